Context: an optimization exercise on an open-source flow, tuned for small area and a short achievable clock period. The choices shown serve that exercise and are no tape-out recipe. Where RTL was checked, it was by simulation tests only, not by an equivalence proof against the original. Order is by start time. A run may have started before the one above it ended, and the first run may already hold edits. The series may have gaps, and a smaller design here may also do less where the tests do not look. Function not checked in runs 20 and 21: the RTL went through the layout flow alone.

===== flow/run.sh =====
#!/bin/bash
# synth_recipe.tcl (not shown) runs the flow's synth.tcl, then flattens the netlist and writes it again
# the make line also repeats each setting of config.mk as NAME=value (left out here)
make -C /OpenROAD-flow-scripts/flow DESIGN_CONFIG=/design/flow/config.mk WORK_HOME=/design/flow/orfs CLKGATE_MAP_FILE= SYNTH_SCRIPT=/design/flow/synth_recipe.tcl finish

===== flow/config.mk =====
export PLATFORM = sky130hd
export DESIGN_NAME = conv_bn_act
export DESIGN_NICKNAME = conv_bn_act
export VERILOG_FILES = /design/flow/design.v
export SDC_FILE = /design/flow/constraint.sdc
export NUM_CORES = 4
export LEC_CHECK = 0
export CAP_MARGIN = 20
export CORE_MARGIN = 2
export CORE_UTILIZATION = 40
export SLEW_MARGIN = 20

===== flow/constraint.sdc =====
create_clock -name core_clock -period 18.0 [get_ports {clk}]
set_input_delay 3.6000 -clock core_clock [delete_from_list [all_inputs] [get_ports {clk}]]
set_output_delay 3.6000 -clock core_clock [all_outputs]
set_load 0.01 [all_outputs]

===== flow/design.v =====
module vector_alu #(
    parameter DATA_WIDTH = 16,
    parameter IMG_WIDTH = 224,
    parameter IMG_HEIGHT = 224
)(
    input  logic                  clk,
    input  logic                  rst_n,
    input  logic [DATA_WIDTH-1:0] in_data,
    input  logic                  in_valid,
    output logic                  in_ready,
    output logic [DATA_WIDTH-1:0] out_data,
    output logic                  out_valid,
    input  logic                  out_ready,
    input  logic                  enable_bn,
    input  logic [15:0]           current_channel
);
    logic [DATA_WIDTH-1:0] bn_mean;
    logic [DATA_WIDTH-1:0] bn_var;
    logic [DATA_WIDTH-1:0] bn_gamma;
    logic [DATA_WIDTH-1:0] bn_beta;
    logic [DATA_WIDTH-1:0] weights [8:0];
    typedef enum logic [1:0] {
        IDLE,
        LOAD_PARAMS,
        PROCESS,
        FINISH
    } alu_state_t;
    alu_state_t current_state, next_state;
    logic [3:0] param_counter;
    logic [3:0] weight_counter;
    logic processing_valid;
    logic [DATA_WIDTH-1:0] result_q;   
    logic params_loaded;   
    logic [31:0] conv_result;
    logic [31:0] bn_result;
    always_comb begin
        conv_result = '0;
        bn_result = '0;
        if (in_valid && current_state == PROCESS) begin
            conv_result = $signed(in_data) * $signed(weights[4]);
            if (enable_bn) begin
                bn_result = $signed(conv_result - bn_mean);
                bn_result = $signed(bn_result * bn_gamma / 256);  
                bn_result = $signed(bn_result + bn_beta);
            end else begin
                bn_result = conv_result;
            end
        end
    end
    always_ff @(posedge clk or negedge rst_n) begin
        if (!rst_n) begin
            current_state <= IDLE;
            param_counter <= '0;
            weight_counter <= '0;
            bn_mean <= '0;
            bn_var <= '0;
            bn_gamma <= '0;
            bn_beta <= '0;
            params_loaded <= 1'b0;
            out_data <= '0;
            out_valid <= 1'b0;
            processing_valid <= 1'b0;
            result_q <= '0;
            for (int i = 0; i < 9; i++) begin
                weights[i] <= '0;
            end
        end else begin
            current_state <= next_state;
            if (current_state == LOAD_PARAMS && in_valid) begin
                if (param_counter < 4) begin
                    case (param_counter)
                        0: bn_mean <= in_data;
                        1: bn_var <= in_data;
                        2: bn_gamma <= in_data;
                        3: bn_beta <= in_data;
                    endcase
                    param_counter <= param_counter + 1;
                end else if (weight_counter < 9) begin
                    weights[weight_counter] <= in_data;
                    weight_counter <= weight_counter + 1;
                end
            end
            if (param_counter >= 4 && weight_counter >= 4) begin
                params_loaded <= 1'b1;
            end
            if (next_state == IDLE) begin
                param_counter <= '0;
                weight_counter <= '0;
                params_loaded <= 1'b0;
            end
            processing_valid <= (current_state == PROCESS) && in_valid;
            out_valid <= processing_valid;
            if ((current_state == PROCESS) && in_valid) begin
                if ($signed(bn_result) > $signed({1'b0, {(DATA_WIDTH-1){1'b1}}}))
                    result_q <= {1'b0, {(DATA_WIDTH-1){1'b1}}};  
                else if ($signed(bn_result) < $signed({1'b1, {(DATA_WIDTH-1){1'b0}}}))
                    result_q <= {1'b1, {(DATA_WIDTH-1){1'b0}}};  
                else
                    result_q <= bn_result[DATA_WIDTH-1:0];
            end
            if (processing_valid) begin
                out_data <= result_q;
            end
        end
    end
    always_comb begin
        next_state = current_state;
        case (current_state)
            IDLE: begin
                if (in_valid)
                    next_state = LOAD_PARAMS;
            end
            LOAD_PARAMS: begin
                if (params_loaded)
                    next_state = PROCESS;
            end
            PROCESS: begin
                if (!in_valid || !out_ready)
                    next_state = FINISH;
            end
            FINISH: begin
                if (!in_valid && !out_valid)
                    next_state = IDLE;
                else if (in_valid)
                    next_state = PROCESS;
            end
            default: next_state = IDLE;
        endcase
    end
    assign in_ready = (current_state == IDLE) || (current_state == LOAD_PARAMS) || 
                    ((current_state == PROCESS) && out_ready);
endmodule
module activation_unit #(
    parameter DATA_WIDTH = 16
)(
    input  logic                  clk,
    input  logic                  rst_n,
    input  logic [DATA_WIDTH-1:0] in_data,
    input  logic                  in_valid,
    output logic                  in_ready,
    output logic [DATA_WIDTH-1:0] out_data,
    output logic                  out_valid,
    input  logic                  out_ready,
    input  logic                  use_relu   
);
    logic [DATA_WIDTH-1:0] result_relu;
    logic [DATA_WIDTH-1:0] result_hswish;
    logic [DATA_WIDTH-1:0] x_plus_3;
    logic [DATA_WIDTH-1:0] relu6_result;
    logic [31:0] mult_result;
    always_comb begin
        result_relu = '0;
        result_hswish = '0;
        x_plus_3 = '0;
        relu6_result = '0;
        mult_result = '0;
        result_relu = (in_data[DATA_WIDTH-1]) ? '0 : in_data;  
        x_plus_3 = in_data + 16'h0300;  
        if (x_plus_3[DATA_WIDTH-1]) begin  
            relu6_result = '0;
        end else if ($signed(x_plus_3) > $signed(16'h0600)) begin  
            relu6_result = 16'h0600;  
        end else begin
            relu6_result = x_plus_3;
        end
        mult_result = $signed(in_data) * $signed(relu6_result);
        result_hswish = mult_result[DATA_WIDTH+8-1:8] / 6;
    end
    always_ff @(posedge clk or negedge rst_n) begin
        if (!rst_n) begin
            out_data <= '0;
            out_valid <= 1'b0;
        end else begin
            if (in_valid && in_ready) begin
                if (use_relu)
                    out_data <= result_relu;
                else
                    out_data <= result_hswish;
                out_valid <= 1'b1;
            end else if (out_valid && out_ready) begin
                out_valid <= 1'b0;
            end
        end
    end
    assign in_ready = !out_valid || out_ready;
endmodule
module conv_bn_act #(
    parameter DATA_WIDTH = 16
)(
    input  logic                  clk,
    input  logic                  rst_n,
    input  logic [DATA_WIDTH-1:0] in_data,
    input  logic                  in_valid,
    output logic                  in_ready,
    output logic [DATA_WIDTH-1:0] out_data,
    output logic                  out_valid,
    input  logic                  enable_bn,
    input  logic                  use_relu          
);
    logic [DATA_WIDTH-1:0] valu_out_data;
    logic                  valu_out_valid;
    logic                  act_ready;
    vector_alu #(
        .DATA_WIDTH(DATA_WIDTH)
    ) valu_inst (
        .clk            (clk),
        .rst_n          (rst_n),
        .in_data        (in_data),
        .in_valid       (in_valid),
        .in_ready       (in_ready),
        .out_data       (valu_out_data),
        .out_valid      (valu_out_valid),
        .out_ready      (act_ready),
        .enable_bn      (enable_bn),
        .current_channel(16'd0)
    );
    activation_unit #(
        .DATA_WIDTH(DATA_WIDTH)
    ) act_inst (
        .clk      (clk),
        .rst_n    (rst_n),
        .in_data  (valu_out_data),
        .in_valid (valu_out_valid),
        .in_ready (act_ready),
        .out_data (out_data),
        .out_valid(out_valid),
        .out_ready(1'b1),
        .use_relu (use_relu)
    );
endmodule

==> summary.txt, run 1 <==
maxcap violations=0; endpoints failing hold=0; initial cell density of the core=0.403; Area Overhead vs Synth=12.1%; hold path endpoint=valu_inst.result_q[15]$_DFFE_PN0P_; initial antenna violation count=2; CTS Hold Bufs=0; die footprint=96300 um2; DP Wirelength=79.7 mm; Cell Area, Synth=37500 um2; H-tree depth=4; FFs w/ async S/R, synth=1.00; post-synthesis area per instance=8.85 um2; ant diodes=0; Slew Limit Headroom=0.241; Clock transition at path regs=0.06 ns; largest net degree at the start of global routing=88; Final Critical Period=17.45 ns; reg-to-reg slack, setup=2.24 ns; Worst Hold Launch=valu_inst.result_q[15]$_DFFE_PN0P_; DR DRC count=0; Unique masters post-synth=107; Overall Global Routing Usage=0.219; CTS Sinks=125; status=complete, no violations; synth top area cells=fa_1, inv_1, dfrtp_1; post-synth top area cell=fa_1; top-area cell type share of the netlist area=0.397; R2R Path Start=valu_inst.out_data[9]$_DFFE_PN0P_; Final #Nets=5459; Syn Inst Count=4240; Setup CP Type=in2reg; Core Rows=112; crit path from=in_data[11]; Hold Crit Class=reg2reg; Worst path most repeated cell=fa_1; number of global-route vias before repair=30800; max incr delay on CP=0.55 ns; TritonCTS clock tree=yes; Iter 0 DRT Violations=2023; Min-Delay Path Depth=2; number of buffers on the longest clock path=2; clk root buf=clkbuf_16; Num CTS Buffers=17; Worst Setup Start Kind=input port; slowest cell on the critical path=fa_1; Via density=5.08; Synthesis Warnings=3; worst skew pair latency=0.50 ns; width of the die=310 um; Final Wtd Congestion=0.898; CP arrival=17.79 ns; Final Core Density=0.452; Final period util=0.969; reg-to-reg endpoint=act_inst.out_data[0]$_DFFE_PN0P_; Setup TNS=0 ns; Post-synth top flop=dfrtp_1; port bufs=37; most common cell after layout, fill and taps aside=inv_1; Die H=310 um; Core Region=93200 um2; I/O pin count=39; global-route wire length before repair=165 mm; mean routed wirelength per cell=17.3 um; critical path peak fanout=18; EDFF count, synth=0; Required @ worst endpoint=18.34 ns; Worst Reg-to-Reg Cells=42; crit end category=flip-flop; sequential area share after synthesis=0.0833; Initial DRT Pass Iterations=6; Clock Skews=0.0235 ns; most frequent cells in the layout=inv_1, fa_1, nand2_1; Peak Freq=57.3 MHz; Worst Max-Slew Pin Slew=1.14 ns; grt total ovfl=0; layout cells sized above 1=0.118; antenna-violating nets left=0; flops & latches, synth=125; DR vias=29000; Total Routed Length=99.0 mm; final-report max-slew violation count=0; Final setup violation count=0
worst max path at each step:
stage                                                     to  slack [ns]  cells past startpoint
after global placement     valu_inst.result_q[1]$_DFFE_PN0P_       -0.47                     62
after detailed placement   valu_inst.result_q[4]$_DFFE_PN0P_       -0.73                     59
after floorplan           valu_inst.result_q[10]$_DFFE_PN0P_        0.08                     57
final                      valu_inst.result_q[6]$_DFFE_PN0P_        0.55                     55
after global routing       valu_inst.result_q[6]$_DFFE_PN0P_       -0.02                     54
after CTS                  valu_inst.result_q[6]$_DFFE_PN0P_       0.006                     63
layout make-up:
| class | instances | area [um2] |
|---|---|---|
| repair buffers | 344 | 2750 |
| inverters | 857 | 3220 |
| fillers | 9065 | 51100 |
| clock buffers | 19 | 433 |
| flip-flops and latches | 125 | 3130 |
| clock inverters | 13 | 155 |
| multi-input cells | 3102 | 30800 |
| well taps | 1254 | 1570 |
sequential cells by signal, summed over array words and instances, names as in the netlist, 2 cells and up:
register / count
valu_inst.current_state: 2
act_inst.out_data: 15
valu_inst.result_q: 16
valu_inst.weights: 16
valu_inst.param_counter: 4
valu_inst.weight_counter: 4
valu_inst.bn_beta: 16
valu_inst.out_data: 16
valu_inst.bn_mean: 16
valu_inst.bn_gamma: 16
cell usage after synthesis (all sizes together) (29+ instances only):
library cell and instances:
nor2 183, inv 855, clkbuf 179, xnor2 120, o211ai 29, mux2 78
nor2b 45, and2 270, fa 745, ha 246, and3 51, nand2 561
nand2b 31, nor3 57, a21oi 115, xor2 41, dfrtp 125, nand3 42
o21ai 97
metrics by stage:
stage	cell area, um2	hold slack (ns)	setup slack [ns]	cells
final	42100	0.476	0.552	5714
after global routing	42100	0.517	-0.0188	5714
after CTS	41700	0.485	0.00613	5696
after detailed placement	41100	0.470	-0.730	5664
after global placement	41100	0.468	-0.474	5664
after floorplan	37700	0.370	0.0807	4282
timing repair:
item                       4_1_cts  5_1_grt
pin swaps                        1       35
resized for setup                7       71
setup endpoints to repair       14       15
buffers inserted                 0       18
gates cloned                     0        0
kinds of logic after synthesis:
| group | after synthesis | synth area share |
|---|---|---|
| AOI/OAI and AO/OA | 466 | 0.0854 |
| DFF | 125 | 0.0833 |
| buffers and inverters | 1055 | 0.106 |
| muxes | 97 | 0.0295 |
| xor gates and xnor gates | 168 | 0.0430 |
| and+or+nand+nor | 1336 | 0.173 |
| other | 2 | 0.000200 |
| adders and majority gates | 991 | 0.479 |
worst max-delay path, delay by kind of cell:
kind | cells | cell delay [ns]
AOI/OAI and AO/OA | 10 | 1.36
xor gates and xnor gates | 4 | 0.73
adders and majority gates | 16 | 7.14
buffers and inverters | 14 | 1.68
and+or+nand+nor | 11 | 3.25
per-layer routing:
layer | part of all wire | GRT usage
met5 | 0.00013 | 0
met4 | 0.019 | 0.0476
met3 | 0.051 | 0.0319
met2 | 0.49 | 0.372
met1 | 0.44 | 0.296
Power of run 1 is not shown: default switching activity piles up to over one toggle a cycle in this logic, so the estimate is an artifact.
==> inputs of run 2 (changes only) <==
==> flow/design.v (replaced) <==
module vector_alu (
    input  logic        clk,
    input  logic        rst_n,
    input  logic [15:0] in_data,
    input  logic        in_valid,
    output logic        in_ready,
    output logic [15:0] out_data,
    output logic        out_valid,
    input  logic        enable_bn
);
    localparam logic [1:0] IDLE = 2'd0, LOAD_PARAMS = 2'd1, PROCESS = 2'd2, FINISH = 2'd3;
    logic [1:0]  current_state, next_state;
    logic [3:0]  load_count;
    logic        params_loaded;
    logic [15:0] bn_mean, bn_gamma, bn_beta, w4;
    logic        take;
    logic        processing_valid;
    logic        bn_q;
    logic [31:0] r1_q;
    assign take     = (current_state == PROCESS) && in_valid;
    assign in_ready = (current_state != FINISH);
    always_comb begin
        next_state = current_state;
        case (current_state)
            IDLE:        if (in_valid) next_state = LOAD_PARAMS;
            LOAD_PARAMS: if (params_loaded) next_state = PROCESS;
            PROCESS:     if (!in_valid) next_state = FINISH;
            default: begin
                if (in_valid) next_state = PROCESS;
                else if (!out_valid) next_state = IDLE;
            end
        endcase
    end
    always_ff @(posedge clk or negedge rst_n) begin
        if (!rst_n) begin
            current_state    <= IDLE;
            load_count       <= '0;
            params_loaded    <= 1'b0;
            w4               <= '0;
            processing_valid <= 1'b0;
            out_valid        <= 1'b0;
        end else begin
            current_state <= next_state;
            if (current_state == LOAD_PARAMS && in_valid && load_count != 4'd9)
                load_count <= load_count + 4'd1;
            if (current_state == LOAD_PARAMS && in_valid && load_count == 4'd8)
                w4 <= in_data;
            if (load_count[3])
                params_loaded <= 1'b1;
            if (next_state == IDLE) begin
                load_count    <= '0;
                params_loaded <= 1'b0;
            end
            processing_valid <= take;
            out_valid        <= processing_valid;
        end
    end
    always_ff @(posedge clk) begin
        if (current_state == LOAD_PARAMS && in_valid) begin
            if (load_count == 4'd0) bn_mean  <= in_data;
            if (load_count == 4'd2) bn_gamma <= in_data;
            if (load_count == 4'd3) bn_beta  <= in_data;
        end
    end
    logic signed [31:0] conv;
    assign conv = $signed(in_data) * $signed(w4);
    always_ff @(posedge clk) begin
        if (take) begin
            r1_q <= conv - (enable_bn ? {16'd0, bn_mean} : 32'd0);
            bn_q <= enable_bn;
        end
    end
    logic [31:0] prod;
    logic [15:0] lo;
    logic        bn_sat, conv_ovf;
    logic [15:0] y;
    assign prod     = r1_q * {16'd0, bn_gamma};
    assign lo       = {1'b0, prod[22:8]} + {1'b0, bn_beta[14:0]};
    assign bn_sat   = (|prod[31:23]) | bn_beta[15] | lo[15];
    assign conv_ovf = ~((&r1_q[31:15]) | ~(|r1_q[31:15]));
    always_comb begin
        if (bn_q)
            y = bn_sat ? 16'h7fff : {1'b0, lo[14:0]};
        else if (conv_ovf)
            y = r1_q[31] ? 16'h8000 : 16'h7fff;
        else
            y = r1_q[15:0];
    end
    always_ff @(posedge clk) begin
        if (processing_valid) out_data <= y;
    end
endmodule
module activation_unit (
    input  logic        clk,
    input  logic        rst_n,
    input  logic [15:0] in_data,
    input  logic        in_valid,
    output logic [15:0] out_data,
    output logic        out_valid,
    input  logic        use_relu
);
    logic signed [15:0] y;
    assign y = $signed(in_data);
    logic        n, mid, hi;
    assign n   = y[15];
    assign mid = (y >= -16'sd767) && (y <= 16'sd768);
    assign hi  = (y >= 16'sd769) && (y <= 16'sd31999);
    logic signed [10:0] u;
    logic        [19:0] sq;
    logic        [9:0]  ua;
    assign u  = y[10:0] + 11'sd128;
    assign ua = u[10] ? -u[9:0] : u[9:0];
    assign sq = ua * ua;
    logic [11:0] wq;    
    assign wq = sq[19:9] - 12'd32 + y[11:0] + (n ? 12'd290 : 12'd0);
    logic [9:0] d3;
    assign d3 = wq / 12'd3;
    logic [15:0] q_mid, q_hi, hsw;
    assign q_mid = {6'd0, d3} + (n ? 16'd10826 : 16'd0);
    assign q_hi  = in_data - ((y >= 16'sd21846) ? 16'd21846 : (y >= 16'sd10923) ? 16'd10923 : 16'd0);
    assign hsw   = mid ? q_mid : (hi ? q_hi : 16'd0);
    always_ff @(posedge clk) begin
        out_data <= use_relu ? (n ? 16'd0 : in_data) : hsw;
    end
    always_ff @(posedge clk or negedge rst_n) begin
        if (!rst_n) out_valid <= 1'b0;
        else        out_valid <= in_valid;
    end
endmodule
module conv_bn_act #(
    parameter DATA_WIDTH = 16
)(
    input  logic                  clk,
    input  logic                  rst_n,
    input  logic [DATA_WIDTH-1:0] in_data,
    input  logic                  in_valid,
    output logic                  in_ready,
    output logic [DATA_WIDTH-1:0] out_data,
    output logic                  out_valid,
    input  logic                  enable_bn,
    input  logic                  use_relu          
);
    logic [15:0] valu_out_data;
    logic        valu_out_valid;
    vector_alu valu_inst (
        .clk      (clk),
        .rst_n    (rst_n),
        .in_data  (in_data),
        .in_valid (in_valid),
        .in_ready (in_ready),
        .out_data (valu_out_data),
        .out_valid(valu_out_valid),
        .enable_bn(enable_bn)
    );
    activation_unit act_inst (
        .clk      (clk),
        .rst_n    (rst_n),
        .in_data  (valu_out_data),
        .in_valid (valu_out_valid),
        .out_data (out_data),
        .out_valid(out_valid),
        .use_relu (use_relu)
    );
endmodule
==> summary.txt, run 2 <==
Clock transition at path regs=0.07 ns (was 0.06 ns); final-report max-slew violation count=0 (unchanged); largest net degree at the start of global routing=35 (was 88); worst skew pair latency=0.46 ns (was 0.50 ns); Core Rows=105 (was 112); Worst path most repeated cell=ha_1 (was fa_1); Iter 0 DRT Violations=1355 (was 2023); Unique masters post-synth=89 (was 107); sequential area share after synthesis=0.118 (was 0.0833); R2R Path Start=valu_inst.out_data[0]$_DFFE_PP_ (was valu_inst.out_data[9]$_DFFE_PN0P_); Post-DP Area=34400 um2 (was 41100 um2); CTS resizes=0 (was 7); Setup TNS=0 ns (unchanged); Die H=291 um (was 310 um); slowest cell on the critical path=o41ai_1 (was fa_1); FFs w/ async S/R, synth=0.187 (was 1.00); fin worst setup slack=3.77 ns (was 0.552 ns); Final period util=0.790 (was 0.969); layout cells sized above 1=0.0379 (was 0.118); Slew Limit Headroom=0.285 (was 0.241); status=complete, no violations (unchanged); Worst Max-Slew Pin Slew=1.07 ns (was 1.14 ns); Required @ worst endpoint=18.31 ns (was 18.34 ns); CTS Hold Bufs=0 (unchanged); grt total ovfl=0 (unchanged); Fillers=8016 (was 9065); DR DRC count=0 (unchanged); hold_ws=0.461 ns (was 0.476 ns); area of the multi-input gates=25700 um2 (was 30800 um2); Final Critical Period=14.23 ns (was 17.45 ns); Worst Setup Start Kind=flip-flop (was input port); Final #Nets=4460 (was 5459); CP Capture Point=act_inst.out_data[5]$_DFF_P_ (was valu_inst.result_q[6]$_DFFE_PN0P_); CP arrival=14.54 ns (was 17.79 ns); post-CTS setup buffers=0 (unchanged); max incr delay on CP=0.62 ns (was 0.55 ns); synth top area cells=fa_1, ha_1, edfxtp_1 (was fa_1, inv_1, dfrtp_1); pre-CTS worst setup slack=3.81 ns (was -0.730 ns); Initial DRT Pass Iterations=6 (unchanged); DP Wirelength=62.6 mm (was 79.7 mm); global-route wire length before repair=136 mm (was 165 mm); reg-to-reg slack, setup=3.77 ns (was 2.24 ns); crit end category=flip-flop (unchanged); Synthesis Warnings=2 (was 3); Post-synth top flop=edfxtp_1 (was dfrtp_1); width of the die=291 um (was 310 um); endpoints failing hold=0 (unchanged); Peak Freq=70.3 MHz (was 57.3 MHz); crit path from=valu_inst.out_data[0]$_DFFE_PP_ (was in_data[11]); Overall Global Routing Usage=0.203 (was 0.219); Cell Area, Synth=32900 um2 (was 37500 um2); Clock Skews=0.0249 ns (was 0.0235 ns); Final Cell Area=35100 um2 (was 42100 um2); DR vias=23600 (was 29000); EDFF count, synth=97 (was 0); Final Wtd Congestion=0.867 (was 0.898); antenna-violating nets left=0 (unchanged); Via density=5.13 (was 5.08); maxcap violations=0 (unchanged); initial antenna violation count=0 (was 2); most common cell in the netlist=inv_1 (unchanged); Worst Reg-to-Reg Cells=50 (was 42); flops & latches, synth=139 (was 125); Core Region=81700 um2 (was 93200 um2); Syn Inst Count=3562 (was 4240); die footprint=84500 um2 (was 96300 um2); synth cell count leaders=inv_1, fa_1, nand2_1, and2_1, ha_1 (unchanged); Setup CP Type=reg2reg (was in2reg); Hold Crit Class=reg2reg (unchanged); CTS Sinks=139 (was 125); most frequent cells in the layout=inv_1, fa_1, nand2_1 (unchanged); register area=3880 um2 (was 3130 um2); RSZ-0062 raised after global routing=no; most common cell after layout, fill and taps aside=inv_1 (unchanged); Num CTS Buffers=17 (unchanged); mean routed wirelength per cell=17.8 um (was 17.3 um); top-area cell type share of the netlist area=0.383 (was 0.397); Total Routed Length=82.2 mm (was 99.0 mm); TritonCTS clock tree=yes (unchanged); Area Overhead vs Synth=6.60% (was 12.1%); post-synthesis area per instance=9.23 um2 (was 8.85 um2); Top reg by flops=valu_inst.r1_q; number of buffers on the longest clock path=2 (unchanged); initial cell density of the core=0.402 (was 0.403); I/O pin count=39 (unchanged); reg-to-reg endpoint=act_inst.out_data[5]$_DFF_P_ (was act_inst.out_data[0]$_DFFE_PN0P_); clk root buf=clkbuf_16 (unchanged); number of global-route vias before repair=25100 (was 30800); ant diodes=0 (unchanged); post-synth top area cell=fa_1 (unchanged); H-tree depth=4 (unchanged); Final setup violation count=0 (unchanged); Min-Delay Path Depth=0 (was 2); port bufs=38 (was 37); critical path peak fanout=16 (was 18); max reg flops=32
[run 2: cell count changes after synthesis, sizes merged, moves of 62 or more]
cell / previous run / this run
edfxtp: 0 / 97
dfrtp: 125 / 26
inv: 855 / 741
nand2: 561 / 425
nor2: 183 / 121
fa: 745 / 629
and2: 270 / 335
[run 2: final cells by class]
| type | count | area share |
|---|---|---|
| Multi-Input combinational cell | 2535 | 0.732 |
| Sequential cell | 139 | 0.111 |
| Inverter | 741 | 0.0793 |
| Tap cell | 1070 | 0.0382 |
| Timing Repair Buffer | 89 | 0.0218 |
| Clock buffer | 19 | 0.0123 |
| Clock inverter | 13 | 0.00521 |
[run 2: critical path, delay by kind of cell, from the launching register on]
family	cells	cell delay [ns]
muxes	1	0.41
and+or+nand+nor	7	1.73
DFF	1	0.54
xor gates and xnor gates	4	1.22
adders and majority gates	13	4.82
buffers and inverters	6	0.66
AOI/OAI and AO/OA	19	4.72
[run 2: worst min path at each step]
stage	from	end	slack (ns)
after floorplan	valu_inst.out_valid$_DFF_PN0_	act_inst.out_valid$_DFF_PN0_	0.38
after global placement	valu_inst.out_valid$_DFF_PN0_	act_inst.out_valid$_DFF_PN0_	0.46
after detailed placement	valu_inst.out_valid$_DFF_PN0_	act_inst.out_valid$_DFF_PN0_	0.46
after CTS	valu_inst.out_valid$_DFF_PN0_	act_inst.out_valid$_DFF_PN0_	0.48
after global routing	valu_inst.out_valid$_DFF_PN0_	act_inst.out_valid$_DFF_PN0_	0.50
final	valu_inst.out_valid$_DFF_PN0_	act_inst.out_valid$_DFF_PN0_	0.46
[run 2: per-stage QoR]
step	instances	util
floorplan	3562	-
global placement	4573	0.421
detailed placement	4573	0.421
CTS	4605	0.429
global route	4606	0.429
finish	4606	0.429
[run 2: cells by family after synthesis]
group           after synthesis  synth area share
flops                       139             0.118
xor+xnor                    154            0.0429
compound gates              364            0.0744
buf+inv                     888             0.102
fa+ha+maj                   916             0.492
simple gates               1074             0.162
mux                          27           0.00890
[run 2: layer usage]
| metal | GRT usage | vias up | part of all wire |
|---|---|---|---|
| met5 | 0 | - | 0 |
| met4 | 0.0473 | 0 | 0.021 |
| met3 | 0.0234 | 100 | 0.045 |
| met2 | 0.366 | 558 | 0.51 |
| met1 | 0.261 | 12000 | 0.42 |
| li1 | - | 10900 | - |
Power of run 2 is left out for the same reason.
==> inputs of run 3 (changes only) <==
==> flow/design.v (replaced) <==
module vector_alu (
    input  logic        clk,
    input  logic        rst_n,
    input  logic [15:0] in_data,
    input  logic        in_valid,
    output logic        in_ready,
    output logic [15:0] y,
    output logic        y_valid,
    input  logic        enable_bn
);
    localparam logic [1:0] IDLE = 2'd0, LOAD_PARAMS = 2'd1, PROCESS = 2'd2, FINISH = 2'd3;
    logic [1:0]  current_state, next_state;
    logic [3:0]  load_count;
    logic        params_loaded;
    logic [15:0] bn_gamma, bn_beta, w4;
    logic [31:0] bn_g;      
    logic [31:0] bn_m;      
    logic        loading, take;
    logic        processing_valid;
    assign loading  = (current_state == LOAD_PARAMS);
    assign take     = (current_state == PROCESS) && in_valid;
    assign in_ready = (current_state != FINISH);
    always_comb begin
        next_state = current_state;
        case (current_state)
            IDLE:        if (in_valid) next_state = LOAD_PARAMS;
            LOAD_PARAMS: if (params_loaded) next_state = PROCESS;
            PROCESS:     if (!in_valid) next_state = FINISH;
            default: begin
                if (in_valid) next_state = PROCESS;
                else if (!y_valid) next_state = IDLE;
            end
        endcase
    end
    logic cnt3, take_w0, take_w4, op_g, op_m;
    assign cnt3    = loading && (load_count == 4'd3);
    assign take_w0 = loading && in_valid && (load_count == 4'd4);
    assign take_w4 = loading && in_valid && (load_count == 4'd8);
    always_ff @(posedge clk or negedge rst_n) begin
        if (!rst_n) begin
            current_state    <= IDLE;
            load_count       <= '0;
            params_loaded    <= 1'b0;
            w4               <= '0;
            processing_valid <= 1'b0;
            y_valid          <= 1'b0;
            op_g             <= 1'b0;
            op_m             <= 1'b0;
        end else begin
            current_state <= next_state;
            if (loading && in_valid && load_count != 4'd9)
                load_count <= load_count + 4'd1;
            if (take_w4)
                w4 <= in_data;
            if (load_count[3])
                params_loaded <= 1'b1;
            if (next_state == IDLE) begin
                load_count    <= '0;
                params_loaded <= 1'b0;
            end
            processing_valid <= take;
            y_valid          <= processing_valid;
            op_g             <= cnt3 || take_w4;
            op_m             <= take_w0;
        end
    end
    always_ff @(posedge clk) begin
        if (loading && in_valid) begin
            if (load_count == 4'd2) bn_gamma   <= in_data;
            if (load_count == 4'd3) bn_beta    <= in_data;
        end
    end
    logic [16:0] x_q;
    logic [31:0] bb_q, mt, prod, p_q;
    logic        bn_q, bn2_q;
    always_ff @(posedge clk) begin
        if (cnt3)         x_q <= {w4[15], w4};
        else if (take_w0) x_q <= {1'b0, bn_m[15:0]};
        else              x_q <= {in_data[15], in_data};
        if (cnt3 || take_w0 || take_w4) bb_q <= {16'd0, bn_gamma};
        else if (enable_bn)             bb_q <= op_g ? prod : bn_g;
        else                            bb_q <= {{16{w4[15]}}, w4};
        bn_q <= take && enable_bn;
    end
    assign mt   = bn_q ? bn_m : 32'd0;
    assign prod = x_q[15:0] * bb_q - (x_q[16] ? {bb_q[15:0], 16'd0} : 32'd0) - mt;
    always_ff @(posedge clk) begin
        if (op_g) bn_g <= prod;
        if (op_m) bn_m <= prod;
        else if (loading && in_valid && load_count == 4'd0) bn_m <= {16'd0, in_data};
        p_q   <= prod;
        bn2_q <= bn_q;
    end
    logic [15:0] lo;
    logic        bn_sat, conv_ovf;
    assign lo       = {1'b0, p_q[22:8]} + {1'b0, bn_beta[14:0]};
    assign bn_sat   = (|p_q[31:23]) | bn_beta[15] | lo[15];
    assign conv_ovf = ~((&p_q[31:15]) | ~(|p_q[31:15]));
    always_comb begin
        if (bn2_q)
            y = bn_sat ? 16'h7fff : {1'b0, lo[14:0]};
        else if (conv_ovf)
            y = p_q[31] ? 16'h8000 : 16'h7fff;
        else
            y = p_q[15:0];
    end
endmodule
module activation_unit (
    input  logic        clk,
    input  logic        rst_n,
    input  logic [15:0] in_data,
    input  logic        in_valid,
    output logic [15:0] out_data,
    output logic        out_valid,
    input  logic        use_relu
);
    logic signed [15:0] y;
    assign y = $signed(in_data);
    logic n, mid, hi;
    assign n   = y[15];
    assign mid = (y >= -16'sd767) && (y <= 16'sd768);
    assign hi  = (y >= 16'sd769) && (y <= 16'sd31999);
    logic [9:0]  a;
    logic [20:0] sq, s;
    assign a = y[9:0];
    always_comb begin
        sq = '0;
        for (int i = 0; i < 10; i++) begin
            sq = sq + ({20'd0, a[i]} << (2 * i));
            for (int j = 0; j < 10; j++)
                if (j > i) sq = sq + ({20'd0, a[i] & a[j]} << (i + j + 1));
        end
    end
    assign s = sq + ({11'd0, a} << 9) + ({11'd0, a} << 8)
             - (n ? ({11'd0, a} << 11) : 21'd0) + {1'b0, n, 19'd0};
    logic [15:0] q_hi;
    assign q_hi = in_data - ((y >= 16'sd21846) ? 16'd21846 : (y >= 16'sd10923) ? 16'd10923 : 16'd0);
    logic [11:0] w_q;
    logic [15:0] v_q;
    logic        msel_q, n_q;
    always_ff @(posedge clk) begin
        w_q    <= s[20:9];
        n_q    <= n;
        msel_q <= !use_relu && mid;
        v_q    <= use_relu ? (n ? 16'd0 : in_data) : (hi ? q_hi : 16'd0);
    end
    always_ff @(posedge clk or negedge rst_n) begin
        if (!rst_n) out_valid <= 1'b0;
        else        out_valid <= in_valid;
    end
    logic [1:0] t [5][13];   
    logic [1:0] r [13];      
    logic [9:0] d3;
    function automatic logic [1:0] add3(input logic [1:0] p, input logic [1:0] q);
        add3[0] = (~p[1] & ~p[0] & q[0]) | (p[0] & ~q[1] & ~q[0]) | (p[1] & q[1]);
        add3[1] = (~p[1] & ~p[0] & q[1]) | (p[1] & ~q[1] & ~q[0]) | (p[0] & q[0]);
    endfunction
    always_comb begin
        for (int i = 0; i < 13; i++)
            t[0][i] = (i == 12) ? 2'd0 : (i % 2) ? {w_q[i], 1'b0} : {1'b0, w_q[i]};
        for (int l = 1; l < 5; l++)
            for (int i = 0; i < 13; i++)
                t[l][i] = (i + (1 << (l - 1)) < 13) ? add3(t[l-1][i], t[l-1][(i + (1 << (l - 1))) % 13]) : t[l-1][i];
        for (int i = 0; i < 13; i++)
            r[i] = (i % 2) ? {t[4][i][0], t[4][i][1]} : t[4][i];
        for (int i = 0; i < 10; i++)
            d3[i] = r[i+1][1] | (r[i+1][0] & w_q[i]);
    end
    assign out_data = msel_q ? {n_q ? 6'h0a : 6'h00, n_q ? 2'b10 : d3[9:8], d3[7:0]} : v_q;
endmodule
module conv_bn_act #(
    parameter DATA_WIDTH = 16
)(
    input  logic                  clk,
    input  logic                  rst_n,
    input  logic [DATA_WIDTH-1:0] in_data,
    input  logic                  in_valid,
    output logic                  in_ready,
    output logic [DATA_WIDTH-1:0] out_data,
    output logic                  out_valid,
    input  logic                  enable_bn,
    input  logic                  use_relu          
);
    logic [15:0] valu_y;
    logic        valu_y_valid;
    vector_alu valu_inst (
        .clk      (clk),
        .rst_n    (rst_n),
        .in_data  (in_data),
        .in_valid (in_valid),
        .in_ready (in_ready),
        .y        (valu_y),
        .y_valid  (valu_y_valid),
        .enable_bn(enable_bn)
    );
    activation_unit act_inst (
        .clk      (clk),
        .rst_n    (rst_n),
        .in_data  (valu_y),
        .in_valid (valu_y_valid),
        .out_data (out_data),
        .out_valid(out_valid),
        .use_relu (use_relu)
    );
endmodule
==> summary.txt, run 3 <==
status=complete, no violations (unchanged); Final Wtd Congestion=0.932 (was 0.867); mean routed wirelength per cell=18.7 um (was 17.8 um); Unique masters post-synth=76 (was 89); synth top area cells=fa_1, dfxtp_1, ha_1 (was fa_1, ha_1, edfxtp_1); Num CTS Buffers=26 (was 17); Worst Setup Start Kind=flip-flop (unchanged); Die H=261 um (was 291 um); Worst Max-Slew Pin Slew=1.15 ns (was 1.07 ns); global-route wire length before repair=113 mm (was 136 mm); Worst Reg-to-Reg Cells=28 (was 50); maxcap violations=0 (unchanged); largest net degree at the start of global routing=38 (was 35); Initial DRT Pass Iterations=5 (was 6); TritonCTS clock tree=yes (unchanged); slowest cell on the critical path=o22ai_1 (was o41ai_1); Via density=5.20 (was 5.13); final-report max-slew violation count=0 (unchanged); number of global-route vias before repair=20600 (was 25100); Synthesis Warnings=4 (was 2); synth cell count leaders=inv_1, nand2_1, fa_1, ha_1, dfxtp_1 (was inv_1, fa_1, nand2_1, and2_1, ha_1); Worst Hold Launch=valu_inst.processing_valid$_DFF_PN0_ (was valu_inst.out_valid$_DFF_PN0_); Hold Crit Class=reg2reg (unchanged); post-synth top area cell=fa_1 (unchanged); Core Region=65600 um2 (was 81700 um2); Min-Delay Path Depth=0 (unchanged); Overall Global Routing Usage=0.211 (was 0.203); Core Rows=94 (was 105); grt total ovfl=0 (unchanged); Clock Skews=0.0116 ns (was 0.0249 ns); Required @ worst endpoint=18.40 ns (was 18.31 ns); CTS resizes=0 (unchanged); width of the die=261 um (was 291 um); DR DRC count=0 (unchanged); hold path endpoint=valu_inst.y_valid$_DFF_PN0_ (was act_inst.out_valid$_DFF_PN0_); Iter 0 DRT Violations=1171 (was 1355); most common cell in the netlist=inv_1 (unchanged); RSZ-0062 raised after global routing=no (unchanged); Total Routed Length=70.2 mm (was 82.2 mm); critical path peak fanout=8 (was 16); initial antenna violation count=1 (was 0); clk root buf=clkbuf_16 (unchanged); Slew Limit Headroom=0.230 (was 0.285); CTS Hold Bufs=0 (unchanged); Final #Nets=3473 (was 4460); layout cells sized above 1=0.0590 (was 0.0379); most common cell after layout, fill and taps aside=inv_1 (unchanged); max incr delay on CP=0.73 ns (was 0.62 ns); R2R Path Start=valu_inst.bn_beta[0]$_DFFE_PP_ (was valu_inst.out_data[0]$_DFFE_PP_); Peak Freq=134 MHz (was 70.3 MHz); die footprint=68300 um2 (was 84500 um2); reg-to-reg endpoint=act_inst.v_q[14]$_DFF_P_ (was act_inst.out_data[5]$_DFF_P_); antenna-violating nets left=0 (unchanged); Post-synth top flop=dfxtp_1 (was edfxtp_1); most frequent cells in the layout=inv_1, nand2_1, fa_1 (was inv_1, fa_1, nand2_1); FFs w/ async S/R, synth=0.118 (was 0.187); number of buffers on the longest clock path=3 (was 2); sequential area share after synthesis=0.209 (was 0.118); crit end category=flip-flop (unchanged); Worst path most repeated cell=a21o_1 (was ha_1); Final Critical Period=7.44 ns (was 14.23 ns); post-CTS setup buffers=0 (unchanged); flops & latches, synth=237 (was 139); DP Wirelength=54.2 mm (was 62.6 mm); endpoints failing hold=0 (unchanged); worst skew pair latency=0.54 ns (was 0.46 ns); Area Overhead vs Synth=7.98% (was 6.60%); Final setup violation count=0 (unchanged); initial cell density of the core=0.404 (was 0.402); reg-to-reg slack, setup=10.56 ns (was 3.77 ns); Setup TNS=0 ns (unchanged); Cell Area, Synth=26500 um2 (was 32900 um2); top-area cell type share of the netlist area=0.308 (was 0.383); port bufs=38 (unchanged); CP arrival=7.83 ns (was 14.54 ns); Final period util=0.413 (was 0.790); CTS Sinks=237 (was 139); I/O pin count=39 (unchanged); DR vias=19500 (was 23600); Syn Inst Count=2883 (was 3562); H-tree depth=1 (was 4); Setup CP Type=reg2reg (unchanged); Clock transition at path regs=0.06 ns (was 0.07 ns); EDFF count, synth=64 (was 97); post-synthesis area per instance=9.19 um2 (was 9.23 um2)
-- run 3: cell count changes in the layout (fill, tap and decap cells not counted), sizes merged, moves of 39 or more --
cell   delta
inv     -179
mux2     +41
nand2    +39
ha      -105
and2    -215
fa      -221
dfxtp   +129
-- run 3: worst max-delay path by stage --
stage	startpoint	end
after global routing	valu_inst.bn_beta[0]$_DFFE_PP_	act_inst.v_q[14]$_DFF_P_
after detailed placement	valu_inst.x_q[12]$_DFF_P_	valu_inst.bb_q[30]$_SDFF_PP0_
after floorplan	valu_inst.x_q[3]$_DFF_P_	valu_inst.bb_q[30]$_SDFF_PP0_
after CTS	act_inst.w_q[7]$_DFF_P_	out_data[1]
final	valu_inst.bn_beta[0]$_DFFE_PP_	act_inst.v_q[14]$_DFF_P_
after global placement	valu_inst.x_q[4]$_DFF_P_	valu_inst.bb_q[31]$_SDFF_PP0_
-- run 3: final cells by class --
type,count,area (um2)
Antenna cell,1,2.50
Clock buffer,39,793
Clock inverter,9,83.8
Fill cell,6395,37000
Inverter,569,2140
Multi-Input combinational cell,1968,18400
Sequential cell,237,5540
Tap cell,864,1080
Timing Repair Buffer,60,546
-- run 3: cell families (layout without fill, tap and decap cells) --
family,after synthesis,in the layout,share of synthesized area
AND/OR/NAND/NOR,830,830,0.140
buffers and inverters,678,677,0.0966
adder cells (fa/ha/maj),590,590,0.394
AO/OA/AOI/OAI,353,353,0.0884
flip-flops,237,237,0.209
XOR/XNOR,99,99,0.0327
multiplexers,96,96,0.0391
other,0,1,0
-- run 3: per-stage QoR --
step | instances | setup slack [ns] | util | cell area (um2) | hold WS (ns)
detailed placement | 3698 | 10.71 | 0.422 | 27700 | 0.349
CTS | 3746 | 10.66 | 0.436 | 28600 | 0.352
finish | 3747 | 10.56 | 0.436 | 28600 | 0.351
global route | 3746 | 10.17 | 0.436 | 28600 | 0.371
global placement | 3698 | 10.45 | 0.422 | 27700 | 0.335
floorplan | 2883 | 11.36 | - | 26500 | 0.331
-- run 3: worst max-delay path: cells and delay by family, from the launching register on --
kind,cells,cell delay (ns)
simple gates,2,0.30
buf+inv,2,0.46
flops,1,0.37
compound gates,19,4.67
fa+ha+maj,4,1.29
xor+xnor,1,0.19
-- run 3: routing by layer --
| metal | vias to the layer above | wire length, um | track usage |
|---|---|---|---|
| li1 | 8922 | - | - |
| met1 | 9939 | 30700 | 0.288 |
| met2 | 528 | 33900 | 0.355 |
| met3 | 103 | 3880 | 0.0262 |
| met5 | - | 0 | 0 |
| met4 | 0 | 1680 | 0.0521 |
Power of run 3 is left out for the same reason.
==> inputs of run 4 (changes only) <==
--- a/flow/config.mk
+++ b/flow/config.mk
@@ -8,4 +8,4 @@
 export CAP_MARGIN = 20
 export CORE_MARGIN = 2
-export CORE_UTILIZATION = 40
+export CORE_UTILIZATION = 60
 export SLEW_MARGIN = 20
==> summary.txt, run 4 <==
status=complete, no violations (unchanged); Clock transition at path regs=0.06 ns (about the same); Syn Inst Count=2883 (unchanged); Core Rows=76 (was 94); Fillers=3658 (was 6395); Final setup violation count=0 (unchanged); Initial DRT Pass Iterations=5 (unchanged); largest net degree at the start of global routing=38 (unchanged); Iter 0 DRT Violations=1442 (was 1171); CTS Sinks=237 (unchanged); sequential area share after synthesis=0.209 (unchanged); most common cell in the netlist=inv_1 (unchanged); Overall Global Routing Usage=0.318 (was 0.211); final-report max-slew violation count=0 (unchanged); mean routed wirelength per cell=20.2 um (was 18.7 um); flops & latches, synth=237 (unchanged); EDFF count, synth=64 (unchanged); Final #Nets=3489 (was 3473); Via density=5.63 (was 5.20); synth top area cells=fa_1, dfxtp_1, ha_1 (unchanged); worst skew pair latency=0.58 ns (was 0.54 ns); Clock Skews=0.0140 ns (was 0.0116 ns); number of buffers on the longest clock path=3 (unchanged); Final Wtd Congestion=0.933 (was 0.932); Worst Max-Slew Pin Slew=1.01 ns (was 1.15 ns); Worst path most repeated cell=a22oi_1 (was a21o_1); Area Overhead vs Synth=7.02% (was 7.98%); Worst Reg-to-Reg Cells=24 (was 28); reg-to-reg endpoint=valu_inst.bb_q[30]$_SDFF_PP0_ (was act_inst.v_q[14]$_DFF_P_); layout cells sized above 1=0.0611 (was 0.0590); number of global-route vias before repair=20700 (was 20600); Total Routed Length=70.4 mm (was 70.2 mm); crit path from=act_inst.w_q[10]$_DFF_P_ (was valu_inst.bn_beta[0]$_DFFE_PP_); Core Region=43400 um2 (was 65600 um2); synth cell count leaders=inv_1, nand2_1, fa_1, ha_1, dfxtp_1 (unchanged); grt total ovfl=0 (unchanged); CP arrival=3.84 ns (was 7.83 ns); DP Wirelength=53.7 mm (was 54.2 mm); CP Cell Sequence=clkinv_1 > ha_1 > a22oi_1 > and2_1 > nor2_1 > a22oi_1 > o311ai_0 > nor3_1 > a21oi_1 > mux2_2 > clkdlybuf4s50_1; Unique masters post-synth=76 (unchanged); FFs w/ async S/R, synth=0.118 (unchanged); reg-to-reg slack, setup=10.75 ns (was 10.56 ns); initial antenna violation count=1 (unchanged); endpoints failing hold=0 (unchanged); Setup TNS=0 ns (unchanged); Final Critical Period=7.44 ns (about the same); die footprint=45800 um2 (was 68300 um2); post-route insts no fill=3483 (was 3747); Hold Crit Class=reg2reg (unchanged); Num CTS Buffers=26 (unchanged); post-synth top area cell=fa_1 (unchanged); DR DRC count=0 (unchanged); most frequent cells in the layout=inv_1, nand2_1, fa_1 (unchanged); Slew Limit Headroom=0.326 (was 0.230); antenna-violating nets left=0 (unchanged); Synthesis Warnings=4 (unchanged); clk root buf=clkbuf_16 (unchanged); slowest cell on the critical path=dfxtp_1 (was o22ai_1); global-route wire length before repair=114 mm (was 113 mm); R2R Path Start=valu_inst.bb_q[10]$_DFF_P_ (was valu_inst.bn_beta[0]$_DFFE_PP_); Cell Area, Synth=26500 um2 (unchanged); Required @ worst endpoint=14.40 ns (was 18.40 ns); crit end category=output port (was flip-flop); Final period util=0.413 (about the same); Worst Setup Start Kind=flip-flop (unchanged); H-tree depth=1 (unchanged); post-placement cell count=3435 (was 3698); TritonCTS clock tree=yes (unchanged); top-area cell type share of the netlist area=0.308 (unchanged); Setup CP Type=reg2out (was reg2reg); Post-DP Area=27500 um2 (was 27700 um2); DR vias=19600 (was 19500); most common cell after layout, fill and taps aside=inv_1 (unchanged); CTS Hold Bufs=0 (unchanged); maxcap violations=0 (unchanged); critical path peak fanout=10 (was 8); CP Capture Point=out_data[2] (was act_inst.v_q[14]$_DFF_P_); post-CTS setup buffers=0 (unchanged); ant diodes=0 (was 1); CTS resizes=0 (unchanged); port bufs=38 (unchanged); width of the die=214 um (was 261 um); Die H=214 um (was 261 um); initial cell density of the core=0.611 (was 0.404); max incr delay on CP=0.58 ns (was 0.73 ns); RSZ-0062 raised after global routing=no (unchanged); Post-synth top flop=dfxtp_1 (unchanged); Final Cell Area=28300 um2 (was 28600 um2); post-synthesis area per instance=9.19 um2 (unchanged); Peak Freq=134 MHz (about the same); I/O pin count=39 (unchanged)
==> run 4: cell counts after synthesis <==
No cell type changed its count.
==> run 4: worst min-delay path by stage <==
stage	start	endpoint	cells after the start
floorplan	valu_inst.processing_valid$_DFF_PN0_	valu_inst.y_valid$_DFF_PN0_	0
global placement	valu_inst.processing_valid$_DFF_PN0_	valu_inst.y_valid$_DFF_PN0_	0
detailed placement	valu_inst.processing_valid$_DFF_PN0_	valu_inst.y_valid$_DFF_PN0_	0
CTS	valu_inst.processing_valid$_DFF_PN0_	valu_inst.y_valid$_DFF_PN0_	0
global route	valu_inst.processing_valid$_DFF_PN0_	valu_inst.y_valid$_DFF_PN0_	0
finish	valu_inst.processing_valid$_DFF_PN0_	valu_inst.y_valid$_DFF_PN0_	0
==> run 4: cell type report <==
class,instances,area [um2],share of cell area
clock buffer,32,683,0.0241
sequential,237,5530,0.195
inverter,569,2140,0.0754
tap,585,732,0.0258
multi-input combinational,1968,18400,0.650
timing repair buffer,76,666,0.0235
clock inverter,16,181,0.00640
==> run 4: per-layer routing <==
layer / global-route usage / vias up / share of wire / wire [um]
met5: 0 / - / 0 / 0
met4: 0.0840 / 0 / 0.028 / 1940
met3: 0.0530 / 129 / 0.080 / 5620
met2: 0.509 / 721 / 0.46 / 32100
met1: 0.453 / 9816 / 0.44 / 30700
li1: - / 8960 / - / -
==> run 4: critical path: cells and delay by family (launching register included) <==
family / cells / cell delay, ns
AO/OA/AOI/OAI: 4 / 0.69
buffers and inverters: 2 / 0.85
AND/OR/NAND/NOR: 3 / 0.45
flip-flops: 1 / 0.58
adder cells (fa/ha/maj): 1 / 0.37
multiplexers: 1 / 0.33
==> run 4: metrics by stage <==
step                      worst slack (ns)  hold WS [ns]   util
after CTS                            10.62         0.354  0.654
after detailed placement             10.87         0.339  0.634
after global placement               10.96         0.335  0.634
after floorplan                      11.36         0.331      -
final                                10.56         0.350  0.654
after global routing                 10.28         0.356  0.654
==> run 4: cell families (layout without fill, tap and decap cells) <==
group / count (synthesis) / after routing / synth area share
adders and majority gates: 590 / 590 / 0.394
muxes: 96 / 96 / 0.0391
buffers and inverters: 678 / 693 / 0.0966
DFF: 237 / 237 / 0.209
xor gates and xnor gates: 99 / 99 / 0.0327
AOI/OAI and AO/OA: 353 / 353 / 0.0884
and+or+nand+nor: 830 / 830 / 0.140
Power of run 4 is left out for the same reason.
==> inputs of run 5 (changes only) <==
--- a/flow/config.mk
+++ b/flow/config.mk
@@ -8,4 +8,4 @@
 export CAP_MARGIN = 20
 export CORE_MARGIN = 2
-export CORE_UTILIZATION = 60
+export CORE_UTILIZATION = 75
 export SLEW_MARGIN = 20
==> summary.txt, run 5 <==
number of buffers on the longest clock path=3 (unchanged); Worst Setup Start Kind=flip-flop (unchanged); Iter 0 DRT Violations=1810 (was 1442); width of the die=192 um (was 214 um); port bufs=38 (unchanged); Via density=6.09 (was 5.63); TritonCTS clock tree=yes (unchanged); hold_ws=0.342 ns (was 0.350 ns); flops & latches, synth=237 (unchanged); die footprint=36800 um2 (was 45800 um2); Clock transition at path regs=0.06 ns (about the same); endpoints failing hold=0 (unchanged); post-synth top area cell=fa_1 (unchanged); EDFF count, synth=64 (unchanged); post-CTS setup buffers=0 (unchanged); critical path peak fanout=17 (was 10); mean routed wirelength per cell=21.1 um (was 20.2 um); Setup TNS=0 ns (unchanged); Syn Inst Count=2883 (unchanged); Post-synth top flop=dfxtp_1 (unchanged); most frequent cells in the layout=inv_1, nand2_1, fa_1 (unchanged); CTS Hold Bufs=0 (unchanged); Setup CP Type=reg2reg (was reg2out); post-placement cell count=3299 (was 3435); Buffers & Inverters on Critical Path=6 (was 2); maxcap violations=0 (unchanged); top-area cell type share of the netlist area=0.308 (unchanged); Core Region=34600 um2 (was 43400 um2); RSZ-0062 raised after global routing=no (unchanged); Final #Nets=3481 (was 3489); largest net degree at the start of global routing=38 (unchanged); DR DRC count=0 (unchanged); Worst Max-Slew Pin Slew=1.09 ns (was 1.01 ns); Num CTS Buffers=24 (was 26); most common cell after layout, fill and taps aside=inv_1 (unchanged); global-route wire length before repair=113 mm (was 114 mm); Hold Crit Class=reg2reg (unchanged); Final Wtd Congestion=0.997 (was 0.933); CP arrival=8.11 ns (was 3.84 ns); Peak Freq=130 MHz (was 134 MHz); max incr delay on CP=0.91 ns (was 0.58 ns); final-report max-slew violation count=0 (unchanged); Final Core Density=0.810 (was 0.654); initial antenna violation count=1 (unchanged); layout cells sized above 1=0.0578 (was 0.0611); clk root buf=clkbuf_16 (unchanged); Final Critical Period=7.68 ns (was 7.44 ns); status=complete, no violations (unchanged); post-synthesis area per instance=9.19 um2 (unchanged); synth top area cells=fa_1, dfxtp_1, ha_1 (unchanged); Overall Global Routing Usage=0.405 (was 0.318); CTS resizes=0 (unchanged); Required @ worst endpoint=18.43 ns (was 14.40 ns); H-tree depth=1 (unchanged); Worst path most repeated cell=fa_1 (was a22oi_1); synth cell count leaders=inv_1, nand2_1, fa_1, ha_1, dfxtp_1 (unchanged); Unique masters post-synth=76 (unchanged); DP Wirelength=54.3 mm (was 53.7 mm); grt total ovfl=0 (unchanged); I/O pin count=39 (unchanged); Total Routed Length=70.7 mm (was 70.4 mm); Die H=192 um (was 214 um); initial cell density of the core=0.765 (was 0.611); number of global-route vias before repair=21300 (was 20700); CTS Sinks=237 (unchanged); Core Rows=68 (was 76); Slew Limit Headroom=0.273 (was 0.326); antenna-violating nets left=0 (unchanged); sequential area share after synthesis=0.209 (unchanged); Cell Area, Synth=26500 um2 (unchanged); slowest cell on the critical path=dfxtp_1 (unchanged); Initial DRT Pass Iterations=6 (was 5); Final period util=0.426 (was 0.413); Clock Skews=0.0262 ns (was 0.0140 ns); post-route insts no fill=3344 (was 3483); worst skew pair latency=0.55 ns (was 0.58 ns); Synthesis Warnings=4 (unchanged); Area Overhead vs Synth=5.91% (was 7.02%); DR vias=20300 (was 19600); crit end category=flip-flop (was output port); Worst path top cell family by delay=adder cells (was buffers and inverters); Final setup violation count=0 (unchanged); most common cell in the netlist=inv_1 (unchanged); FFs w/ async S/R, synth=0.118 (unchanged)
==> run 5: cell counts after synthesis <==
Identical to the previous run, type by type.
==> run 5: cell type report <==
type                       instances  area, um2
fill                            2196       6580
multi-input combinational       1968      18400
timing repair buffer              70        621
antenna                            1       2.50
tap                              455        569
inverter                         569       2140
sequential                       237       5530
clock inverter                    12        113
clock buffer                      32        661
==> run 5: cells by family after synthesis <==
family	count (synthesis)	share of synthesized area
compound gates	353	0.0884
xor+xnor	99	0.0327
fa+ha+maj	590	0.394
buf+inv	678	0.0966
flops	237	0.209
mux	96	0.0391
simple gates	830	0.140
==> run 5: metrics by stage <==
stage	setup WS (ns)	area [um2]
CTS	10.53	28000
global placement	10.72	27300
global route	10.19	28000
detailed placement	10.58	27300
floorplan	11.36	26500
finish	10.32	28000
==> run 5: worst paths after layout <==
check	start	cells after the start	slack, ns	end
setup / recovery	valu_inst.x_q[5]$_DFF_P_	25	10.32	valu_inst.bb_q[31]$_SDFF_PP0_
max in group asynchronous	rst_n	2	14.23	valu_inst.processing_valid$_DFF_PN0_
min in group asynchronous	rst_n	2	3.46	valu_inst.w4[15]$_DFFE_PN0P_
hold / removal	valu_inst.processing_valid$_DFF_PN0_	0	0.34	valu_inst.y_valid$_DFF_PN0_
setup reg to reg	valu_inst.x_q[5]$_DFF_P_	25	10.32	valu_inst.bb_q[31]$_SDFF_PP0_
hold reg to reg	valu_inst.processing_valid$_DFF_PN0_	0	0.34	valu_inst.y_valid$_DFF_PN0_
==> run 5: worst register-to-register path: stages (launching register included) <==
cell     delay, ns
dfxtp_1       0.91
buf_4         0.35
nand2_1       0.12
fa_1          0.56
inv_1         0.06
fa_1          0.52
inv_1         0.05
fa_1          0.51
inv_1         0.06
fa_1          0.46
fa_1          0.53
inv_1         0.05
fa_1          0.48
inv_1         0.05
ha_1          0.37
a21o_1        0.23
a21oi_1       0.15
nor2b_1       0.06
o21ai_0       0.21
nand2_1       0.09
a32oi_1       0.36
a21oi_1       0.20
a31oi_1       0.31
xnor2_1       0.30
mux2_2        0.37
o21ba_2       0.20
==> run 5: routing by layer <==
layer,vias to the layer above,global-route usage,share of wire
li1,8930,-,-
met1,10100,0.547,0.38
met2,1135,0.643,0.46
met3,217,0.0844,0.11
met4,0,0.164,0.044
met5,-,0,0
Power of run 5 is left out for the same reason.
==> inputs of run 6 (changes only) <==
==> flow/flow/run.sh (new file) <==
#!/bin/bash
# Standard synthesis, then inverters around full adders folded into the adders'
# polarity (flow/invfold.py), then the standard layout from floorplan on.
set -euo pipefail
here=$(pwd)
bash standard.sh synth > "$here/synth.log" 2>&1
R=orfs/results/${FLOW_PLATFORM}/conv_bn_act/base
cp "$R/1_2_yosys.v" "$here/1_2_yosys.std.v"
python3 flow/invfold.py "$here/1_2_yosys.std.v" "$R/1_2_yosys.v" > "$here/invfold.log" 2>&1
rm -f "$R/1_synth.odb" "$R/1_synth.sdc"
bash standard.sh > "$here/layout.log" 2>&1
==> flow/flow/invfold.py (new file) <==
#!/usr/bin/env python3
"""Remove inverters around sky130 full adders by flipping adder polarity.

A full adder is self-dual: inverting its three inputs inverts both outputs.
When flipping an adder lets more inverters go than it needs, the adder is
flipped. usage: invfold.py IN.v OUT.v
"""
import re, sys, collections

src = open(sys.argv[1]).read()
cell_re = re.compile(r'^\s*(sky130_fd_sc_hd__\w+)\s+(\S+)\s*\((.*?)\);\n', re.S | re.M)
pin_re = re.compile(r'\.(\w+)\(([^()]*)\)')
OUTS = {'X', 'Y', 'Q', 'Q_N', 'SUM', 'COUT', 'HI', 'LO'}

cells = collections.OrderedDict()
first = None
last = None
for m in cell_re.finditer(src):
    if first is None:
        first = m.start()
    last = m.end()
    cells[m.group(2)] = {'type': m.group(1),
                         'pins': collections.OrderedDict((p, n.strip()) for p, n in pin_re.findall(m.group(3)))}
head = src[:first]
# drop attribute lines just before the first cell
head = re.sub(r'(\s*\(\*[^\n]*\*\)\s*)+$', '\n', head)
tail = src[last:]
tail = tail[tail.index('endmodule'):]
body_between = src[first:last]
assert 'assign' not in body_between

ports = set()
for m in re.finditer(r'^\s*(input|output)\s+(?:\[[^\]]*\]\s*)?(\S+);', head, re.M):
    ports.add(m.group(2))
def is_port(n):
    return n.split('[')[0].strip() in ports or n.startswith("1'") 

drv = {}
loads = collections.defaultdict(set)
def index(name):
    c = cells[name]
    for p, n in c['pins'].items():
        if p in OUTS:
            drv[n] = (name, p)
        else:
            loads[n].add((name, p))
def unindex(name):
    c = cells[name]
    for p, n in c['pins'].items():
        if p in OUTS:
            if drv.get(n) == (name, p):
                del drv[n]
        else:
            loads[n].discard((name, p))
for name in cells:
    index(name)

def is_inv(name):
    return cells[name]['type'].startswith('sky130_fd_sc_hd__inv_')

newid = [0]
def fresh_net():
    newid[0] += 1
    return '_ifold_n%d_' % newid[0]
def fresh_cell():
    newid[0] += 1
    return '_ifold_c%d_' % newid[0]
new_wires = []

def inv_of(n):
    """an existing inverter whose input is n, or None"""
    for (c, p) in loads[n]:
        if is_inv(c) and p == 'A':
            return c
    return None

def plan(fa):
    """gain of flipping adder fa"""
    c = cells[fa]
    gain = 0
    freed = collections.Counter()
    need = set()
    for p in ('A', 'B', 'CIN'):
        n = c['pins'][p]
        d = drv.get(n)
        if d and is_inv(d[0]):
            freed[d[0]] += 1
        elif inv_of(n) is None:
            need.add(n)
    for j, k in freed.items():
        # inverter j goes if all its loads are pins of this adder
        if len(loads[cells[j]['pins']['Y']]) == k and not is_port(cells[j]['pins']['Y']):
            gain += 1
    gain -= len(need)
    for p in ('SUM', 'COUT'):
        o = c['pins'][p]
        invs = [cc for (cc, pp) in loads[o] if is_inv(cc) and pp == 'A']
        others = [x for x in loads[o] if not (is_inv(x[0]) and x[1] == 'A')]
        if is_port(o):
            others.append(('port', ''))
        gain += len(invs)
        if others:
            gain -= 1
        if sum(1 for j in invs if is_port(cells[j]['pins']['Y'])) > 1:
            return -99
    return gain

def add_inv(a, y):
    name = fresh_cell()
    cells[name] = {'type': 'sky130_fd_sc_hd__inv_1', 'pins': collections.OrderedDict([('A', a), ('Y', y)])}
    index(name)
    return name

def rename_loads(old, new):
    for (cc, pp) in list(loads[old]):
        unindex(cc)
        cells[cc]['pins'][pp] = new
        index(cc)

def remove_cell(name):
    unindex(name)
    del cells[name]

def flip(fa):
    c = cells[fa]
    # inputs
    for p in ('A', 'B', 'CIN'):
        n = c['pins'][p]
        d = drv.get(n)
        if d and is_inv(d[0]):
            z = cells[d[0]]['pins']['A']
        else:
            j = inv_of(n)
            if j is None:
                z = fresh_net(); new_wires.append(z)
                add_inv(n, z)
            else:
                z = cells[j]['pins']['Y']
        unindex(fa); c['pins'][p] = z; index(fa)
        if d and is_inv(d[0]) and not loads[n] and not is_port(n):
            remove_cell(d[0])
    # outputs
    for p in ('SUM', 'COUT'):
        o = c['pins'][p]
        invs = [cc for (cc, pp) in loads[o] if is_inv(cc) and pp == 'A']
        invs.sort(key=lambda j: not is_port(cells[j]['pins']['Y']))
        if invs:
            w = cells[invs[0]]['pins']['Y']
            for j in invs:
                wj = cells[j]['pins']['Y']
                remove_cell(j)
                if wj != w:
                    rename_loads(wj, w)
            target = w
        else:
            target = fresh_net(); new_wires.append(target)
        unindex(fa); c['pins'][p] = target; index(fa)
        if loads[o] or is_port(o):
            add_inv(target, o)

changed = True
total = 0
while changed:
    changed = False
    for fa in list(cells):
        if fa in cells and cells[fa]['type'].startswith('sky130_fd_sc_hd__fa_'):
            g = plan(fa)
            if g > 0:
                flip(fa)
                total += g
                changed = True

out = [head.rstrip('\n') + '\n']
for w in new_wires:
    out.append('  wire %s;\n' % w)
for name, c in cells.items():
    pins = ',\n'.join('    .%s(%s)' % (p, n if not n.startswith('\\') else n + ' ') for p, n in c['pins'].items())
    nm = name if not name.startswith('\\') else name
    out.append('  %s %s (\n%s\n  );\n' % (c['type'], nm, pins))
out.append(tail)
open(sys.argv[2], 'w').write(''.join(out))
ninv = sum(1 for c in cells.values() if c['type'].startswith('sky130_fd_sc_hd__inv_'))
print('invfold: removed %d inverters net, %d inverters left' % (total, ninv), file=sys.stderr)
==> flow/standard.sh (new file) <==
#!/bin/bash
# synth_recipe.tcl (not shown) runs the flow's synth.tcl, then flattens the netlist and writes it again
# the make line also repeats each setting of config.mk as NAME=value (left out here)
make -C /OpenROAD-flow-scripts/flow DESIGN_CONFIG=/design/flow/config.mk WORK_HOME=/design/flow/orfs CLKGATE_MAP_FILE= SYNTH_SCRIPT=/design/flow/synth_recipe.tcl "${@:-finish}"
--- a/flow/config.mk
+++ b/flow/config.mk
@@ -8,4 +8,4 @@
 export CAP_MARGIN = 20
 export CORE_MARGIN = 2
-export CORE_UTILIZATION = 75
+export CORE_UTILIZATION = 40
 export SLEW_MARGIN = 20
removed: flow/run.sh
==> summary.txt, run 6 <==
status=complete, no violations (unchanged); layout cells sized above 1=0.0659 (was 0.0578); antenna-violating nets left=0 (unchanged); Core Region=61900 um2 (was 34600 um2); Die H=255 um (was 192 um); width of the die=255 um (was 192 um); DP Wirelength=52.5 mm (was 54.3 mm); Clock transition at path regs=0.06 ns (about the same); number of global-route vias before repair=20000 (was 21300); I/O pin count=39 (unchanged); Overall Global Routing Usage=0.214 (was 0.405); Final period util=0.420 (was 0.426); hold_ws=0.355 ns (was 0.342 ns); critical path peak fanout=6 (was 17); DR vias=18200 (was 20300); CTS Sinks=237 (unchanged); Required @ worst endpoint=14.40 ns (was 18.43 ns); die footprint=65000 um2 (was 36800 um2); Setup TNS=0 ns (unchanged); Synthesis Warnings=4 (unchanged); post-synthesis area per instance=9.93 um2 (was 9.19 um2); TritonCTS clock tree=yes (unchanged); Syn Inst Count=2537 (was 2883); Total Routed Length=66.5 mm (was 70.7 mm); maxcap violations=0 (unchanged); H-tree depth=1 (unchanged); Worst Setup Start Kind=flip-flop (unchanged); Initial DRT Pass Iterations=5 (was 6); largest net degree at the start of global routing=37 (was 38); Core Rows=91 (was 68); Via density=5.39 (was 6.09); number of buffers on the longest clock path=3 (unchanged); CTS Hold Bufs=0 (unchanged); Peak Freq=132 MHz (was 130 MHz); final-report max-slew violation count=0 (unchanged); most common cell after layout, fill and taps aside=nand2_1 (was inv_1); Hold Crit Class=reg2reg (unchanged); global-route wire length before repair=109 mm (was 113 mm); Final Critical Period=7.56 ns (was 7.68 ns); most frequent cells in the layout=nand2_1, fa_1, inv_1 (was inv_1, nand2_1, fa_1); mean routed wirelength per cell=19.7 um (was 21.1 um); DR DRC count=0 (unchanged); endpoints failing hold=0 (unchanged); Setup CP Type=reg2out (was reg2reg); Final Wtd Congestion=0.900 (was 0.997); Slew Limit Headroom=0.242 (was 0.273); worst skew pair latency=0.55 ns (about the same); post-CTS setup buffers=0 (unchanged); Area Overhead vs Synth=8.48% (was 5.91%); CP arrival=3.96 ns (was 8.11 ns); port bufs=38 (unchanged); Num CTS Buffers=25 (was 24); Final setup violation count=0 (unchanged); Worst Max-Slew Pin Slew=1.14 ns (was 1.09 ns); Final Core Density=0.441 (was 0.810); Cell Area, Synth=25200 um2 (was 26500 um2); grt total ovfl=0 (unchanged); CTS resizes=0 (unchanged); initial cell density of the core=0.407 (was 0.765); Final #Nets=3125 (was 3481); Clock Skews=0.0133 ns (was 0.0262 ns); initial antenna violation count=2 (was 1); clk root buf=clkbuf_16 (unchanged); crit end category=output port (was flip-flop); Iter 0 DRT Violations=1230 (was 1810); RSZ-0062 raised after global routing=no (unchanged)
[run 6: cell count changes in the layout (fill, tap and decap cells not counted), moves of 2 or more]
cell / before / now
inv_1: 563 / 217
clkinv_4: 0 / 2
buf_4: 32 / 21
inv_6: 1 / 4
dfxtp_1: 144 / 140
bufinv_16: 1 / 7
clkinv_1: 6 / 4
dfxtp_2: 1 / 5
clkbuf_1: 5 / 1
[run 6: stage by stage]
stage,cells,worst slack (ns),cell area (um2)
floorplan,2537,11.50,25200
detailed placement,3324,10.74,26400
CTS,3370,10.42,27300
global route,3370,10.25,27300
finish,3371,10.44,27300
global placement,3324,10.70,26400
[run 6: area by class of cell]
cell class / count / area [um2]
antenna: 1 / 2.50
clock inverter: 18 / 288
multi-input combinational: 1968 / 18400
tap: 837 / 1050
clock buffer: 28 / 657
sequential: 237 / 5530
timing repair buffer: 59 / 538
fill: 5930 / 34600
inverter: 223 / 840
[run 6: routing by layer]
metal,vias to the layer above,GRT usage,wire [um]
li1,8227,-,-
met1,9325,0.280,28700
met2,480,0.374,33000
met3,122,0.0263,2940
met4,2,0.0588,1820
met5,-,0,13
[run 6: final timing paths]
| check | cells after the start | endpoint | startpoint | slack [ns] |
|---|---|---|---|---|
| max | 12 | out_data[1] | act_inst.w_q[7]$_DFF_P_ | 10.44 |
| min | 0 | valu_inst.y_valid$_DFF_PN0_ | valu_inst.processing_valid$_DFF_PN0_ | 0.35 |
| max reg2reg | 20 | valu_inst.bb_q[30]$_SDFF_PP0_ | valu_inst.x_q[9]$_DFF_P_ | 10.78 |
| min reg2reg | 0 | valu_inst.y_valid$_DFF_PN0_ | valu_inst.processing_valid$_DFF_PN0_ | 0.35 |
| max in group asynchronous | 2 | valu_inst.w4[1]$_DFFE_PN0P_ | rst_n | 14.17 |
| min in group asynchronous | 2 | valu_inst.w4[15]$_DFFE_PN0P_ | rst_n | 3.48 |
[run 6: critical path: stages (launching register included)]
cell and delay, ns:
dfxtp_1 0.41, inv_1 0.10, ha_1 0.32, a22o_1 0.21, a21oi_1 0.38, nand2_1 0.16, or2_2 0.33, o221ai_1 0.15
nand3b_1 0.16, a21oi_1 0.08, a311oi_1 0.48, a21oi_1 0.14, clkdlybuf4s50_1 0.52
Power of run 6 is left out for the same reason.
==> inputs of run 7 (changes only) <==
--- a/flow/flow/run.sh
+++ b/flow/flow/run.sh
@@ -3,4 +3,5 @@
 # polarity (flow/invfold.py), then the standard layout from floorplan on.
 set -euo pipefail
+export SETUP_SLACK_MARGIN=10.5
 here=$(pwd)
 bash standard.sh synth > "$here/synth.log" 2>&1
==> summary.txt, run 7 <==
Cell Area, Synth=25200 um2 (unchanged); number of buffers on the longest clock path=3 (unchanged); CP Capture Point=out_data[1] (unchanged); initial cell density of the core=0.407 (unchanged); Synthesis Warnings=4 (unchanged); port bufs=38 (unchanged); worst skew pair latency=0.54 ns (was 0.55 ns); maxcap violations=0 (unchanged); RSZ-0062 raised after global routing=no (unchanged); Total Routed Length=66.5 mm (about the same); global-route wire length before repair=109 mm (about the same); DP Wirelength=52.5 mm (unchanged); crit end category=output port (unchanged); Setup TNS=0 ns (unchanged); Hold Crit Class=reg2reg (unchanged); Worst Max-Slew Pin Slew=1.11 ns (was 1.14 ns); Overall Global Routing Usage=0.214 (about the same); critical path peak fanout=6 (unchanged); DR DRC count=0 (unchanged); antenna-violating nets left=0 (unchanged); Initial DRT Pass Iterations=6 (was 5); Final period util=0.403 (was 0.420); Iter 0 DRT Violations=1153 (was 1230); most common cell after layout, fill and taps aside=nand2_1 (unchanged); die footprint=65000 um2 (unchanged); final-report max-slew violation count=0 (unchanged); CTS Sinks=237 (unchanged); Final setup violation count=0 (unchanged); largest net degree at the start of global routing=37 (unchanged); Core Rows=91 (unchanged); Final #Nets=3125 (unchanged); reg-to-reg endpoint=valu_inst.bb_q[30]$_SDFF_PP0_ (unchanged); Clock Skews=0.0114 ns (was 0.0133 ns); post-synthesis area per instance=9.93 um2 (unchanged); Worst Setup Start Kind=flip-flop (unchanged); Clock transition at path regs=0.06 ns (about the same); Peak Freq=138 MHz (was 132 MHz); Worst Reg-to-Reg Cells=20 (unchanged); mean routed wirelength per cell=19.7 um (about the same); status=complete, no violations (unchanged); Setup CP Type=reg2out (unchanged); grt total ovfl=0 (unchanged); Final Critical Period=7.25 ns (was 7.56 ns); TritonCTS clock tree=yes (unchanged); Area Overhead vs Synth=8.58% (was 8.48%); number of global-route vias before repair=20000 (about the same); R2R Path Start=valu_inst.x_q[10]$_DFF_P_ (was valu_inst.x_q[9]$_DFF_P_); H-tree depth=1 (unchanged); Required @ worst endpoint=14.40 ns (about the same); width of the die=255 um (unchanged); clk root buf=clkbuf_16 (unchanged); Num CTS Buffers=25 (unchanged); layout cells sized above 1=0.0687 (was 0.0659); CP arrival=3.65 ns (was 3.96 ns); post-CTS setup buffers=0 (unchanged); reg-to-reg slack, setup=10.86 ns (was 10.78 ns); Via density=5.39 (about the same); most frequent cells in the layout=nand2_1, fa_1, inv_1 (unchanged); Syn Inst Count=2537 (unchanged); Final Wtd Congestion=0.900 (unchanged); I/O pin count=39 (unchanged); Core Region=61900 um2 (unchanged); endpoints failing hold=0 (unchanged); crit path from=act_inst.w_q[7]$_DFF_P_ (unchanged); Slew Limit Headroom=0.259 (was 0.242); DR vias=18200 (about the same); CTS Hold Bufs=0 (unchanged); initial antenna violation count=2 (unchanged); Die H=255 um (unchanged)
==> run 7: worst min path at each step <==
stage / to / startpoint / slack, ns / depth (start not counted)
2_1_floorplan: valu_inst.y_valid$_DFF_PN0_ / valu_inst.processing_valid$_DFF_PN0_ / 0.33 / 0
6_report: valu_inst.y_valid$_DFF_PN0_ / valu_inst.processing_valid$_DFF_PN0_ / 0.35 / 0
4_1_cts: valu_inst.y_valid$_DFF_PN0_ / valu_inst.processing_valid$_DFF_PN0_ / 0.36 / 0
5_1_grt: valu_inst.y_valid$_DFF_PN0_ / valu_inst.processing_valid$_DFF_PN0_ / 0.36 / 0
3_5_place_dp: valu_inst.y_valid$_DFF_PN0_ / valu_inst.processing_valid$_DFF_PN0_ / 0.34 / 0
3_3_place_gp: valu_inst.y_valid$_DFF_PN0_ / valu_inst.processing_valid$_DFF_PN0_ / 0.34 / 0
==> run 7: repair_timing <==
item / 4_1_cts / 5_1_grt
setup endpoints to repair: 1 / 4
pin swaps: 0 / 0
gates resized for setup: 1 / 6
==> run 7: layout make-up <==
class | count | area [um2]
diodes | 1 | 2.50
clock buffers | 28 | 657
clock inverters | 18 | 288
fillers | 5928 | 34600
inverters | 223 | 843
multi-input cells | 1968 | 18400
flip-flops and latches | 237 | 5530
well taps | 837 | 1050
repair buffers | 59 | 538
==> run 7: stage by stage <==
step	hold slack, ns	utilization	cells	worst slack, ns	cell area (um2)
after floorplan	0.331	-	2537	11.50	25200
after global placement	0.335	0.426	3324	10.70	26400
after detailed placement	0.344	0.426	3324	10.74	26400
after CTS	0.358	0.441	3370	10.56	27300
after global routing	0.360	0.441	3370	10.55	27300
final	0.355	0.442	3371	10.75	27300
==> run 7: critical path: stages (launching register included) <==
cell	delay [ns]
dfxtp_1	0.41
inv_1	0.10
ha_1	0.32
a22o_1	0.22
a21oi_2	0.23
nand2_1	0.14
or2_2	0.32
o221ai_1	0.15
o21ai_0	0.17
a311oi_2	0.42
a21oi_1	0.12
clkdlybuf4s50_1	0.52
==> run 7: layer usage <==
metal / global-route usage / wire length (um) / vias to the layer above
met5: 0 / 19 / -
met4: 0.0588 / 1920 / 2
met3: 0.0263 / 2870 / 128
met2: 0.374 / 33000 / 454
met1: 0.280 / 28800 / 9375
li1: - / - / 8227
Power of run 7 is left out for the same reason.
==> inputs of run 8 (changes only) <==
--- a/flow/flow/run.sh
+++ b/flow/flow/run.sh
@@ -3,5 +3,5 @@
 # polarity (flow/invfold.py), then the standard layout from floorplan on.
 set -euo pipefail
-export SETUP_SLACK_MARGIN=10.5
+export SETUP_SLACK_MARGIN=11.5
 here=$(pwd)
 bash standard.sh synth > "$here/synth.log" 2>&1
==> summary.txt, run 8 <==
width of the die=255 um (unchanged); Worst Setup Start Kind=flip-flop (unchanged); Peak Freq=153 MHz (was 138 MHz); Final period util=0.364 (was 0.403); Required @ worst endpoint=14.40 ns (about the same); DR DRC count=0 (unchanged); TritonCTS clock tree=yes (unchanged); most frequent cells in the layout=nand2_1, fa_1, inv_1 (unchanged); Clock Skews=0.0193 ns (was 0.0114 ns); Initial DRT Pass Iterations=5 (was 6); status=complete, no violations (unchanged); initial antenna violation count=3 (was 2); clk root buf=clkbuf_16 (unchanged); crit end category=output port (unchanged); Hold Crit Class=reg2reg (unchanged); Area Overhead vs Synth=12.0% (was 8.58%); Iter 0 DRT Violations=1225 (was 1153); die footprint=65000 um2 (unchanged); Via density=5.37 (was 5.39); Core Rows=91 (unchanged); CTS Hold Bufs=0 (unchanged); grt total ovfl=0 (unchanged); final-report max-slew violation count=0 (unchanged); Final Cell Area=28200 um2 (was 27300 um2); CTS Sinks=237 (unchanged); Worst Reg-to-Reg Cells=28 (was 20); Syn Inst Count=2537 (unchanged); Final setup violation count=0 (unchanged); RSZ-0062 raised after global routing=yes (was no); CP Capture Point=out_data[2] (was out_data[1]); endpoints failing hold=0 (unchanged); post-route insts no fill=3427 (was 3371); crit path from=act_inst.w_q[10]$_DFF_P_ (was act_inst.w_q[7]$_DFF_P_); Num CTS Buffers=25 (unchanged); port bufs=38 (unchanged); number of global-route vias before repair=19700 (was 20000); layout cells sized above 1=0.124 (was 0.0687); Core Region=61900 um2 (unchanged); Setup CP Type=reg2out (unchanged); H-tree depth=1 (unchanged); antenna-violating nets left=0 (unchanged); Worst Max-Slew Pin Slew=1.08 ns (was 1.11 ns); critical path peak fanout=10 (was 6); post-synthesis area per instance=9.93 um2 (unchanged); DP Wirelength=52.2 mm (was 52.5 mm); DR vias=18400 (was 18200); mean routed wirelength per cell=20.2 um (was 19.7 um); Overall Global Routing Usage=0.216 (was 0.214); Final Wtd Congestion=0.878 (was 0.900); R2R Path Start=valu_inst.bn_beta[10]$_DFFE_PP_ (was valu_inst.x_q[10]$_DFF_P_); Cell Area, Synth=25200 um2 (unchanged); Final #Nets=3182 (was 3125); I/O pin count=39 (unchanged); number of buffers on the longest clock path=3 (unchanged); Clock transition at path regs=0.06 ns (about the same); maxcap violations=0 (unchanged); initial cell density of the core=0.407 (unchanged); most common cell after layout, fill and taps aside=nand2_1 (unchanged); global-route wire length before repair=109 mm (about the same); CP arrival=2.95 ns (was 3.65 ns); reg-to-reg slack, setup=11.66 ns (was 10.86 ns); post-placement cell count=3324 (unchanged); Die H=255 um (unchanged); Slew Limit Headroom=0.282 (was 0.259); Setup TNS=0 ns (unchanged); Post-DP Area=26400 um2 (about the same); largest net degree at the start of global routing=37 (unchanged); worst skew pair latency=0.55 ns (was 0.54 ns); Synthesis Warnings=4 (unchanged); reg-to-reg endpoint=act_inst.v_q[14]$_DFF_P_ (was valu_inst.bb_q[30]$_SDFF_PP0_); Total Routed Length=69.1 mm (was 66.5 mm); Final Critical Period=6.55 ns (was 7.25 ns)
## run 8: worst min path at each step
stage,start,cells past startpoint,slack (ns),end
after floorplan,valu_inst.processing_valid$_DFF_PN0_,0,0.33,valu_inst.y_valid$_DFF_PN0_
after global placement,valu_inst.processing_valid$_DFF_PN0_,0,0.34,valu_inst.y_valid$_DFF_PN0_
after detailed placement,valu_inst.processing_valid$_DFF_PN0_,0,0.34,valu_inst.y_valid$_DFF_PN0_
after CTS,valu_inst.processing_valid$_DFF_PN0_,0,0.36,valu_inst.y_valid$_DFF_PN0_
after global routing,valu_inst.processing_valid$_DFF_PN0_,0,0.38,valu_inst.y_valid$_DFF_PN0_
final,valu_inst.processing_valid$_DFF_PN0_,0,0.36,valu_inst.y_valid$_DFF_PN0_
## run 8: layout make-up
type / count / area, um2
Timing Repair Buffer: 116 / 1100
Clock inverter: 15 / 111
Sequential cell: 237 / 5660
Antenna cell: 1 / 2.50
Fill cell: 5881 / 33700
Inverter: 223 / 855
Clock buffer: 30 / 676
Tap cell: 837 / 1050
Multi-Input combinational cell: 1968 / 18700
## run 8: repair_timing
| item | in CTS | in global routing |
|---|---|---|
| gates resized for setup | 116 | 67 |
| setup endpoints to repair | 69 | 28 |
| pin swaps | 3 | 17 |
| endpoints found under the hold margin | 0 | 0 |
| setup buffers | 21 | 36 |
## run 8: through the flow
stage / util / setup WS, ns / hold slack, ns
6_report: 0.455 / 11.45 / 0.362
5_1_grt: 0.455 / 11.33 / 0.377
4_1_cts: 0.446 / 11.33 / 0.362
3_5_place_dp: 0.426 / 10.65 / 0.345
3_3_place_gp: 0.426 / 10.74 / 0.336
2_1_floorplan: - / 11.55 / 0.331
## run 8: metal layers
layer	wire length (um)	track usage	part of all wire	vias up
met4	1730	0.0496	0.025	0
met1	29400	0.284	0.43	9405
met3	3990	0.0337	0.058	123
met5	0	0	0	-
li1	-	-	-	8345
met2	34000	0.376	0.49	522
## run 8: worst max-delay path: stages (launching register included)
cell and delay (ns):
dfxtp_4 0.42, clkinv_4 0.12, ha_2 0.24, nor2_1 0.12, nand2_1 0.08, and2_4 0.16
a21oi_1 0.14, o21ai_0 0.11, a211oi_1 0.32, a21oi_2 0.13, mux2_2 0.29, dlygate4sd2_1 0.28
Power of run 8 is left out for the same reason.
==> inputs of run 9 (changes only) <==
--- a/flow/flow/run.sh
+++ b/flow/flow/run.sh
@@ -3,5 +3,5 @@
 # polarity (flow/invfold.py), then the standard layout from floorplan on.
 set -euo pipefail
-export SETUP_SLACK_MARGIN=11.5
+export SETUP_SLACK_MARGIN=13.5
 here=$(pwd)
 bash standard.sh synth > "$here/synth.log" 2>&1
==> summary.txt, run 9 <==
number of global-route vias before repair=22000 (was 19700); grt total ovfl=0 (unchanged); layout cells sized above 1=0.340 (was 0.124); die footprint=65000 um2 (unchanged); Final period util=0.353 (was 0.364); Slew Limit Headroom=0.368 (was 0.282); CP arrival=2.76 ns (was 2.95 ns); H-tree depth=1 (unchanged); slowest cell on the critical path=dfxtp_4 (unchanged); most frequent cells in the layout=nand2_1, fa_1, buf_4 (was nand2_1, fa_1, inv_1); Worst path top cell family by delay=compound AO/OA/AOI/OAI gates (unchanged); Synthesis Warnings=4 (unchanged); clk root buf=clkbuf_16 (unchanged); Worst Max-Slew Pin Slew=0.948 ns (was 1.08 ns); Setup TNS=0 ns (unchanged); final-report max-slew violation count=0 (unchanged); global-route wire length before repair=128 mm (was 109 mm); Clock transition at path regs=0.07 ns (was 0.06 ns); R2R Path Start=valu_inst.x_q[4]$_DFF_P_ (was valu_inst.bn_beta[10]$_DFFE_PP_); hold_ws=0.350 ns (was 0.362 ns); Final setup violation count=0 (unchanged); critical path peak fanout=4 (was 10); post-synthesis area per instance=9.93 um2 (unchanged); Stages on worst setup path=11 (unchanged); mean routed wirelength per cell=22.9 um (was 20.2 um); crit end category=output port (unchanged); endpoints failing hold=0 (unchanged); Final Wtd Congestion=0.903 (was 0.878); Syn Inst Count=2537 (unchanged); initial antenna violation count=2 (was 3); status=complete, no violations (unchanged); Required @ worst endpoint=14.40 ns (about the same); Hold Crit Class=reg2reg (unchanged); worst skew pair latency=0.56 ns (was 0.55 ns); CTS Sinks=237 (unchanged); Core Region=61900 um2 (unchanged); Iter 0 DRT Violations=1434 (was 1225); Final #Nets=3449 (was 3182); Final Critical Period=6.36 ns (was 6.55 ns); Worst Setup Start Kind=flip-flop (unchanged); Core Rows=91 (unchanged); Num CTS Buffers=25 (unchanged); antenna-violating nets left=0 (unchanged); number of buffers on the longest clock path=3 (unchanged); port bufs=38 (unchanged); largest net degree at the start of global routing=36 (was 37); width of the die=255 um (unchanged); Via density=5.54 (was 5.37); CP Capture Point=out_data[1] (was out_data[2]); maxcap violations=0 (unchanged); Overall Global Routing Usage=0.261 (was 0.216); max incr delay on CP=0.40 ns (was 0.42 ns); TritonCTS clock tree=yes (unchanged); DP Wirelength=54.9 mm (was 52.2 mm); Die H=255 um (unchanged); Setup CP Type=reg2out (unchanged); I/O pin count=39 (unchanged); DR vias=20500 (was 18400); Cell Area, Synth=25200 um2 (unchanged); DR DRC count=0 (unchanged); Clock Skews=0.0170 ns (was 0.0193 ns); Worst Reg-to-Reg Cells=21 (was 28); Peak Freq=157 MHz (was 153 MHz); Total Routed Length=84.7 mm (was 69.1 mm); RSZ-0062 raised after global routing=yes (unchanged); crit path from=act_inst.w_q[3]$_DFF_P_ (was act_inst.w_q[10]$_DFF_P_); CTS Hold Bufs=0 (unchanged); initial cell density of the core=0.407 (unchanged); CP Cell Sequence=inv_2 > ha_4 > a22o_1 > a21oi_2 > buf_4 > o22ai_1 > nor2_1 > o21ai_1 > a311oi_1 > a21oi_1 > buf_2 (was clkinv_4 > ha_2 > nor2_1 > nand2_1 > and2_4 > a21oi_1 > o21ai_0 > a211oi_1 > a21oi_2 > mux2_2 > dlygate4sd2_1); Area Overhead vs Synth=34.1% (was 12.0%); Buffers & Inverters on Critical Path=3 (was 2); reg-to-reg slack, setup=11.69 ns (was 11.66 ns); reg-to-reg endpoint=valu_inst.bb_q[30]$_SDFF_PP0_ (was act_inst.v_q[14]$_DFF_P_); Initial DRT Pass Iterations=5 (unchanged); most common cell after layout, fill and taps aside=nand2_1 (unchanged)
run 9: worst min-delay path by stage:
stage	start	to	slack, ns	depth (start not counted)
final	valu_inst.processing_valid$_DFF_PN0_	valu_inst.y_valid$_DFF_PN0_	0.35	0
after detailed placement	valu_inst.processing_valid$_DFF_PN0_	valu_inst.y_valid$_DFF_PN0_	0.34	0
after global placement	valu_inst.processing_valid$_DFF_PN0_	valu_inst.y_valid$_DFF_PN0_	0.33	0
after CTS	valu_inst.processing_valid$_DFF_PN0_	valu_inst.y_valid$_DFF_PN0_	0.35	0
after floorplan	valu_inst.processing_valid$_DFF_PN0_	valu_inst.y_valid$_DFF_PN0_	0.33	0
after global routing	valu_inst.processing_valid$_DFF_PN0_	valu_inst.y_valid$_DFF_PN0_	0.37	0
run 9: final cells by class:
type | count | area, um2
fill | 5201 | 28200
antenna | 1 | 2.50
inverter | 223 | 890
tap | 837 | 1050
clock inverter | 12 | 129
timing repair buffer | 379 | 3740
clock buffer | 34 | 731
multi-input combinational | 1972 | 21500
sequential | 237 | 5700
run 9: worst reg2reg max path, cell delays in order (launching register included):
cell	delay, ns
dfxtp_4	0.45
buf_12	0.18
nand2_4	0.06
fa_1	0.48
fa_2	0.56
fa_2	0.44
fa_2	0.55
inv_2	0.04
fa_2	0.54
fa_2	0.46
ha_4	0.19
a21o_1	0.16
a21o_1	0.15
a21o_1	0.19
a221o_1	0.37
a22o_1	0.23
a2111oi_2	0.22
o21bai_1	0.14
a21oi_2	0.18
xnor2_2	0.13
mux2_4	0.29
o21ba_2	0.20
run 9: what timing repair did:
| item | 4_1_cts | 5_1_grt |
|---|---|---|
| pin swaps | 185 | 140 |
| setup buffers | 251 | 69 |
| resized for setup | 483 | 199 |
| hold endpoints to repair | 0 | 0 |
| gates cloned | 7 | 3 |
| endpoints found under the setup margin | 263 | 160 |
run 9: stage by stage:
stage,instance area (um2),util,instances,worst slack [ns]
after floorplan,26600,-,2537,12.04
after global placement,27200,0.440,3318,10.72
after CTS,32300,0.522,3622,11.69
after detailed placement,27200,0.440,3318,10.93
after global routing,33800,0.545,3694,11.56
final,33800,0.545,3695,11.64
run 9: routing by layer:
layer,global-route usage,up-vias,share of wire
li1,-,8910,-
met1,0.322,10500,0.39
met2,0.461,788,0.50
met3,0.0303,238,0.057
met4,0.114,2,0.053
met5,0,-,0.00015
Power of run 9 is left out for the same reason.
==> inputs of run 10 (changes only) <==
--- a/flow/flow/run.sh
+++ b/flow/flow/run.sh
@@ -3,5 +3,5 @@
 # polarity (flow/invfold.py), then the standard layout from floorplan on.
 set -euo pipefail
-export SETUP_SLACK_MARGIN=13.5
+export SETUP_SLACK_MARGIN=12.5
 here=$(pwd)
 bash standard.sh synth > "$here/synth.log" 2>&1
==> summary.txt, run 10 <==
Final period util=0.360 (was 0.353); Min-Delay Path Depth=0 (unchanged); Stages on worst setup path=11 (unchanged); CP Cell Sequence=inv_2 > ha_4 > a22o_1 > a21oi_2 > nor2_2 > a22oi_1 > o311ai_1 > nor3_1 > a21oi_2 > mux2_4 > buf_6 (was inv_2 > ha_4 > a22o_1 > a21oi_2 > buf_4 > o22ai_1 > nor2_1 > o21ai_1 > a311oi_1 > a21oi_1 > buf_2); TritonCTS clock tree=yes (unchanged); Cell Area, Synth=25200 um2 (unchanged); largest net degree at the start of global routing=37 (was 36); RSZ-0062 raised after global routing=yes (unchanged); most frequent cells in the layout=nand2_1, fa_1, buf_4 (unchanged); Slew Limit Headroom=0.292 (was 0.368); I/O pin count=39 (unchanged); number of global-route vias before repair=21400 (was 22000); Overall Global Routing Usage=0.249 (was 0.261); grt total ovfl=0 (unchanged); Final Critical Period=6.48 ns (was 6.36 ns); slowest cell on the critical path=dfxtp_4 (unchanged); Clock Skews=0.0611 ns (was 0.0170 ns); area of the multi-input gates=20800 um2 (was 21500 um2); width of the die=255 um (unchanged); Die H=255 um (unchanged); Hold Crit Class=reg2reg (unchanged); die footprint=65000 um2 (unchanged); Worst path most repeated cell=a21oi_2; Synthesis Warnings=4 (unchanged); initial antenna violation count=1 (was 2); Via density=5.47 (was 5.54); Syn Inst Count=2537 (unchanged); Worst Reg-to-Reg Cells=22 (was 21); worst skew pair latency=0.60 ns (was 0.56 ns); initial cell density of the core=0.407 (unchanged); Worst path top cell family by delay=compound AO/OA/AOI/OAI gates (unchanged); Num CTS Buffers=28 (was 25); maxcap violations=0 (unchanged); Total Routed Length=80.8 mm (was 84.7 mm); critical path peak fanout=4 (unchanged); H-tree depth=1 (unchanged); CTS Sinks=237 (unchanged); Peak Freq=154 MHz (was 157 MHz); Iter 0 DRT Violations=1488 (was 1434); Final #Nets=3416 (was 3449); Core Region=61900 um2 (unchanged); DR vias=20100 (was 20500); Final setup violation count=0 (unchanged); Setup TNS=0 ns (unchanged); Clock transition at path regs=0.06 ns (was 0.07 ns); crit end category=output port (unchanged); DR DRC count=0 (unchanged); layout cells sized above 1=0.303 (was 0.340); number of buffers on the longest clock path=3 (unchanged); Final Wtd Congestion=0.916 (was 0.903); endpoints failing hold=0 (unchanged); Fillers=5376 (was 5201); Setup CP Type=reg2out (unchanged); Worst Max-Slew Pin Slew=1.06 ns (was 0.948 ns); status=complete, no violations (unchanged); Initial DRT Pass Iterations=6 (was 5); clk root buf=clkbuf_16 (unchanged); mean routed wirelength per cell=22.0 um (was 22.9 um); max incr delay on CP=0.38 ns (was 0.40 ns); antenna-violating nets left=0 (unchanged); CP arrival=2.88 ns (was 2.76 ns); most common cell after layout, fill and taps aside=nand2_1 (unchanged); Required @ worst endpoint=14.40 ns (about the same); Buffers & Inverters on Critical Path=2 (was 3); global-route wire length before repair=124 mm (was 128 mm); Core Rows=91 (unchanged); post-synthesis area per instance=9.93 um2 (unchanged); Worst Setup Start Kind=flip-flop (unchanged); final-report max-slew violation count=0 (unchanged); register area=5700 um2 (about the same); Area Overhead vs Synth=29.2% (was 34.1%); DP Wirelength=54.9 mm (about the same); port bufs=38 (unchanged)
run 10: cell type report:
type,count,area share
multi-input combinational,1968,0.638
sequential,237,0.175
timing repair buffer,347,0.0999
tap,837,0.0322
inverter,223,0.0269
clock buffer,40,0.0238
clock inverter,12,0.00339
antenna,1,0.0000769
run 10: final timing paths:
check                                                      from                            end  slack, ns
max                                     act_inst.w_q[4]$_DFF_P_                    out_data[2]      11.52
min                        valu_inst.processing_valid$_DFF_PN0_    valu_inst.y_valid$_DFF_PN0_       0.35
max reg2reg                           valu_inst.bb_q[2]$_DFF_P_  valu_inst.bb_q[30]$_SDFF_PP0_      11.65
min reg2reg                valu_inst.processing_valid$_DFF_PN0_    valu_inst.y_valid$_DFF_PN0_       0.35
max in group asynchronous                                 rst_n   valu_inst.w4[14]$_DFFE_PN0P_      14.22
min in group asynchronous                                 rst_n    valu_inst.w4[8]$_DFFE_PN0P_       3.44
run 10: stage by stage:
stage                     worst slack, ns  hold slack (ns)   util  area, um2  std cells
final                               11.52            0.354  0.525      32500       3665
after detailed placement            10.87            0.345  0.433      26800       3319
after floorplan                     12.04            0.331      -      26000       2537
after global placement              10.95            0.336  0.433      26800       3319
after global routing                11.48            0.363  0.525      32500       3664
after CTS                           11.63            0.359  0.507      31400       3607
run 10: repair_timing:
action,CTS,global route
hold buffers,0,0
setup endpoints to repair,122,115
cloned,1,0
gates resized for setup,445,169
buffers inserted,235,57
pin swaps,181,137
run 10: metal layers:
metal | wire [um] | GRT usage | vias up
met3 | 5360 | 0.0464 | 142
met1 | 33500 | 0.322 | 10300
li1 | - | - | 8831
met5 | 0 | 0 | -
met4 | 2670 | 0.0845 | 0
met2 | 39300 | 0.419 | 778
Power of run 10 is left out for the same reason.
==> inputs of run 11 (changes only) <==
--- a/flow/design.v
+++ b/flow/design.v
@@ -134,6 +134,9 @@
     assign s = sq + ({11'd0, a} << 9) + ({11'd0, a} << 8)
              - (n ? ({11'd0, a} << 11) : 21'd0) + {1'b0, n, 19'd0};
+    logic [16:0] d1, d2;
     logic [15:0] q_hi;
-    assign q_hi = in_data - ((y >= 16'sd21846) ? 16'd21846 : (y >= 16'sd10923) ? 16'd10923 : 16'd0);
+    assign d1   = {1'b0, in_data} - 17'd10923;
+    assign d2   = {1'b0, in_data} - 17'd21846;
+    assign q_hi = !d2[16] ? d2[15:0] : !d1[16] ? d1[15:0] : in_data;
     logic [11:0] w_q;
     logic [15:0] v_q;
--- a/flow/flow/run.sh
+++ b/flow/flow/run.sh
@@ -3,5 +3,5 @@
 # polarity (flow/invfold.py), then the standard layout from floorplan on.
 set -euo pipefail
-export SETUP_SLACK_MARGIN=12.5
+export SETUP_SLACK_MARGIN=11.5
 here=$(pwd)
 bash standard.sh synth > "$here/synth.log" 2>&1
==> summary.txt, run 11 <==
maxcap violations=0 (unchanged); Hold Crit Class=reg2reg (unchanged); slowest cell on the critical path=dfxtp_4 (unchanged); number of buffers on the longest clock path=3 (unchanged); Final Wtd Congestion=0.855 (was 0.916); largest net degree at the start of global routing=37 (unchanged); post-synthesis area per instance=9.92 um2 (was 9.93 um2); Post-DP Area=26400 um2 (was 26800 um2); Via density=5.44 (was 5.47); Total Routed Length=72.8 mm (was 80.8 mm); Iter 0 DRT Violations=1082 (was 1488); DP Wirelength=52.6 mm (was 54.9 mm); antenna-violating nets left=0 (unchanged); most common cell after layout, fill and taps aside=nand2_1 (unchanged); endpoints failing hold=0 (unchanged); Core Rows=92 (was 91); critical path peak fanout=5 (was 4); grt total ovfl=0 (unchanged); post-placement cell count=3336 (was 3319); Final period util=0.363 (was 0.360); Setup TNS=0 ns (unchanged); Slew Limit Headroom=0.296 (was 0.292); Min-Delay Path Depth=0 (unchanged); clk root buf=clkbuf_16 (unchanged); Initial DRT Pass Iterations=5 (was 6); Worst Max-Slew Pin Slew=1.06 ns (about the same); CP arrival=2.93 ns (was 2.88 ns); crit end category=output port (unchanged); Die H=256 um (was 255 um); width of the die=256 um (was 255 um); most frequent cells in the layout=nand2_1, fa_1, inv_1 (was nand2_1, fa_1, buf_4); DR vias=19000 (was 20100); Final Cell Area=28900 um2 (was 32500 um2); TritonCTS clock tree=yes (unchanged); I/O pin count=39 (unchanged); CTS Hold Bufs=0 (unchanged); global-route wire length before repair=113 mm (was 124 mm); DR DRC count=0 (unchanged); Clock Skews=0.0346 ns (was 0.0611 ns); CP Cell Sequence=inv_1 > ha_2 > a22o_1 > a21oi_4 > nand2_2 > o22a_1 > o21ai_2 > buf_4 > nor2_1 > a221oi_1 > a311oi_2 > a21oi_1 > buf_2 (was inv_2 > ha_4 > a22o_1 > a21oi_2 > nor2_2 > a22oi_1 > o311ai_1 > nor3_1 > a21oi_2 > mux2_4 > buf_6); Cell Area, Synth=25300 um2 (was 25200 um2); layout cells sized above 1=0.153 (was 0.303); Area Overhead vs Synth=14.2% (was 29.2%); Setup CP Type=reg2out (unchanged); initial cell density of the core=0.403 (was 0.407); Peak Freq=153 MHz (was 154 MHz); Syn Inst Count=2553 (was 2537); Worst Reg-to-Reg Cells=23 (was 22); final-report max-slew violation count=0 (unchanged); hold_ws=0.359 ns (was 0.354 ns); Clock transition at path regs=0.06 ns (about the same); Synthesis Warnings=4 (unchanged); Final setup violation count=0 (unchanged); RSZ-0062 raised after global routing=yes (unchanged); Final #Nets=3224 (was 3416); initial antenna violation count=3 (was 1); worst skew pair latency=0.56 ns (was 0.60 ns); CTS Sinks=237 (unchanged); Final Critical Period=6.53 ns (was 6.48 ns); port bufs=38 (unchanged); post-route insts no fill=3489 (was 3665); ant diodes=0 (was 1); status=complete, no violations (unchanged); max incr delay on CP=0.37 ns (was 0.38 ns); Required @ worst endpoint=14.40 ns (about the same); mean routed wirelength per cell=20.9 um (was 22.0 um); Num CTS Buffers=26 (was 28); die footprint=65300 um2 (was 65000 um2); Worst Setup Start Kind=flip-flop (unchanged); H-tree depth=1 (unchanged); Core Region=62900 um2 (was 61900 um2); number of global-route vias before repair=20100 (was 21400); Overall Global Routing Usage=0.219 (was 0.249)
==> run 11: worst max-delay path, delay by kind of cell, from the launching register on <==
| family | cells | cell delay [ns] |
|---|---|---|
| simple gates | 2 | 0.11 |
| buf+inv | 3 | 0.38 |
| compound gates | 7 | 1.29 |
| flops | 1 | 0.37 |
| fa+ha+maj | 1 | 0.22 |
==> run 11: metal layers <==
metal  vias up  track usage  part of all wire
li1       8511            -                 -
met1      9762        0.280              0.41
met2       564        0.385              0.50
met3       142       0.0272             0.054
met4         0       0.0684             0.032
met5         -            0                 0
==> run 11: final cells by class <==
cell class              instances  area [um2]
clock buffers                  34         712
repair buffers                161        1500
flip-flops and latches        237        5660
well taps                     846        1060
multi-input cells            1982       19000
fillers                      5934       33900
inverters                     215         837
clock inverters                14         144
==> run 11: what timing repair did <==
action | CTS | global route
gates cloned | 0 | 0
pin swaps | 11 | 33
resized for setup | 128 | 97
endpoints found under the setup margin | 67 | 37
buffers inserted | 34 | 71
==> run 11: through the flow <==
stage               utilization  worst slack (ns)
floorplan                     -             11.55
global placement          0.420             10.68
detailed placement        0.420             10.57
CTS                       0.444             11.42
global route              0.460             11.34
finish                    0.460             11.47
==> run 11: final timing paths <==
path,from,to,slack (ns)
worst min register to register,valu_inst.processing_valid$_DFF_PN0_,valu_inst.y_valid$_DFF_PN0_,0.36
min in group asynchronous,rst_n,valu_inst.w4[10]$_DFFE_PN0P_,3.48
worst max register to register,valu_inst.bb_q[7]$_DFF_P_,valu_inst.bb_q[31]$_SDFF_PP0_,11.54
worst max-delay path,act_inst.w_q[8]$_DFF_P_,out_data[1],11.47
max in group asynchronous,rst_n,valu_inst.op_g$_DFF_PN0_,14.17
worst min-delay path,valu_inst.processing_valid$_DFF_PN0_,valu_inst.y_valid$_DFF_PN0_,0.36
Power of run 11 is left out for the same reason.
==> inputs of run 12 (changes only) <==
--- a/flow/design.v
+++ b/flow/design.v
@@ -71,11 +71,21 @@
         end
     end
-    logic [16:0] x_q;
+    logic [16:0] xs;
+    logic [18:0] xe;
+    logic [8:0]  b_one, b_two, b_neg;
     logic [31:0] bb_q, mt, prod, p_q;
     logic        bn_q, bn2_q;
-    always_ff @(posedge clk) begin
-        if (cnt3)         x_q <= {w4[15], w4};
-        else if (take_w0) x_q <= {1'b0, bn_m[15:0]};
-        else              x_q <= {in_data[15], in_data};
+    always_comb begin
+        if (cnt3)         xs = {w4[15], w4};
+        else if (take_w0) xs = {1'b0, bn_m[15:0]};
+        else              xs = {in_data[15], in_data};
+    end
+    assign xe = {xs[16], xs, 1'b0};
+    always_ff @(posedge clk) begin
+        for (int j = 0; j < 9; j++) begin
+            b_one[j] <= xe[2*j+1] ^ xe[2*j];
+            b_two[j] <= (xe[2*j+2] & ~xe[2*j+1] & ~xe[2*j]) | (~xe[2*j+2] & xe[2*j+1] & xe[2*j]);
+            b_neg[j] <= xe[2*j+2];
+        end
         if (cnt3 || take_w0 || take_w4) bb_q <= {16'd0, bn_gamma};
         else if (enable_bn)             bb_q <= op_g ? prod : bn_g;
@@ -83,6 +93,18 @@
         bn_q <= take && enable_bn;
     end
+    logic [31:0] rows [9];
+    logic [31:0] negs;
+    always_comb begin
+        negs = '0;
+        for (int j = 0; j < 9; j++) begin
+            rows[j] = '0;
+            for (int k = 2 * j; k < 32; k++)
+                rows[j][k] = ((b_one[j] & bb_q[k-2*j]) | (b_two[j] & ((k > 2 * j) ? bb_q[(k-2*j+31)%32] : 1'b0))) ^ b_neg[j];
+            negs[2*j] = b_neg[j];
+        end
+    end
     assign mt   = bn_q ? bn_m : 32'd0;
-    assign prod = x_q[15:0] * bb_q - (x_q[16] ? {bb_q[15:0], 16'd0} : 32'd0) - mt;
+    assign prod = rows[0] + rows[1] + rows[2] + rows[3] + rows[4] + rows[5] + rows[6]
+                + rows[7] + rows[8] + negs - mt;
     always_ff @(posedge clk) begin
         if (op_g) bn_g <= prod;
==> summary.txt, run 12 <==
CP arrival=2.93 ns (about the same); initial antenna violation count=2 (was 3); mean routed wirelength per cell=22.0 um (was 20.9 um); Initial DRT Pass Iterations=7 (was 5); Required @ worst endpoint=14.40 ns (about the same); initial cell density of the core=0.404 (was 0.403); Clock transition at path regs=0.06 ns (about the same); RSZ-0062 raised after global routing=yes (unchanged); Final Wtd Congestion=0.892 (was 0.855); Via density=5.72 (was 5.44); grt total ovfl=0 (unchanged); Slew Limit Headroom=0.303 (was 0.296); most common cell after layout, fill and taps aside=fa_1 (was nand2_1); global-route wire length before repair=107 mm (was 113 mm); Final period util=0.363 (unchanged); Peak Freq=153 MHz (about the same); CTS Sinks=246 (was 237); Setup CP Type=reg2out (unchanged); number of global-route vias before repair=18700 (was 20100); endpoints failing hold=0 (unchanged); post-placement cell count=3037 (was 3336); Total Routed Length=69.4 mm (was 72.8 mm); Worst path top cell family by delay=compound AO/OA/AOI/OAI gates (unchanged); GR Util met2=0.385 (about the same); Worst path most repeated cell=a21oi_1; status=complete, no violations (unchanged); Worst Max-Slew Pin Slew=1.05 ns (was 1.06 ns); Final #Nets=2794 (was 3224); layout cells sized above 1=0.155 (was 0.153); CTS Hold Bufs=0 (unchanged); Buffers & Inverters on Critical Path=2 (was 3); DR DRC count=0 (unchanged); width of the die=245 um (was 256 um); clk root buf=clkbuf_16 (unchanged); worst skew pair latency=0.59 ns (was 0.56 ns); crit end category=output port (unchanged); Core Region=57700 um2 (was 62900 um2); DR vias=18100 (was 19000); Hold Crit Class=reg2reg (unchanged); Final Core Density=0.461 (was 0.460); die footprint=60300 um2 (was 65300 um2); met3 usage=0.0314 (was 0.0272); number of buffers on the longest clock path=3 (unchanged); Synthesis Warnings=5 (was 4); gr busiest metal=met2 (unchanged); Die H=245 um (was 256 um); max incr delay on CP=0.34 ns (was 0.37 ns); maxcap violations=0 (unchanged); Iter 0 DRT Violations=1469 (was 1082); Num CTS Buffers=30 (was 26); Cell Area, Synth=23300 um2 (was 25300 um2); Final Critical Period=6.53 ns (unchanged); Area Overhead vs Synth=14.0% (was 14.2%); slowest cell on the critical path=dfxtp_4 (unchanged); antenna-violating nets left=0 (unchanged); largest net degree at the start of global routing=37 (unchanged); Core Rows=88 (was 92); Overall Global Routing Usage=0.226 (was 0.219); port bufs=38 (unchanged); DP Wirelength=50.2 mm (was 52.6 mm); TritonCTS clock tree=yes (unchanged); met1 Usage GRT=0.301 (was 0.280); post-synthesis area per instance=9.81 um2 (was 9.92 um2); I/O pin count=39 (unchanged); Syn Inst Count=2377 (was 2553); Clock Skews=0.0298 ns (was 0.0346 ns); critical path peak fanout=5 (unchanged); most frequent cells in the layout=fa_1, xnor2_1, a22oi_1 (was nand2_1, fa_1, inv_1); hold_ws=0.358 ns (was 0.359 ns); Setup TNS=0 ns (unchanged); H-tree depth=1 (unchanged); Final setup violation count=0 (unchanged); post-route insts no fill=3159 (was 3489); final-report max-slew violation count=0 (unchanged); Worst Setup Start Kind=flip-flop (unchanged); CP Cell Sequence=buf_4 > ha_1 > a22oi_1 > nand2_1 > a21oi_1 > o21ai_0 > a211oi_1 > a21oi_1 > mux2_4 > dlygate4sd2_1 (was inv_1 > ha_2 > a22o_1 > a21oi_4 > nand2_2 > o22a_1 > o21ai_2 > buf_4 > nor2_1 > a221oi_1 > a311oi_2 > a21oi_1 > buf_2)
run 12: per-stage QoR:
stage | setup WS, ns | cell area (um2)
2_1_floorplan | 11.44 | 23300
3_3_place_gp | 10.52 | 24200
3_5_place_dp | 10.50 | 24200
4_1_cts | 11.46 | 25900
5_1_grt | 11.33 | 26600
6_report | 11.47 | 26600
run 12: worst paths after layout:
kind	from	end	slack (ns)	cells past startpoint
worst max-delay path	act_inst.w_q[4]$_DFF_P_	out_data[2]	11.47	10
worst min-delay path	valu_inst.processing_valid$_DFF_PN0_	valu_inst.y_valid$_DFF_PN0_	0.36	0
worst max register to register	valu_inst.bn_beta[1]$_DFFE_PP_	act_inst.w_q[11]$_DFF_P_	11.59	23
worst min register to register	valu_inst.processing_valid$_DFF_PN0_	valu_inst.y_valid$_DFF_PN0_	0.36	0
max in group asynchronous	rst_n	valu_inst.w4[9]$_DFFE_PN0P_	14.22	2
min in group asynchronous	rst_n	valu_inst.w4[10]$_DFFE_PN0P_	3.43	2
run 12: area by class of cell:
type	count	area [um2]
multi-input cells	1826	17000
clock inverters	22	268
repair buffers	126	1160
well taps	765	957
clock buffers	34	776
flip-flops and latches	246	5860
inverters	139	571
diodes	1	2.50
fillers	5404	31100
run 12: what timing repair did:
action,4_1_cts,5_1_grt
hold endpoints to repair,0,0
gates cloned,0,2
buffers inserted,25,38
endpoints found under the setup margin,69,31
gates resized for setup,137,95
pin swaps,14,37
run 12: layer usage:
layer / up-vias / routed length [um]
li1: 8222 / -
met1: 9087 / 30100
met2: 638 / 33400
met3: 114 / 4040
met4: 2 / 1850
met5: - / 10
Power of run 12 is left out for the same reason.
==> inputs of run 13 (changes only) <==
--- a/flow/flow/run.sh
+++ b/flow/flow/run.sh
@@ -1,5 +1,6 @@
 #!/bin/bash
 # Standard synthesis, then inverters around full adders folded into the adders'
-# polarity (flow/invfold.py), then the standard layout from floorplan on.
+# polarity (flow/invfold.py), then the standard layout from floorplan on, with
+# timing repair aiming at a setup slack of SETUP_SLACK_MARGIN.
 set -euo pipefail
 export SETUP_SLACK_MARGIN=11.5
==> summary.txt, run 13 <==
status=complete, no violations (unchanged); global-route wire length before repair=107 mm (unchanged); Iter 0 DRT Violations=1469 (unchanged); RSZ-0062 raised after global routing=yes (unchanged); Final Critical Period=6.53 ns (unchanged); CP arrival=2.93 ns (about the same); Final Wtd Congestion=0.892 (unchanged); Die H=245 um (unchanged); Worst path top cell family by delay=compound AO/OA/AOI/OAI gates (unchanged); DR DRC count=0 (unchanged); clk root buf=clkbuf_16 (unchanged); Worst Setup Start Kind=flip-flop (unchanged); CP Cell Sequence=buf_4 > ha_1 > a22oi_1 > nand2_1 > a21oi_1 > o21ai_0 > a211oi_1 > a21oi_1 > mux2_4 > dlygate4sd2_1 (unchanged); crit end category=output port (unchanged); layout cells sized above 1=0.155 (unchanged); Num CTS Buffers=30 (unchanged); Worst path most repeated cell=a21oi_1 (unchanged); Worst Reg-to-Reg Cells=23 (unchanged); Clock transition at path regs=0.06 ns (about the same); Core Region=57700 um2 (unchanged); Cell Area, Synth=23300 um2 (unchanged); Peak Freq=153 MHz (unchanged); I/O pin count=39 (unchanged); crit path from=act_inst.w_q[4]$_DFF_P_ (unchanged); Syn Inst Count=2377 (unchanged); Final setup violation count=0 (unchanged); Synthesis Warnings=5 (unchanged); reg-to-reg endpoint=act_inst.w_q[11]$_DFF_P_ (unchanged); Stages on worst setup path=10 (unchanged); critical path peak fanout=5 (unchanged); Worst Max-Slew Pin Slew=1.05 ns (unchanged); port bufs=38 (unchanged); Setup CP Type=reg2out (unchanged); DR vias=18100 (unchanged); DP Wirelength=50.2 mm (unchanged); slowest cell on the critical path=dfxtp_4 (unchanged); Slew Limit Headroom=0.303 (unchanged); endpoints failing hold=0 (unchanged); Area Overhead vs Synth=14.0% (unchanged); TritonCTS clock tree=yes (unchanged); final-report max-slew violation count=0 (unchanged); max incr delay on CP=0.34 ns (about the same); CTS Hold Bufs=0 (unchanged); CTS Sinks=246 (unchanged); initial cell density of the core=0.404 (unchanged); Final #Nets=2794 (unchanged); reg-to-reg slack, setup=11.59 ns (about the same); Core Rows=88 (unchanged); largest net degree at the start of global routing=37 (unchanged); Initial DRT Pass Iterations=7 (unchanged); Clock Skews=0.0298 ns (unchanged); maxcap violations=0 (unchanged); initial antenna violation count=2 (unchanged); width of the die=245 um (unchanged); number of buffers on the longest clock path=3 (unchanged); Setup TNS=0 ns (unchanged); Buffers & Inverters on Critical Path=2 (unchanged); Via density=5.72 (unchanged); Required @ worst endpoint=14.40 ns (about the same); mean routed wirelength per cell=22.0 um (unchanged); post-synthesis area per instance=9.81 um2 (unchanged); worst skew pair latency=0.59 ns (about the same); register area=5860 um2 (unchanged); die footprint=60300 um2 (unchanged); Overall Global Routing Usage=0.226 (unchanged); R2R Path Start=valu_inst.bn_beta[1]$_DFFE_PP_ (unchanged); area of the multi-input gates=17000 um2 (unchanged); most frequent cells in the layout=fa_1, xnor2_1, a22oi_1 (unchanged); Final period util=0.363 (unchanged); number of global-route vias before repair=18700 (unchanged); grt total ovfl=0 (unchanged); antenna-violating nets left=0 (unchanged); H-tree depth=1 (unchanged); CP Capture Point=out_data[2] (unchanged); Total Routed Length=69.4 mm (unchanged); most common cell after layout, fill and taps aside=fa_1 (unchanged); Hold Crit Class=reg2reg (unchanged); Fillers=5404 (unchanged)
run 13: worst register-to-register path, delay by kind of cell (launching register included):
kind | cells | cell delay (ns)
DFF | 1 | 0.43
buffers and inverters | 2 | 0.30
xor gates and xnor gates | 1 | 0.11
and+or+nand+nor | 5 | 0.98
AOI/OAI and AO/OA | 9 | 1.91
adders and majority gates | 6 | 2.53
run 13: per-layer routing:
metal | share of wire | wire length [um] | GRT usage | up-vias
li1 | - | - | - | 8222
met1 | 0.43 | 30100 | 0.301 | 9087
met2 | 0.48 | 33400 | 0.385 | 638
met3 | 0.058 | 4040 | 0.0314 | 114
met4 | 0.027 | 1850 | 0.0574 | 2
met5 | 0.00014 | 10 | 0 | -
run 13: per-stage QoR:
stage	hold WS [ns]	setup slack, ns	instance area [um2]	utilization	cells
floorplan	0.331	11.44	23300	-	2377
global placement	0.337	10.52	24200	0.420	3037
detailed placement	0.340	10.50	24200	0.420	3037
CTS	0.354	11.46	25900	0.448	3118
global route	0.367	11.33	26600	0.461	3158
finish	0.358	11.47	26600	0.461	3159
run 13: how the worst min path moves through the flow:
| stage | start | to | slack [ns] | depth (start not counted) |
|---|---|---|---|---|
| detailed placement | valu_inst.processing_valid$_DFF_PN0_ | valu_inst.y_valid$_DFF_PN0_ | 0.34 | 0 |
| finish | valu_inst.processing_valid$_DFF_PN0_ | valu_inst.y_valid$_DFF_PN0_ | 0.36 | 0 |
| floorplan | valu_inst.processing_valid$_DFF_PN0_ | valu_inst.y_valid$_DFF_PN0_ | 0.33 | 0 |
| global placement | valu_inst.processing_valid$_DFF_PN0_ | valu_inst.y_valid$_DFF_PN0_ | 0.34 | 0 |
| CTS | valu_inst.processing_valid$_DFF_PN0_ | valu_inst.y_valid$_DFF_PN0_ | 0.35 | 0 |
| global route | valu_inst.processing_valid$_DFF_PN0_ | valu_inst.y_valid$_DFF_PN0_ | 0.37 | 0 |
run 13: cell type report:
cell class	count	share of cell area
diodes	1	0.0000941
clock buffers	34	0.0292
clock inverters	22	0.0101
inverters	139	0.0215
multi-input cells	1826	0.639
flip-flops and latches	246	0.221
well taps	765	0.0360
repair buffers	126	0.0437
run 13: timing repair:
action,4_1_cts,5_1_grt
resized for setup,137,95
setup endpoints to repair,69,31
gates cloned,0,2
pin swaps,14,37
setup buffers,25,38
Power of run 13 is left out for the same reason.
==> inputs of run 14 (changes only) <==
--- a/flow/design.v
+++ b/flow/design.v
@@ -6,4 +6,6 @@
     output logic        in_ready,
     output logic [15:0] y,
+    output logic [9:0]  y_lo,
+    output logic        y_neg,
     output logic        y_valid,
     input  logic        enable_bn
@@ -104,7 +106,9 @@
         end
     end
+    logic [31:0] bt;
     assign mt   = bn_q ? bn_m : 32'd0;
+    assign bt   = bn_q ? {8'd0, bn_beta, 8'd0} : 32'd0;
     assign prod = rows[0] + rows[1] + rows[2] + rows[3] + rows[4] + rows[5] + rows[6]
-                + rows[7] + rows[8] + negs - mt;
+                + rows[7] + rows[8] + negs - mt + bt;
     always_ff @(posedge clk) begin
         if (op_g) bn_g <= prod;
@@ -114,12 +118,12 @@
         bn2_q <= bn_q;
     end
-    logic [15:0] lo;
     logic        bn_sat, conv_ovf;
-    assign lo       = {1'b0, p_q[22:8]} + {1'b0, bn_beta[14:0]};
-    assign bn_sat   = (|p_q[31:23]) | bn_beta[15] | lo[15];
+    assign bn_sat   = (|p_q[31:23]) | (p_q[23:8] < bn_beta);
     assign conv_ovf = ~((&p_q[31:15]) | ~(|p_q[31:15]));
+    assign y_lo  = bn2_q ? p_q[17:8] : p_q[9:0];
+    assign y_neg = !bn2_q && p_q[31];
     always_comb begin
         if (bn2_q)
-            y = bn_sat ? 16'h7fff : {1'b0, lo[14:0]};
+            y = bn_sat ? 16'h7fff : {1'b0, p_q[22:8]};
         else if (conv_ovf)
             y = p_q[31] ? 16'h8000 : 16'h7fff;
@@ -132,4 +136,6 @@
     input  logic        rst_n,
     input  logic [15:0] in_data,
+    input  logic [9:0]  in_lo,       
+    input  logic        in_neg,      
     input  logic        in_valid,
     output logic [15:0] out_data,
@@ -144,6 +150,8 @@
     assign hi  = (y >= 16'sd769) && (y <= 16'sd31999);
     logic [9:0]  a;
+    logic        m;
     logic [20:0] sq, s;
-    assign a = y[9:0];
+    assign a = in_lo;
+    assign m = in_neg;
     always_comb begin
         sq = '0;
@@ -155,5 +163,5 @@
     end
     assign s = sq + ({11'd0, a} << 9) + ({11'd0, a} << 8)
-             - (n ? ({11'd0, a} << 11) : 21'd0) + {1'b0, n, 19'd0};
+             - (m ? ({11'd0, a} << 11) : 21'd0) + {1'b0, m, 19'd0};
     logic [16:0] d1, d2;
     logic [15:0] q_hi;
@@ -161,32 +169,47 @@
     assign d2   = {1'b0, in_data} - 17'd21846;
     assign q_hi = !d2[16] ? d2[15:0] : !d1[16] ? d1[15:0] : in_data;
-    logic [11:0] w_q;
-    logic [15:0] v_q;
-    logic        msel_q, n_q;
-    always_ff @(posedge clk) begin
-        w_q    <= s[20:9];
-        n_q    <= n;
-        msel_q <= !use_relu && mid;
-        v_q    <= use_relu ? (n ? 16'd0 : in_data) : (hi ? q_hi : 16'd0);
-    end
-    always_ff @(posedge clk or negedge rst_n) begin
-        if (!rst_n) out_valid <= 1'b0;
-        else        out_valid <= in_valid;
-    end
-    logic [1:0] t [5][13];   
-    logic [1:0] r [13];      
-    logic [9:0] d3;
+    logic [11:0] w;
+    assign w = s[20:9];
     function automatic logic [1:0] add3(input logic [1:0] p, input logic [1:0] q);
         add3[0] = (~p[1] & ~p[0] & q[0]) | (p[0] & ~q[1] & ~q[0]) | (p[1] & q[1]);
         add3[1] = (~p[1] & ~p[0] & q[1]) | (p[1] & ~q[1] & ~q[0]) | (p[0] & q[0]);
     endfunction
+    logic [1:0] t [5][13];   
     always_comb begin
         for (int i = 0; i < 13; i++)
-            t[0][i] = (i == 12) ? 2'd0 : (i % 2) ? {w_q[i], 1'b0} : {1'b0, w_q[i]};
-        for (int l = 1; l < 5; l++)
+            t[0][i] = (i == 12) ? 2'd0 : (i % 2) ? {w[i], 1'b0} : {1'b0, w[i]};
+        for (int l = 1; l < 3; l++)
             for (int i = 0; i < 13; i++)
                 t[l][i] = (i + (1 << (l - 1)) < 13) ? add3(t[l-1][i], t[l-1][(i + (1 << (l - 1))) % 13]) : t[l-1][i];
+    end
+    logic [1:0]  t2_q [11];
+    logic [9:0]  w_q;
+    logic [15:0] v_q;
+    logic        msel_q, n_q;
+    always_ff @(posedge clk) begin
+        for (int i = 0; i < 11; i++)
+            t2_q[i] <= t[2][i+1];
+        w_q    <= w[9:0];
+        n_q    <= m;
+        msel_q <= !use_relu && mid;
+        v_q    <= use_relu ? (n ? 16'd0 : in_data) : (hi ? q_hi : 16'd0);
+    end
+    always_ff @(posedge clk or negedge rst_n) begin
+        if (!rst_n) out_valid <= 1'b0;
+        else        out_valid <= in_valid;
+    end
+    logic [1:0] u [3][13];   
+    logic [1:0] r [13];      
+    logic [9:0] d3;
+    always_comb begin
+        u[0][0]  = 2'd0;     
+        u[0][12] = 2'd0;
+        for (int i = 1; i < 12; i++)
+            u[0][i] = t2_q[i-1];
+        for (int l = 1; l < 3; l++)
+            for (int i = 0; i < 13; i++)
+                u[l][i] = (i + (1 << (l + 1)) < 13) ? add3(u[l-1][i], u[l-1][(i + (1 << (l + 1))) % 13]) : u[l-1][i];
         for (int i = 0; i < 13; i++)
-            r[i] = (i % 2) ? {t[4][i][0], t[4][i][1]} : t[4][i];
+            r[i] = (i % 2) ? {u[2][i][0], u[2][i][1]} : u[2][i];
         for (int i = 0; i < 10; i++)
             d3[i] = r[i+1][1] | (r[i+1][0] & w_q[i]);
@@ -208,4 +231,6 @@
 );
     logic [15:0] valu_y;
+    logic [9:0]  valu_y_lo;
+    logic        valu_y_neg;
     logic        valu_y_valid;
     vector_alu valu_inst (
@@ -216,4 +241,6 @@
         .in_ready (in_ready),
         .y        (valu_y),
+        .y_lo     (valu_y_lo),
+        .y_neg    (valu_y_neg),
         .y_valid  (valu_y_valid),
         .enable_bn(enable_bn)
@@ -223,4 +250,6 @@
         .rst_n    (rst_n),
         .in_data  (valu_y),
+        .in_lo    (valu_y_lo),
+        .in_neg   (valu_y_neg),
         .in_valid (valu_y_valid),
         .out_data (out_data),
==> summary.txt, run 14 <==
Setup CP Type=reg2out (unchanged); Num CTS Buffers=31 (was 30); reg-to-reg slack, setup=11.74 ns (was 11.59 ns); number of global-route vias before repair=19000 (was 18700); critical path peak fanout=9 (was 5); Peak Freq=159 MHz (was 153 MHz); hold_ws=0.355 ns (was 0.358 ns); layout cells sized above 1=0.106 (was 0.155); Syn Inst Count=2464 (was 2377); Final Cell Area=26700 um2 (was 26600 um2); crit end category=output port (unchanged); largest net degree at the start of global routing=50 (was 37); width of the die=250 um (was 245 um); grt total ovfl=0 (unchanged); H-tree depth=1 (unchanged); number of buffers on the longest clock path=3 (unchanged); RSZ-0062 raised after global routing=yes (unchanged); Final period util=0.350 (was 0.363); Die H=250 um (was 245 um); final-report max-slew violation count=0 (unchanged); CTS Sinks=265 (was 246); worst skew pair latency=0.61 ns (was 0.59 ns); CP Cell Sequence=nor2_1 > and2_1 > a21oi_1 > nor2_1 > a21oi_1 > o21ai_0 > a21oi_1 > a21oi_1 > clkdlybuf4s50_1 (was buf_4 > ha_1 > a22oi_1 > nand2_1 > a21oi_1 > o21ai_0 > a211oi_1 > a21oi_1 > mux2_4 > dlygate4sd2_1); I/O pin count=39 (unchanged); Setup TNS=0 ns (unchanged); Clock transition at path regs=0.06 ns (about the same); Synthesis Warnings=7 (was 5); slowest cell on the critical path=clkdlybuf4s50_1 (was dfxtp_4); TritonCTS clock tree=yes (unchanged); die footprint=62700 um2 (was 60300 um2); clk root buf=clkbuf_16 (unchanged); CTS Hold Bufs=0 (unchanged); Core Rows=90 (was 88); most frequent cells in the layout=fa_1, xnor2_1, nand2_1 (was fa_1, xnor2_1, a22oi_1); DR DRC count=0 (unchanged); Required @ worst endpoint=14.40 ns (about the same); Hold Crit Class=reg2reg (unchanged); global-route wire length before repair=108 mm (was 107 mm); port bufs=38 (unchanged); initial antenna violation count=2 (unchanged); Area Overhead vs Synth=9.90% (was 14.0%); Final Wtd Congestion=0.880 (was 0.892); CP arrival=2.70 ns (was 2.93 ns); ant diodes=0 (was 1); Cell Area, Synth=24300 um2 (was 23300 um2); post-synthesis area per instance=9.86 um2 (was 9.81 um2); Final #Nets=2847 (was 2794); antenna-violating nets left=0 (unchanged); DR vias=18500 (was 18100); DP Wirelength=52.3 mm (was 50.2 mm); Buffers & Inverters on Critical Path=1 (was 2); Initial DRT Pass Iterations=5 (was 7); status=complete, no violations (unchanged); Core Region=60200 um2 (was 57700 um2); max incr delay on CP=0.51 ns (was 0.34 ns); most common cell after layout, fill and taps aside=fa_1 (unchanged); initial cell density of the core=0.403 (was 0.404); Total Routed Length=69.3 mm (was 69.4 mm); mean routed wirelength per cell=21.5 um (was 22.0 um); Final setup violation count=0 (unchanged); Clock Skews=0.0459 ns (was 0.0298 ns); Overall Global Routing Usage=0.219 (was 0.226); Via density=5.75 (was 5.72); post-route insts no fill=3220 (was 3159); Worst path top cell family by delay=compound AO/OA/AOI/OAI gates (unchanged); maxcap violations=0 (unchanged); Worst Setup Start Kind=flip-flop (unchanged); Worst path most repeated cell=a21oi_1 (unchanged); post-placement cell count=3141 (was 3037); Slew Limit Headroom=0.275 (was 0.303); Iter 0 DRT Violations=1549 (was 1469); endpoints failing hold=0 (unchanged); Final Critical Period=6.30 ns (was 6.53 ns); Post-DP Area=25200 um2 (was 24200 um2); Worst Max-Slew Pin Slew=1.09 ns (was 1.05 ns)
run 14: repair_timing:
action | in CTS | in global routing
endpoints found under the setup margin | 67 | 30
setup buffers | 0 | 19
gates resized for setup | 37 | 47
pin swaps | 0 | 3
gates cloned | 0 | 2
run 14: area by class of cell:
class	count	area (um2)
inverter	168	636
clock buffer	40	860
timing repair buffer	83	818
fill	5655	33500
tap	782	978
multi-input combinational	1864	17000
clock inverter	18	224
sequential	265	6170
run 14: path summary, 6_finish.rpt:
kind                       depth (start not counted)                          endpoint                                  from
setup / recovery                                   9                       out_data[0]           act_inst.t2_q[8][0]$_DFF_P_
hold / removal                                     0       valu_inst.y_valid$_DFF_PN0_  valu_inst.processing_valid$_DFF_PN0_
setup reg to reg                                  19  valu_inst.bn_m[30]$_SDFFCE_PN0P_            valu_inst.b_two[2]$_DFF_P_
hold reg to reg                                    0       valu_inst.y_valid$_DFF_PN0_  valu_inst.processing_valid$_DFF_PN0_
max in group asynchronous                          2      valu_inst.w4[13]$_DFFE_PN0P_                                 rst_n
min in group asynchronous                          2       valu_inst.w4[5]$_DFFE_PN0P_                                 rst_n
run 14: through the flow:
step	utilization	setup WS (ns)
finish	0.443	11.70
global route	0.443	11.48
CTS	0.437	11.41
detailed placement	0.418	10.82
global placement	0.418	10.92
floorplan	-	11.55
run 14: metal layers:
layer	wire length, um	up-vias	track usage
met3	4940	137	0.0356
li1	-	8391	-
met2	32800	694	0.371
met4	2430	0	0.0754
met5	0	-	0
met1	29100	9303	0.285
Power of run 14 is left out for the same reason.
==> inputs of run 15 (changes only) <==
--- a/flow/flow/run.sh
+++ b/flow/flow/run.sh
@@ -4,5 +4,5 @@
 # timing repair aiming at a setup slack of SETUP_SLACK_MARGIN.
 set -euo pipefail
-export SETUP_SLACK_MARGIN=11.5
+export SETUP_SLACK_MARGIN=11.8
 here=$(pwd)
 bash standard.sh synth > "$here/synth.log" 2>&1
==> summary.txt, run 15 <==
reg-to-reg endpoint=valu_inst.bn_m[30]$_SDFFCE_PN0P_ (unchanged); global-route wire length before repair=110 mm (was 108 mm); Num CTS Buffers=31 (unchanged); CTS Hold Bufs=0 (unchanged); Final #Nets=2868 (was 2847); fin worst setup slack=11.93 ns (was 11.70 ns); crit end category=output port (unchanged); I/O pin count=39 (unchanged); Iter 0 DRT Violations=1418 (was 1549); Final Critical Period=6.07 ns (was 6.30 ns); mean routed wirelength per cell=21.5 um (about the same); layout cells sized above 1=0.131 (was 0.106); crit path from=act_inst.t2_q[10][1]$_DFF_P_ (was act_inst.t2_q[8][0]$_DFF_P_); Hold Crit Class=reg2reg (unchanged); worst skew pair latency=0.60 ns (was 0.61 ns); grt total ovfl=0 (unchanged); Worst Setup Start Kind=flip-flop (unchanged); Overall Global Routing Usage=0.221 (was 0.219); Initial DRT Pass Iterations=6 (was 5); antenna-violating nets left=0 (unchanged); DR vias=18500 (about the same); Final setup violation count=0 (unchanged); width of the die=250 um (unchanged); Core Region=60200 um2 (unchanged); Setup CP Type=reg2out (unchanged); clk root buf=clkbuf_16 (unchanged); largest net degree at the start of global routing=50 (unchanged); status=complete, no violations (unchanged); port bufs=38 (unchanged); DP Wirelength=52.2 mm (was 52.3 mm); number of buffers on the longest clock path=3 (unchanged); Clock transition at path regs=0.06 ns (about the same); most common cell after layout, fill and taps aside=fa_1 (unchanged); maxcap violations=0 (unchanged); final-report max-slew violation count=0 (unchanged); Final Wtd Congestion=0.876 (was 0.880); Cell Area, Synth=24300 um2 (unchanged); most frequent cells in the layout=fa_1, xnor2_1, nand2_1 (unchanged); RSZ-0062 raised after global routing=yes (unchanged); Syn Inst Count=2464 (unchanged); Required @ worst endpoint=14.40 ns (about the same); Core Rows=90 (unchanged); CP arrival=2.47 ns (was 2.70 ns); Area Overhead vs Synth=11.7% (was 9.90%); endpoints failing hold=0 (unchanged); Synthesis Warnings=7 (unchanged); ant diodes=0 (unchanged); CP Capture Point=out_data[2] (was out_data[0]); Via density=5.70 (was 5.75); DR DRC count=0 (unchanged); Worst Reg-to-Reg Cells=21 (was 19); Setup TNS=0 ns (unchanged); CTS Sinks=265 (unchanged); pre-CTS worst setup slack=10.85 ns (was 10.82 ns); TritonCTS clock tree=yes (unchanged); Total Routed Length=69.8 mm (was 69.3 mm); Peak Freq=165 MHz (was 159 MHz); post-synthesis area per instance=9.86 um2 (unchanged); R2R Path Start=valu_inst.bn_q$_DFF_P_ (was valu_inst.b_two[2]$_DFF_P_); Slew Limit Headroom=0.282 (was 0.275); reg-to-reg slack, setup=12.01 ns (was 11.74 ns); Clock Skews=0.0302 ns (was 0.0459 ns); number of global-route vias before repair=19100 (was 19000); die footprint=62700 um2 (unchanged); Die H=250 um (unchanged); Final period util=0.337 (was 0.350); H-tree depth=1 (unchanged); initial antenna violation count=2 (unchanged); initial cell density of the core=0.403 (unchanged); Worst Max-Slew Pin Slew=1.08 ns (was 1.09 ns); critical path peak fanout=8 (was 9)
## run 15: changes by cell type in the layout (fill, tap and decap cells not counted), moves of 4 or more
cell     delta
a21oi_1     -7
a21oi_2     +7
a22oi_1     -8
a22oi_2     +8
buf_4      +11
buf_6       +6
dfxtp_1     -9
dfxtp_2     -9
dfxtp_4    +18
ha_1        -5
ha_2        +4
## run 15: metrics by stage
step | cell area (um2) | cells | utilization | hold slack (ns)
2_1_floorplan | 24300 | 2464 | - | 0.331
3_3_place_gp | 25200 | 3141 | 0.418 | 0.336
3_5_place_dp | 25200 | 3141 | 0.418 | 0.359
4_1_cts | 26600 | 3220 | 0.441 | 0.371
5_1_grt | 27100 | 3240 | 0.450 | 0.390
6_report | 27100 | 3240 | 0.450 | 0.362
## run 15: repair_timing
| action | 4_1_cts | 5_1_grt |
|---|---|---|
| resized for setup | 75 | 92 |
| hold endpoints to repair | 0 | 0 |
| gates cloned | 0 | 3 |
| pin swaps | 7 | 20 |
| setup buffers | 22 | 16 |
| setup endpoints to repair | 90 | 31 |
## run 15: area by class of cell
cell class / count / area [um2]
inverter: 168 / 636
timing repair buffer: 104 / 1050
clock inverter: 18 / 169
clock buffer: 39 / 857
multi-input combinational: 1864 / 17200
sequential: 265 / 6220
fill: 5595 / 33100
tap: 782 / 978
## run 15: worst max-delay path, cell delays in order, from the launching register on
cell and delay [ns]:
dfxtp_1 0.38, or4b_2 0.69, a41oi_1 0.25, clkdlybuf4s50_1 0.57
## run 15: metal layers
layer	vias up	share of wire	global-route usage
met3	98	0.062	0.0316
met2	642	0.49	0.383
met4	0	0.024	0.0551
met1	9266	0.43	0.290
met5	-	0	0
li1	8450	-	-
## run 15: worst min-delay path by stage
stage	slack [ns]	start	depth (start not counted)	end
global placement	0.34	valu_inst.processing_valid$_DFF_PN0_	0	valu_inst.y_valid$_DFF_PN0_
finish	0.36	valu_inst.processing_valid$_DFF_PN0_	0	valu_inst.y_valid$_DFF_PN0_
global route	0.39	valu_inst.processing_valid$_DFF_PN0_	0	valu_inst.y_valid$_DFF_PN0_
CTS	0.37	valu_inst.processing_valid$_DFF_PN0_	0	valu_inst.y_valid$_DFF_PN0_
floorplan	0.33	valu_inst.processing_valid$_DFF_PN0_	0	valu_inst.y_valid$_DFF_PN0_
detailed placement	0.36	valu_inst.processing_valid$_DFF_PN0_	0	valu_inst.y_valid$_DFF_PN0_
Power of run 15 is left out for the same reason.
==> inputs of run 16 (changes only) <==
--- a/flow/flow/run.sh
+++ b/flow/flow/run.sh
@@ -4,5 +4,5 @@
 # timing repair aiming at a setup slack of SETUP_SLACK_MARGIN.
 set -euo pipefail
-export SETUP_SLACK_MARGIN=11.8
+export SETUP_SLACK_MARGIN=11.5
 here=$(pwd)
 bash standard.sh synth > "$here/synth.log" 2>&1
--- a/flow/config.mk
+++ b/flow/config.mk
@@ -8,4 +8,4 @@
 export CAP_MARGIN = 20
 export CORE_MARGIN = 2
-export CORE_UTILIZATION = 40
+export CORE_UTILIZATION = 60
 export SLEW_MARGIN = 20
==> summary.txt, run 16 <==
Worst Max-Slew Pin Slew=1.02 ns (was 1.08 ns); grt total ovfl=0 (unchanged); DP Wirelength=54.0 mm (was 52.2 mm); Core Rows=73 (was 90); critical path peak fanout=7 (was 8); Peak Freq=158 MHz (was 165 MHz); antenna-violating nets left=0 (unchanged); most frequent cells in the layout=fa_1, xnor2_1, nand2_1 (unchanged); Slew Limit Headroom=0.315 (was 0.282); Die H=205 um (was 250 um); Core Region=39800 um2 (was 60200 um2); crit end category=output port (unchanged); Initial DRT Pass Iterations=9 (was 6); endpoints failing hold=0 (unchanged); port bufs=38 (unchanged); number of buffers on the longest clock path=3 (unchanged); Final #Nets=2838 (was 2868); Synthesis Warnings=7 (unchanged); mean routed wirelength per cell=24.0 um (was 21.5 um); number of global-route vias before repair=18100 (was 19100); initial antenna violation count=0 (was 2); Final Wtd Congestion=0.951 (was 0.876); ant diodes=0 (unchanged); H-tree depth=1 (unchanged); Total Routed Length=70.8 mm (was 69.8 mm); layout cells sized above 1=0.104 (was 0.131); DR DRC count=0 (unchanged); status=complete, no violations (unchanged); clk root buf=clkbuf_16 (unchanged); hold path endpoint=valu_inst.y_valid$_DFF_PN0_ (unchanged); slowest cell on the critical path=clkdlybuf4s50_1 (was or4b_2); Min-Delay Path Depth=0 (unchanged); Syn Inst Count=2464 (unchanged); Clock Skews=0.0418 ns (was 0.0302 ns); Worst Reg-to-Reg Cells=20 (was 21); worst skew pair latency=0.60 ns (about the same); Final period util=0.352 (was 0.337); Clock transition at path regs=0.06 ns (about the same); Worst Setup Start Kind=flip-flop (unchanged); I/O pin count=39 (unchanged); die footprint=42100 um2 (was 62700 um2); Iter 0 DRT Violations=1627 (was 1418); most common cell after layout, fill and taps aside=fa_1 (unchanged); Overall Global Routing Usage=0.338 (was 0.221); R2R Path Start=valu_inst.b_one[2]$_DFF_P_ (was valu_inst.bn_q$_DFF_P_); final-report max-slew violation count=0 (unchanged); RSZ-0062 raised after global routing=yes (unchanged); Area Overhead vs Synth=8.01% (was 11.7%); CP Cell Sequence=inv_1 > nor3_1 > a21o_1 > a22o_1 > a21oi_1 > o21ai_0 > a21oi_1 > a21oi_1 > clkdlybuf4s50_1 (was or4b_2 > a41oi_1 > clkdlybuf4s50_1); largest net degree at the start of global routing=50 (unchanged); reg-to-reg endpoint=valu_inst.bn_m[30]$_SDFFCE_PN0P_ (unchanged); Required @ worst endpoint=14.40 ns (about the same); post-synthesis area per instance=9.86 um2 (unchanged); Worst Hold Launch=valu_inst.processing_valid$_DFF_PN0_ (unchanged); Post-DP Area=24900 um2 (was 25200 um2); initial cell density of the core=0.610 (was 0.403); CTS Hold Bufs=0 (unchanged); reg-to-reg slack, setup=11.71 ns (was 12.01 ns); Final Cell Area=26200 um2 (was 27100 um2); Final setup violation count=0 (unchanged); Final Critical Period=6.33 ns (was 6.07 ns); Setup CP Type=reg2out (unchanged); Via density=6.32 (was 5.70); DR vias=18600 (was 18500); global-route wire length before repair=108 mm (was 110 mm); CTS Sinks=265 (unchanged); maxcap violations=0 (unchanged); Setup TNS=0 ns (unchanged); Hold Crit Class=reg2reg (unchanged); Num CTS Buffers=28 (was 31); width of the die=205 um (was 250 um); Cell Area, Synth=24300 um2 (unchanged); Worst path most repeated cell=a21oi_1; CP arrival=2.73 ns (was 2.47 ns); max incr delay on CP=0.57 ns (was 0.69 ns); Fillers=3247 (was 5595); TritonCTS clock tree=yes (unchanged)
## run 16: critical path: cells and delay by family (launching register included)
kind,cells,cell delay (ns)
compound gates,6,0.69
buf+inv,2,0.69
flops,1,0.47
simple gates,1,0.28
## run 16: final cells by class
cell class | count | area, um2 | share of cell area
multi-input combinational | 1864 | 17100 | 0.650
timing repair buffer | 77 | 747 | 0.0285
clock inverter | 21 | 246 | 0.00939
inverter | 168 | 634 | 0.0242
clock buffer | 31 | 712 | 0.0271
tap | 525 | 657 | 0.0250
sequential | 265 | 6180 | 0.236
## run 16: per-stage QoR
stage	utilization	setup WS, ns	cells	hold WS [ns]
after global routing	0.659	11.47	2951	0.365
after CTS	0.652	11.54	2940	0.351
after detailed placement	0.626	10.90	2888	0.347
final	0.659	11.67	2951	0.349
after global placement	0.625	11.02	2888	0.337
after floorplan	-	11.55	2464	0.331
## run 16: per-layer routing
metal	vias to the layer above	global-route usage	share of wire
met4	0	0.0876	0.026
met5	-	0	0
met3	92	0.0689	0.093
met1	9359	0.488	0.43
met2	810	0.520	0.45
li1	8378	-	-
## run 16: timing repair
item,CTS,global route
gates cloned,0,1
endpoints found under the hold margin,0,0
buffers inserted,0,9
endpoints found under the setup margin,65,20
resized for setup,44,55
pin swaps,0,6
## run 16: how the worst max path moves through the flow
| stage | end | startpoint | depth (start not counted) |
|---|---|---|---|
| after floorplan | valu_inst.bn_m[30]$_SDFFCE_PN0P_ | valu_inst.b_neg[2]$_DFF_P_ | 21 |
| after global placement | valu_inst.bn_m[30]$_SDFFCE_PN0P_ | valu_inst.b_neg[1]$_DFF_P_ | 20 |
| after detailed placement | valu_inst.bn_m[30]$_SDFFCE_PN0P_ | valu_inst.b_neg[1]$_DFF_P_ | 20 |
| after CTS | valu_inst.bn_m[30]$_SDFFCE_PN0P_ | valu_inst.b_two[2]$_DFF_P_ | 20 |
| after global routing | act_inst.t2_q[7][0]$_DFF_P_ | valu_inst.bn2_q$_DFF_P_ | 22 |
| final | out_data[0] | act_inst.t2_q[4][0]$_DFF_P_ | 9 |
Power of run 16 is left out for the same reason.
==> inputs of run 17 (changes only) <==
--- a/flow/flow/run.sh
+++ b/flow/flow/run.sh
@@ -4,5 +4,5 @@
 # timing repair aiming at a setup slack of SETUP_SLACK_MARGIN.
 set -euo pipefail
-export SETUP_SLACK_MARGIN=11.5
+export SETUP_SLACK_MARGIN=12.3
 here=$(pwd)
 bash standard.sh synth > "$here/synth.log" 2>&1
--- a/flow/config.mk
+++ b/flow/config.mk
@@ -8,4 +8,4 @@
 export CAP_MARGIN = 20
 export CORE_MARGIN = 2
-export CORE_UTILIZATION = 60
+export CORE_UTILIZATION = 40
 export SLEW_MARGIN = 20
==> summary.txt, run 17 <==
largest net degree at the start of global routing=36 (was 50); mean routed wirelength per cell=22.3 um (was 24.0 um); Required @ worst endpoint=18.46 ns (was 14.40 ns); I/O pin count=39 (unchanged); clk root buf=clkbuf_16 (unchanged); crit end category=flip-flop (was output port); Worst Max-Slew Pin Slew=1.07 ns (was 1.02 ns); Final Wtd Congestion=0.882 (was 0.951); grt total ovfl=0 (unchanged); hold_ws=0.356 ns (was 0.349 ns); die footprint=62700 um2 (was 42100 um2); Cell Area, Synth=24300 um2 (unchanged); ant diodes=0 (unchanged); post-synthesis area per instance=9.86 um2 (unchanged); Worst Setup Start Kind=flip-flop (unchanged); Slew Limit Headroom=0.285 (was 0.315); Final Critical Period=5.80 ns (was 6.33 ns); final-report max-slew violation count=0 (unchanged); Clock transition at path regs=0.07 ns (was 0.06 ns); Overall Global Routing Usage=0.231 (was 0.338); post-route insts no fill=3358 (was 2951); Clock Skews=0.0187 ns (was 0.0418 ns); initial cell density of the core=0.403 (was 0.610); worst skew pair latency=0.59 ns (was 0.60 ns); Final Cell Area=29600 um2 (was 26200 um2); Setup TNS=0 ns (unchanged); global-route wire length before repair=114 mm (was 108 mm); Final period util=0.322 (was 0.352); critical path peak fanout=13 (was 7); layout cells sized above 1=0.243 (was 0.104); Core Rows=90 (was 73); Post-DP Area=25300 um2 (was 24900 um2); Setup CP Type=reg2reg (was reg2out); CTS Sinks=265 (unchanged); antenna-violating nets left=0 (unchanged); port bufs=38 (unchanged); Peak Freq=173 MHz (was 158 MHz); DR DRC count=0 (unchanged); CP arrival=6.26 ns (was 2.73 ns); Hold Crit Class=reg2reg (unchanged); endpoints failing hold=0 (unchanged); Core Region=60200 um2 (was 39800 um2); Final setup violation count=0 (unchanged); Total Routed Length=74.9 mm (was 70.8 mm); Area Overhead vs Synth=21.9% (was 8.01%); Num CTS Buffers=31 (was 28); maxcap violations=0 (unchanged); RSZ-0062 raised after global routing=yes (unchanged); initial antenna violation count=3 (was 0); width of the die=250 um (was 205 um); Syn Inst Count=2464 (unchanged); most common cell after layout, fill and taps aside=fa_1 (unchanged); DR vias=19300 (was 18600); post-placement cell count=3139 (was 2888); Iter 0 DRT Violations=1490 (was 1627); Final #Nets=2986 (was 2838); DP Wirelength=52.1 mm (was 54.0 mm); Die H=250 um (was 205 um); number of buffers on the longest clock path=3 (unchanged); Via density=5.76 (was 6.32); number of global-route vias before repair=19500 (was 18100); most frequent cells in the layout=fa_1, nand2_1, xnor2_1 (was fa_1, xnor2_1, nand2_1); TritonCTS clock tree=yes (unchanged); H-tree depth=1 (unchanged); status=complete, no violations (unchanged); Initial DRT Pass Iterations=5 (was 9); Synthesis Warnings=7 (unchanged)
[run 17: layer usage]
metal / up-vias / GRT usage / routed length, um
met5: - / 0 / 14
met2: 796 / 0.392 / 35900
met4: 2 / 0.0837 / 3330
li1: 8683 / - / -
met3: 176 / 0.0299 / 4860
met1: 9685 / 0.302 / 30800
[run 17: cell type report]
class,count,area (um2)
Timing Repair Buffer,221,2290
Inverter,168,648
Multi-Input combinational cell,1865,18400
Sequential cell,265,6280
Tap cell,782,978
Clock buffer,46,922
Clock inverter,11,104
Fill cell,5354,30600
[run 17: what timing repair did]
action | 4_1_cts | 5_1_grt
hold endpoints to repair | 0 | 0
pin swaps | 90 | 128
cloned | 8 | 2
buffers inserted | 81 | 70
setup endpoints to repair | 119 | 69
hold buffers | 0 | 0
gates resized for setup | 259 | 171
[run 17: worst paths after layout]
| check | from | slack (ns) | end | depth (start not counted) |
|---|---|---|---|---|
| max in group asynchronous | rst_n | 14.27 | valu_inst.op_g$_DFF_PN0_ | 2 |
| worst max-delay path | valu_inst.b_two[3]$_DFF_P_ | 12.20 | valu_inst.bb_q[31]$_SDFF_PP0_ | 20 |
| worst min register to register | valu_inst.processing_valid$_DFF_PN0_ | 0.36 | valu_inst.y_valid$_DFF_PN0_ | 0 |
| worst max register to register | valu_inst.b_two[3]$_DFF_P_ | 12.20 | valu_inst.bb_q[31]$_SDFF_PP0_ | 20 |
| min in group asynchronous | rst_n | 3.41 | valu_inst.w4[7]$_DFFE_PN0P_ | 2 |
| worst min-delay path | valu_inst.processing_valid$_DFF_PN0_ | 0.36 | valu_inst.y_valid$_DFF_PN0_ | 0 |
[run 17: critical path, cell delays in order, from the launching register on]
cell,delay (ns)
dfxtp_4,0.37
buf_12,0.16
a22oi_2,0.18
xor2_1,0.13
fa_1,0.59
inv_1,0.06
fa_1,0.45
fa_1,0.53
fa_1,0.57
fa_1,0.45
ha_4,0.29
buf_4,0.12
nand4_1,0.17
nor3_4,0.30
nand3_2,0.18
o2111ai_4,0.26
a41oi_2,0.19
xnor2_2,0.19
mux2_4,0.28
mux2i_1,0.14
nor2_1,0.06
[run 17: per-stage QoR]
step                      worst slack, ns  utilization
after floorplan                     12.30            -
after global placement              11.19        0.420
after detailed placement            11.09        0.420
after CTS                           12.18        0.468
after global routing                12.01        0.492
final                               12.20        0.492
Power of run 17 is left out for the same reason.
==> inputs of run 18 (changes only) <==
--- a/flow/flow/run.sh
+++ b/flow/flow/run.sh
@@ -4,5 +4,5 @@
 # timing repair aiming at a setup slack of SETUP_SLACK_MARGIN.
 set -euo pipefail
-export SETUP_SLACK_MARGIN=12.3
+export SETUP_SLACK_MARGIN=12.0
 here=$(pwd)
 bash standard.sh synth > "$here/synth.log" 2>&1
==> summary.txt, run 18 <==
status=complete, no violations (unchanged); Peak Freq=169 MHz (was 173 MHz); Clock Skews=0.0230 ns (was 0.0187 ns); Synthesis Warnings=7 (unchanged); GR Util met2=0.387 (was 0.392); DP Wirelength=52.0 mm (was 52.1 mm); Num CTS Buffers=31 (unchanged); worst skew pair latency=0.59 ns (about the same); Total Routed Length=71.6 mm (was 74.9 mm); Core Rows=90 (unchanged); met1 Usage GRT=0.295 (was 0.302); Syn Inst Count=2464 (unchanged); Initial DRT Pass Iterations=6 (was 5); Post-DP Area=25200 um2 (was 25300 um2); Clock transition at path regs=0.06 ns (was 0.07 ns); CTS Sinks=265 (unchanged); gr busiest metal=met2 (unchanged); layout cells sized above 1=0.180 (was 0.243); mean routed wirelength per cell=21.8 um (was 22.3 um); TritonCTS clock tree=yes (unchanged); global-route wire length before repair=111 mm (was 114 mm); port bufs=38 (unchanged); ant diodes=0 (unchanged); initial antenna violation count=2 (was 3); number of global-route vias before repair=19100 (was 19500); clk root buf=clkbuf_16 (unchanged); DR vias=18800 (was 19300); RSZ-0062 raised after global routing=yes (unchanged); Overall Global Routing Usage=0.224 (was 0.231); CTS Hold Bufs=0 (unchanged); final-report max-slew violation count=0 (unchanged); Setup CP Type=reg2reg (unchanged); post-synthesis area per instance=9.86 um2 (unchanged); Hold Crit Class=reg2reg (unchanged); most common cell after layout, fill and taps aside=fa_1 (unchanged); Slew Limit Headroom=0.245 (was 0.285); Core Region=60200 um2 (unchanged); Die H=250 um (unchanged); maxcap violations=0 (unchanged); Area Overhead vs Synth=16.1% (was 21.9%); hold_ws=0.360 ns (was 0.356 ns); Final #Nets=2919 (was 2986); Final Wtd Congestion=0.868 (was 0.882); Final Core Density=0.468 (was 0.492); Setup TNS=0 ns (unchanged); Cell Area, Synth=24300 um2 (unchanged); critical path peak fanout=12 (was 13); Worst Setup Start Kind=flip-flop (unchanged); CP arrival=6.40 ns (was 6.26 ns); met3 usage=0.0286 (was 0.0299); most frequent cells in the layout=fa_1, nand2_1, xnor2_1 (unchanged); Required @ worst endpoint=18.47 ns (was 18.46 ns); H-tree depth=1 (unchanged); initial cell density of the core=0.403 (unchanged); I/O pin count=39 (unchanged); Worst Max-Slew Pin Slew=1.13 ns (was 1.07 ns); grt total ovfl=0 (unchanged); largest net degree at the start of global routing=36 (unchanged); DR DRC count=0 (unchanged); number of buffers on the longest clock path=3 (unchanged); width of the die=250 um (unchanged); Final period util=0.329 (was 0.322); Final Cell Area=28200 um2 (was 29600 um2); endpoints failing hold=0 (unchanged); Final setup violation count=0 (unchanged); Iter 0 DRT Violations=1336 (was 1490); Via density=5.70 (was 5.76); crit end category=flip-flop (unchanged); die footprint=62700 um2 (unchanged); antenna-violating nets left=0 (unchanged); Final Critical Period=5.93 ns (was 5.80 ns)
-- run 18: metrics by stage --
stage          worst slack [ns]  std cells
3_3_place_gp              11.04       3140
6_report                  12.07       3291
3_5_place_dp              10.92       3140
2_1_floorplan             12.00       2464
5_1_grt                   11.93       3291
4_1_cts                   11.97       3243
-- run 18: worst max-delay path, cell delays in order (launching register included) --
cell and delay [ns]:
dfxtp_4 0.39, a22oi_1 0.23, xnor2_1 0.12, fa_1 0.51, inv_1 0.06, fa_1 0.48
ha_1 0.34, ha_4 0.27, ha_4 0.24, ha_4 0.16, fa_2 0.38, a21o_1 0.20
a211o_1 0.34, a2111o_1 0.46, nor3b_4 0.18, o21ai_0 0.29, nand2_1 0.15, a21o_1 0.23
a21oi_1 0.18, xnor2_1 0.11, mux2_2 0.29, o21ba_2 0.19
-- run 18: final cells by class --
class                           count  area (um2)
Multi-Input combinational cell   1864       17800
Clock inverter                     11        87.6
Fill cell                        5479       32000
Tap cell                          782         978
Sequential cell                   265        6240
Timing Repair Buffer              155        1550
Clock buffer                       46         915
Inverter                          168         647
-- run 18: path summary, 6_finish.rpt --
kind / from / depth (start not counted) / slack (ns) / endpoint
setup / recovery: valu_inst.b_one[1]$_DFF_P_ / 21 / 12.07 / valu_inst.bb_q[20]$_SDFF_PP0_
hold / removal: valu_inst.processing_valid$_DFF_PN0_ / 0 / 0.36 / valu_inst.y_valid$_DFF_PN0_
setup reg to reg: valu_inst.b_one[1]$_DFF_P_ / 21 / 12.07 / valu_inst.bb_q[20]$_SDFF_PP0_
hold reg to reg: valu_inst.processing_valid$_DFF_PN0_ / 0 / 0.36 / valu_inst.y_valid$_DFF_PN0_
max in group asynchronous: rst_n / 2 / 14.23 / valu_inst.op_g$_DFF_PN0_
min in group asynchronous: rst_n / 2 / 3.42 / valu_inst.w4[5]$_DFFE_PN0P_
-- run 18: timing repair --
item / CTS / global route
pin swaps: 18 / 100
resized for setup: 142 / 131
gates cloned: 4 / 1
setup buffers: 42 / 47
setup endpoints to repair: 111 / 44
-- run 18: per-layer routing --
| layer | vias up | part of all wire |
|---|---|---|
| li1 | 8539 | - |
| met1 | 9415 | 0.42 |
| met2 | 658 | 0.48 |
| met3 | 155 | 0.060 |
| met4 | 0 | 0.034 |
| met5 | - | 0 |
Power of run 18 is left out for the same reason.
==> inputs of run 19 (changes only) <==
--- a/flow/design.v
+++ b/flow/design.v
@@ -114,5 +114,5 @@
         if (op_g) bn_g <= prod;
         if (op_m) bn_m <= prod;
-        else if (loading && in_valid && load_count == 4'd0) bn_m <= {16'd0, in_data};
+        else if (loading && in_valid && load_count == 4'd0) bn_m[15:0] <= in_data;
         p_q   <= prod;
         bn2_q <= bn_q;
--- a/flow/flow/run.sh
+++ b/flow/flow/run.sh
@@ -4,5 +4,5 @@
 # timing repair aiming at a setup slack of SETUP_SLACK_MARGIN.
 set -euo pipefail
-export SETUP_SLACK_MARGIN=12.0
+export SETUP_SLACK_MARGIN=11.8
 here=$(pwd)
 bash standard.sh synth > "$here/synth.log" 2>&1
==> summary.txt, run 19 <==
R2R Path Start=valu_inst.b_one[0]$_DFF_P_ (was valu_inst.b_one[1]$_DFF_P_); status=complete, no violations (unchanged); width of the die=250 um (about the same); CTS Sinks=265 (unchanged); Final Cell Area=27300 um2 (was 28200 um2); Required @ worst endpoint=18.49 ns (was 18.47 ns); TritonCTS clock tree=yes (unchanged); die footprint=62300 um2 (was 62700 um2); Final period util=0.338 (was 0.329); mean routed wirelength per cell=21.9 um (was 21.8 um); Total Routed Length=71.0 mm (was 71.6 mm); port bufs=38 (unchanged); Via density=5.70 (about the same); final-report max-slew violation count=0 (unchanged); Slew Limit Headroom=0.357 (was 0.245); layout cells sized above 1=0.143 (was 0.180); Syn Inst Count=2438 (was 2464); top sig layer=met4 (unchanged); WL met1=29.9 mm (was 30.3 mm); Iter 0 DRT Violations=1610 (was 1336); Setup TNS=0 ns (unchanged); Min-Delay Path Depth=0 (unchanged); Core Region=60000 um2 (was 60200 um2); largest net degree at the start of global routing=50 (was 36); number of buffers on the longest clock path=3 (unchanged); crit end category=flip-flop (unchanged); Core Rows=90 (unchanged); Fillers=5576 (was 5479); Worst Hold Launch=valu_inst.processing_valid$_DFF_PN0_ (unchanged); Initial DRT Pass Iterations=6 (unchanged); Hold Crit Class=reg2reg (unchanged); Post-DP Area=25000 um2 (was 25200 um2); Final setup violation count=0 (unchanged); slowest cell on the critical path=fa_1 (unchanged); I/O pin count=39 (unchanged); critical path peak fanout=16 (was 12); initial cell density of the core=0.402 (was 0.403); hold path endpoint=valu_inst.y_valid$_DFF_PN0_ (unchanged); RSZ-0062 raised after global routing=yes (unchanged); Die H=250 um (about the same); reg-to-reg endpoint=valu_inst.bb_q[30]$_SDFF_PP0_ (was valu_inst.bb_q[20]$_SDFF_PP0_); met3 routed WL=4.38 mm (was 4.32 mm); endpoints failing hold=0 (unchanged); Clock transition at path regs=0.06 ns (about the same); number of global-route vias before repair=18700 (was 19100); maxcap violations=0 (unchanged); worst skew pair latency=0.62 ns (was 0.59 ns); DP Wirelength=51.6 mm (was 52.0 mm); Synthesis Warnings=7 (unchanged); grt total ovfl=0 (unchanged); DR DRC count=0 (unchanged); Clock Skews=0.0269 ns (was 0.0230 ns); CP arrival=6.57 ns (was 6.40 ns); Worst Max-Slew Pin Slew=0.964 ns (was 1.13 ns); CP Cell Sequence=buf_12 > a22oi_2 > xor2_1 > fa_1 > inv_1 > fa_1 > fa_1 > fa_1 > fa_1 > ha_4 > a21o_1 > a21o_1 > a21o_1 > a21oi_2 > a211oi_4 > nor2_2 > or2_4 > a31oi_2 > o41ai_2 > xnor2_1 > mux2_2 > o21ba_2 (was a22oi_1 > xnor2_1 > fa_1 > inv_1 > fa_1 > ha_1 > ha_4 > ha_4 > ha_4 > fa_2 > a21o_1 > a211o_1 > a2111o_1 > nor3b_4 > o21ai_0 > nand2_1 > a21o_1 > a21oi_1 > xnor2_1 > mux2_2 > o21ba_2); Num CTS Buffers=31 (unchanged); most common cell after layout, fill and taps aside=fa_1 (unchanged); Final #Nets=2870 (was 2919); Worst path top cell family by delay=adder cells (unchanged); Worst Reg-to-Reg Cells=22 (was 21); antenna-violating nets left=0 (unchanged); Final Wtd Congestion=0.928 (was 0.868); Final Critical Period=6.08 ns (was 5.93 ns); Met2 Routed Length=34.0 mm (was 34.6 mm); Cell Area, Synth=24100 um2 (was 24300 um2); Peak Freq=165 MHz (was 169 MHz); clk root buf=clkbuf_16 (unchanged); global-route wire length before repair=108 mm (was 111 mm); Worst path most repeated cell=fa_1 (was ha_4); post-synthesis area per instance=9.89 um2 (was 9.86 um2); CTS Hold Bufs=0 (unchanged); Worst Setup Start Kind=flip-flop (unchanged); Buffers & Inverters on Critical Path=2 (was 1); reg-to-reg slack, setup=11.92 ns (was 12.07 ns); H-tree depth=1 (unchanged); Area Overhead vs Synth=13.3% (was 16.1%); Overall Global Routing Usage=0.220 (was 0.224); DR vias=18500 (was 18800); initial antenna violation count=2 (unchanged); Setup CP Type=reg2reg (unchanged); most frequent cells in the layout=fa_1, nand2_1, xnor2_1 (unchanged); max incr delay on CP=0.59 ns (was 0.51 ns)
-- run 19: layout make-up --
class                           count  area (um2)  area share
Multi-Input combinational cell   1848       17100       0.628
Sequential cell                   265        6250       0.229
Timing Repair Buffer              124        1310      0.0479
Tap cell                          782         978      0.0358
Clock buffer                       42         890      0.0326
Inverter                          166         629      0.0230
Clock inverter                     16         116     0.00426
Antenna cell                        1        2.50   0.0000916
-- run 19: worst max-delay path by stage --
stage / startpoint / cells past startpoint / endpoint
after floorplan: valu_inst.b_neg[2]$_DFF_P_ / 21 / valu_inst.bn_g[31]$_DFF_P_
after global placement: valu_inst.b_neg[1]$_DFF_P_ / 20 / valu_inst.bn_g[31]$_DFF_P_
after detailed placement: valu_inst.b_neg[1]$_DFF_P_ / 20 / valu_inst.bn_g[31]$_DFF_P_
after CTS: valu_inst.bb_q[19]$_SDFF_PP0_ / 18 / valu_inst.bb_q[30]$_SDFF_PP0_
after global routing: valu_inst.b_two[1]$_DFF_P_ / 21 / valu_inst.bb_q[31]$_SDFF_PP0_
final: valu_inst.b_one[0]$_DFF_P_ / 22 / valu_inst.bb_q[30]$_SDFF_PP0_
-- run 19: worst reg2reg max path, cell delays in order, from the launching register on --
cell and delay [ns]:
dfxtp_4 0.38, buf_12 0.17, a22oi_2 0.19, xor2_1 0.19, fa_1 0.44, inv_1 0.08, fa_1 0.44, fa_1 0.59
fa_1 0.45, fa_1 0.55, ha_4 0.24, a21o_1 0.17, a21o_1 0.18, a21o_1 0.21, a21oi_2 0.22, a211oi_4 0.12
nor2_2 0.14, or2_4 0.15, a31oi_2 0.10, o41ai_2 0.31, xnor2_1 0.16, mux2_2 0.29, o21ba_2 0.20
-- run 19: metal layers --
layer / vias to the layer above / GRT usage
met5: - / 0
met4: 0 / 0.0781
met3: 154 / 0.0267
met2: 682 / 0.371
met1: 9258 / 0.290
li1: 8398 / -
-- run 19: what timing repair did --
| action | in CTS | in global routing |
|---|---|---|
| gates resized for setup | 102 | 94 |
| cloned | 1 | 4 |
| setup endpoints to repair | 87 | 36 |
| setup buffers | 12 | 50 |
| pin swaps | 0 | 38 |
-- run 19: metrics by stage --
step | hold WS, ns | worst slack (ns) | std cells | utilization
after floorplan | 0.331 | 11.81 | 2438 | -
after global placement | 0.334 | 10.89 | 3118 | 0.416
after detailed placement | 0.340 | 10.84 | 3118 | 0.416
after CTS | 0.355 | 11.80 | 3189 | 0.440
after global routing | 0.366 | 11.67 | 3243 | 0.455
final | 0.351 | 11.92 | 3244 | 0.455
Power of run 19 is left out for the same reason.
==> inputs of run 20 (changes only) <==
--- a/flow/design.v
+++ b/flow/design.v
@@ -95,15 +95,13 @@
         bn_q <= take && enable_bn;
     end
-    logic [31:0] rows [9];
-    logic [31:0] negs;
-    always_comb begin
-        negs = '0;
-        for (int j = 0; j < 9; j++) begin
-            rows[j] = '0;
-            for (int k = 2 * j; k < 32; k++)
-                rows[j][k] = ((b_one[j] & bb_q[k-2*j]) | (b_two[j] & ((k > 2 * j) ? bb_q[(k-2*j+31)%32] : 1'b0))) ^ b_neg[j];
-            negs[2*j] = b_neg[j];
-        end
-    end
+    logic [8:0][31:0] rows;
+    logic [31:0]      negs;
+    for (genvar j = 0; j < 9; j++) begin : g_rows
+        assign rows[j] = ((({32{b_one[j]}} & bb_q) | ({32{b_two[j]}} & (bb_q << 1)))
+                          ^ {32{b_neg[j]}}) << (2 * j);
+        assign negs[2*j]   = b_neg[j];
+        assign negs[2*j+1] = 1'b0;
+    end
+    assign negs[31:18] = '0;
     logic [31:0] bt;
     assign mt   = bn_q ? bn_m : 32'd0;
@@ -154,12 +152,10 @@
     assign a = in_lo;
     assign m = in_neg;
-    always_comb begin
-        sq = '0;
-        for (int i = 0; i < 10; i++) begin
-            sq = sq + ({20'd0, a[i]} << (2 * i));
-            for (int j = 0; j < 10; j++)
-                if (j > i) sq = sq + ({20'd0, a[i] & a[j]} << (i + j + 1));
-        end
-    end
+    logic [9:0][20:0] sqrow;
+    for (genvar i = 0; i < 10; i++) begin : g_sq
+        assign sqrow[i] = ({20'd0, a[i]} << (2 * i)) | ((a[i] ? {11'd0, a >> (i + 1)} : 21'd0) << (2 * i + 2));
+    end
+    assign sq = sqrow[0] + sqrow[1] + sqrow[2] + sqrow[3] + sqrow[4]
+              + sqrow[5] + sqrow[6] + sqrow[7] + sqrow[8] + sqrow[9];
     assign s = sq + ({11'd0, a} << 9) + ({11'd0, a} << 8)
              - (m ? ({11'd0, a} << 11) : 21'd0) + {1'b0, m, 19'd0};
@@ -171,23 +167,22 @@
     logic [11:0] w;
     assign w = s[20:9];
-    function automatic logic [1:0] add3(input logic [1:0] p, input logic [1:0] q);
-        add3[0] = (~p[1] & ~p[0] & q[0]) | (p[0] & ~q[1] & ~q[0]) | (p[1] & q[1]);
-        add3[1] = (~p[1] & ~p[0] & q[1]) | (p[1] & ~q[1] & ~q[0]) | (p[0] & q[0]);
+    localparam logic [12:0] EVEN = 13'b0_0101_0101_0101;
+    logic [12:0] t0a, t0b, t1a, t1b, t2a, t2b;
+    function automatic logic [25:0] add3v(input logic [12:0] p0, input logic [12:0] p1,
+                                          input logic [12:0] q0, input logic [12:0] q1);
+        add3v[12:0]  = (~p1 & ~p0 & q0) | (p0 & ~q1 & ~q0) | (p1 & q1);
+        add3v[25:13] = (~p1 & ~p0 & q1) | (p1 & ~q1 & ~q0) | (p0 & q0);
     endfunction
-    logic [1:0] t [5][13];   
-    always_comb begin
-        for (int i = 0; i < 13; i++)
-            t[0][i] = (i == 12) ? 2'd0 : (i % 2) ? {w[i], 1'b0} : {1'b0, w[i]};
-        for (int l = 1; l < 3; l++)
-            for (int i = 0; i < 13; i++)
-                t[l][i] = (i + (1 << (l - 1)) < 13) ? add3(t[l-1][i], t[l-1][(i + (1 << (l - 1))) % 13]) : t[l-1][i];
-    end
-    logic [1:0]  t2_q [11];
+    assign t0a = {1'b0, w} & EVEN;
+    assign t0b = {1'b0, w} & ~EVEN;
+    assign {t1b, t1a} = add3v(t0a, t0b, t0a >> 1, t0b >> 1);
+    assign {t2b, t2a} = add3v(t1a, t1b, t1a >> 2, t1b >> 2);
+    logic [11:1] t2a_q, t2b_q;      
     logic [9:0]  w_q;
     logic [15:0] v_q;
     logic        msel_q, n_q;
     always_ff @(posedge clk) begin
-        for (int i = 0; i < 11; i++)
-            t2_q[i] <= t[2][i+1];
+        t2a_q  <= t2a[11:1];
+        t2b_q  <= t2b[11:1];
         w_q    <= w[9:0];
         n_q    <= m;
@@ -199,20 +194,14 @@
         else        out_valid <= in_valid;
     end
-    logic [1:0] u [3][13];   
-    logic [1:0] r [13];      
-    logic [9:0] d3;
-    always_comb begin
-        u[0][0]  = 2'd0;     
-        u[0][12] = 2'd0;
-        for (int i = 1; i < 12; i++)
-            u[0][i] = t2_q[i-1];
-        for (int l = 1; l < 3; l++)
-            for (int i = 0; i < 13; i++)
-                u[l][i] = (i + (1 << (l + 1)) < 13) ? add3(u[l-1][i], u[l-1][(i + (1 << (l + 1))) % 13]) : u[l-1][i];
-        for (int i = 0; i < 13; i++)
-            r[i] = (i % 2) ? {u[2][i][0], u[2][i][1]} : u[2][i];
-        for (int i = 0; i < 10; i++)
-            d3[i] = r[i+1][1] | (r[i+1][0] & w_q[i]);
-    end
+    logic [12:0] t3a, t3b, t4a, t4b, r0, r1;
+    logic [9:0]  d3;
+    logic [12:0] t2ar, t2br;
+    assign t2ar = {1'b0, t2a_q, 1'b0};
+    assign t2br = {1'b0, t2b_q, 1'b0};
+    assign {t3b, t3a} = add3v(t2ar, t2br, t2ar >> 4, t2br >> 4);
+    assign {t4b, t4a} = add3v(t3a, t3b, t3a >> 8, t3b >> 8);
+    assign r0 = (t4a & EVEN) | (t4b & ~EVEN);
+    assign r1 = (t4b & EVEN) | (t4a & ~EVEN);
+    assign d3 = r1[10:1] | (r0[10:1] & w_q);
     assign out_data = msel_q ? {n_q ? 6'h0a : 6'h00, n_q ? 2'b10 : d3[9:8], d3[7:0]} : v_q;
 endmodule
==> summary.txt, run 20 <==
Final Wtd Congestion=0.916 (was 0.928); Final Critical Period=6.14 ns (was 6.08 ns); layout cells sized above 1=0.150 (was 0.143); Min-Delay Path Depth=0 (unchanged); max incr delay on CP=0.68 ns (was 0.59 ns); crit end category=output port (was flip-flop); Fillers=5497 (was 5576); grt total ovfl=0 (unchanged); crit path from=act_inst.t2b_q[11]$_DFF_P_ (was valu_inst.b_one[0]$_DFF_P_); Required @ worst endpoint=14.40 ns (was 18.49 ns); CP Capture Point=out_data[2] (was valu_inst.bb_q[30]$_SDFF_PP0_); slowest cell on the critical path=or4b_2 (was fa_1); area of the multi-input gates=17000 um2 (was 17100 um2); ant diodes=0 (was 1); worst skew pair latency=0.62 ns (about the same); number of global-route vias before repair=18200 (was 18700); Final setup violation count=0 (unchanged); number of buffers on the longest clock path=3 (unchanged); Slew Limit Headroom=0.470 (was 0.357); reg-to-reg endpoint=act_inst.t2a_q[8]$_DFF_P_ (was valu_inst.bb_q[30]$_SDFF_PP0_); Total Routed Length=67.5 mm (was 71.0 mm); Overall Global Routing Usage=0.208 (was 0.220); initial antenna violation count=1 (was 2); Num CTS Buffers=31 (unchanged); Buffers & Inverters on Critical Path=1 (was 2); die footprint=62000 um2 (was 62300 um2); Initial DRT Pass Iterations=5 (was 6); Hold Crit Class=reg2reg (unchanged); final-report max-slew violation count=0 (unchanged); reg-to-reg slack, setup=11.97 ns (was 11.92 ns); global-route wire length before repair=103 mm (was 108 mm); Final #Nets=2849 (was 2870); most common cell after layout, fill and taps aside=fa_1 (unchanged); mean routed wirelength per cell=21.0 um (was 21.9 um); largest net degree at the start of global routing=50 (unchanged); R2R Path Start=valu_inst.bn2_q$_DFF_P_ (was valu_inst.b_one[0]$_DFF_P_); clk root buf=clkbuf_16 (unchanged); initial cell density of the core=0.406 (was 0.402); Clock Skews=0.0467 ns (was 0.0269 ns); DR DRC count=0 (unchanged); endpoints failing hold=0 (unchanged); Final period util=0.341 (was 0.338); Syn Inst Count=2415 (was 2438); Die H=249 um (was 250 um); CP Cell Sequence=or4b_2 > a41oi_1 > clkdlybuf4s50_1 (was buf_12 > a22oi_2 > xor2_1 > fa_1 > inv_1 > fa_1 > fa_1 > fa_1 > fa_1 > ha_4 > a21o_1 > a21o_1 > a21o_1 > a21oi_2 > a211oi_4 > nor2_2 > or2_4 > a31oi_2 > o41ai_2 > xnor2_1 > mux2_2 > o21ba_2); Cell Area, Synth=24000 um2 (was 24100 um2); CTS Sinks=265 (unchanged); Worst Setup Start Kind=flip-flop (unchanged); maxcap violations=0 (unchanged); Worst Reg-to-Reg Cells=22 (unchanged); Core Region=59100 um2 (was 60000 um2); H-tree depth=1 (unchanged); width of the die=249 um (was 250 um); Setup CP Type=reg2out (was reg2reg); port bufs=38 (unchanged); Peak Freq=163 MHz (was 165 MHz); DR vias=18200 (was 18500); I/O pin count=39 (unchanged); most frequent cells in the layout=fa_1, nand2_1, a22oi_1 (was fa_1, nand2_1, xnor2_1); Clock transition at path regs=0.06 ns (about the same); status=complete, no violations (unchanged); Synthesis Warnings=2 (was 7); CP arrival=2.54 ns (was 6.57 ns); antenna-violating nets left=0 (unchanged); Worst Max-Slew Pin Slew=0.795 ns (was 0.964 ns); Iter 0 DRT Violations=1654 (was 1610); CTS Hold Bufs=0 (unchanged); Via density=5.64 (was 5.70); register area=6220 um2 (was 6250 um2); critical path peak fanout=8 (was 16); TritonCTS clock tree=yes (unchanged); Core Rows=89 (was 90); post-synthesis area per instance=9.94 um2 (was 9.89 um2); Area Overhead vs Synth=13.5% (was 13.3%); Worst path top cell family by delay=simple AND/OR/NAND/NOR gates (was adder cells); Setup TNS=0 ns (unchanged); DP Wirelength=49.6 mm (was 51.6 mm); RSZ-0062 raised after global routing=yes (unchanged); Stages on worst setup path=3 (was 22)
==> run 20: cell type report <==
cell class	count	area share
Clock buffer	41	0.0309
Clock inverter	17	0.00913
Inverter	160	0.0223
Multi-Input combinational cell	1829	0.625
Sequential cell	265	0.228
Tap cell	773	0.0355
Timing Repair Buffer	133	0.0491
==> run 20: timing repair <==
action	CTS	global route
pin swaps	4	19
setup buffers	11	54
setup endpoints to repair	84	22
resized for setup	93	88
cloned	1	5
==> run 20: through the flow <==
stage / hold WS (ns) / instances / cell area [um2] / util / setup WS (ns)
detailed placement: 0.337 / 3089 / 24900 / 0.422 / 10.80
floorplan: 0.331 / 2415 / 24000 / - / 11.75
CTS: 0.351 / 3159 / 26400 / 0.446 / 11.76
finish: 0.347 / 3218 / 27300 / 0.461 / 11.86
global placement: 0.336 / 3088 / 24900 / 0.421 / 10.94
global route: 0.360 / 3218 / 27300 / 0.461 / 11.66
==> run 20: worst min-delay path by stage <==
stage / start / endpoint / slack [ns]
2_1_floorplan: valu_inst.processing_valid$_DFF_PN0_ / valu_inst.y_valid$_DFF_PN0_ / 0.33
3_3_place_gp: valu_inst.processing_valid$_DFF_PN0_ / valu_inst.y_valid$_DFF_PN0_ / 0.34
3_5_place_dp: valu_inst.processing_valid$_DFF_PN0_ / valu_inst.y_valid$_DFF_PN0_ / 0.34
4_1_cts: valu_inst.processing_valid$_DFF_PN0_ / valu_inst.y_valid$_DFF_PN0_ / 0.35
5_1_grt: valu_inst.processing_valid$_DFF_PN0_ / valu_inst.y_valid$_DFF_PN0_ / 0.36
6_report: valu_inst.processing_valid$_DFF_PN0_ / valu_inst.y_valid$_DFF_PN0_ / 0.35
==> run 20: metal layers <==
| layer | vias up | wire length [um] | track usage |
|---|---|---|---|
| li1 | 8323 | - | - |
| met1 | 9027 | 29800 | 0.289 |
| met2 | 672 | 30800 | 0.337 |
| met3 | 131 | 4610 | 0.0341 |
| met4 | 2 | 2290 | 0.0566 |
| met5 | - | 12 | 0 |
Power of run 20 is left out for the same reason.
==> inputs of run 21 (changes only) <==
--- a/flow/design.v
+++ b/flow/design.v
@@ -73,21 +73,25 @@
         end
     end
-    logic [16:0] xs;
-    logic [18:0] xe;
-    logic [8:0]  b_one, b_two, b_neg;
+    logic [15:0] xs;
+    logic        xs_uns;
+    logic [16:0] xe;
+    logic [7:0]  b_one, b_two, b_neg;
+    logic        x_hi;
     logic [31:0] bb_q, mt, prod, p_q;
     logic        bn_q, bn2_q;
     always_comb begin
-        if (cnt3)         xs = {w4[15], w4};
-        else if (take_w0) xs = {1'b0, bn_m[15:0]};
-        else              xs = {in_data[15], in_data};
-    end
-    assign xe = {xs[16], xs, 1'b0};
-    always_ff @(posedge clk) begin
-        for (int j = 0; j < 9; j++) begin
+        xs_uns = 1'b0;
+        if (cnt3)         xs = w4;
+        else if (take_w0) begin xs = bn_m[15:0]; xs_uns = 1'b1; end
+        else              xs = in_data;
+    end
+    assign xe = {xs, 1'b0};
+    always_ff @(posedge clk) begin
+        for (int j = 0; j < 8; j++) begin
             b_one[j] <= xe[2*j+1] ^ xe[2*j];
             b_two[j] <= (xe[2*j+2] & ~xe[2*j+1] & ~xe[2*j]) | (~xe[2*j+2] & xe[2*j+1] & xe[2*j]);
             b_neg[j] <= xe[2*j+2];
         end
+        x_hi <= xs_uns && xs[15];
         if (cnt3 || take_w0 || take_w4) bb_q <= {16'd0, bn_gamma};
         else if (enable_bn)             bb_q <= op_g ? prod : bn_g;
@@ -97,5 +101,5 @@
     logic [8:0][31:0] rows;
     logic [31:0]      negs;
-    for (genvar j = 0; j < 9; j++) begin : g_rows
+    for (genvar j = 0; j < 8; j++) begin : g_rows
         assign rows[j] = ((({32{b_one[j]}} & bb_q) | ({32{b_two[j]}} & (bb_q << 1)))
                           ^ {32{b_neg[j]}}) << (2 * j);
@@ -103,5 +107,6 @@
         assign negs[2*j+1] = 1'b0;
     end
-    assign negs[31:18] = '0;
+    assign rows[8]     = {x_hi ? bb_q[15:0] : 16'd0, 16'd0};
+    assign negs[31:16] = '0;
     logic [31:0] bt;
     assign mt   = bn_q ? bn_m : 32'd0;
@@ -160,9 +165,6 @@
     assign s = sq + ({11'd0, a} << 9) + ({11'd0, a} << 8)
              - (m ? ({11'd0, a} << 11) : 21'd0) + {1'b0, m, 19'd0};
-    logic [16:0] d1, d2;
     logic [15:0] q_hi;
-    assign d1   = {1'b0, in_data} - 17'd10923;
-    assign d2   = {1'b0, in_data} - 17'd21846;
-    assign q_hi = !d2[16] ? d2[15:0] : !d1[16] ? d1[15:0] : in_data;
+    assign q_hi = in_data - ((y >= 16'sd21846) ? 16'd21846 : (y >= 16'sd10923) ? 16'd10923 : 16'd0);
     logic [11:0] w;
     assign w = s[20:9];
==> summary.txt, run 21 <==
status=complete, no violations (unchanged); Setup CP Type=reg2reg (was reg2out); post-synthesis area per instance=9.98 um2 (was 9.94 um2); Cell Area, Synth=23800 um2 (was 24000 um2); Overall Global Routing Usage=0.209 (was 0.208); grt total ovfl=0 (unchanged); Final setup violation count=0 (unchanged); mean routed wirelength per cell=20.9 um (was 21.0 um); Worst path top cell family by delay=adder cells (was simple AND/OR/NAND/NOR gates); number of global-route vias before repair=17800 (was 18200); Setup TNS=0 ns (unchanged); initial cell density of the core=0.404 (was 0.406); Num CTS Buffers=31 (unchanged); TritonCTS clock tree=yes (unchanged); Min-Delay Path Depth=0 (unchanged); Via density=5.59 (was 5.64); Slew Limit Headroom=0.222 (was 0.470); max incr delay on CP=0.56 ns (was 0.68 ns); DR DRC count=0 (unchanged); most common cell after layout, fill and taps aside=fa_1 (unchanged); clk root buf=clkbuf_16 (unchanged); width of the die=248 um (was 249 um); post-placement cell count=3056 (was 3089); port bufs=38 (unchanged); CP arrival=6.68 ns (was 2.54 ns); Clock Skews=0.0458 ns (was 0.0467 ns); Core Rows=89 (unchanged); Syn Inst Count=2385 (was 2415); Area Overhead vs Synth=14.6% (was 13.5%); most frequent cells in the layout=fa_1, a22oi_1, xnor2_1 (was fa_1, nand2_1, a22oi_1); DR vias=17800 (was 18200); Peak Freq=161 MHz (was 163 MHz); Worst Setup Start Kind=flip-flop (unchanged); ant diodes=0 (unchanged); initial antenna violation count=2 (was 1); post-route insts no fill=3193 (was 3218); CTS Hold Bufs=0 (unchanged); DP Wirelength=48.7 mm (was 49.6 mm); Final Wtd Congestion=0.899 (was 0.916); Stages on worst setup path=25 (was 3); Initial DRT Pass Iterations=6 (was 5); Worst Reg-to-Reg Cells=25 (was 22); final-report max-slew violation count=0 (unchanged); Final Cell Area=27300 um2 (about the same); CTS Sinks=264 (was 265); Final #Nets=2824 (was 2849); antenna-violating nets left=0 (unchanged); Die H=248 um (was 249 um); endpoints failing hold=0 (unchanged); worst skew pair latency=0.60 ns (was 0.62 ns); hold_ws=0.347 ns (about the same); critical path peak fanout=7 (was 8); crit end category=flip-flop (was output port); maxcap violations=0 (unchanged); Clock transition at path regs=0.06 ns (about the same); I/O pin count=39 (unchanged); layout cells sized above 1=0.163 (was 0.150); Core Region=58900 um2 (was 59100 um2); Worst Max-Slew Pin Slew=1.16 ns (was 0.795 ns); Final Critical Period=6.23 ns (was 6.14 ns); Final period util=0.346 (was 0.341); die footprint=61500 um2 (was 62000 um2); RSZ-0062 raised after global routing=yes (unchanged); global-route wire length before repair=101 mm (was 103 mm); slowest cell on the critical path=fa_1 (was or4b_2); Iter 0 DRT Violations=1530 (was 1654); Synthesis Warnings=2 (unchanged); H-tree depth=1 (unchanged); Worst path most repeated cell=fa_1; Required @ worst endpoint=18.45 ns (was 14.40 ns); Post-DP Area=24700 um2 (was 24900 um2); largest net degree at the start of global routing=50 (unchanged); Buffers & Inverters on Critical Path=4 (was 1); Hold Crit Class=reg2reg (unchanged); number of buffers on the longest clock path=3 (unchanged); Total Routed Length=66.8 mm (was 67.5 mm)
[run 21: per-layer routing]
layer  up-vias  share of wire  global-route usage
met5         -        0.00019                   0
li1       8249              -                   -
met1      8844           0.43               0.283
met2       627           0.46               0.339
met3       122          0.077              0.0437
met4         2          0.031              0.0576
[run 21: cell type report]
class                   count  area (um2)
multi-input cells        1785       17000
repair buffers            136        1310
clock buffers              41         853
clock inverters            17         230
fillers                  5451       31600
inverters                 177         683
flip-flops and latches    264        6220
well taps                 773         967
[run 21: path summary, 6_finish.rpt]
check	slack (ns)	endpoint	start
max in group asynchronous	14.32	act_inst.out_valid$_DFF_PN0_	rst_n
min	0.35	valu_inst.y_valid$_DFF_PN0_	valu_inst.processing_valid$_DFF_PN0_
min in group asynchronous	3.38	valu_inst.w4[15]$_DFFE_PN0P_	rst_n
max	11.77	act_inst.t2b_q[8]$_DFF_P_	valu_inst.bn2_q$_DFF_P_
max reg2reg	11.77	act_inst.t2b_q[8]$_DFF_P_	valu_inst.bn2_q$_DFF_P_
min reg2reg	0.35	valu_inst.y_valid$_DFF_PN0_	valu_inst.processing_valid$_DFF_PN0_
[run 21: stage by stage]
| step | utilization | setup WS, ns |
|---|---|---|
| after floorplan | - | 11.76 |
| after global placement | 0.419 | 10.87 |
| after detailed placement | 0.419 | 10.67 |
| after CTS | 0.447 | 11.70 |
| after global routing | 0.463 | 11.57 |
| final | 0.463 | 11.77 |
[run 21: worst reg2reg max path: cells and delay by family (launching register included)]
family,cells,cell delay (ns)
compound gates,11,2.03
simple gates,4,0.82
buf+inv,4,0.42
fa+ha+maj,6,2.43
flops,1,0.42
[run 21: timing repair]
action	in CTS	in global routing
cloned	0	5
hold endpoints to repair	0	0
gates resized for setup	127	101
pin swaps	8	45
setup buffers	22	52
setup endpoints to repair	81	24
Power of run 21 is left out for the same reason.
==> inputs of run 22 (changes only) <==
--- a/flow/design.v
+++ b/flow/design.v
@@ -73,25 +73,21 @@
         end
     end
-    logic [15:0] xs;
-    logic        xs_uns;
-    logic [16:0] xe;
-    logic [7:0]  b_one, b_two, b_neg;
-    logic        x_hi;
+    logic [16:0] xs;
+    logic [18:0] xe;
+    logic [8:0]  b_one, b_two, b_neg;
     logic [31:0] bb_q, mt, prod, p_q;
     logic        bn_q, bn2_q;
     always_comb begin
-        xs_uns = 1'b0;
-        if (cnt3)         xs = w4;
-        else if (take_w0) begin xs = bn_m[15:0]; xs_uns = 1'b1; end
-        else              xs = in_data;
-    end
-    assign xe = {xs, 1'b0};
-    always_ff @(posedge clk) begin
-        for (int j = 0; j < 8; j++) begin
+        if (cnt3)         xs = {w4[15], w4};
+        else if (take_w0) xs = {1'b0, bn_m[15:0]};
+        else              xs = {in_data[15], in_data};
+    end
+    assign xe = {xs[16], xs, 1'b0};
+    always_ff @(posedge clk) begin
+        for (int j = 0; j < 9; j++) begin
             b_one[j] <= xe[2*j+1] ^ xe[2*j];
             b_two[j] <= (xe[2*j+2] & ~xe[2*j+1] & ~xe[2*j]) | (~xe[2*j+2] & xe[2*j+1] & xe[2*j]);
             b_neg[j] <= xe[2*j+2];
         end
-        x_hi <= xs_uns && xs[15];
         if (cnt3 || take_w0 || take_w4) bb_q <= {16'd0, bn_gamma};
         else if (enable_bn)             bb_q <= op_g ? prod : bn_g;
@@ -101,5 +97,5 @@
     logic [8:0][31:0] rows;
     logic [31:0]      negs;
-    for (genvar j = 0; j < 8; j++) begin : g_rows
+    for (genvar j = 0; j < 9; j++) begin : g_rows
         assign rows[j] = ((({32{b_one[j]}} & bb_q) | ({32{b_two[j]}} & (bb_q << 1)))
                           ^ {32{b_neg[j]}}) << (2 * j);
@@ -107,6 +103,5 @@
         assign negs[2*j+1] = 1'b0;
     end
-    assign rows[8]     = {x_hi ? bb_q[15:0] : 16'd0, 16'd0};
-    assign negs[31:16] = '0;
+    assign negs[31:18] = '0;
     logic [31:0] bt;
     assign mt   = bn_q ? bn_m : 32'd0;
@@ -165,19 +160,19 @@
     assign s = sq + ({11'd0, a} << 9) + ({11'd0, a} << 8)
              - (m ? ({11'd0, a} << 11) : 21'd0) + {1'b0, m, 19'd0};
+    logic [16:0] d1, d2;
     logic [15:0] q_hi;
-    assign q_hi = in_data - ((y >= 16'sd21846) ? 16'd21846 : (y >= 16'sd10923) ? 16'd10923 : 16'd0);
+    assign d1   = {1'b0, in_data} - 17'd10923;
+    assign d2   = {1'b0, in_data} - 17'd21846;
+    assign q_hi = !d2[16] ? d2[15:0] : !d1[16] ? d1[15:0] : in_data;
     logic [11:0] w;
     assign w = s[20:9];
     localparam logic [12:0] EVEN = 13'b0_0101_0101_0101;
     logic [12:0] t0a, t0b, t1a, t1b, t2a, t2b;
-    function automatic logic [25:0] add3v(input logic [12:0] p0, input logic [12:0] p1,
-                                          input logic [12:0] q0, input logic [12:0] q1);
-        add3v[12:0]  = (~p1 & ~p0 & q0) | (p0 & ~q1 & ~q0) | (p1 & q1);
-        add3v[25:13] = (~p1 & ~p0 & q1) | (p1 & ~q1 & ~q0) | (p0 & q0);
-    endfunction
     assign t0a = {1'b0, w} & EVEN;
     assign t0b = {1'b0, w} & ~EVEN;
-    assign {t1b, t1a} = add3v(t0a, t0b, t0a >> 1, t0b >> 1);
-    assign {t2b, t2a} = add3v(t1a, t1b, t1a >> 2, t1b >> 2);
+    assign t1a = (~t0b & ~t0a & (t0a >> 1)) | (t0a & ~(t0b >> 1) & ~(t0a >> 1)) | (t0b & (t0b >> 1));
+    assign t1b = (~t0b & ~t0a & (t0b >> 1)) | (t0b & ~(t0b >> 1) & ~(t0a >> 1)) | (t0a & (t0a >> 1));
+    assign t2a = (~t1b & ~t1a & (t1a >> 2)) | (t1a & ~(t1b >> 2) & ~(t1a >> 2)) | (t1b & (t1b >> 2));
+    assign t2b = (~t1b & ~t1a & (t1b >> 2)) | (t1b & ~(t1b >> 2) & ~(t1a >> 2)) | (t1a & (t1a >> 2));
     logic [11:1] t2a_q, t2b_q;      
     logic [9:0]  w_q;
@@ -196,14 +191,20 @@
         else        out_valid <= in_valid;
     end
-    logic [12:0] t3a, t3b, t4a, t4b, r0, r1;
+    logic [12:0] t3a, t3b, t4a, t4b;
     logic [9:0]  d3;
     logic [12:0] t2ar, t2br;
     assign t2ar = {1'b0, t2a_q, 1'b0};
     assign t2br = {1'b0, t2b_q, 1'b0};
-    assign {t3b, t3a} = add3v(t2ar, t2br, t2ar >> 4, t2br >> 4);
-    assign {t4b, t4a} = add3v(t3a, t3b, t3a >> 8, t3b >> 8);
-    assign r0 = (t4a & EVEN) | (t4b & ~EVEN);
-    assign r1 = (t4b & EVEN) | (t4a & ~EVEN);
-    assign d3 = r1[10:1] | (r0[10:1] & w_q);
+    assign t3a = (~t2br & ~t2ar & (t2ar >> 4)) | (t2ar & ~(t2br >> 4) & ~(t2ar >> 4)) | (t2br & (t2br >> 4));
+    assign t3b = (~t2br & ~t2ar & (t2br >> 4)) | (t2br & ~(t2br >> 4) & ~(t2ar >> 4)) | (t2ar & (t2ar >> 4));
+    assign t4a = (~t3b & ~t3a & (t3a >> 8)) | (t3a & ~(t3b >> 8) & ~(t3a >> 8)) | (t3b & (t3b >> 8));
+    assign t4b = (~t3b & ~t3a & (t3b >> 8)) | (t3b & ~(t3b >> 8) & ~(t3a >> 8)) | (t3a & (t3a >> 8));
+    for (genvar i = 0; i < 10; i++) begin : g_d3
+        if (i % 2) begin : g_even      
+            assign d3[i] = t4b[i+1] | (t4a[i+1] & w_q[i]);
+        end else begin : g_odd
+            assign d3[i] = t4a[i+1] | (t4b[i+1] & w_q[i]);
+        end
+    end
     assign out_data = msel_q ? {n_q ? 6'h0a : 6'h00, n_q ? 2'b10 : d3[9:8], d3[7:0]} : v_q;
 endmodule
==> summary.txt, run 22 <==
status=complete, no violations (unchanged); critical path peak fanout=6 (was 7); layout cells sized above 1=0.125 (was 0.163); Final #Nets=2846 (was 2824); Worst path most repeated cell=a21oi_1 (was fa_1); Final setup violation count=0 (unchanged); H-tree depth=1 (unchanged); slowest cell on the critical path=a2111oi_4 (was fa_1); Initial DRT Pass Iterations=5 (was 6); Setup CP Type=reg2out (was reg2reg); endpoints failing hold=0 (unchanged); mean routed wirelength per cell=21.6 um (was 20.9 um); width of the die=250 um (was 248 um); maxcap violations=0 (unchanged); CP Capture Point=out_data[0] (was act_inst.t2b_q[8]$_DFF_P_); largest net degree at the start of global routing=50 (unchanged); CP arrival=2.53 ns (was 6.68 ns); Clock transition at path regs=0.06 ns (about the same); Total Routed Length=69.7 mm (was 66.8 mm); DR vias=18500 (was 17800); Final Critical Period=6.13 ns (was 6.23 ns); Hold Crit Class=reg2reg (unchanged); max incr delay on CP=0.45 ns (was 0.56 ns); Worst Setup Start Kind=flip-flop (unchanged); global-route wire length before repair=107 mm (was 101 mm); port bufs=38 (unchanged); Slew Limit Headroom=0.376 (was 0.222); Worst Reg-to-Reg Cells=20 (was 25); initial antenna violation count=2 (unchanged); Core Region=60000 um2 (was 58900 um2); reg-to-reg endpoint=valu_inst.bb_q[28]$_SDFF_PP0_ (was act_inst.t2b_q[8]$_DFF_P_); Via density=5.73 (was 5.59); number of buffers on the longest clock path=3 (unchanged); Final period util=0.340 (was 0.346); most common cell after layout, fill and taps aside=fa_1 (unchanged); crit path from=act_inst.t2b_q[1]$_DFF_P_ (was valu_inst.bn2_q$_DFF_P_); post-synthesis area per instance=9.89 um2 (was 9.98 um2); RSZ-0062 raised after global routing=yes (unchanged); DP Wirelength=51.6 mm (was 48.7 mm); I/O pin count=39 (unchanged); Num CTS Buffers=30 (was 31); clk root buf=clkbuf_16 (unchanged); TritonCTS clock tree=yes (unchanged); R2R Path Start=valu_inst.b_one[0]$_DFF_P_ (was valu_inst.bn2_q$_DFF_P_); Overall Global Routing Usage=0.216 (was 0.209); antenna-violating nets left=0 (unchanged); crit end category=output port (was flip-flop); DR DRC count=0 (unchanged); Peak Freq=163 MHz (was 161 MHz); CTS Sinks=265 (was 264); number of global-route vias before repair=18700 (was 17800); Iter 0 DRT Violations=1254 (was 1530); most frequent cells in the layout=fa_1, a22oi_1, xnor2_1 (unchanged); worst skew pair latency=0.62 ns (was 0.60 ns); hold_ws=0.353 ns (was 0.347 ns); Synthesis Warnings=2 (unchanged); reg-to-reg slack, setup=11.97 ns (was 11.77 ns); Syn Inst Count=2446 (was 2385); Required @ worst endpoint=14.40 ns (was 18.45 ns); die footprint=62500 um2 (was 61500 um2); Setup TNS=0 ns (unchanged); Area Overhead vs Synth=11.1% (was 14.6%); Final Wtd Congestion=0.922 (was 0.899); Clock Skews=0.0649 ns (was 0.0458 ns); Core Rows=90 (was 89); CP Cell Sequence=inv_1 > nand2_1 > o21ai_0 > a22o_1 > a21oi_1 > o21ai_1 > a2111oi_4 > a21oi_1 > clkbuf_2; final-report max-slew violation count=0 (unchanged); Cell Area, Synth=24200 um2 (was 23800 um2); grt total ovfl=0 (unchanged); initial cell density of the core=0.403 (was 0.404); Die H=250 um (was 248 um); Worst Max-Slew Pin Slew=0.935 ns (was 1.16 ns); ant diodes=0 (unchanged)
[run 22: what timing repair did]
item / CTS / global route
buffers inserted: 1 / 39
resized for setup: 82 / 53
gates cloned: 0 / 3
setup endpoints to repair: 54 / 37
pin swaps: 1 / 6
hold buffers: 0 / 0
[run 22: per-stage QoR]
step	cell area [um2]	utilization	setup slack (ns)	cells
6_report	26900	0.448	11.87	3223
5_1_grt	26900	0.448	11.72	3223
4_1_cts	26300	0.438	11.75	3180
3_5_place_dp	25000	0.417	11.25	3123
3_3_place_gp	25000	0.417	11.41	3123
2_1_floorplan	24200	-	11.81	2446
[run 22: worst min path at each step]
stage / slack, ns / to / cells past startpoint / from
2_1_floorplan: 0.33 / valu_inst.y_valid$_DFF_PN0_ / 0 / valu_inst.processing_valid$_DFF_PN0_
3_3_place_gp: 0.34 / valu_inst.y_valid$_DFF_PN0_ / 0 / valu_inst.processing_valid$_DFF_PN0_
3_5_place_dp: 0.34 / valu_inst.y_valid$_DFF_PN0_ / 0 / valu_inst.processing_valid$_DFF_PN0_
4_1_cts: 0.36 / valu_inst.y_valid$_DFF_PN0_ / 0 / valu_inst.processing_valid$_DFF_PN0_
5_1_grt: 0.37 / valu_inst.y_valid$_DFF_PN0_ / 0 / valu_inst.processing_valid$_DFF_PN0_
6_report: 0.35 / valu_inst.y_valid$_DFF_PN0_ / 0 / valu_inst.processing_valid$_DFF_PN0_
[run 22: layout make-up]
| type | count | area (um2) |
|---|---|---|
| fill | 5653 | 33100 |
| multi-input combinational | 1869 | 17100 |
| sequential | 265 | 6230 |
| timing repair buffer | 102 | 1020 |
| tap | 782 | 978 |
| clock buffer | 38 | 845 |
| inverter | 149 | 559 |
| clock inverter | 18 | 193 |
[run 22: critical path: cells and delay by family, from the launching register on]
kind                   cells  cell delay (ns)
DFF                        1             0.37
AOI/OAI and AO/OA          6             1.15
buffers and inverters      2             0.28
and+or+nand+nor            1             0.11
[run 22: metal layers]
metal  part of all wire  up-vias  routed length, um  global-route usage
met1               0.44     9252              30600               0.296
met5            0.00017        -                 12                   0
met2               0.47      667              32900               0.359
met4              0.027        2               1890              0.0594
li1                   -     8411                  -                   -
met3              0.061      120               4280              0.0267
Power of run 22 is left out for the same reason.
==> inputs of run 23 (changes only) <==
--- a/flow/design.v
+++ b/flow/design.v
@@ -73,21 +73,25 @@
         end
     end
-    logic [16:0] xs;
-    logic [18:0] xe;
-    logic [8:0]  b_one, b_two, b_neg;
+    logic [15:0] xs;
+    logic        xs_uns;
+    logic [16:0] xe;
+    logic [7:0]  b_one, b_two, b_neg;
+    logic        x_hi;
     logic [31:0] bb_q, mt, prod, p_q;
     logic        bn_q, bn2_q;
     always_comb begin
-        if (cnt3)         xs = {w4[15], w4};
-        else if (take_w0) xs = {1'b0, bn_m[15:0]};
-        else              xs = {in_data[15], in_data};
-    end
-    assign xe = {xs[16], xs, 1'b0};
-    always_ff @(posedge clk) begin
-        for (int j = 0; j < 9; j++) begin
+        xs_uns = 1'b0;
+        if (cnt3)         xs = w4;
+        else if (take_w0) begin xs = bn_m[15:0]; xs_uns = 1'b1; end
+        else              xs = in_data;
+    end
+    assign xe = {xs, 1'b0};
+    always_ff @(posedge clk) begin
+        for (int j = 0; j < 8; j++) begin
             b_one[j] <= xe[2*j+1] ^ xe[2*j];
             b_two[j] <= (xe[2*j+2] & ~xe[2*j+1] & ~xe[2*j]) | (~xe[2*j+2] & xe[2*j+1] & xe[2*j]);
             b_neg[j] <= xe[2*j+2];
         end
+        x_hi <= xs_uns && xs[15];
         if (cnt3 || take_w0 || take_w4) bb_q <= {16'd0, bn_gamma};
         else if (enable_bn)             bb_q <= op_g ? prod : bn_g;
@@ -97,5 +101,5 @@
     logic [8:0][31:0] rows;
     logic [31:0]      negs;
-    for (genvar j = 0; j < 9; j++) begin : g_rows
+    for (genvar j = 0; j < 8; j++) begin : g_rows
         assign rows[j] = ((({32{b_one[j]}} & bb_q) | ({32{b_two[j]}} & (bb_q << 1)))
                           ^ {32{b_neg[j]}}) << (2 * j);
@@ -103,5 +107,6 @@
         assign negs[2*j+1] = 1'b0;
     end
-    assign negs[31:18] = '0;
+    assign rows[8]     = {x_hi ? bb_q[15:0] : 16'd0, 16'd0};
+    assign negs[31:16] = '0;
     logic [31:0] bt;
     assign mt   = bn_q ? bn_m : 32'd0;
@@ -160,9 +165,6 @@
     assign s = sq + ({11'd0, a} << 9) + ({11'd0, a} << 8)
              - (m ? ({11'd0, a} << 11) : 21'd0) + {1'b0, m, 19'd0};
-    logic [16:0] d1, d2;
     logic [15:0] q_hi;
-    assign d1   = {1'b0, in_data} - 17'd10923;
-    assign d2   = {1'b0, in_data} - 17'd21846;
-    assign q_hi = !d2[16] ? d2[15:0] : !d1[16] ? d1[15:0] : in_data;
+    assign q_hi = in_data - ((y >= 16'sd21846) ? 16'd21846 : (y >= 16'sd10923) ? 16'd10923 : 16'd0);
     logic [11:0] w;
     assign w = s[20:9];
==> summary.txt, run 23 <==
CTS Hold Bufs=0 (unchanged); width of the die=248 um (was 250 um); grt total ovfl=0 (unchanged); Core Region=58900 um2 (was 60000 um2); crit end category=output port (unchanged); Clock transition at path regs=0.06 ns (about the same); layout cells sized above 1=0.115 (was 0.125); Final setup violation count=0 (unchanged); worst skew pair latency=0.61 ns (was 0.62 ns); Iter 0 DRT Violations=1146 (was 1254); hold_ws=0.375 ns (was 0.353 ns); H-tree depth=1 (unchanged); Final Critical Period=6.07 ns (was 6.13 ns); Worst Max-Slew Pin Slew=1.05 ns (was 0.935 ns); Setup CP Type=reg2out (unchanged); Setup TNS=0 ns (unchanged); Via density=5.50 (was 5.73); initial antenna violation count=4 (was 2); port bufs=38 (unchanged); register area=6200 um2 (was 6230 um2); CTS Sinks=264 (was 265); Hold Crit Class=reg2reg (unchanged); Worst Reg-to-Reg Cells=22 (was 20); Syn Inst Count=2411 (was 2446); met3 usage=0.0229 (was 0.0267); R2R Path Start=valu_inst.b_one[2]$_DFF_P_ (was valu_inst.b_one[0]$_DFF_P_); met1 Usage GRT=0.286 (was 0.296); GR Util met2=0.346 (was 0.359); Clock Skews=0.0388 ns (was 0.0649 ns); Slew Limit Headroom=0.301 (was 0.376); critical path peak fanout=9 (was 6); status=complete, no violations (unchanged); most frequent cells in the layout=fa_1, a22oi_1, inv_1 (was fa_1, a22oi_1, xnor2_1); most common cell after layout, fill and taps aside=fa_1 (unchanged); antenna-violating nets left=0 (unchanged); Synthesis Warnings=2 (unchanged); number of global-route vias before repair=17800 (was 18700); area of the multi-input gates=16600 um2 (was 17100 um2); clk root buf=clkbuf_16 (unchanged); reg-to-reg endpoint=valu_inst.bb_q[30]$_SDFF_PP0_ (was valu_inst.bb_q[28]$_SDFF_PP0_); Initial DRT Pass Iterations=5 (unchanged); maxcap violations=0 (unchanged); Final Wtd Congestion=0.899 (was 0.922); Num CTS Buffers=29 (was 30); hold path endpoint=valu_inst.y_valid$_DFF_PN0_ (unchanged); Worst Hold Launch=valu_inst.processing_valid$_DFF_PN0_ (unchanged); Total Routed Length=63.9 mm (was 69.7 mm); Overall Global Routing Usage=0.208 (was 0.216); Core Rows=89 (was 90); die footprint=61500 um2 (was 62500 um2); DP Wirelength=48.9 mm (was 51.6 mm); Final period util=0.337 (was 0.340); gr busiest metal=met2 (unchanged); Area Overhead vs Synth=10.5% (was 11.1%); post-synthesis area per instance=9.88 um2 (was 9.89 um2); Cell Area, Synth=23800 um2 (was 24200 um2); initial cell density of the core=0.404 (was 0.403); Required @ worst endpoint=14.40 ns (about the same); Fillers=5458 (was 5653); largest net degree at the start of global routing=50 (unchanged); CP arrival=2.47 ns (was 2.53 ns); Min-Delay Path Depth=0 (unchanged); global-route wire length before repair=101 mm (was 107 mm); Die H=248 um (was 250 um); I/O pin count=39 (unchanged); mean routed wirelength per cell=20.2 um (was 21.6 um); TritonCTS clock tree=yes (unchanged); number of buffers on the longest clock path=3 (unchanged); ant diodes=0 (unchanged); DR vias=17400 (was 18500); Worst Setup Start Kind=flip-flop (unchanged); RSZ-0062 raised after global routing=yes (unchanged); DR DRC count=0 (unchanged); final-report max-slew violation count=0 (unchanged); Peak Freq=165 MHz (was 163 MHz); Final #Nets=2791 (was 2846); reg-to-reg slack, setup=12.05 ns (was 11.97 ns); endpoints failing hold=0 (unchanged)
-- run 23: repair_timing --
action                                  in CTS  in global routing
buffers inserted                             5                 14
resized for setup                           64                 72
endpoints found under the setup margin      61                 28
gates cloned                                 0                  0
pin swaps                                    1                  5
-- run 23: critical path: stages, from the launching register on --
cell	delay (ns)
dfxtp_2	0.41
nand2b_1	0.15
o21ai_0	0.11
a22oi_1	0.20
o211ai_1	0.16
a2111oi_4	0.42
a21oi_1	0.12
dlygate4sd2_1	0.32
-- run 23: layout make-up --
cell class | count | area share
Clock inverter | 13 | 0.00642
Tap cell | 773 | 0.0368
Clock buffer | 40 | 0.0327
Timing Repair Buffer | 74 | 0.0273
Multi-Input combinational cell | 1796 | 0.633
Sequential cell | 264 | 0.236
Inverter | 197 | 0.0287
-- run 23: per-layer routing --
metal  wire [um]  up-vias
li1            -     8110
met4        1660        2
met2       29900      536
met5          13        -
met3        3430       87
met1       28900     8640
-- run 23: worst max-delay path by stage --
| stage | to | startpoint |
|---|---|---|
| global route | act_inst.t2b_q[8]$_DFF_P_ | valu_inst.bn2_q$_DFF_P_ |
| floorplan | valu_inst.bb_q[30]$_SDFF_PP0_ | valu_inst.b_neg[6]$_DFF_P_ |
| detailed placement | valu_inst.bb_q[21]$_SDFF_PP0_ | valu_inst.b_one[1]$_DFF_P_ |
| CTS | valu_inst.bb_q[21]$_SDFF_PP0_ | valu_inst.bb_q[3]$_DFF_P_ |
| finish | out_data[0] | act_inst.t2b_q[1]$_DFF_P_ |
| global placement | valu_inst.bb_q[30]$_SDFF_PP0_ | valu_inst.b_two[0]$_DFF_P_ |
-- run 23: through the flow --
stage           util  setup slack (ns)  area [um2]  std cells
6_report       0.447             11.93       26300       3157
5_1_grt        0.447             11.77       26300       3157
4_1_cts        0.441             11.84       26000       3143
3_5_place_dp   0.420             11.11       24700       3085
2_1_floorplan      -             11.88       23800       2411
3_3_place_gp   0.420             11.18       24700       3085
Power of run 23 is left out for the same reason.
==> inputs of run 24 (changes only) <==
--- a/flow/flow/run.sh
+++ b/flow/flow/run.sh
@@ -4,5 +4,5 @@
 # timing repair aiming at a setup slack of SETUP_SLACK_MARGIN.
 set -euo pipefail
-export SETUP_SLACK_MARGIN=11.8
+export SETUP_SLACK_MARGIN=11.6
 here=$(pwd)
 bash standard.sh synth > "$here/synth.log" 2>&1
==> summary.txt, run 24 <==
Core Rows=89 (unchanged); Hold Crit Class=reg2reg (unchanged); Total Routed Length=63.7 mm (was 63.9 mm); DR DRC count=0 (unchanged); maxcap violations=0 (unchanged); Clock Skews=0.0328 ns (was 0.0388 ns); Setup TNS=0 ns (unchanged); global-route wire length before repair=100 mm (was 101 mm); Num CTS Buffers=29 (unchanged); die footprint=61500 um2 (unchanged); crit path from=act_inst.t2a_q[9]$_DFF_P_ (was act_inst.t2b_q[1]$_DFF_P_); antenna-violating nets left=0 (unchanged); Final setup violation count=0 (unchanged); Clock transition at path regs=0.06 ns (about the same); Worst Max-Slew Pin Slew=0.997 ns (was 1.05 ns); number of global-route vias before repair=17800 (about the same); Setup CP Type=reg2out (unchanged); Die H=248 um (unchanged); Core Region=58900 um2 (unchanged); most frequent cells in the layout=fa_1, a22oi_1, inv_1 (unchanged); initial cell density of the core=0.404 (unchanged); worst skew pair latency=0.60 ns (was 0.61 ns); Peak Freq=159 MHz (was 165 MHz); Initial DRT Pass Iterations=5 (unchanged); critical path peak fanout=9 (unchanged); TritonCTS clock tree=yes (unchanged); ant diodes=0 (unchanged); reg-to-reg slack, setup=11.86 ns (was 12.05 ns); RSZ-0062 raised after global routing=no (was yes); crit end category=output port (unchanged); status=complete, no violations (unchanged); Worst Hold Launch=valu_inst.processing_valid$_DFF_PN0_ (unchanged); layout cells sized above 1=0.104 (was 0.115); post-placement cell count=3085 (unchanged); I/O pin count=39 (unchanged); Worst Setup Start Kind=flip-flop (unchanged); number of buffers on the longest clock path=3 (unchanged); Final Critical Period=6.28 ns (was 6.07 ns); CP Capture Point=out_data[0] (unchanged); DR vias=17300 (was 17400); Final period util=0.349 (was 0.337); CP arrival=2.68 ns (was 2.47 ns); CTS Hold Bufs=0 (unchanged); Worst Reg-to-Reg Cells=21 (was 22); port bufs=38 (unchanged); Required @ worst endpoint=14.40 ns (about the same); post-synthesis area per instance=9.88 um2 (unchanged); most common cell after layout, fill and taps aside=fa_1 (unchanged); final-report max-slew violation count=0 (unchanged); mean routed wirelength per cell=20.2 um (about the same); post-route insts no fill=3147 (was 3157); initial antenna violation count=4 (unchanged); Final #Nets=2781 (was 2791); reg-to-reg endpoint=valu_inst.bb_q[30]$_SDFF_PP0_ (unchanged); endpoints failing hold=0 (unchanged); clk root buf=clkbuf_16 (unchanged); Overall Global Routing Usage=0.206 (was 0.208); largest net degree at the start of global routing=50 (unchanged); R2R Path Start=valu_inst.bb_q[9]$_DFF_P_ (was valu_inst.b_one[2]$_DFF_P_); Cell Area, Synth=23800 um2 (unchanged); Syn Inst Count=2411 (unchanged); Final Wtd Congestion=0.899 (unchanged); H-tree depth=1 (unchanged); width of the die=248 um (unchanged); CTS Sinks=264 (unchanged); Area Overhead vs Synth=9.45% (was 10.5%); grt total ovfl=0 (unchanged); Iter 0 DRT Violations=1167 (was 1146); Via density=5.51 (was 5.50); Slew Limit Headroom=0.335 (was 0.301); DP Wirelength=48.9 mm (unchanged); Synthesis Warnings=2 (unchanged)
[run 24: layout make-up]
cell class | instances | area [um2]
clock buffer | 40 | 860
clock inverter | 13 | 169
fill | 5491 | 32800
inverter | 197 | 748
multi-input combinational | 1796 | 16600
sequential | 264 | 6160
tap | 773 | 967
timing repair buffer | 64 | 614
[run 24: how the worst min path moves through the flow]
stage                                  end  slack (ns)  cells after the start
2_1_floorplan  valu_inst.y_valid$_DFF_PN0_        0.33                      0
3_3_place_gp   valu_inst.y_valid$_DFF_PN0_        0.34                      0
3_5_place_dp   valu_inst.y_valid$_DFF_PN0_        0.35                      0
4_1_cts        valu_inst.y_valid$_DFF_PN0_        0.37                      0
5_1_grt        valu_inst.y_valid$_DFF_PN0_        0.40                      0
6_report       valu_inst.y_valid$_DFF_PN0_        0.37                      0
[run 24: stage by stage]
step / utilization / worst slack, ns / area (um2) / hold slack, ns
after floorplan: - / 11.88 / 23800 / 0.331
after global placement: 0.420 / 11.18 / 24700 / 0.339
after global routing: 0.443 / 11.59 / 26100 / 0.399
final: 0.443 / 11.72 / 26100 / 0.371
after detailed placement: 0.420 / 11.11 / 24700 / 0.346
after CTS: 0.438 / 11.52 / 25800 / 0.374
[run 24: what timing repair did]
action	in CTS	in global routing
endpoints found under the hold margin	0	0
pin swaps	0	1
setup buffers	0	9
setup endpoints to repair	39	28
resized for setup	34	52
[run 24: critical path: stages, from the launching register on]
cell             delay [ns]
dfxtp_2                0.43
nor2_1                 0.11
a22oi_1                0.18
o32ai_1                0.11
nand2_1                0.08
o211ai_1               0.13
a2111oi_4              0.42
a21oi_1                0.12
clkdlybuf4s50_1        0.51
[run 24: per-layer routing]
layer,track usage,wire length [um]
met1,0.285,28900
met2,0.345,29600
met3,0.0231,3490
met4,0.0527,1740
met5,0,13
Power of run 24 is left out for the same reason.
==> inputs of run 25 (changes only) <==
--- a/flow/flow/run.sh
+++ b/flow/flow/run.sh
@@ -4,5 +4,5 @@
 # timing repair aiming at a setup slack of SETUP_SLACK_MARGIN.
 set -euo pipefail
-export SETUP_SLACK_MARGIN=11.6
+export SETUP_SLACK_MARGIN=12.0
 here=$(pwd)
 bash standard.sh synth > "$here/synth.log" 2>&1
==> summary.txt, run 25 <==
Setup TNS=0 ns (unchanged); Iter 0 DRT Violations=1199 (was 1167); post-synthesis area per instance=9.88 um2 (unchanged); DR vias=17500 (was 17300); Slew Limit Headroom=0.341 (was 0.335); Post-DP Area=24700 um2 (about the same); H-tree depth=1 (unchanged); status=complete, no violations (unchanged); Cell Area, Synth=23800 um2 (unchanged); Buffers & Inverters on Critical Path=2 (was 1); Syn Inst Count=2411 (unchanged); Total Routed Length=65.1 mm (was 63.7 mm); Synthesis Warnings=2 (unchanged); Peak Freq=171 MHz (was 159 MHz); Initial DRT Pass Iterations=5 (unchanged); DR DRC count=0 (unchanged); die footprint=61500 um2 (unchanged); port bufs=38 (unchanged); Worst path top cell family by delay=compound AO/OA/AOI/OAI gates (unchanged); Num CTS Buffers=30 (was 29); Final #Nets=2803 (was 2781); CTS Sinks=264 (unchanged); DP Wirelength=48.7 mm (was 48.9 mm); Die H=248 um (unchanged); RSZ-0062 raised after global routing=yes (was no); initial cell density of the core=0.404 (unchanged); Worst Max-Slew Pin Slew=0.989 ns (was 0.997 ns); Final period util=0.326 (was 0.349); Area Overhead vs Synth=11.3% (was 9.45%); number of global-route vias before repair=17800 (about the same); width of the die=248 um (unchanged); hold_ws=0.354 ns (was 0.371 ns); Final Wtd Congestion=0.910 (was 0.899); max incr delay on CP=0.41 ns (was 0.51 ns); Overall Global Routing Usage=0.210 (was 0.206); Final Cell Area=26500 um2 (was 26100 um2); initial antenna violation count=1 (was 4); Clock transition at path regs=0.07 ns (was 0.06 ns); crit end category=output port (unchanged); Final Critical Period=5.86 ns (was 6.28 ns); CP arrival=2.26 ns (was 2.68 ns); Clock Skews=0.0168 ns (was 0.0328 ns); clk root buf=clkbuf_16 (unchanged); Worst Setup Start Kind=flip-flop (unchanged); endpoints failing hold=0 (unchanged); mean routed wirelength per cell=20.5 um (was 20.2 um); Hold Crit Class=reg2reg (unchanged); final-report max-slew violation count=0 (unchanged); slowest cell on the critical path=dfxtp_4 (was clkdlybuf4s50_1); TritonCTS clock tree=yes (unchanged); critical path peak fanout=9 (unchanged); global-route wire length before repair=101 mm (was 100 mm); Setup CP Type=reg2out (unchanged); layout cells sized above 1=0.132 (was 0.104); Required @ worst endpoint=14.40 ns (about the same); most frequent cells in the layout=fa_1, a22oi_1, inv_1 (unchanged); CTS Hold Bufs=0 (unchanged); Core Rows=89 (unchanged); I/O pin count=39 (unchanged); grt total ovfl=0 (unchanged); Core Region=58900 um2 (unchanged); largest net degree at the start of global routing=50 (unchanged); Final setup violation count=0 (unchanged); Via density=5.50 (was 5.51); worst skew pair latency=0.59 ns (was 0.60 ns); number of buffers on the longest clock path=3 (unchanged); maxcap violations=0 (unchanged); CP Cell Sequence=nor2_1 > a22oi_1 > o32ai_1 > nand2_1 > o211ai_1 > a2111oi_2 > buf_4 > a21oi_1 > buf_2 (was nor2_1 > a22oi_1 > o32ai_1 > nand2_1 > o211ai_1 > a2111oi_4 > a21oi_1 > clkdlybuf4s50_1); most common cell after layout, fill and taps aside=fa_1 (unchanged); antenna-violating nets left=0 (unchanged)
run 25: routing by layer:
metal | part of all wire | vias up | GRT usage
li1 | - | 8133 | -
met5 | 0.00018 | - | 0
met1 | 0.44 | 8639 | 0.282
met2 | 0.46 | 575 | 0.347
met3 | 0.065 | 107 | 0.0342
met4 | 0.029 | 2 | 0.0613
run 25: timing repair:
item	in CTS	in global routing
pin swaps	1	16
gates resized for setup	88	92
setup buffers	6	21
endpoints found under the setup margin	83	40
run 25: area by class of cell:
type,instances,area [um2]
clock inverters,19,199
clock buffers,37,797
fillers,5449,32400
multi-input cells,1796,16800
diodes,1,2.50
flip-flops and latches,264,6210
well taps,773,967
inverters,197,754
repair buffers,85,813
run 25: per-stage QoR:
step	worst slack, ns	instances	util
floorplan	12.02	2411	-
global placement	11.24	3088	0.420
detailed placement	11.05	3088	0.420
CTS	11.91	3150	0.441
global route	11.93	3171	0.450
finish	12.14	3172	0.450
run 25: final timing paths:
kind / from / end / slack [ns] / cells after the start
max reg2reg: valu_inst.b_one[1]$_DFF_P_ / valu_inst.bb_q[30]$_SDFF_PP0_ / 12.17 / 20
max in group asynchronous: rst_n / valu_inst.w4[15]$_DFFE_PN0P_ / 14.26 / 2
min: valu_inst.processing_valid$_DFF_PN0_ / valu_inst.y_valid$_DFF_PN0_ / 0.35 / 0
min in group asynchronous: rst_n / valu_inst.w4[2]$_DFFE_PN0P_ / 3.42 / 2
max: act_inst.t2a_q[9]$_DFF_P_ / out_data[0] / 12.14 / 9
min reg2reg: valu_inst.processing_valid$_DFF_PN0_ / valu_inst.y_valid$_DFF_PN0_ / 0.35 / 0
Power of run 25 is left out for the same reason.

-- afterwards: timing with drivers on the ports --
In the flow no input, the clock included, has a driving cell. The finished layouts below were timed again as built, in two steps.
Step 1: set_driving_cell puts a clkbuf_16 on clk and a buf_2 on each other input, an assumption about the parent block.
Step 2, shift: input delay + t, output delay - t, t = (earliest + latest rising clock arrival at the registers) / 2. This alone moves slack from input paths to output paths.
Slacks: ideal ports / drivers / drivers and shift; pairs: ideal ports / drivers.
run	t (ns)	setup slack, ns	slew at the worst register clock pin (ns)	cell pins on the clock port's net
run 1	0.549	0.552 / 0.589 / 0.040	0.08 / 0.08	1
run 2	0.517	3.771 / 3.771 / 3.771	0.09 / 0.09	1
run 3	0.579	10.563 / 10.563 / 10.563	0.07 / 0.07	1
run 4	0.628	10.564 / 10.503 / 10.750	0.07 / 0.07	1
run 5	0.598	10.324 / 10.324 / 10.324	0.07 / 0.07	1
run 6	0.600	10.437 / 10.376 / 10.783	0.07 / 0.07	1
run 7	0.599	10.750 / 10.689 / 10.863	0.07 / 0.07	1
run 8	0.593	11.447 / 11.390 / 11.665	0.07 / 0.07	1
run 9	0.615	11.645 / 11.585 / 11.689	0.07 / 0.07	1
run 10	0.625	11.516 / 11.459 / 11.648	0.07 / 0.07	1
run 11	0.597	11.473 / 11.417 / 11.544	0.07 / 0.07	1
run 12	0.629	11.473 / 11.414 / 11.291	0.07 / 0.07	1
run 13	0.629	11.473 / 11.414 / 11.291	0.07 / 0.07	1
run 14	0.651	11.704 / 11.640 / 11.736	0.07 / 0.07	1
run 15	0.643	11.932 / 11.871 / 11.797	0.07 / 0.07	1
run 16	0.638	11.672 / 11.612 / 11.336	0.07 / 0.07	1
run 17	0.645	12.205 / 12.205 / 11.866	0.07 / 0.07	1
run 18	0.645	12.071 / 12.071 / 11.683	0.07 / 0.07	1
run 19	0.669	11.921 / 11.896 / 11.573	0.07 / 0.07	1
run 20	0.657	11.863 / 11.806 / 11.592	0.07 / 0.07	1
run 21	0.638	11.773 / 11.773 / 11.708	0.06 / 0.06	1
run 22	0.651	11.871 / 11.810 / 11.527	0.07 / 0.07	1
run 23	0.647	11.929 / 11.869 / 11.520	0.07 / 0.07	1
run 24	0.645	11.720 / 11.660 / 11.522	0.07 / 0.07	1
run 25	0.644	12.138 / 12.076 / 11.657	0.07 / 0.07	1
After both steps every run listed still meets setup and hold. The setup slack of run 1, which loses most, moves by +0.037 ns with the drivers and by -0.512 ns with both steps.
